Context: an optimization exercise on an open-source flow, tuned for small area and a short achievable clock period. The choices shown serve that exercise and are no tape-out recipe. At most, simulation tests tie the RTL to the original design; equivalence was not proved. Order is by start time. A run may have started before the one above it ended, and the first run may already hold edits. Some runs may be left out. An edit can pass the tests and still lose a function that they never use. Only the layout flow was run in runs 2, 3, 8, 12, 18, 19 and 21; the RTL was not checked for function there. Power figures rest on the tool's default switching activity, not on a simulated workload.

## flow/run.sh

```bash
#!/bin/bash
# synth_recipe.tcl (not shown) runs the flow's synth.tcl, then flattens the netlist and writes it again
# the make line also repeats each setting of config.mk as NAME=value (left out here)
make -C /OpenROAD-flow-scripts/flow DESIGN_CONFIG=/design/flow/config.mk WORK_HOME=/design/flow/orfs CLKGATE_MAP_FILE= SYNTH_SCRIPT=/design/flow/synth_recipe.tcl finish
```

## flow/config.mk

```make
export PLATFORM = sky130hd
export DESIGN_NAME = datapath
export DESIGN_NICKNAME = datapath
export VERILOG_FILES = /design/flow/design.v
export SDC_FILE = /design/flow/constraint.sdc
export NUM_CORES = 4
export LEC_CHECK = 0
export CAP_MARGIN = 20
export CORE_MARGIN = 2
export CORE_UTILIZATION = 40
export SLEW_MARGIN = 20
```

## flow/constraint.sdc

```tcl
create_clock -name core_clock -period 17.0 [get_ports {clk}]
set_input_delay 3.4000 -clock core_clock [delete_from_list [all_inputs] [get_ports {clk}]]
set_output_delay 3.4000 -clock core_clock [all_outputs]
set_load 0.01 [all_outputs]
```

## flow/design.v

```verilog
`timescale 1ns / 1ps
module half_adder(A, B, Cout, Sum);
	input A, B;
	output Cout, Sum;
	assign Sum = A^B;
	assign Cout = A&B;
endmodule
`timescale 1ns / 1ps
module full_adder(A, B, Cin, Cout, Sum);
	input A, B, Cin;
	output Cout, Sum;
	wire S;
	wire [1:0] C;
	half_adder HA_1(.A(A), .B(B), .Cout(C[0]), .Sum(S));
	half_adder HA_2(.A(S), .B(Cin), .Cout(C[1]), .Sum(Sum));
	assign Cout = C[0] | C[1];
endmodule
`timescale 1ns / 1ps
module add_sub(A, B, cond, out, cout);
	parameter nBit = 16;
	input [nBit-1:0] A, B;
	input cond;
	output [nBit-1:0] out;
	output cout;
	reg [nBit-1:0] B_actual;
	wire [nBit-1:0] c;
	always@(*)
	begin
		if(cond)
			B_actual <= ~B + cond;
		else
			B_actual <= B;
	end
	genvar i;
	generate
		for(i=0; i <= nBit-1; i=i+1)
		begin: generate_add_sub
			if(i==0)
				half_adder HA(A[0], B_actual[0], c[0], out[0]);
			else
				full_adder FA(A[i], B_actual[i], c[i-1], c[i], out[i]);
		end
		assign cout = c[nBit-1];
	endgenerate
endmodule
`timescale 1ns / 1ps
module ALU_toplevel(FS, A, B, out, zero_flag);
	parameter nBit = 16;
	input [2:0] FS;
	input [nBit-1:0] A, B;
	output reg [nBit-1:0] out;
	output reg zero_flag;
	wire cout;
	wire [nBit-1:0] arith_out;
	wire op_sel;
	assign op_sel = FS[2] | FS[1];
	add_sub #(nBit) CE1(.A(A), .B(B), .cond(FS[0]), .out(arith_out), .cout(cout));
	always@(*)
	begin
		if(op_sel == 0)
			out <= arith_out;
		else
		begin
			case(FS[1:0])
				2'b10: out <= A & B;
				2'b11: out <= A | B;
				2'b00: out <= A ^ B;
				2'b01: out <= ~A;
			endcase
		end
	end
	always@(*)
	begin
		if(out != 0)
			zero_flag <= 1'b0;
		else
		begin
			if(op_sel == 0)
			begin
				if(FS[0] == 1 & cout == 1)
					zero_flag <= 1'b1;
				else if(FS[0] == 0 & cout == 0)
					zero_flag <= 1'b1;
				else
					zero_flag <= 1'b0;
			end
			else
				zero_flag <= 1'b1;
		end
	end
endmodule
`timescale 1ns / 1ps
module ShiftArray(In, sh_cond, out);
	parameter nBit = 16;
	input [nBit-1:0] In;
	input sh_cond;
	output [nBit-1:0] out;
	assign out = sh_cond ? {In[nBit-1], In[nBit-1:1]} : {In[nBit-2:0], 1'b0};
endmodule
`timescale 1ns / 1ps
module FunctionalUnit(FS, A, B, zero_flag, out);
	parameter nBit = 16;
	input [2:0] FS;
	input [nBit-1:0] A, B;
	output zero_flag;
	output reg [nBit-1:0] out;
	wire [nBit-1:0] ALU_out;
	wire [nBit-1:0] shift_out;
	ALU_toplevel #(nBit) CE2(.FS(FS), .A(A), .B(B), .out(ALU_out), .zero_flag(zero_flag));
	ShiftArray #(nBit) CE3(.In(A), .sh_cond(FS[0]), .out(shift_out));
	always@(*)
	begin
		if(FS[2] && FS[1])
			out <= shift_out;
		else
			out <= ALU_out;
	end
endmodule
`timescale 1ns / 1ps
module fileReg(
	input [15:0] D,
	input [3:0] DA, 
	input [3:0] AA,
	input [3:0] BA,  
	input RW,
	input clk,
	input clr,
	output reg [15:0] A, 
	output reg [15:0] B
    );
	 reg [15:0] register0,
	 register1, 
	 register2, 
	 register3,
	 register4,
	 register5,
	 register6,
	 register7,
	 register8,
	 register9,
	 register10,
	 register11,
	 register12,
	 register13,
	 register14,
	 register15;
	 always @(posedge clk) begin
		if(clr) begin
			register0 <= 1'b0;
			register1 <= 1'b0;
			register2 <= 1'b0;
			register3 <= 1'b0;
			register4 <= 1'b0;
			register5 <= 1'b0;
			register6 <= 1'b0;
			register7 <= 1'b0;
			register8 <= 1'b0;
			register9 <= 1'b0;
			register10 <= 1'b0;
			register11 <= 1'b0;
			register12 <= 1'b0;
			register13 <= 1'b0;
			register14 <= 1'b0;
			register15 <= 1'b0;
		end
		else if(RW) begin
			if(DA==0)
				register0 <= D;
			if(DA==1)
				register1 <= D;
			if(DA==2)
				register2 <= D;
			if(DA==3)
				register3 <= D;
			if(DA==4)
				register4 <= D;
			if(DA==5)
				register5 <= D;
			if(DA==6)
				register6 <= D;
			if(DA==7)
				register7 <= D;
			if(DA==8)
				register8 <= D;
			if(DA==9)
				register9 <= D;
			if(DA==10)
				register10 <= D;
			if(DA==11)
				register11 <= D;
			if(DA==12)
				register12 <= D;
			if(DA==13)
				register13 <= D;
			if(DA==14)
				register14 <= D;
			if(DA==15)
				register15 <= D;
		end
	end
	always @(AA, BA, register0, register1, register2, register3, register4, register5, register6, register7, register8,
				register9, register10, register11, register12, register13, register14, register15) begin
				case(AA)
					4'b0000 : A <= register0;
					4'b0001 : A <= register1;
					4'b0010 : A <= register2;
					4'b0011 : A <= register3;
					4'b0100 : A <= register4;
					4'b0101 : A <= register5;
					4'b0110 : A <= register6;
					4'b0111 : A <= register7;
					4'b1000 : A <= register8;
					4'b1001 : A <= register9;
					4'b1010 : A <= register10;
					4'b1011 : A <= register11;
					4'b1100 : A <= register12;
					4'b1101 : A <= register13;
					4'b1110 : A <= register14;
					4'b1111 : A <= register15;
				endcase
				case(BA)
					4'b0000 : B <= register0;
					4'b0001 : B <= register1;
					4'b0010 : B <= register2;
					4'b0011 : B <= register3;
					4'b0100 : B <= register4;
					4'b0101 : B <= register5;
					4'b0110 : B <= register6;
					4'b0111 : B <= register7;
					4'b1000 : B <= register8;
					4'b1001 : B <= register9;
					4'b1010 : B <= register10;
					4'b1011 : B <= register11;
					4'b1100 : B <= register12;
					4'b1101 : B <= register13;
					4'b1110 : B <= register14;
					4'b1111 : B <= register15;
				endcase
	end
endmodule
`timescale 1ns / 1ps
module datapath(
	input clk,
	input clr,
	input RW,
	input [3:0] DA,
	input [3:0] AA,
	input [3:0] BA,
	input MB,
	input [2:0] FS,
	input MD,
	input [15:0] const_in,
	input [15:0] data_in,
	output [15:0] addr_out,
	output [15:0] data_out,
	output [15:0] f_out,
	output zero_flag
	);
	wire [15:0] A_bus, B_reg, B_bus, F, D_bus;
	fileReg RF(.D(D_bus), .DA(DA), .AA(AA), .BA(BA), .RW(RW), .clk(clk), .clr(clr),
		.A(A_bus), .B(B_reg));
	assign B_bus = MB ? const_in : B_reg;
	FunctionalUnit #(16) FU(.FS(FS), .A(A_bus), .B(B_bus), .zero_flag(zero_flag), .out(F));
	assign D_bus = MD ? data_in : F;
	assign addr_out = A_bus;
	assign data_out = B_bus;
	assign f_out = F;
endmodule
```

==> impl_results.md, run 1 <==
- Initial antenna violation count: 1
- Max VDD drop: 0.0000696 V
- Die X: 212 um
- Overflow after GRT: 0
- Die Footprint: 0.0448 mm^2
- Post-route cell area: 0.0204 mm^2
- P_sw: 0.000539 W
- Hold path start: RF.register8[6]
- Cts hold-fix bufs: 0
- Syn Nets: 2,191
- CTS max path bufs: 3
- Max_cap viols: 0
- Post-route DRC: 0
- Dpl ws: -0.342 ns
- Core area: 0.0428 mm^2
- Setup CP Type: in -> out
- Most used DFF post-synth: dfxtp_1
- Internal: 0.00118 W
- Unique masters post-synth: 110
- Reg2Reg Launch Point: RF.register13[0]
- CP max-delay cell: or4_1
- Routability Congestion: 1.05
- Clock power share: 40.5%
- Hpwl dp: 62,500 um
- Share of cells above drive strength 1: 18.0%
- Seq pwr share: 36.3%
- Root Driver: clkbuf_16
- I/O Buffers: 100
- DRT iter0 DRCs: 2,450
- RSZ-0062 raised after global routing: false
- TritonCTS Buffers: 29
- Worst-path clk slew: 0.06 ns
- Highest Signal Layer: met4
- CP max stage delay: 0.52 ns
- Vias per cell: 6.68
- First-pass GRT wire length: 122,000 um
- CP Data Arrival Time: 13.18 ns
- Post-route ant nets: 0
- Tcrit/Tclk final: 97.5%
- LEAKAGE: 7.93 nW
- Post-synth EDFFs: 0
- Die Y: 212 um
- Seq/Total Area, Yosys: 29.7%
- Initial Util: 40.3%
- Row count: 76
- Switching share of total power: 31.4%
- Cell count after synthesis: 2,091
- Placed Area: 0.0192 mm^2
- Required time of the critical path: 13.60 ns
- Final setup viols: 0
- Outcome: timing/DRC/antenna clean
- Fin util: 47.6%
- GRT Overall Usage: 37.5%
- Power Total: 0.00172 W
- Met2 WL post-DR: 37,000 um
- Area of the mapped netlist: 0.0172 mm^2
- Critical path's most frequent cell: fa_1
- Io pins: 101
- CP startpoint: AA[3]
- Vias: 18,500
- Vias in the first global route: 17,300
- Mapped Avg Cell Area: 8.24 um^2
- Metal1 wirelength: 34,800 um
- #FFs+latches synth: 256
- Worst-margin pin slew: 1.19 ns
- Final count of hold timing violations: 0
- Clock tree sinks: 256
- Worst skew pair latency: 0.59 ns
- Worst Clk Skew: 0.0300 ns
- Max frequency: 0.0603 GHz
- Drt pass-1 iters: 8
- Worst Setup End Kind: primary output
- Largest net degree at the start of global routing: 93
- Worst setup margin: 0.418 ns
- Max Fanout on Critical Path: 13
- Crit path time final: 16.58 ns
- Drt wl/cell: 30.9 um
- Worst hold margin: 0.482 ns
- H-Tree Depth: 1
- Routed WL: 85,600 um
- CTS tree: built
- Synth warn: 4
- Hold WC Path Type: reg -> reg
- Share of flip-flops with an asynchronous set or reset: 0%
- Nets: 2,302
- WL met3: 8620 um
- Logic pwr share: 23.2%
- Most frequent cells in the layout: o21ai_0 (259), dfxtp_1 (256), buf_4 (190)
- Startpoint types: primary input
- Pins Over Slew Limit: 0
- P per Cell Area: 84.4 mW/mm^2
- Max_slew headroom: 20.5%
- Area delta synth->final: 18.1%
- Most common cell after layout, fill and taps aside: o21ai_0
-- stage by stage --
| step | TNS, ns | std cells |
|---|---|---|
| 2_1_floorplan | 0 | 2091 |
| 5_1_grt | 0 | 2770 |
| 3_5_place_dp | -0.342 | 2716 |
| 4_1_cts | 0 | 2769 |
| 6_report | 0 | 2772 |
| 3_3_place_gp | -0.249 | 2716 |
-- path summary, 6_finish.rpt --
path / end / slack (ns) / depth (start not counted)
worst max-delay path: zero_flag / 0.42 / 31
worst min-delay path: RF.register8[6] / 0.48 / 2
worst max register to register: RF.register12[15] / 7.67 / 27
worst min register to register: RF.register8[6] / 0.48 / 2
-- critical path, delay by kind of cell --
kind	cells	cell delay (ns)
AND/OR/NAND/NOR	5	1.61
XOR/XNOR	1	0.14
adder cells (fa/ha/maj)	15	6.00
AO/OA/AOI/OAI	6	1.31
buffers and inverters	4	0.68
-- cells by family after synthesis --
| logic type | after synthesis | share of synthesized area (%) |
|---|---|---|
| compound gates | 818 | 32.0 |
| simple gates | 583 | 18.1 |
| buf+inv | 275 | 8.51 |
| flops | 256 | 29.7 |
| mux | 94 | 6.58 |
| fa+ha+maj | 48 | 4.14 |
| xor+xnor | 17 | 0.864 |
-- per-layer routing --
| metal | up-vias | track usage, % |
|---|---|---|
| li1 | 8066 | - |
| met1 | 8998 | 49.7 |
| met2 | 1189 | 58.0 |
| met3 | 277 | 6.79 |
| met4 | 0 | 19.8 |
| met5 | - | 0 |
-- Yosys cell counts, drive strengths merged (9+ instances only) --
library cell  instances  area share, %
a311oi               10           0.51
o22a                  9           0.46
o221ai               11           0.56
o32ai                10           0.64
a21o                 21           0.91
a221oi               33            1.9
a22oi                38            1.7
o22ai                18           0.69
fa                   15            1.7
buf                 116            5.0
or3                  11           0.40
dfxtp               256             30
a32oi                12           0.65
o31ai                24            1.4
nor3                 23           0.73
mux2                 28            1.9
nand3b               25            1.1
xnor2                16           0.81
or3b                 10           0.51
ha                   33            2.4
a21oi               173            5.3
o211ai               13           0.60
clkbuf               99            2.2
a22o                 21            1.1
a211oi               13           0.57
mux2i                60            3.9
nand2b               26           0.94
nand2                95            2.1
inv                  58            1.3
nor2b                40            1.5
o21ai               276            8.0
a31oi                39            1.5
or2                  11           0.40
nand4                 9           0.41
and2                 17           0.62
nor2                113            2.5
o211a                17           0.99
and3                 29            1.1
nand3               130            3.8
-- cell type report --
class	count	area (um^2)
inverters	60	230
repair buffers	295	2460
clock buffers	39	843
diodes	2	5.00
well taps	546	683
clock inverters	14	206
flip-flops and latches	256	5120
fillers	4212	22400
multi-input cells	1560	10800
-- power groups by stage --
| stage | sequential, W | combinational [W] | clock (W) |
|---|---|---|---|
| floorplan | 0.000630 | 0.000221 | 0 |
| CTS | 0.000623 | 0.000382 | 0.000699 |
| detailed placement | 0.000636 | 0.000381 | 0 |
| global placement | 0.000636 | 0.000379 | 0 |
| finish | 0.000623 | 0.000399 | 0.000695 |
| global route | 0.000624 | 0.000416 | 0.000725 |
-- timing repair --
action,in CTS,in global routing
gates cloned,0,0
gates resized for setup,2,32
pin swaps,0,12
buffers inserted,0,1
setup endpoints to repair,1,1
==> run 2, diff against run 1 <==
==> flow/design.v (replaced) <==
`timescale 1ns / 1ps
module datapath(
	input clk,
	input clr,
	input RW,
	input [3:0] DA,
	input [3:0] AA,
	input [3:0] BA,
	input MB,
	input [2:0] FS,
	input MD,
	input [15:0] const_in,
	input [15:0] data_in,
	output [15:0] addr_out,
	output [15:0] data_out,
	output [15:0] f_out,
	output zero_flag
	);
	wire [15:0] F;
	wire [15:0] Dw = clr ? 16'd0 : (MD ? data_in : F);
	wire [15:0] dec = 16'd1 << DA;
	wire [255:0] Rf;
	genvar i;
	generate
		for (i = 0; i < 16; i = i + 1) begin: regs
			reg [15:0] q;
			wire we = clr | (RW & dec[i]);
			always @(posedge clk)
				if (we) q <= Dw;
			assign Rf[16*i +: 16] = q;
		end
	endgenerate
	wire [15:0] A = Rf[16*AA +: 16];
	wire [15:0] B = MB ? const_in : Rf[16*BA +: 16];
	wire sub = FS[0];
	wire [15:0] sum = A + (B ^ {16{sub}}) + sub;
	reg [15:0] Fr;
	always @(*)
		case (FS)
			3'b000, 3'b001: Fr = sum;
			3'b010: Fr = A & B;
			3'b011: Fr = A | B;
			3'b100: Fr = A ^ B;
			3'b101: Fr = ~A;
			3'b110: Fr = {A[14:0], 1'b0};
			default: Fr = {A[15], A[15:1]};
		endcase
	assign F = Fr;
	wire z_or = ~|(A | B);
	wire z_and = ~|(A & B);
	wire z_xor = ~|(A ^ B);
	reg z;
	always @(*)
		case (FS)
			3'b000: z = z_or;
			3'b001: z = z_xor & (|B);
			3'b010, 3'b110: z = z_and;
			3'b011, 3'b111: z = z_or;
			3'b100: z = z_xor;
			default: z = &A;
		endcase
	assign addr_out = A;
	assign data_out = B;
	assign f_out = F;
	assign zero_flag = z;
endmodule
==> run 2 against run 1 <==
Effect of this change:
- critical endpoint is now f_out[8]
- hold slack improved by 1.2 ns
- area after synthesis fell by 14%
- maximum frequency rose by 36%
- cell area fell by 15%
- utilization fell by 0.42 points
- synthesized cell count fell by 54%
- register-to-register slack improved by 4.5 ns
- clock skew rose by 0.0021 ns
- highest routed layer is now met5
- flip-flop and latch count did not move
- global-route usage fell by 12 points
- sequential power rose by 28%
- combinational power rose by 36%
- critical path type unchanged
==> impl_results.md, run 2 <==
- Core area: 0.0365 mm^2
- Most frequent cells after synthesis: edfxtp_1 (256), mux4_2 (152), a21oi_1 (51), ha_1 (46), nand2_1 (38)
- Drt pass-1 iters: 5
- Most common cell after layout, fill and taps aside: edfxtp_1
- Vias per cell: 6.50
- Crit path time final: 12.24 ns
- Max_cap viols: 0
- DRT iter0 DRCs: 1,235
- Syn Nets: 1,069
- Initial Util: 40.6%
- Max reg flops: 256
- TritonCTS Buffers: 27
- Most used DFF post-synth: edfxtp_1
- Startpoint types: primary input
- Vias in the first global route: 10,100
- Dpl ws: 4.69 ns
- Final count of hold timing violations: 0
- Area delta synth->final: 16.1%
- P_sw: 0.000574 W
- Overflow after GRT: 0
- Max_slew headroom: 28.5%
- Resize count post-CTS: 0
- Root Driver: clkbuf_16
- Fillers: 3,159
- Worst Clk Skew: 0.0321 ns
- Internal: 0.00131 W
- Grt peak-use layer: met2
- Final TNS setup: 0 ns
- Row count: 70
- Max VDD drop: 0.0000668 V
- I/O Buffers: 100
- Met2 usage: 38.3%
- Worst-margin pin slew: 1.07 ns
- Post-route DRC: 0
- Post-CTS setup buffers: 0
- Worst skew pair latency: 0.56 ns
- Required time of the critical path: 13.60 ns
- P per Cell Area: 109 mW/mm^2
- Seq pwr share: 42.4%
- Routing usage on met1: 35.9%
- Seq/Total Area, Yosys: 51.8%
- GRT Overall Usage: 25.2%
- CTS tree: built
- Routed WL: 48,200 um
- Max Fanout on Critical Path: 40
- Largest net degree at the start of global routing: 61
- Hold WC Path Type: reg -> reg
- Die Y: 197 um
- Outcome: timing/DRC/antenna clean
- Tcrit/Tclk final: 72.0%
- Most frequent cells in the layout: edfxtp_1 (256), mux4_2 (152), clkdlybuf4s50_1 (94)
- Share of flip-flops with an asynchronous set or reset: 0%
- Synth top area share: 51.8%
- CTS max path bufs: 3
- Post-synth EDFFs: 256
- CP Data Arrival Time: 8.84 ns
- Mapped Avg Cell Area: 15.3 um^2
- Cell count after synthesis: 970
- Biggest regs: regs.q: 256 flops
- Post-route ant nets: 0
- Vias: 10,100
- RSZ-0062 raised after global routing: false
- Final setup viols: 0
- Most common cell in the netlist: edfxtp_1
- Switching share of total power: 30.5%
- Pins Over Slew Limit: 0
- Nets: 1,164
- #FFs+latches synth: 256
- Worst Setup End Kind: primary output
- Area of the mapped netlist: 0.0148 mm^2
- Hpwl dp: 32,600 um
- Share of cells above drive strength 1: 24.1%
- Routability Congestion: 1.01
- Area contributors post-synth: edfxtp_1 (52%), mux4_2 (23%), ha_1 (3.9%), mux2i_1 (2.0%), a21oi_1 (1.7%)
- Setup CP Type: in -> out
- Initial antenna violation count: 3
- Worst setup margin: 4.76 ns
- First-pass GRT wire length: 69,700 um
- Die Footprint: 0.0386 mm^2
- Top reg by flops: regs.q
- Logic pwr share: 28.8%
- # diodes: 0
- Clock power share: 28.8%
- Worst-path clk slew: 0.06 ns
- Io pins: 101
- LEAKAGE: 6.05 nW
- Synth warn: 1
- Cts hold-fix bufs: 0
- H-Tree Depth: 1
- Drt wl/cell: 31.1 um
- Met3 Usage GRT: 5.72%
- Yosys top cell by area: edfxtp_1
- Die X: 197 um
- Clock tree sinks: 256
- Max frequency: 0.0817 GHz
- Unique masters post-synth: 69
[run 2: cell count changes in the layout (fill, tap and decap cells not counted), sizes merged, moves of 121 or more]
| cell | previous run | this run |
|---|---|---|
| mux4 | 6 | 152 |
| a21oi | 173 | 52 |
| edfxtp | 0 | 256 |
| buf | 204 | 38 |
| dfxtp | 256 | 0 |
| o21ai | 276 | 27 |
[run 2: worst paths after layout]
check / slack (ns) / endpoint / depth (start not counted) / startpoint
worst min register to register: 1.69 / regs[3].q[8] / 5 / regs[15].q[9]
worst max-delay path: 4.76 / f_out[8] / 17 / BA[0]
worst min-delay path: 1.69 / regs[3].q[8] / 5 / regs[15].q[9]
worst max register to register: 12.21 / regs[4].q[13] / 12 / regs[15].q[6]
[run 2: logic make-up (layout without fill, tap and decap cells)]
logic type                 after synthesis  after routing  share of synthesized area [%]
DFF                                    256            256                           51.8
muxes                                  190            190                           25.9
AOI/OAI and AO/OA                      180            180                           8.11
and+or+nand+nor                        166            166                           5.63
buffers and inverters                  112            223                           3.37
adders and majority gates               47             47                           4.02
xor gates and xnor gates                19             19                           1.12
[run 2: power by group through the flow]
stage	sequential, W	clock [W]	combinational (W)
after global placement	0.000809	0	0.000533
after floorplan	0.000802	0	0.000328
after global routing	0.000806	0.000575	0.000574
after detailed placement	0.000812	0	0.000530
final	0.000799	0.000542	0.000542
after CTS	0.000799	0.000550	0.000532
[run 2: critical path, stage by stage]
cell and delay, ns:
buf_4 0.39, buf_4 0.74, mux4_2 0.59, mux4_2 0.47, mux2i_1 0.40, xnor2_1 0.21, inv_1 0.08, fa_1 0.40
nor2b_1 0.12, o21ai_0 0.11, a21oi_1 0.33, o211ai_1 0.15, a211o_1 0.32, a31oi_1 0.21, nor2_1 0.07, a21oi_1 0.20
clkdlybuf4s50_1 0.58
[run 2: layer usage]
metal	part of all wire, %	up-vias
li1	-	4212
met1	41	5175
met2	45	565
met3	10	108
met4	3.5	4
met5	0.056	-
[run 2: cell type report]
| cell class | instances | area (um^2) | share of cell area (%) |
|---|---|---|---|
| Inverter | 46 | 173 | 1.00 |
| Multi-Input combinational cell | 602 | 6770 | 39.3 |
| Tap cell | 468 | 586 | 3.40 |
| Clock buffer | 34 | 702 | 4.08 |
| Clock inverter | 11 | 82.6 | 0.480 |
| Sequential cell | 256 | 7690 | 44.6 |
| Timing Repair Buffer | 132 | 1220 | 7.06 |
[run 2: through the flow]
stage          util [%]  instances  total power, W  instance area, um^2  hold slack (ns)
2_1_floorplan         -        970         0.00113                14800             1.44
3_3_place_gp       44.9       1504         0.00134                16400             1.68
3_5_place_dp       45.0       1504         0.00134                16400             1.67
4_1_cts            47.1       1549         0.00188                17200             1.68
5_1_grt            47.1       1549         0.00196                17200             1.77
6_report           47.1       1549         0.00188                17200             1.69
==> run 3, diff against run 2 <==
==> flow/design.v (replaced) <==
`timescale 1ns / 1ps
module FunctionalUnit(FS, A, B, zero_flag, out);
	input [2:0] FS;
	input [15:0] A, B;
	output zero_flag;
	output [15:0] out;
	wire inv = ~FS[2] & ~FS[1] & FS[0];
	wire [15:0] bx = B ^ {16{inv}};
	wire [15:0] g = A & bx;
	wire [15:0] p = A ^ bx;
	wire [15:0] c;
	prefix_carry PC(.g(g), .p(p), .cin(inv), .c(c));
	wire [15:0] sum = p ^ c;
	wire [15:0] o = g | p;
	reg [15:0] F;
	always @(*)
		case (FS)
			3'b000, 3'b001: F = sum;
			3'b010: F = g;
			3'b011: F = o;
			3'b100: F = p;
			3'b101: F = ~A;
			3'b110: F = {A[14:0], 1'b0};
			default: F = {A[15], A[15:1]};
		endcase
	reg z;
	always @(*)
		case (FS)
			3'b001: z = (&p) & (|B);
			3'b010, 3'b110: z = ~|g;
			3'b100: z = ~|p;
			3'b101: z = &A;
			default: z = ~|o;
		endcase
	assign out = F;
	assign zero_flag = z;
endmodule
module prefix_carry(input [15:0] g, input [15:0] p, input cin, output [15:0] c);
	wire [15:0] G0, P0, G1, P1, G2, P2, G3, P3;
	genvar i;
	generate
		for (i = 0; i < 16; i = i + 1) begin: lv
			if (i == 0) begin: b0
				assign G0[i] = g[0] | (p[0] & cin);
				assign P0[i] = 1'b0;
			end else begin: bn
				assign G0[i] = g[i];
				assign P0[i] = p[i];
			end
			if (i[0]) begin: l1
				assign G1[i] = G0[i] | (P0[i] & G0[i-1]);
				assign P1[i] = P0[i] & P0[i-1];
			end else begin: l1n
				assign G1[i] = G0[i];
				assign P1[i] = P0[i];
			end
			if (i[1]) begin: l2
				assign G2[i] = G1[i] | (P1[i] & G1[(i & ~1) - 1]);
				assign P2[i] = P1[i] & P1[(i & ~1) - 1];
			end else begin: l2n
				assign G2[i] = G1[i];
				assign P2[i] = P1[i];
			end
			if (i[2]) begin: l3
				assign G3[i] = G2[i] | (P2[i] & G2[(i & ~3) - 1]);
				assign P3[i] = P2[i] & P2[(i & ~3) - 1];
			end else begin: l3n
				assign G3[i] = G2[i];
				assign P3[i] = P2[i];
			end
		end
		assign c[0] = cin;
		for (i = 1; i < 16; i = i + 1) begin: co
			if (i - 1 >= 8)
				assign c[i] = G3[i-1] | (P3[i-1] & G3[7]);
			else
				assign c[i] = G3[i-1];
		end
	endgenerate
endmodule
`timescale 1ns / 1ps
module hold_mux(input we, input hold, input d, input q, output y);
	assign y = (we & d) | (hold & q);
endmodule
module aoi222(input a0, input a1, input b0, input b1, input c0, input c1, output y);
	assign y = ~((a0 & a1) | (b0 & b1) | (c0 & c1));
endmodule
module nand2g(input a, input b, output y);
	assign y = ~(a & b);
endmodule
module nand3g(input a, input b, input c, output y);
	assign y = ~(a & b & c);
endmodule
module or2g(input a, input b, output y);
	assign y = a | b;
endmodule
module rd_mux16(input [15:0] d, input [15:0] s, output y);
	wire [5:0] t;
	wire n0, n1;
	aoi222 g0(d[0], s[0], d[1], s[1], d[2], s[2], t[0]);
	aoi222 g1(d[3], s[3], d[4], s[4], d[5], s[5], t[1]);
	aoi222 g2(d[6], s[6], d[7], s[7], d[8], s[8], t[2]);
	aoi222 g3(d[9], s[9], d[10], s[10], d[11], s[11], t[3]);
	aoi222 g4(d[12], s[12], d[13], s[13], d[14], s[14], t[4]);
	nand2g g5(d[15], s[15], t[5]);
	nand3g c0(t[0], t[1], t[2], n0);
	nand3g c1(t[3], t[4], t[5], n1);
	or2g c2(n0, n1, y);
endmodule
`timescale 1ns / 1ps
module datapath(
	input clk,
	input clr,
	input RW,
	input [3:0] DA,
	input [3:0] AA,
	input [3:0] BA,
	input MB,
	input [2:0] FS,
	input MD,
	input [15:0] const_in,
	input [15:0] data_in,
	output [15:0] addr_out,
	output [15:0] data_out,
	output [15:0] f_out,
	output zero_flag
	);
	wire [15:0] F;
	wire [15:0] Dw = clr ? 16'd0 : (MD ? data_in : F);
	wire [15:0] dec = 16'd1 << DA;
	wire [15:0] selA = 16'd1 << AA;
	wire [15:0] selB = 16'd1 << BA;
	wire [15:0] A, Br;
	wire [15:0] rd [0:15];
	genvar i, j;
	generate
		for (i = 0; i < 16; i = i + 1) begin: regs
			reg [15:0] q;
			wire [15:0] nq;
			wire we = clr | (RW & dec[i]);
			wire hold = ~we;
			for (j = 0; j < 16; j = j + 1) begin: bits
				hold_mux m(.we(we), .hold(hold), .d(Dw[j]), .q(q[j]), .y(nq[j]));
				assign rd[j][i] = q[j];
			end
			always @(posedge clk)
				q <= nq;
		end
		for (j = 0; j < 16; j = j + 1) begin: rports
			rd_mux16 ma(.d(rd[j]), .s(selA), .y(A[j]));
			rd_mux16 mb(.d(rd[j]), .s(selB), .y(Br[j]));
		end
	endgenerate
	wire [15:0] B = MB ? const_in : Br;
	wire z;
	FunctionalUnit FU(.FS(FS), .A(A), .B(B), .zero_flag(z), .out(F));
	assign addr_out = A;
	assign data_out = B;
	assign f_out = F;
	assign zero_flag = z;
endmodule
--- a/flow/config.mk
+++ b/flow/config.mk
@@ -9,3 +9,4 @@
 export CORE_MARGIN = 2
 export CORE_UTILIZATION = 40
 export SLEW_MARGIN = 20
+export SYNTH_HIERARCHICAL = 1
==> run 3 against run 2 <==
Effect of this change:
- critical path depth grew 2
- cell area shrank 9.2%
- setup slack lost 0.040 ns
- via count grew 31%
- first-iteration DRC count grew 120%
- maximum frequency shrank 0.33%
- critical endpoint is now f_out[10]
- largest power group unchanged
==> impl_results.md, run 3 <==
- Most frequent cells in the layout: a22o_1 (256), dfxtp_1 (256), a222oi_1 (160)
- Post-synth EDFFs: 0
- CTS tree: built
- Outcome: timing/DRC/antenna clean
- CP max stage delay: 0.68 ns
- H-Tree Depth: 1
- Row count: 65
- Post-route DRC: 0
- Worst-path clk slew: 0.06 ns
- Power Total: 0.00185 W
- Root Driver: clkbuf_16
- Synth top area share: 39.6%
- Seq/Total Area, Yosys: 39.6%
- Tcrit/Tclk final: 72.2%
- Most frequent cells after synthesis: a22o_1 (256), dfxtp_1 (256), a222oi_1 (160), nand3_1 (68), nand2_1 (56)
- Die Y: 184 um
- Worst Setup End Kind: primary output
- DRT iter0 DRCs: 2,722
- Io pins: 101
- Final setup viols: 0
- First-pass GRT wire length: 78,300 um
- Hpwl dp: 34,900 um
- Final count of hold timing violations: 0
- Initial Util: 40.8%
- Reg2Reg Launch Point: regs[6].q[2]
- # diodes: 0
- Post-route ant nets: 0
- Drt wl/cell: 29.2 um
- Worst-margin pin slew: 1.13 ns
- Clock tree sinks: 256
- Routed WL: 53,600 um
- Max frequency: 0.0815 GHz
- CP Data Arrival Time: 8.88 ns
- Hold path start: regs[15].q[0]
- CP Cell Sequence: clkdlybuf4s50_1, nand2b_1, nor2_1, buf_4, a222oi_1, nand3_1, or2_1, mux2_2, xor2_1, inv_1, ha_1, a21oi_1, o21ai_0, nor2_1, a21oi_1, a21o_1, xnor2_1, o311ai_0, clkdlybuf4s50_1
- RSZ-0062 raised after global routing: false
- #FFs+latches synth: 256
- TritonCTS Buffers: 26
- Biggest regs: regs.q: 256 flops
- Final TNS setup: 0 ns
- P per Cell Area: 118 mW/mm^2
- Vias in the first global route: 12,200
- Share of flip-flops with an asynchronous set or reset: 0%
- Cts hold-fix bufs: 0
- Routability Congestion: 0.939
- Mapped Avg Cell Area: 10.2 um^2
- Unique masters post-synth: 59
- Max reg flops: 256
- Vias per cell: 7.17
- Hold WC Path Type: reg -> reg
- GRT Overall Usage: 30.5%
- Largest net degree at the start of global routing: 53
- Reg2reg path depth: 18
- Die X: 184 um
- Cell count after synthesis: 1,272
- Yosys top cell by area: dfxtp_1
- Top reg by flops: regs.q
- I/O Buffers: 100
- Syn Nets: 1,356
- Drt pass-1 iters: 12
- Max VDD drop: 0.0000669 V
- Core area: 0.0317 mm^2
- Synth warn: 8
- Post-CTS setup buffers: 0
- Resize count post-CTS: 0
- CP max-delay cell: o311ai_0
- Fillers: 2,974
- Crit path time final: 12.28 ns
- Max_cap viols: 0
- Pins Over Slew Limit: 0
- Max_slew headroom: 24.3%
- Vias: 13,200
- Area delta synth->final: 20.8%
- Worst Clk Skew: 0.0410 ns
- Die Footprint: 0.0338 mm^2
- Initial antenna violation count: 1
- Max Fanout on Critical Path: 16
- Most used DFF post-synth: dfxtp_1
- Overflow after GRT: 0
- Required time of the critical path: 13.60 ns
- CP startpoint: BA[0]
- Share of cells above drive strength 1: 12.0%
- Area contributors post-synth: dfxtp_1 (40%), a22o_1 (17%), a222oi_1 (12%), ha_1 (3.1%), nand3_1 (2.6%)
- Worst Hold Path Cells: 1
- CTS max path bufs: 3
- Worst skew pair latency: 0.55 ns
- Setup CP Type: in -> out
- Startpoint types: primary input
- LEAKAGE: 6.30 nW
- Area of the mapped netlist: 0.0129 mm^2
- Nets: 1,503
[run 3: cell types whose count changed after synthesis, sizes merged, moves of 29 or more]
cell	delta
a222oi	+155
mux4	-144
dfxtp	+256
edfxtp	-256
a22o	+254
or2	+29
nand3	+52
[run 3: final timing paths]
kind	to	slack, ns
setup / recovery	f_out[10]	4.72
hold / removal	regs[15].q[0]	0.50
setup reg to reg	regs[14].q[7]	12.00
hold reg to reg	regs[15].q[0]	0.50
[run 3: modules after synthesis, one instance, submodules excluded, excerpt]
module	cells	cell area [um^2]	copies in the design	flops+latches
nand2g	1	3.75	32	0
prefix_carry	44	272	1	0
nand3g	1	5.00	64	0
datapath	403	6150	1	256
or2g	1	6.26	32	0
aoi222	1	10.0	160	0
hold_mux	1	8.76	256	0
FunctionalUnit	281	2040	1	0
[run 3: critical path, delay by kind of cell]
kind,cells,cell delay [ns]
adder cells (fa/ha/maj),1,0.43
AO/OA/AOI/OAI,6,2.00
AND/OR/NAND/NOR,5,0.85
buffers and inverters,4,1.61
multiplexers,1,0.32
XOR/XNOR,2,0.27
[run 3: area by class of cell]
cell class,count,area [um^2],share of cell area [%]
sequential,256,5120,32.8
clock inverter,13,156,1.00
tap,402,503,3.22
inverter,48,180,1.15
clock buffer,33,737,4.71
multi-input combinational,935,7550,48.3
timing repair buffer,152,1380,8.84
[run 3: cells by family after synthesis]
group	after synthesis	synth area share, %
adder cells (fa/ha/maj)	32	3.09
buffers and inverters	81	3.16
AND/OR/NAND/NOR	292	11.6
AO/OA/AOI/OAI	528	35.4
XOR/XNOR	29	1.96
flip-flops	256	39.6
multiplexers	54	5.12
[run 3: per-stage QoR]
step	instances	area [um^2]	hold slack, ns	worst slack [ns]	util [%]
floorplan	1272	12900	0.461	6.26	-
global placement	1793	14700	0.476	4.87	46.4
detailed placement	1793	14700	0.477	4.85	46.4
CTS	1839	15600	0.498	4.83	49.3
global route	1839	15600	0.514	4.37	49.3
finish	1839	15600	0.497	4.72	49.3
[run 3: layer usage]
| metal | part of all wire (%) | up-vias | routed length (um) | track usage [%] |
|---|---|---|---|---|
| met3 | 11 | 157 | 5720 | 6.20 |
| li1 | - | 5654 | - | - |
| met2 | 44 | 914 | 23500 | 47.4 |
| met1 | 41 | 6455 | 21800 | 40.7 |
| met4 | 4.6 | 2 | 2480 | 13.9 |
| met5 | 0.21 | - | 113 | 2.52 |
[run 3: power by group]
| group | internal, W | switching, W |
|---|---|---|
| registers | 0.000684 | 0.0000702 |
| logic | 0.000211 | 0.000281 |
| clock network | 0.000352 | 0.000247 |
| total | 0.00125 | 0.000598 |
==> run 4, diff against run 3 <==
--- a/flow/design.v
+++ b/flow/design.v
@@ -5,35 +5,33 @@
 	output zero_flag;
 	output [15:0] out;
 	wire inv = ~FS[2] & ~FS[1] & FS[0];
-	wire [15:0] bx = B ^ {16{inv}};
-	wire [15:0] g = A & bx;
-	wire [15:0] p = A ^ bx;
-	wire [15:0] c;
+	reg ksum, kl, kr, kL, kg, kp, kna;
+	always @(*) begin
+		{ksum, kl, kr, kL, kg, kp, kna} = 7'b0;
+		case (FS)
+			3'b000: {ksum, kg, kp} = 3'b111;
+			3'b001: ksum = 1'b1;
+			3'b010: {kL, kg} = 2'b11;
+			3'b011: {kL, kg, kp} = 3'b111;
+			3'b100: {kL, kp} = 2'b11;
+			3'b101: {kL, kna} = 2'b11;
+			3'b110: {kl, kg} = 2'b11;
+			default: {kr, kg, kp} = 3'b111;
+		endcase
+	end
+	wire [15:0] g, p, L, c;
+	wire [17:0] Ae = {A[15], A, 1'b0};
+	genvar i;
+	generate
+		for (i = 0; i < 16; i = i + 1) begin: sl
+			alu_gp gp(.a(A[i]), .b(B[i]), .inv(inv), .g(g[i]), .p(p[i]));
+			alu_out fo(.ksum(ksum), .kL(kL), .kl(kl), .kr(kr), .kg(kg), .kp(kp), .kna(kna),
+				.a(A[i]), .g(g[i]), .p(p[i]), .c(c[i]),
+				.al(Ae[i]), .ar(Ae[i+2]), .L(L[i]), .f(out[i]));
+		end
+	endgenerate
 	prefix_carry PC(.g(g), .p(p), .cin(inv), .c(c));
-	wire [15:0] sum = p ^ c;
-	wire [15:0] o = g | p;
-	reg [15:0] F;
-	always @(*)
-		case (FS)
-			3'b000, 3'b001: F = sum;
-			3'b010: F = g;
-			3'b011: F = o;
-			3'b100: F = p;
-			3'b101: F = ~A;
-			3'b110: F = {A[14:0], 1'b0};
-			default: F = {A[15], A[15:1]};
-		endcase
-	reg z;
-	always @(*)
-		case (FS)
-			3'b001: z = (&p) & (|B);
-			3'b010, 3'b110: z = ~|g;
-			3'b100: z = ~|p;
-			3'b101: z = &A;
-			default: z = ~|o;
-		endcase
-	assign out = F;
-	assign zero_flag = z;
+	assign zero_flag = inv ? ((&p) & (|B)) : ~|L;
 endmodule
 module prefix_carry(input [15:0] g, input [15:0] p, input cin, output [15:0] c);
 	wire [15:0] G0, P0, G1, P1, G2, P2, G3, P3;
@@ -77,6 +75,16 @@
 				assign c[i] = G3[i-1];
 		end
 	endgenerate
+endmodule
+module alu_gp(input a, input b, input inv, output g, output p);
+	wire bx = b ^ inv;
+	assign g = a & bx;
+	assign p = a ^ bx;
+endmodule
+module alu_out(input ksum, input kL, input kl, input kr, input kg, input kp, input kna,
+	input a, input g, input p, input c, input al, input ar, output L, output f);
+	assign L = (g & kg) | (p & kp) | (~a & kna);
+	assign f = ((p ^ c) & ksum) | (L & kL) | (al & kl) | (ar & kr);
 endmodule
 `timescale 1ns / 1ps
 module hold_mux(input we, input hold, input d, input q, output y);
@@ -126,7 +134,7 @@
 	output zero_flag
 	);
 	wire [15:0] F;
-	wire [15:0] Dw = clr ? 16'd0 : (MD ? data_in : F);
+	wire [15:0] Dw = MD ? data_in : F;
 	wire [15:0] dec = 16'd1 << DA;
 	wire [15:0] selA = 16'd1 << AA;
 	wire [15:0] selB = 16'd1 << BA;
@@ -137,8 +145,8 @@
 		for (i = 0; i < 16; i = i + 1) begin: regs
 			reg [15:0] q;
 			wire [15:0] nq;
-			wire we = clr | (RW & dec[i]);
-			wire hold = ~we;
+			wire we = ~clr & RW & dec[i];
+			wire hold = ~clr & ~(RW & dec[i]);
 			for (j = 0; j < 16; j = j + 1) begin: bits
 				hold_mux m(.we(we), .hold(hold), .d(Dw[j]), .q(q[j]), .y(nq[j]));
 				assign rd[j][i] = q[j];
==> flow/flow/run.sh (new file) <==
#!/bin/bash
# Standard layout, with plain buffers (not delay cells) on the ports.
set -euo pipefail
export BUFFER_PORTS_ARGS="-buffer_cell sky130_fd_sc_hd__buf_2"
bash standard.sh > standard_flow.log 2>&1
==> flow/standard.sh (new file) <==
#!/bin/bash
# synth_recipe.tcl (not shown) runs the flow's synth.tcl, then flattens the netlist and writes it again
# the make line also repeats each setting of config.mk as NAME=value (left out here)
make -C /OpenROAD-flow-scripts/flow DESIGN_CONFIG=/design/flow/config.mk WORK_HOME=/design/flow/orfs CLKGATE_MAP_FILE= SYNTH_SCRIPT=/design/flow/synth_recipe.tcl "${@:-finish}"
removed: flow/run.sh
==> run 4 against run 3 <==
Effect of this change:
- total power fell by 24%
- still clean
- largest cell class unchanged
- non-clock buffer count up 8
- die area down 7.2%
==> impl_results.md, run 4 <==
- Max reg flops: 256
- Routed WL: 49,900 um
- Drt wl/cell: 29.3 um
- Worst Setup End Kind: primary output
- Hpwl dp: 32,700 um
- Dpl ws: 6.12 ns
- Area contributors post-synth: dfxtp_1 (43%), a22o_1 (20%), a222oi_1 (13%), mux2_2 (3.0%), nand3_1 (2.8%)
- CP Data Arrival Time: 7.55 ns
- Post-route ant nets: 0
- Placed Instances: 1,653
- Vias per cell: 7.21
- Nets: 1,361
- Startpoint types: primary input
- CTS max path bufs: 3
- Setup CP Type: in -> out
- TritonCTS Buffers: 27
- Yosys top cell by area: dfxtp_1
- Worst setup margin: 6.05 ns
- Biggest regs: regs.q: 256 flops
- Clock tree sinks: 256
- Die Y: 177 um
- Synth Area in Compound Gates: 38.3%
- Io pins: 101
- Largest family of logic cells by synthesized area: compound AO/OA/AOI/OAI gates
- Outcome: timing/DRC/antenna clean
- Synth top area share: 42.7%
- Reg2reg path depth: 15
- Overflow after GRT: 0
- Post-Synth Simple-Gate Area: 11.1%
- Hold WC Path Type: reg -> reg
- Cts hold-fix bufs: 0
- CP max stage delay: 0.50 ns
- Area of the mapped netlist: 0.0120 mm^2
- Reg2Reg Launch Point: regs[3].q[2]
- Cell count after synthesis: 1,116
- Most common cell after layout, fill and taps aside: a22o_1
- GRT Overall Usage: 30.3%
- CP max-delay cell: a222oi_1
- Largest net degree at the start of global routing: 21
- CP Cell Sequence: buf_2, nand2b_1, nor2_1, buf_6, a222oi_1, nand3_1, or2_1, mux2_2, xor2_1, ha_1, a21o_1, a21oi_1, o211a_1, o221ai_1, xor2_1, a221o_1, buf_2
- H-Tree Depth: 1
- R2R setup slack: 12.46 ns
- Area delta synth->final: 20.2%
- LEAKAGE: 5.93 nW
- Drt pass-1 iters: 14
- Share of flip-flops with an asynchronous set or reset: 0%
- Die X: 177 um
- Die Footprint: 0.0314 mm^2
- Mapped Avg Cell Area: 10.7 um^2
- Crit path to: f_out[15]
- Most common cell in the netlist: a22o_1
- Post-CTS setup buffers: 0
- Post-synth EDFFs: 0
- Pins Over Slew Limit: 0
- Worst hold margin: 0.499 ns
- Worst-path clk slew: 0.06 ns
- Final TNS setup: 0 ns
- Max Fanout on Critical Path: 9
- # diodes: 0
- Routability Congestion: 0.944
- Required time of the critical path: 13.60 ns
- Seq/Total Area, Yosys: 42.7%
- Max frequency: 0.0913 GHz
- Final instance count without filler cells: 1,701
- Vias in the first global route: 11,200
- Most frequent cells after synthesis: a22o_1 (272), dfxtp_1 (256), a222oi_1 (160), nand3_1 (67), nand2_1 (41)
- Reg-to-Reg End: regs[11].q[15]
- Row count: 63
- Max_slew headroom: 25.9%
- Tcrit/Tclk final: 64.4%
- Post-Synth XOR/XNOR Area: 2.48%
- Worst skew pair latency: 0.55 ns
- Post-route DRC: 0
- DRT iter0 DRCs: 2,462
- Root Driver: clkbuf_16
- Initial antenna violation count: 2
- CTS tree: built
- Max_cap viols: 0
- Adder-Cell Fraction of Synth Area: 1.67%
- Max VDD drop: 0.0000863 V
- Most frequent cells in the layout: a22o_1 (272), dfxtp_1 (256), a222oi_1 (160)
- Synth warn: 8
- RSZ-0062 raised after global routing: false
- Resize count post-CTS: 0
- Final count of hold timing violations: 0
- Syn Nets: 1,184
- CP startpoint: BA[3]
- First-pass GRT wire length: 72,200 um
- Unique masters post-synth: 46
- Crit path time final: 10.95 ns
- Top reg by flops: regs.q
- Core area: 0.0296 mm^2
- Worst Clk Skew: 0.0268 ns
- Hold path start: regs[15].q[6]
- Share of cells above drive strength 1: 20.4%
- Worst-margin pin slew: 1.11 ns
- Initial Util: 40.6%
- Vias: 12,300
- I/O Buffers: 100
- #FFs+latches synth: 256
- Most used DFF post-synth: dfxtp_1
- P per Cell Area: 96.7 mW/mm^2
- Final setup viols: 0
- Post-synthesis mux area share: 3.00%
## run 4: changes by cell type after synthesis, moves of 16 or more
cell     delta
a221o_1    +31
a22o_1     +16
ha_1       -16
inv_1      -44
mux2i_1    -28
nor2_1     -17
o21ai_0    -17
## run 4: cell families after synthesis
logic type | count (synthesis)
buffers and inverters | 16
XOR/XNOR | 34
adder cells (fa/ha/maj) | 16
flip-flops | 256
other | 1
AND/OR/NAND/NOR | 253
AO/OA/AOI/OAI | 508
multiplexers | 32
## run 4: worst min path at each step
stage                     to  slack (ns)  cells past startpoint
3_3_place_gp    regs[0].q[8]        0.47                      1
3_5_place_dp   regs[6].q[12]        0.48                      1
4_1_cts        regs[15].q[6]        0.50                      1
6_report       regs[15].q[6]        0.50                      1
5_1_grt        regs[10].q[8]        0.51                      1
2_1_floorplan   regs[0].q[0]        0.46                      1
## run 4: area by class of cell
class | count | area [um^2]
Multi-Input combinational cell | 844 | 6910
Clock inverter | 12 | 156
Clock buffer | 35 | 766
Inverter | 4 | 15.0
Tap cell | 390 | 488
Fill cell | 2787 | 15100
Sequential cell | 256 | 5120
Timing Repair Buffer | 160 | 955
## run 4: layer usage
metal / vias up / track usage, % / routed length (um)
met3: 158 / 6.25 / 5440
met4: 2 / 12.6 / 2290
met2: 928 / 47.2 / 21900
met5: - / 0 / 13
met1: 5923 / 40.9 / 20300
li1: 5261 / - / -
## run 4: power by group
group / internal [W] / switching (W) / total [W] / leakage, nW
logic: 0.0000503 / 0.000117 / 0.000167 / 3.40
clock network: 0.000364 / 0.000251 / 0.000615 / 0.464
registers: 0.000607 / 0.00000582 / 0.000613 / 2.06
total: 0.00102 / 0.000374 / 0.00139 / 5.93
## run 4: critical path, delay by kind of cell
family / cells / cell delay [ns]
AO/OA/AOI/OAI: 6 / 1.67
AND/OR/NAND/NOR: 4 / 1.06
buffers and inverters: 3 / 0.52
XOR/XNOR: 2 / 0.34
multiplexers: 1 / 0.32
adder cells (fa/ha/maj): 1 / 0.24
## run 4: Yosys stat by module, one instance, submodules excluded, a selection
module | cell area [um^2] | cells | copies in the design
FunctionalUnit | 189 | 28 | 1
alu_gp | 21.3 | 2 | 16
alu_out | 43.8 | 5 | 16
aoi222 | 10.0 | 1 | 160
datapath | 6010 | 388 | 1
hold_mux | 8.76 | 1 | 256
nand2g | 3.75 | 1 | 32
nand3g | 5.00 | 1 | 64
or2g | 6.26 | 1 | 32
prefix_carry | 272 | 44 | 1
## run 4: metrics by stage
stage	power, W	area [um^2]	utilization [%]
3_3_place_gp	0.000786	13400	45.5
5_1_grt	0.00143	14400	48.8
4_1_cts	0.00139	14400	48.7
2_1_floorplan	0.000715	12000	-
3_5_place_dp	0.000787	13500	45.6
6_report	0.00139	14400	48.8
==> run 5, diff against run 4 <==
==> flow/flow/run.sh (replaced) <==
#!/bin/bash
# Standard layout, with plain buffers (not delay cells) on the ports and a
# clock tree of small buffers without dummy loads.
set -euo pipefail
export BUFFER_PORTS_ARGS="-buffer_cell sky130_fd_sc_hd__buf_2"
export CTS_ARGS="-sink_clustering_enable -repair_clock_nets -dont_use_dummy_load -buf_list {sky130_fd_sc_hd__clkbuf_4 sky130_fd_sc_hd__clkbuf_8}"
bash standard.sh > standard_flow.log 2>&1
--- a/flow/config.mk
+++ b/flow/config.mk
@@ -7,6 +7,6 @@
 export LEC_CHECK = 0
 export CAP_MARGIN = 20
 export CORE_MARGIN = 2
-export CORE_UTILIZATION = 40
+export CORE_UTILIZATION = 60
 export SLEW_MARGIN = 20
 export SYNTH_HIERARCHICAL = 1
==> run 5 against run 4 <==
Effect of this change:
- setup slack improved by 0.015 ns
- cell count decreased by 7.8%
- die area decreased by 33%
- critical path type unchanged
- largest cell class unchanged
- largest power group is now sequential cells
==> impl_results.md, run 5 <==
- CTS max path bufs: 3
- Post-CTS setup buffers: 0
- Max Fanout on Critical Path: 16
- Pins Over Slew Limit: 0
- Initial antenna violation count: 1
- Vias: 12,500
- Final TNS setup: 0 ns
- Reg2Reg Launch Point: regs[6].q[6]
- Clock tree sinks: 256
- Io pins: 101
- Share of flip-flops with an asynchronous set or reset: 0%
- Most common cell after layout, fill and taps aside: a22o_1
- Cts hold-fix bufs: 0
- Initial Util: 61.4%
- Hold path start: regs[15].q[11]
- Tcrit/Tclk final: 64.3%
- Hpwl dp: 31,200 um
- Startpoint types: primary input
- Post-route ant nets: 0
- Final setup viols: 0
- P per Cell Area: 87.8 mW/mm^2
- TritonCTS Buffers: 42
- Worst Setup End Kind: primary output
- Die X: 145 um
- Drt pass-1 iters: 22
- Max_cap viols: 0
- Max frequency: 0.0915 GHz
- Hold WC Path Type: reg -> reg
- Required time of the critical path: 13.60 ns
- Sink of the worst hold path: regs[15].q[11]
- Unique masters post-synth: 46
- Area of the mapped netlist: 0.0120 mm^2
- Most common cell in the netlist: a22o_1
- CTS tree: built
- Synth top area share: 42.7%
- H-Tree Depth: 2
- Max reg flops: 256
- Worst-margin pin slew: 1.17 ns
- Area contributors post-synth: dfxtp_1 (43%), a22o_1 (20%), a222oi_1 (13%), mux2_2 (3.0%), nand3_1 (2.8%)
- Post-route DRC: 0
- Vias per cell: 7.99
- Root Driver: clkbuf_8
- CP Cell Sequence: buf_2, nand2b_1, nor3_2, buf_4, a222oi_1, nand3_1, or2_1, mux2_2, xor2_1, ha_1, nand2_1, o21ai_0, o2111ai_2, a32oi_1, xor2_1, a221o_1, buf_2
- Worst Hold Path Cells: 1
- Crit path time final: 10.93 ns
- Mapped Avg Cell Area: 10.7 um^2
- Overflow after GRT: 0
- Most frequent cells in the layout: a22o_1 (272), dfxtp_1 (256), a222oi_1 (160)
- I/O Buffers: 100
- DRT iter0 DRCs: 2,927
- Outcome: timing/DRC/antenna clean
- CP max-delay cell: a222oi_1
- #FFs+latches synth: 256
- Most frequent cells after synthesis: a22o_1 (272), dfxtp_1 (256), a222oi_1 (160), nand3_1 (67), nand2_1 (41)
- Cell count after synthesis: 1,116
- Post-synth EDFFs: 0
- Syn Nets: 1,184
- R2R setup slack: 12.44 ns
- Yosys top cell by area: dfxtp_1
- Routed WL: 47,400 um
- Most used DFF post-synth: dfxtp_1
- Core area: 0.0195 mm^2
- Final count of hold timing violations: 0
- CP max stage delay: 0.60 ns
- Vias in the first global route: 11,700
- Reg-to-Reg End: regs[13].q[14]
- LEAKAGE: 5.75 nW
- # diodes: 0
- Max VDD drop: 0.0000666 V
- First-pass GRT wire length: 70,600 um
- Die Footprint: 0.0211 mm^2
- Reg2reg path depth: 14
- Top reg by flops: regs.q
- Seq/Total Area, Yosys: 42.7%
- Worst Clk Skew: 0.0912 ns
- Largest net degree at the start of global routing: 21
- CP Data Arrival Time: 7.53 ns
- CP startpoint: BA[1]
- Synth warn: 8
- Drt wl/cell: 30.2 um
- Worst skew pair latency: 0.57 ns
- Nets: 1,374
- Worst-path clk slew: 0.06 ns
- RSZ-0062 raised after global routing: false
- Worst hold margin: 0.496 ns
- GRT Overall Usage: 42.6%
- Routability Congestion: 0.983
- Max_slew headroom: 22.2%
- Setup CP Type: in -> out
- Biggest regs: regs.q: 256 flops
- Area delta synth->final: 15.9%
- Resize count post-CTS: 0
- Share of cells above drive strength 1: 20.2%
- Row count: 51
- Die Y: 145 um
==> run 5: cell counts after synthesis <==
Identical to the previous run, type by type.
==> run 5: through the flow <==
stage	total power (W)	setup slack [ns]	instances	cell area, um^2	utilization [%]
2_1_floorplan	0.000715	6.50	1116	12000	-
3_5_place_dp	0.000783	6.22	1527	13300	68.2
6_report	0.00122	6.07	1569	13900	71.2
3_3_place_gp	0.000781	6.32	1527	13300	68.1
5_1_grt	0.00125	5.90	1569	13900	71.2
4_1_cts	0.00121	6.21	1569	13900	71.1
==> run 5: area by class of cell <==
class                           count  area (um^2)
Clock buffer                       42          578
Fill cell                        1533         5630
Inverter                            4         15.0
Multi-Input combinational cell    844         6910
Sequential cell                   256         5120
Tap cell                          265          332
Timing Repair Buffer              158          936
==> run 5: logic make-up (layout without fill, tap and decap cells) <==
group | count (synthesis) | in the layout | synth area share (%)
compound gates | 508 | 508 | 38.3
flops | 256 | 256 | 42.7
simple gates | 253 | 253 | 11.1
xor+xnor | 34 | 34 | 2.48
mux | 32 | 32 | 3.00
fa+ha+maj | 16 | 16 | 1.67
buf+inv | 16 | 204 | 0.709
other cells | 1 | 1 | 0.0313
==> run 5: per-layer routing <==
layer | global-route usage (%) | vias up | routed length, um
met4 | 24.9 | 2 | 3290
met1 | 57.4 | 5918 | 17600
met5 | 0.455 | - | 13
met2 | 60.3 | 1129 | 19500
met3 | 13.1 | 220 | 7050
li1 | - | 5269 | -
==> run 5: critical path, delay by kind of cell <==
kind | cells | cell delay (ns)
AOI/OAI and AO/OA | 5 | 1.81
and+or+nand+nor | 5 | 0.79
buffers and inverters | 3 | 0.53
adders and majority gates | 1 | 0.43
muxes | 1 | 0.32
xor gates and xnor gates | 2 | 0.26
==> run 5: Yosys stat by module, one instance, submodules excluded, excerpt <==
module | cells | cell area, um^2 | flops+latches | copies in the design
prefix_carry | 44 | 272 | 0 | 1
FunctionalUnit | 28 | 189 | 0 | 1
hold_mux | 1 | 8.76 | 0 | 256
nand2g | 1 | 3.75 | 0 | 32
nand3g | 1 | 5.00 | 0 | 64
alu_out | 5 | 43.8 | 0 | 16
aoi222 | 1 | 10.0 | 0 | 160
alu_gp | 2 | 21.3 | 0 | 16
or2g | 1 | 6.26 | 0 | 32
==> run 5: worst max-delay path by stage <==
stage	endpoint	slack, ns
final	f_out[13]	6.07
after global routing	f_out[14]	5.90
after CTS	f_out[13]	6.21
after global placement	f_out[7]	6.32
after detailed placement	f_out[13]	6.22
after floorplan	f_out[7]	6.50
==> run 5: power by group <==
group / internal, W / total, W / switching (W)
registers: 0.000607 / 0.000613 / 0.00000597
logic: 0.0000494 / 0.000164 / 0.000115
clock network: 0.000218 / 0.000442 / 0.000224
==> run 6, diff against run 5 <==
--- a/flow/flow/run.sh
+++ b/flow/flow/run.sh
@@ -4,4 +4,5 @@
 set -euo pipefail
 export BUFFER_PORTS_ARGS="-buffer_cell sky130_fd_sc_hd__buf_2"
 export CTS_ARGS="-sink_clustering_enable -repair_clock_nets -dont_use_dummy_load -buf_list {sky130_fd_sc_hd__clkbuf_4 sky130_fd_sc_hd__clkbuf_8}"
+export SETUP_SLACK_MARGIN=7.5
 bash standard.sh > standard_flow.log 2>&1
==> run 6 against run 5 <==
Effect of this change:
- first-iteration DRC count shrank 1.6%
- global-route usage up 2.0 points
- sequential share of layout area is 2.2 points lower
- clock power about the same
- hold slack worse by 0.0019 ns
- combinational power grew 16%
- flip-flop and latch count unchanged
- via count increased by 4.7%
- synthesized cell count did not move
- count of clock-buffer cells in the layout stayed put
- clock skew fell by 0.0089 ns
- sequential power about the same
==> impl_results.md, run 6 <==
- Outcome: timing/DRC/antenna clean
- Most used DFF post-synth: dfxtp_1
- Max reg flops: 256
- Clock power share: 35.4%
- Synth top area share: 42.7%
- Io pins: 101
- Die Footprint: 0.0211 mm^2
- Setup CP Type: in -> out
- Hold WC Path Type: reg -> reg
- Post-synth EDFFs: 0
- FF+latch area: 0.00512 mm^2
- Vias: 13,100
- Vias per cell: 8.08
- TritonCTS Buffers: 42
- Seq pwr share: 49.3%
- Reg2reg path depth: 16
- P_sw: 0.000354 W
- Worst skew pair latency: 0.57 ns
- Clock tree sinks: 256
- Worst Setup End Kind: primary output
- Biggest regs: regs.q: 256 flops
- Initial Util: 61.4%
- Drt pass-1 iters: 11
- Most common cell in the netlist: a22o_1
- Startpoint types: primary input
- Pins Over Slew Limit: 0
- Most frequent cells after synthesis: a22o_1 (272), dfxtp_1 (256), a222oi_1 (160), nand3_1 (67), nand2_1 (41)
- Post-route DRC: 0
- H-Tree Depth: 2
- CTS tree: built
- Max frequency: 0.0938 GHz
- Most frequent cells in the layout: a22o_1 (272), dfxtp_1 (256), a222oi_1 (160)
- First-pass GRT wire length: 73,800 um
- Max Fanout on Critical Path: 6
- Die X: 145 um
- Area delta synth->final: 23.3%
- Crit path time final: 10.66 ns
- Unique masters post-synth: 46
- Worst-path clk slew: 0.05 ns
- Most common cell after layout, fill and taps aside: a22o_1
- Worst Hold Path Cells: 1
- Worst setup margin: 6.34 ns
- Area contributors post-synth: dfxtp_1 (43%), a22o_1 (20%), a222oi_1 (13%), mux2_2 (3.0%), nand3_1 (2.8%)
- Fillers: 1,393
- Tcrit/Tclk final: 62.7%
- Syn Nets: 1,184
- CP Data Arrival Time: 7.26 ns
- CTS max path bufs: 3
- DRT iter0 DRCs: 2,879
- #FFs+latches synth: 256
- Final setup viols: 0
- Worst Clk Skew: 0.0822 ns
- Post-route ant nets: 0
- Area occupied by multi-input gates: 0.00724 mm^2
- Nets: 1,427
- Switching share of total power: 28.4%
- Sink of the worst hold path: regs[15].q[14]
- I/O Buffers: 100
- Root Driver: clkbuf_8
- Routability Congestion: 0.954
- Max_slew headroom: 20.9%
- Final count of hold timing violations: 0
- Max VDD drop: 0.0000684 V
- Initial antenna violation count: 6
- Routed WL: 49,800 um
- Hold path start: regs[15].q[14]
- Reg2Reg Launch Point: regs[0].q[1]
- RSZ-0062 raised after global routing: true
- Internal: 0.000891 W
- Hpwl dp: 30,200 um
- Final TNS setup: 0 ns
- LEAKAGE: 6.12 nW
- Dpl ws: 6.22 ns
- Cell count after synthesis: 1,116
- Share of cells above drive strength 1: 26.5%
- Overflow after GRT: 0
- Mapped Avg Cell Area: 10.7 um^2
- P per Cell Area: 84.2 mW/mm^2
- Area of the mapped netlist: 0.0120 mm^2
- Die Y: 145 um
- Max_cap viols: 0
- Share of flip-flops with an asynchronous set or reset: 0%
- Largest net degree at the start of global routing: 21
- Yosys top cell by area: dfxtp_1
- Worst-margin pin slew: 1.19 ns
- Drt wl/cell: 30.6 um
- Required time of the critical path: 13.60 ns
- Row count: 51
- GRT Overall Usage: 44.5%
- Top reg by flops: regs.q
- R2R setup slack: 12.41 ns
- Logic pwr share: 15.3%
- Reg-to-Reg End: regs[15].q[6]
- Vias in the first global route: 12,300
- Core area: 0.0195 mm^2
- Seq/Total Area, Yosys: 42.7%
- Synth warn: 8
## run 6: metrics by stage
step / instances / instance area [um^2] / hold WS [ns] / utilization, % / total power, W
after floorplan: 1116 / 12200 / 0.461 / - / 0.000717
after global placement: 1518 / 13400 / 0.475 / 68.4 / 0.000782
after detailed placement: 1518 / 13400 / 0.479 / 68.4 / 0.000783
after CTS: 1610 / 14600 / 0.496 / 74.7 / 0.00122
after global routing: 1624 / 14800 / 0.508 / 75.7 / 0.00127
final: 1624 / 14800 / 0.494 / 75.7 / 0.00124
## run 6: power groups by stage
stage / logic, W / registers (W) / clock network, W
global placement: 0.000157 / 0.000625 / 0
global route: 0.000196 / 0.000614 / 0.000463
detailed placement: 0.000158 / 0.000626 / 0
CTS: 0.000174 / 0.000613 / 0.000436
floorplan: 0.0000932 / 0.000624 / 0
finish: 0.000190 / 0.000613 / 0.000441
## run 6: worst max-delay path, cell delays in order
cell and delay (ns):
buf_12 0.10, nand2b_4 0.19, nor3_4 0.07, buf_6 0.13
a222oi_1 0.52, nand3_2 0.30, or2_1 0.32, mux2_4 0.30
xor2_1 0.15, ha_2 0.36, nand4_1 0.18, a21oi_2 0.23
o2111ai_4 0.17, a32oi_1 0.27, xor2_1 0.09, a221o_1 0.33
buf_2 0.15
## run 6: modules after synthesis (local to each module, per instance), excerpt
module	cells inside	flip-flops and latches	times used
nand2g	1	0	32
alu_out	5	0	16
aoi222	1	0	160
datapath	388	256	1
nand3g	1	0	64
alu_gp	2	0	16
prefix_carry	44	0	1
FunctionalUnit	28	0	1
or2g	1	0	32
hold_mux	1	0	256
## run 6: metal layers
layer	vias up	share of wire (%)	GRT usage, %
li1	5381	-	-
met1	6264	36	55.2
met2	1213	44	68.2
met3	263	14	15.2
met4	2	6.0	25.0
met5	-	0.016	0
## run 6: cell families (layout without fill, tap and decap cells)
logic type      Yosys count  count (layout)  synth area share [%]
compound gates          508             508                  38.3
mux                      32              32                  3.00
flops                   256             256                  42.7
simple gates            253             255                  11.1
fa+ha+maj                16              16                  1.67
other cells               1               3                0.0313
xor+xnor                 34              34                  2.48
buf+inv                  16             255                 0.709
## run 6: worst max-delay path by stage
stage / startpoint / to / slack (ns) / cells after the start
after floorplan: BA[2] / f_out[7] / 7.18 / 15
after CTS: BA[0] / f_out[13] / 6.60 / 18
after global routing: BA[3] / f_out[13] / 6.29 / 17
after global placement: BA[0] / f_out[12] / 6.29 / 18
after detailed placement: BA[0] / f_out[13] / 6.22 / 18
final: BA[3] / f_out[13] / 6.34 / 17
## run 6: cell type report
| type | instances | share of cell area (%) |
|---|---|---|
| Multi-Input combinational cell | 846 | 49.0 |
| Clock buffer | 42 | 3.91 |
| Timing Repair Buffer | 209 | 10.1 |
| Tap cell | 265 | 2.24 |
| Antenna cell | 2 | 0.0338 |
| Sequential cell | 256 | 34.7 |
| Inverter | 4 | 0.102 |
## run 6: timing repair
action,4_1_cts,5_1_grt
setup buffers,47,12
endpoints found under the hold margin,0,0
endpoints found under the setup margin,17,17
hold buffers,0,0
gates cloned,3,0
gates resized for setup,49,20
pin swaps,56,58
==> run 7, diff against run 6 <==
==> flow/flow/run.sh (replaced) <==
#!/bin/bash
# Standard layout, with plain buffers (not delay cells) on the ports and a
# smaller clock tree without dummy loads.
set -euo pipefail
export BUFFER_PORTS_ARGS="-buffer_cell sky130_fd_sc_hd__buf_2"
export CTS_ARGS="-sink_clustering_enable -repair_clock_nets -dont_use_dummy_load -buf_list {sky130_fd_sc_hd__clkbuf_8} -sink_clustering_size 18 -sink_clustering_max_diameter 80"
bash standard.sh > standard_flow.log 2>&1
--- a/flow/config.mk
+++ b/flow/config.mk
@@ -7,6 +7,6 @@
 export LEC_CHECK = 0
 export CAP_MARGIN = 20
 export CORE_MARGIN = 2
-export CORE_UTILIZATION = 60
+export CORE_UTILIZATION = 55
 export SLEW_MARGIN = 20
 export SYNTH_HIERARCHICAL = 1
==> run 7 against run 6 <==
Effect of this change:
- via count is 6.8% lower
- setup slack worse by 0.48 ns
- synthesized cell count stayed put
- count of clock-buffer cells in the layout is 24 lower
- first-iteration DRC count is 17% lower
- non-clock buffer count is 58 lower
- critical endpoint unchanged
- maximum frequency is 4.3% lower
- total power is 14% lower
- clock power is 34% lower
- area after synthesis stayed put
- sequential power hardly changed
==> impl_results.md, run 7 <==
- Largest net degree at the start of global routing: 21
- I/O Buffers: 100
- Cell count after synthesis: 1,116
- Post-Synth XOR/XNOR Area: 2.48%
- Max_cap viols: 0
- Syn Nets: 1,184
- Outcome: timing/DRC/antenna clean
- Vias in the first global route: 10,900
- Max frequency: 0.0898 GHz
- CP Cell Sequence: buf_2, nand2b_1, nor3_1, buf_4, a222oi_1, nand3_1, or2_1, mux2_2, xor2_1, ha_1, nand2_1, o21ai_0, o2111ai_2, a32oi_1, xor2_1, a221o_1, buf_2
- Seq/Total Area, Yosys: 42.7%
- Adder-Cell Fraction of Synth Area: 1.67%
- Most used DFF post-synth: dfxtp_1
- Synth warn: 8
- Share of cells above drive strength 1: 18.5%
- Cts hold-fix bufs: 0
- Vias: 12,200
- Most frequent cells in the layout: a22o_1 (272), dfxtp_1 (256), a222oi_1 (160)
- P per Cell Area: 78.9 mW/mm^2
- Worst-margin pin slew: 1.21 ns
- Core area: 0.0216 mm^2
- Resize count post-CTS: 0
- Most common cell after layout, fill and taps aside: a22o_1
- Hold WC Path Type: reg -> reg
- Mapped Avg Cell Area: 10.7 um^2
- CP max stage delay: 0.57 ns
- Yosys top cell by area: dfxtp_1
- Routed WL: 48,700 um
- Crit path time final: 11.14 ns
- Fin util: 62.7%
- Tcrit/Tclk final: 65.5%
- Die Y: 152 um
- Max reg flops: 256
- Unique masters post-synth: 46
- Row count: 54
- Initial Util: 55.5%
- Max VDD drop: 0.0000635 V
- First-pass GRT wire length: 69,800 um
- Drt wl/cell: 31.3 um
- Overflow after GRT: 0
- Routability Congestion: 0.992
- Final TNS setup: 0 ns
- CTS max path bufs: 3
- Setup CP Type: in -> out
- Max Fanout on Critical Path: 16
- Synth top area share: 42.7%
- Worst-path clk slew: 0.10 ns
- Max_slew headroom: 19.3%
- Post-CTS setup buffers: 0
- Worst Setup End Kind: primary output
- CTS tree: built
- Area of the mapped netlist: 0.0120 mm^2
- Post-synthesis mux area share: 3.00%
- GRT Overall Usage: 40.4%
- #FFs+latches synth: 256
- Area contributors post-synth: dfxtp_1 (43%), a22o_1 (20%), a222oi_1 (13%), mux2_2 (3.0%), nand3_1 (2.8%)
- Post-Synth Simple-Gate Area: 11.1%
- Pins Over Slew Limit: 0
- Initial antenna violation count: 3
- CP max-delay cell: a222oi_1
- H-Tree Depth: 1
- Most frequent cells after synthesis: a22o_1 (272), dfxtp_1 (256), a222oi_1 (160), nand3_1 (67), nand2_1 (41)
- CP Data Arrival Time: 7.74 ns
- Nets: 1,343
- Synth Area in Compound Gates: 38.3%
- Worst skew pair latency: 0.56 ns
- Most common cell in the netlist: a22o_1
- Hpwl dp: 32,200 um
- Top reg by flops: regs.q
- Required time of the critical path: 13.60 ns
- Die X: 152 um
- RSZ-0062 raised after global routing: false
- TritonCTS Buffers: 18
- DRT iter0 DRCs: 2,394
- Die Footprint: 0.0230 mm^2
- Io pins: 101
- Post-route DRC: 0
- Worst hold margin: 0.513 ns
- Share of flip-flops with an asynchronous set or reset: 0%
- LEAKAGE: 5.56 nW
- Drt pass-1 iters: 14
- Root Driver: clkbuf_8
- Post-synth EDFFs: 0
- Area delta synth->final: 13.1%
- Vias per cell: 7.86
- Post-route ant nets: 0
- Worst Clk Skew: 0.0395 ns
- Biggest regs: regs.q: 256 flops
- Final count of hold timing violations: 0
- Largest family of logic cells by synthesized area: compound AO/OA/AOI/OAI gates
- Clock tree sinks: 256
- Startpoint types: primary input
- Final setup viols: 0
==> run 7: cell counts after synthesis <==
Identical to the previous run, type by type.
==> run 7: per-stage QoR <==
step | total power (W) | cells | worst slack [ns] | instance area, um^2
after global placement | 0.000782 | 1535 | 5.97 | 13300
after CTS | 0.00106 | 1553 | 6.05 | 13500
after global routing | 0.00110 | 1553 | 5.66 | 13600
after floorplan | 0.000715 | 1116 | 6.50 | 12000
final | 0.00107 | 1556 | 5.86 | 13600
after detailed placement | 0.000784 | 1535 | 6.07 | 13300
==> run 7: layout make-up <==
class                      instances  area, um^2
inverter                           4        15.0
tap                              280         350
clock buffer                      18         248
multi-input combinational        844        6930
timing repair buffer             151         883
fill                            1863        8060
antenna                            3        7.51
sequential                       256        5120
==> run 7: where the power goes <==
| part | switching (W) | leakage (nW) | internal, W |
|---|---|---|---|
| registers | 0.00000607 | 2.06 | 0.000606 |
| clock network | 0.000196 | 0.129 | 0.0000961 |
| logic | 0.000117 | 3.36 | 0.0000487 |
==> run 7: layer usage <==
layer	track usage (%)	share of wire [%]
met4	20.0	5.8
met5	0	0.018
met2	60.4	43
met1	54.0	39
met3	10.6	13
==> run 7: cell families after synthesis <==
kind of cell,count (synthesis)
DFF,256
AOI/OAI and AO/OA,508
adders and majority gates,16
xor gates and xnor gates,34
and+or+nand+nor,253
buffers and inverters,16
muxes,32
other,1
==> run 7: critical path, delay by kind of cell <==
| family | cells | cell delay (ns) |
|---|---|---|
| AOI/OAI and AO/OA | 5 | 1.74 |
| and+or+nand+nor | 5 | 1.06 |
| adders and majority gates | 1 | 0.44 |
| muxes | 1 | 0.30 |
| buffers and inverters | 3 | 0.53 |
| xor gates and xnor gates | 2 | 0.27 |
==> run 7: path summary, 6_finish.rpt <==
kind	endpoint	cells past startpoint	slack, ns	from
worst max-delay path	f_out[13]	17	5.86	BA[3]
worst min-delay path	regs[15].q[15]	1	0.51	regs[15].q[15]
worst max register to register	regs[4].q[12]	14	12.28	regs[0].q[6]
worst min register to register	regs[15].q[15]	1	0.51	regs[15].q[15]
==> run 7: Yosys stat by module (local to each module, per instance), a selection <==
module | flip-flops and latches | cells
FunctionalUnit | 0 | 28
alu_gp | 0 | 2
alu_out | 0 | 5
aoi222 | 0 | 1
datapath | 256 | 388
hold_mux | 0 | 1
nand2g | 0 | 1
nand3g | 0 | 1
or2g | 0 | 1
prefix_carry | 0 | 44
==> run 8, diff against run 7 <==
--- a/flow/design.v
+++ b/flow/design.v
@@ -1,7 +1,8 @@
 `timescale 1ns / 1ps
-module FunctionalUnit(FS, A, B, zero_flag, out);
+module FunctionalUnit(FS, A, An, B, nbx, zero_flag, out);
 	input [2:0] FS;
-	input [15:0] A, B;
+	input [15:0] A, An, B;	 
+	input [15:0] nbx;	 
 	output zero_flag;
 	output [15:0] out;
 	wire inv = ~FS[2] & ~FS[1] & FS[0];
@@ -24,7 +25,8 @@
 	genvar i;
 	generate
 		for (i = 0; i < 16; i = i + 1) begin: sl
-			alu_gp gp(.a(A[i]), .b(B[i]), .inv(inv), .g(g[i]), .p(p[i]));
+			nor2g gg(.a(An[i]), .b(nbx[i]), .y(g[i]));
+			gen_p gp(.a(A[i]), .nb(nbx[i]), .p(p[i]));
 			alu_out fo(.ksum(ksum), .kL(kL), .kl(kl), .kr(kr), .kg(kg), .kp(kp), .kna(kna),
 				.a(A[i]), .g(g[i]), .p(p[i]), .c(c[i]),
 				.al(Ae[i]), .ar(Ae[i+2]), .L(L[i]), .f(out[i]));
@@ -76,10 +78,8 @@
 		end
 	endgenerate
 endmodule
-module alu_gp(input a, input b, input inv, output g, output p);
-	wire bx = b ^ inv;
-	assign g = a & bx;
-	assign p = a ^ bx;
+module gen_p(input a, input nb, output p);
+	assign p = ~(a ^ nb);
 endmodule
 module alu_out(input ksum, input kL, input kl, input kr, input kg, input kp, input kna,
 	input a, input g, input p, input c, input al, input ar, output L, output f);
@@ -99,10 +99,16 @@
 module nand3g(input a, input b, input c, output y);
 	assign y = ~(a & b & c);
 endmodule
+module nand4g(input a, input b, input c, input d, output y);
+	assign y = ~(a & b & c & d);
+endmodule
 module or2g(input a, input b, output y);
 	assign y = a | b;
 endmodule
-module rd_mux16(input [15:0] d, input [15:0] s, output y);
+module nor2g(input a, input b, output y);
+	assign y = ~(a | b);
+endmodule
+module rd_mux16(input [15:0] d, input [15:0] s, output y, output yn);
 	wire [5:0] t;
 	wire n0, n1;
 	aoi222 g0(d[0], s[0], d[1], s[1], d[2], s[2], t[0]);
@@ -113,6 +119,21 @@
 	nand2g g5(d[15], s[15], t[5]);
 	nand3g c0(t[0], t[1], t[2], n0);
 	nand3g c1(t[3], t[4], t[5], n1);
+	or2g c2(n0, n1, y);
+	nor2g c3(n0, n1, yn);
+endmodule
+module rd_mux17(input [16:0] d, input [16:0] s, output y);
+	wire [6:0] t;
+	wire n0, n1;
+	aoi222 g0(d[0], s[0], d[1], s[1], d[2], s[2], t[0]);
+	aoi222 g1(d[3], s[3], d[4], s[4], d[5], s[5], t[1]);
+	aoi222 g2(d[6], s[6], d[7], s[7], d[8], s[8], t[2]);
+	aoi222 g3(d[9], s[9], d[10], s[10], d[11], s[11], t[3]);
+	aoi222 g4(d[12], s[12], d[13], s[13], d[14], s[14], t[4]);
+	nand2g g5(d[15], s[15], t[5]);
+	nand2g g6(d[16], s[16], t[6]);
+	nand3g c0(t[0], t[1], t[2], n0);
+	nand4g c1(t[3], t[4], t[5], t[6], n1);
 	or2g c2(n0, n1, y);
 endmodule
 `timescale 1ns / 1ps
@@ -138,7 +159,8 @@
 	wire [15:0] dec = 16'd1 << DA;
 	wire [15:0] selA = 16'd1 << AA;
 	wire [15:0] selB = 16'd1 << BA;
-	wire [15:0] A, Br;
+	wire [15:0] A, An, B;
+	wire [16:0] selBc = {MB, selB & {16{~MB}}};
 	wire [15:0] rd [0:15];
 	genvar i, j;
 	generate
@@ -155,13 +177,19 @@
 				q <= nq;
 		end
 		for (j = 0; j < 16; j = j + 1) begin: rports
-			rd_mux16 ma(.d(rd[j]), .s(selA), .y(A[j]));
-			rd_mux16 mb(.d(rd[j]), .s(selB), .y(Br[j]));
+			rd_mux16 ma(.d(rd[j]), .s(selA), .y(A[j]), .yn(An[j]));
+			rd_mux17 mb(.d({const_in[j], rd[j]}), .s(selBc), .y(B[j]));
 		end
 	endgenerate
-	wire [15:0] B = MB ? const_in : Br;
+	wire inv = ~FS[2] & ~FS[1] & FS[0];
+	wire [15:0] nbx;
+	generate
+		for (j = 0; j < 16; j = j + 1) begin: opb
+			gen_p g(.a(B[j]), .nb(inv), .p(nbx[j]));
+		end
+	endgenerate
 	wire z;
-	FunctionalUnit FU(.FS(FS), .A(A), .B(B), .zero_flag(z), .out(F));
+	FunctionalUnit FU(.FS(FS), .A(A), .An(An), .B(B), .nbx(nbx), .zero_flag(z), .out(F));
 	assign addr_out = A;
 	assign data_out = B;
 	assign f_out = F;
==> flow/flow/run.sh (replaced) <==
#!/bin/bash
# Standard layout, with plain buffers (not delay cells) on the ports and a
# smaller clock tree without dummy loads.
set -euo pipefail
export BUFFER_PORTS_ARGS="-buffer_cell sky130_fd_sc_hd__buf_2"
export CTS_ARGS="-sink_clustering_enable -repair_clock_nets -dont_use_dummy_load -buf_list {sky130_fd_sc_hd__clkbuf_8} -sink_clustering_size 14 -sink_clustering_max_diameter 80"
bash standard.sh > standard_flow.log 2>&1
==> run 8 against run 7 <==
Effect of this change:
- setup slack improved by 0.034 ns
- register-to-register slack better by 0.26 ns
- global-route usage grew 0.90 points
- hold slack worse by 0.0038 ns
- synthesized cell count grew 2.9%
- critical endpoint unchanged
- wire length is 1.5% higher
- maximum frequency increased by 0.30%
- count of clock-buffer cells in the layout grew 4
- die area shrank 0.26%
- highest routed layer is now met4
- combinational power is essentially flat
- total power increased by 1.9%
==> impl_results.md, run 8 <==
- Outcome: timing/DRC/antenna clean
- CTS tree: built
- Max_cap viols: 0
- Startpoint types: primary input
- Most common cell after layout, fill and taps aside: a22o_1
- TritonCTS Buffers: 22
- Post-route DRC: 0
- Overflow after GRT: 0
- Biggest regs: regs.q: 256 flops
- Most used DFF post-synth: dfxtp_1
- Worst-margin pin slew: 0.761 ns
- CP Data Arrival Time: 7.70 ns
- Syn Nets: 1,200
- Core area: 0.0212 mm^2
- Worst-path clk slew: 0.09 ns
- Worst skew pair latency: 0.59 ns
- Area of the mapped netlist: 0.0120 mm^2
- Nets: 1,382
- RSZ-0062 raised after global routing: false
- Area contributors post-synth: dfxtp_1 (43%), a22o_1 (20%), a222oi_1 (13%), a221o_1 (2.7%), xnor2_1 (2.4%)
- Worst Setup End Kind: primary output
- Pins Over Slew Limit: 0
- Max Fanout on Critical Path: 20
- Final instance count without filler cells: 1,605
- Top reg by flops: regs.q
- Required time of the critical path: 13.60 ns
- Tcrit/Tclk final: 65.3%
- Final count of hold timing violations: 0
- Hpwl dp: 31,900 um
- Mapped Avg Cell Area: 10.4 um^2
- Power Total: 0.00109 W
- First-pass GRT wire length: 70,800 um
- Area occupied by multi-input gates: 0.00684 mm^2
- Root Driver: clkbuf_8
- Cell count after synthesis: 1,148
- Routed WL: 49,400 um
- CTS max path bufs: 3
- Drt pass-1 iters: 14
- Share of cells above drive strength 1: 17.3%
- Post-route ant nets: 0
- Cts hold-fix bufs: 0
- #FFs+latches synth: 256
- Final setup viols: 0
- Die X: 151 um
- Share of flip-flops with an asynchronous set or reset: 0%
- Unique masters post-synth: 47
- GRT Overall Usage: 41.3%
- Setup CP Type: in -> out
- Vias in the first global route: 11,400
- Area delta synth->final: 14.0%
- Synth top area share: 42.8%
- Post-synth EDFFs: 0
- LEAKAGE: 5.37 nW
- Yosys top cell by area: dfxtp_1
- Most frequent cells after synthesis: a22o_1 (272), dfxtp_1 (256), a222oi_1 (160), nor2_1 (72), nand2_1 (56)
- Vias: 12,700
- Most common cell in the netlist: a22o_1
- Largest net degree at the start of global routing: 21
- Io pins: 101
- Final TNS setup: 0 ns
- Clock tree sinks: 256
- P per Cell Area: 80.0 mW/mm^2
- Resize count post-CTS: 0
- Initial Util: 56.5%
- Max VDD drop: 0.0000678 V
- Worst Clk Skew: 0.106 ns
- Hold WC Path Type: reg -> reg
- I/O Buffers: 100
- Seq/Total Area, Yosys: 42.8%
- FF+latch area: 0.00512 mm^2
- Vias per cell: 7.91
- Max frequency: 0.0901 GHz
- Max reg flops: 256
- Row count: 53
- Drt wl/cell: 30.8 um
- Synth warn: 8
- Most frequent cells in the layout: a22o_1 (272), dfxtp_1 (256), a222oi_1 (160)
- Post-CTS setup buffers: 0
- DRT iter0 DRCs: 2,796
- Max_slew headroom: 49.2%
- Placed Instances: 1,581
- Die Footprint: 0.0229 mm^2
- Initial antenna violation count: 3
- Routability Congestion: 1.01
- Die Y: 151 um
- H-Tree Depth: 1
- Fillers: 1,818
- Crit path time final: 11.10 ns
-- run 8: modules after synthesis (local to each module, per instance), a selection --
| module | area [um^2] | copies in the design | flip-flops and latches | cells |
|---|---|---|---|---|
| nand3g | 5.00 | 48 | 0 | 1 |
| gen_p | 8.76 | 32 | 0 | 1 |
| or2g | 6.26 | 32 | 0 | 1 |
| hold_mux | 8.76 | 256 | 0 | 1 |
| prefix_carry | 272 | 1 | 0 | 44 |
| nand4g | 6.26 | 16 | 0 | 1 |
| nor2g | 3.75 | 32 | 0 | 1 |
| FunctionalUnit | 189 | 1 | 0 | 28 |
| alu_out | 43.8 | 16 | 0 | 5 |
-- run 8: cells by family (layout without fill, tap and decap cells) --
group | Yosys count | after routing | share of synthesized area [%]
compound gates | 508 | 508 | 38.4
simple gates | 303 | 303 | 13.0
flops | 256 | 256 | 42.8
xor+xnor | 50 | 50 | 3.66
mux | 16 | 16 | 1.51
buf+inv | 14 | 194 | 0.628
other cells | 1 | 3 | 0.0314
-- run 8: path summary, 6_finish.rpt --
check | cells past startpoint | startpoint | slack, ns | to
setup reg to reg | 13 | regs[6].q[6] | 12.54 | regs[12].q[13]
hold / removal | 1 | regs[11].q[11] | 0.51 | regs[11].q[11]
setup / recovery | 16 | MB | 5.90 | f_out[13]
hold reg to reg | 1 | regs[11].q[11] | 0.51 | regs[11].q[11]
-- run 8: critical path, cell delays in order --
cell,delay (ns)
buf_2,0.35
or3b_2,0.25
nor2_1,0.06
buf_4,0.20
a222oi_1,0.55
nand4_1,0.15
or2_1,0.31
xnor2_1,0.17
xnor2_1,0.50
a21oi_1,0.14
o21ai_0,0.41
o2111ai_2,0.29
a32oi_1,0.32
xor2_1,0.10
a221o_1,0.34
buf_2,0.15
-- run 8: report_power, final --
group / switching [W] / total, W / leakage [nW] / internal [W]
Sequential: 0.00000614 / 0.000612 / 2.06 / 0.000606
Clock: 0.000196 / 0.000312 / 0.158 / 0.000116
Combinational: 0.000117 / 0.000166 / 3.14 / 0.0000495
Total: 0.000319 / 0.00109 / 5.37 / 0.000771
-- run 8: area by class of cell --
type | instances | share of cell area, %
Antenna cell | 2 | 0.0367
Sequential cell | 256 | 37.6
Timing Repair Buffer | 168 | 7.41
Inverter | 4 | 0.110
Multi-Input combinational cell | 878 | 50.1
Clock buffer | 22 | 2.22
Tap cell | 275 | 2.52
-- run 8: through the flow --
| step | hold slack, ns | util (%) | worst slack (ns) | cell area (um^2) |
|---|---|---|---|---|
| final | 0.509 | 64.5 | 5.90 | 13600 |
| after CTS | 0.508 | 64.4 | 6.08 | 13600 |
| after detailed placement | 0.482 | 63.0 | 6.08 | 13300 |
| after global placement | 0.475 | 63.0 | 6.20 | 13300 |
| after global routing | 0.520 | 64.5 | 5.71 | 13600 |
| after floorplan | 0.461 | - | 6.45 | 12000 |
-- run 8: routing by layer --
layer	global-route usage (%)	part of all wire (%)	vias up
met5	0	0	-
met4	23.5	7.2	0
met3	11.6	14	252
met2	62.6	43	1141
met1	52.8	36	5975
li1	-	-	5328
==> run 9, diff against run 8 <==
==> flow/design.v: back to that of run 4 <==
==> run 9 against run 8 <==
Effect of this change:
- critical path depth up 1
- register-to-register slack worse by 0.32 ns
- setup slack worse by 0.11 ns
- count of clock-buffer cells in the layout unchanged
- clock skew down 0.064 ns
- total power up 0.16%
- cell count down 2.9%
- area after synthesis up 0.27%
- cell area down 0.17%
- clock power about the same
- sequential share of layout area up 0.065 points
- wire length down 1.8%
- highest routed layer is now met5
==> impl_results.md, run 9 <==
- Seq/Total Area, Yosys: 42.7%
- Reg2Reg Launch Point: regs[0].q[6]
- Most frequent cells after synthesis: a22o_1 (272), dfxtp_1 (256), a222oi_1 (160), nand3_1 (67), nand2_1 (41)
- DRT iter0 DRCs: 2,339
- First-pass GRT wire length: 69,600 um
- Max reg flops: 256
- Biggest regs: regs.q: 256 flops
- Top reg by flops: regs.q
- Power Total: 0.00109 W
- Die Footprint: 0.0230 mm^2
- Routed WL: 48,500 um
- Initial antenna violation count: 2
- Syn Nets: 1,184
- Area delta synth->final: 13.5%
- Crit path time final: 11.21 ns
- Required time of the critical path: 13.60 ns
- Share of flip-flops with an asynchronous set or reset: 0%
- Setup CP Type: in -> out
- Vias: 12,300
- GRT Overall Usage: 40.3%
- Startpoint types: primary input
- Post-CTS setup buffers: 0
- Most frequent cells in the layout: a22o_1 (272), dfxtp_1 (256), a222oi_1 (160)
- Most common cell in the netlist: a22o_1
- Overflow after GRT: 0
- Post-synth EDFFs: 0
- Post-route DRC: 0
- Synth warn: 8
- Worst Setup End Kind: primary output
- Vias per cell: 7.88
- Pins Over Slew Limit: 0
- Clock tree sinks: 256
- Drt pass-1 iters: 15
- CP Data Arrival Time: 7.81 ns
- #FFs+latches synth: 256
- Area contributors post-synth: dfxtp_1 (43%), a22o_1 (20%), a222oi_1 (13%), mux2_2 (3.0%), nand3_1 (2.8%)
- Worst Hold Path Cells: 1
- Routability Congestion: 0.992
- Final TNS setup: 0 ns
- Largest net degree at the start of global routing: 21
- Hold WC Path Type: reg -> reg
- CP max stage delay: 0.63 ns
- Worst Clk Skew: 0.0421 ns
- CTS max path bufs: 3
- CP Cell Sequence: buf_2, nand2b_1, nor3_1, buf_4, a222oi_1, nand3_1, or2_1, mux2_2, xor2_1, ha_1, nand2_1, o21ai_0, o2111ai_2, a32oi_1, xor2_1, a221o_1, buf_2
- CTS tree: built
- Cell count after synthesis: 1,116
- Vias in the first global route: 11,000
- TritonCTS Buffers: 22
- LEAKAGE: 5.59 nW
- Sink of the worst hold path: regs[12].q[5]
- Area of the mapped netlist: 0.0120 mm^2
- Hold path start: regs[12].q[5]
- Max_cap viols: 0
- Max Fanout on Critical Path: 16
- Reg2reg path depth: 14
- R2R setup slack: 12.22 ns
- Max frequency: 0.0892 GHz
- Worst hold margin: 0.508 ns
- Tcrit/Tclk final: 65.9%
- Initial Util: 55.5%
- Final count of hold timing violations: 0
- Share of cells above drive strength 1: 18.7%
- Final setup viols: 0
- Max VDD drop: 0.0000573 V
- CP max-delay cell: a222oi_1
- Yosys top cell by area: dfxtp_1
- I/O Buffers: 100
- Synth top area share: 42.7%
- Die Y: 152 um
- Outcome: timing/DRC/antenna clean
- Io pins: 101
- Worst-path clk slew: 0.09 ns
- Core area: 0.0216 mm^2
- Hpwl dp: 32,200 um
- Nets: 1,347
- Max_slew headroom: 20.0%
- Die X: 152 um
- Cts hold-fix bufs: 0
- Unique masters post-synth: 46
- Most used DFF post-synth: dfxtp_1
- H-Tree Depth: 1
- Mapped Avg Cell Area: 10.7 um^2
- P per Cell Area: 80.2 mW/mm^2
- Row count: 54
- Most common cell after layout, fill and taps aside: a22o_1
- Root Driver: clkbuf_8
- Post-route ant nets: 0
- Worst-margin pin slew: 1.20 ns
- Drt wl/cell: 31.1 um
- Worst skew pair latency: 0.56 ns
- Resize count post-CTS: 0
- RSZ-0062 raised after global routing: false
- Reg-to-Reg End: regs[10].q[13]
-- run 9: cell types whose count changed after synthesis, sizes merged, moves of 2 or more --
cell	previous run	this run
xor2	17	33
nor3	14	16
mux2	16	32
xnor2	33	1
nand4	25	9
buf	6	9
nand3	51	67
or3b	2	0
nand2b	9	11
ha	0	16
nand2	56	41
nor2	72	37
-- run 9: power by group --
part	internal [W]	switching [W]	total, W	leakage (nW)
clock network	0.000116	0.000199	0.000315	0.158
logic	0.0000487	0.000117	0.000165	3.36
registers	0.000606	0.00000605	0.000612	2.06
-- run 9: how the worst max path moves through the flow --
| stage | startpoint | end | slack, ns | depth (start not counted) |
|---|---|---|---|---|
| finish | BA[3] | f_out[13] | 5.79 | 17 |
| CTS | BA[3] | f_out[13] | 6.05 | 17 |
| floorplan | BA[2] | f_out[7] | 6.50 | 14 |
| global placement | BA[0] | f_out[13] | 5.97 | 17 |
| global route | BA[3] | f_out[13] | 5.64 | 17 |
| detailed placement | BA[3] | f_out[13] | 6.07 | 18 |
-- run 9: cells by family (layout without fill, tap and decap cells) --
logic type	count (synthesis)	after routing	share of synthesized area [%]
muxes	32	32	3.00
buffers and inverters	16	177	0.709
and+or+nand+nor	253	253	11.1
DFF	256	256	42.7
other	1	3	0.0313
xor gates and xnor gates	34	34	2.48
adders and majority gates	16	16	1.67
AOI/OAI and AO/OA	508	508	38.3
-- run 9: Yosys stat by module (local to each module, per instance), a selection --
module          cell area, um^2  flip-flops and latches  times used
prefix_carry                272                       0           1
hold_mux                   8.76                       0         256
nand3g                     5.00                       0          64
alu_out                    43.8                       0          16
aoi222                     10.0                       0         160
alu_gp                     21.3                       0          16
datapath                   6010                     256           1
FunctionalUnit              189                       0           1
-- run 9: cell type report --
| cell class | count | area [um^2] |
|---|---|---|
| Fill cell | 1856 | 8010 |
| Multi-Input combinational cell | 844 | 6930 |
| Sequential cell | 256 | 5120 |
| Timing Repair Buffer | 151 | 883 |
| Tap cell | 280 | 350 |
| Clock buffer | 22 | 303 |
| Inverter | 4 | 15.0 |
| Antenna cell | 2 | 5.00 |
-- run 9: per-stage QoR --
stage	std cells	utilization (%)	worst slack (ns)	cell area [um^2]
floorplan	1116	-	6.50	12000
global placement	1535	61.3	5.97	13300
detailed placement	1535	61.4	6.07	13300
CTS	1557	62.8	6.05	13600
global route	1557	63.0	5.64	13600
finish	1559	63.0	5.79	13600
-- run 9: critical path: cells and delay by family --
kind	cells	cell delay [ns]
xor+xnor	2	0.27
mux	1	0.30
simple gates	5	1.06
fa+ha+maj	1	0.43
compound gates	5	1.80
buf+inv	3	0.54
-- run 9: per-layer routing --
metal	track usage (%)	vias to the layer above	wire length (um)
met5	0	-	8
met4	20.0	2	2830
met3	9.94	183	6220
met2	60.7	959	20800
met1	53.9	5933	18600
li1	-	5209	-
==> run 10, diff against run 9 <==
--- a/flow/design.v
+++ b/flow/design.v
@@ -1,7 +1,8 @@
 `timescale 1ns / 1ps
-module FunctionalUnit(FS, A, B, zero_flag, out);
+module FunctionalUnit(FS, A, An, B, nbx, zero_flag, out);
 	input [2:0] FS;
-	input [15:0] A, B;
+	input [15:0] A, An, B;	 
+	input [15:0] nbx;	 
 	output zero_flag;
 	output [15:0] out;
 	wire inv = ~FS[2] & ~FS[1] & FS[0];
@@ -19,18 +20,20 @@
 			default: {kr, kg, kp} = 3'b111;
 		endcase
 	end
-	wire [15:0] g, p, L, c;
+	wire [15:0] g, p, t, L, c;
 	wire [17:0] Ae = {A[15], A, 1'b0};
 	genvar i;
 	generate
 		for (i = 0; i < 16; i = i + 1) begin: sl
-			alu_gp gp(.a(A[i]), .b(B[i]), .inv(inv), .g(g[i]), .p(p[i]));
+			nor2g gg(.a(An[i]), .b(nbx[i]), .y(g[i]));
+			gen_p gp(.a(A[i]), .nb(nbx[i]), .p(p[i]));
+			nand2g gt(.a(An[i]), .b(nbx[i]), .y(t[i]));
 			alu_out fo(.ksum(ksum), .kL(kL), .kl(kl), .kr(kr), .kg(kg), .kp(kp), .kna(kna),
 				.a(A[i]), .g(g[i]), .p(p[i]), .c(c[i]),
 				.al(Ae[i]), .ar(Ae[i+2]), .L(L[i]), .f(out[i]));
 		end
 	endgenerate
-	prefix_carry PC(.g(g), .p(p), .cin(inv), .c(c));
+	prefix_carry PC(.g(g), .p(t), .cin(inv), .c(c));
 	assign zero_flag = inv ? ((&p) & (|B)) : ~|L;
 endmodule
 module prefix_carry(input [15:0] g, input [15:0] p, input cin, output [15:0] c);
@@ -76,10 +79,8 @@
 		end
 	endgenerate
 endmodule
-module alu_gp(input a, input b, input inv, output g, output p);
-	wire bx = b ^ inv;
-	assign g = a & bx;
-	assign p = a ^ bx;
+module gen_p(input a, input nb, output p);
+	assign p = ~(a ^ nb);
 endmodule
 module alu_out(input ksum, input kL, input kl, input kr, input kg, input kp, input kna,
 	input a, input g, input p, input c, input al, input ar, output L, output f);
@@ -99,10 +100,16 @@
 module nand3g(input a, input b, input c, output y);
 	assign y = ~(a & b & c);
 endmodule
+module nand4g(input a, input b, input c, input d, output y);
+	assign y = ~(a & b & c & d);
+endmodule
 module or2g(input a, input b, output y);
 	assign y = a | b;
 endmodule
-module rd_mux16(input [15:0] d, input [15:0] s, output y);
+module nor2g(input a, input b, output y);
+	assign y = ~(a | b);
+endmodule
+module rd_mux16(input [15:0] d, input [15:0] s, output y, output yn);
 	wire [5:0] t;
 	wire n0, n1;
 	aoi222 g0(d[0], s[0], d[1], s[1], d[2], s[2], t[0]);
@@ -114,6 +121,67 @@
 	nand3g c0(t[0], t[1], t[2], n0);
 	nand3g c1(t[3], t[4], t[5], n1);
 	or2g c2(n0, n1, y);
+	nor2g c3(n0, n1, yn);
+endmodule
+module rd_mux17(input [16:0] d, input [16:0] s, output y);
+	wire [6:0] t;
+	wire n0, n1;
+	aoi222 g0(d[0], s[0], d[1], s[1], d[2], s[2], t[0]);
+	aoi222 g1(d[3], s[3], d[4], s[4], d[5], s[5], t[1]);
+	aoi222 g2(d[6], s[6], d[7], s[7], d[8], s[8], t[2]);
+	aoi222 g3(d[9], s[9], d[10], s[10], d[11], s[11], t[3]);
+	aoi222 g4(d[12], s[12], d[13], s[13], d[14], s[14], t[4]);
+	nand2g g5(d[15], s[15], t[5]);
+	nand2g g6(d[16], s[16], t[6]);
+	nand3g c0(t[0], t[1], t[2], n0);
+	nand4g c1(t[3], t[4], t[5], t[6], n1);
+	or2g c2(n0, n1, y);
+endmodule
+module nand2bg(input an, input b, output y);
+	assign y = ~(~an & b);
+endmodule
+module or3g(input a, input b, input c, output y);
+	assign y = a | b | c;
+endmodule
+module or3bg(input a, input b, input cn, output y);
+	assign y = a | b | ~cn;
+endmodule
+module nand3bg(input an, input b, input c, output y);
+	assign y = ~(~an & b & c);
+endmodule
+module predec2(input [1:0] a, output [3:0] yn);
+	or2g p0(a[1], a[0], yn[0]);
+	nand2bg p1(a[1], a[0], yn[1]);
+	nand2bg p2(a[0], a[1], yn[2]);
+	nand2g p3(a[1], a[0], yn[3]);
+endmodule
+module predec2off(input [1:0] a, input off, output [3:0] yn);
+	or3g p0(a[1], a[0], off, yn[0]);
+	or3bg p1(a[1], off, a[0], yn[1]);
+	or3bg p2(a[0], off, a[1], yn[2]);
+	nand3bg p3(off, a[1], a[0], yn[3]);
+endmodule
+module dec4(input [3:0] a, output [15:0] y);
+	wire [3:0] lo, hi;
+	predec2 pl(a[1:0], lo);
+	predec2 ph(a[3:2], hi);
+	genvar k;
+	generate
+		for (k = 0; k < 16; k = k + 1) begin: o
+			nor2g g(lo[k % 4], hi[k / 4], y[k]);
+		end
+	endgenerate
+endmodule
+module dec4off(input [3:0] a, input off, output [15:0] y);
+	wire [3:0] lo, hi;
+	predec2 pl(a[1:0], lo);
+	predec2off ph(a[3:2], off, hi);
+	genvar k;
+	generate
+		for (k = 0; k < 16; k = k + 1) begin: o
+			nor2g g(lo[k % 4], hi[k / 4], y[k]);
+		end
+	endgenerate
 endmodule
 `timescale 1ns / 1ps
 module datapath(
@@ -136,9 +204,12 @@
 	wire [15:0] F;
 	wire [15:0] Dw = MD ? data_in : F;
 	wire [15:0] dec = 16'd1 << DA;
-	wire [15:0] selA = 16'd1 << AA;
-	wire [15:0] selB = 16'd1 << BA;
-	wire [15:0] A, Br;
+	wire [15:0] selA0, selA1, selB0, selB1;
+	dec4 da0(.a(AA), .y(selA0));
+	dec4 da1(.a(AA), .y(selA1));
+	dec4off db0(.a(BA), .off(MB), .y(selB0));
+	dec4off db1(.a(BA), .off(MB), .y(selB1));
+	wire [15:0] A, An, B;
 	wire [15:0] rd [0:15];
 	genvar i, j;
 	generate
@@ -155,13 +226,19 @@
 				q <= nq;
 		end
 		for (j = 0; j < 16; j = j + 1) begin: rports
-			rd_mux16 ma(.d(rd[j]), .s(selA), .y(A[j]));
-			rd_mux16 mb(.d(rd[j]), .s(selB), .y(Br[j]));
-		end
-	endgenerate
-	wire [15:0] B = MB ? const_in : Br;
+			rd_mux16 ma(.d(rd[j]), .s(j < 8 ? selA0 : selA1), .y(A[j]), .yn(An[j]));
+			rd_mux17 mb(.d({const_in[j], rd[j]}), .s({MB, j < 8 ? selB0 : selB1}), .y(B[j]));
+		end
+	endgenerate
+	wire inv = ~FS[2] & ~FS[1] & FS[0];
+	wire [15:0] nbx;
+	generate
+		for (j = 0; j < 16; j = j + 1) begin: opb
+			gen_p g(.a(B[j]), .nb(inv), .p(nbx[j]));
+		end
+	endgenerate
 	wire z;
-	FunctionalUnit FU(.FS(FS), .A(A), .B(B), .zero_flag(z), .out(F));
+	FunctionalUnit FU(.FS(FS), .A(A), .An(An), .B(B), .nbx(nbx), .zero_flag(z), .out(F));
 	assign addr_out = A;
 	assign data_out = B;
 	assign f_out = F;
==> run 10 against run 9 <==
Effect of this change:
- synthesized cell count rose by 8.8%
- flip-flop and latch count stayed put
- wire length fell by 1.6%
- die area grew 2.0%
- area after synthesis up 2.1%
- count of clock-buffer cells in the layout unchanged
- setup slack improved by 0.37 ns
- cell area decreased by 0.10%
- sequential share of layout area barely moved
- critical path depth is 2 lower
==> impl_results.md, run 10 <==
- Largest net degree at the start of global routing: 25
- First-pass GRT wire length: 70,600 um
- Post-route cell area: 0.0136 mm^2
- Die X: 153 um
- Max Fanout on Critical Path: 24
- Clock tree sinks: 256
- Fillers: 1,919
- Hpwl dp: 33,300 um
- Post-route ant nets: 0
- Die Footprint: 0.0235 mm^2
- CP Data Arrival Time: 7.44 ns
- Share of cells above drive strength 1: 13.6%
- Worst Clk Skew: 0.0972 ns
- Vias per cell: 7.86
- Worst hold margin: 0.508 ns
- Top reg by flops: regs.q
- Drt pass-1 iters: 17
- Vias: 12,800
- Worst Hold Path Cells: 1
- CTS max path bufs: 3
- Io pins: 101
- GRT Overall Usage: 38.4%
- Max_slew headroom: 26.2%
- Tcrit/Tclk final: 63.7%
- Max frequency: 0.0923 GHz
- Biggest regs: regs.q: 256 flops
- RSZ-0062 raised after global routing: false
- Routability Congestion: 1.00
- Final instance count without filler cells: 1,635
- CP max stage delay: 0.60 ns
- Setup CP Type: in -> out
- Startpoint types: primary input
- Area of the mapped netlist: 0.0122 mm^2
- Worst Setup End Kind: primary output
- Initial antenna violation count: 1
- Final TNS setup: 0 ns
- Post-route DRC: 0
- Fin util: 62.3%
- Placed Instances: 1,613
- Most frequent cells in the layout: a22o_1 (272), dfxtp_1 (256), a222oi_1 (160)
- Crit path max-delay family: simple AND/OR/NAND/NOR gates
- Root Driver: clkbuf_8
- Worst skew pair latency: 0.58 ns
- Max VDD drop: 0.0000775 V
- Cts hold-fix bufs: 0
- Max_cap viols: 0
- Routed WL: 47,700 um
- Synth warn: 8
- Worst-path clk slew: 0.09 ns
- Initial Util: 56.1%
- H-Tree Depth: 1
- Core area: 0.0218 mm^2
- R2R setup slack: 12.77 ns
- CP max-delay cell: nor2_1
- Hold WC Path Type: reg -> reg
- Critical path's most frequent cell: buf_2
- WP depth: 15
- Cell count after synthesis: 1,214
- Nets: 1,409
- Most common cell after layout, fill and taps aside: a22o_1
- Die Y: 153 um
- Vias in the first global route: 11,700
- Row count: 54
- Reg2reg path depth: 13
- Area delta synth->final: 11.1%
- Drt wl/cell: 29.2 um
- Max reg flops: 256
- CTS tree: built
- Outcome: timing/DRC/antenna clean
- LEAKAGE: 5.32 nW
- I/O Buffers: 100
- Sum of buffers and inverters on the critical path: 2
- P per Cell Area: 79.9 mW/mm^2
- Pins Over Slew Limit: 0
- Worst-margin pin slew: 1.11 ns
- Resize count post-CTS: 0
- DRT iter0 DRCs: 2,718
- Placed Area: 0.0133 mm^2
- Post-CTS setup buffers: 0
- CP Cell Sequence: buf_2, or3b_1, nor2_1, a222oi_1, nand3_1, or2_1, xnor2_1, nand2_1, a21oi_1, o21ai_0, o2111ai_2, a32oi_1, xor2_1, a221o_1, buf_2
- Required time of the critical path: 13.60 ns
- Syn Nets: 1,266
- Overflow after GRT: 0
- Final setup viols: 0
- Final count of hold timing violations: 0
- TritonCTS Buffers: 22
- # diodes: 0
- Crit path time final: 10.84 ns
- Mapped Avg Cell Area: 10.1 um^2
## run 10: worst paths after layout
| path | start | end |
|---|---|---|
| setup reg to reg | regs[3].q[7] | regs[13].q[12] |
| setup / recovery | MB | f_out[13] |
| hold reg to reg | regs[13].q[8] | regs[13].q[8] |
| hold / removal | regs[13].q[8] | regs[13].q[8] |
## run 10: per-stage QoR
stage	power, W	worst slack, ns
2_1_floorplan	0.000719	6.69
3_3_place_gp	0.000785	6.42
3_5_place_dp	0.000785	6.40
4_1_cts	0.00108	6.39
5_1_grt	0.00112	6.03
6_report	0.00109	6.16
## run 10: power by group
group	switching (W)	internal [W]	total, W	leakage [nW]
Sequential	0.00000640	0.000606	0.000613	2.06
Clock	0.000193	0.000116	0.000309	0.158
Combinational	0.000117	0.0000486	0.000166	3.10
Total	0.000316	0.000770	0.00109	5.32
## run 10: area by class of cell
cell class / instances / area (um^2) / area share (%)
Clock buffer: 22 / 303 / 2.23
Inverter: 4 / 15.0 / 0.110
Multi-Input combinational cell: 944 / 7090 / 52.1
Tap cell: 280 / 350 / 2.58
Sequential cell: 256 / 5120 / 37.7
Timing Repair Buffer: 129 / 718 / 5.28
## run 10: routing by layer
metal | global-route usage (%) | part of all wire, % | vias to the layer above
met4 | 13.4 | 4.4 | 0
met5 | 0 | 0 | -
li1 | - | - | 5454
met1 | 52.2 | 39 | 6153
met3 | 10.7 | 14 | 168
met2 | 58.7 | 43 | 1069
==> run 11, diff against run 10 <==
--- a/flow/flow/run.sh
+++ b/flow/flow/run.sh
@@ -4,4 +4,6 @@
 set -euo pipefail
 export BUFFER_PORTS_ARGS="-buffer_cell sky130_fd_sc_hd__buf_2"
 export CTS_ARGS="-sink_clustering_enable -repair_clock_nets -dont_use_dummy_load -buf_list {sky130_fd_sc_hd__clkbuf_8} -sink_clustering_size 14 -sink_clustering_max_diameter 80"
+export SETUP_SLACK_MARGIN=7.2
+export SETUP_MOVE_SEQUENCE=sizeup,swap
 bash standard.sh > standard_flow.log 2>&1
==> run 11 against run 10 <==
Effect of this change:
- maximum frequency grew 6.6%
- via count shrank 0.20%
- hold slack gained 0.0044 ns
- global-route usage grew 0.58 points
- total power grew 1.9%
- die area is the same
- cell count shrank 0.18%
- wire length grew 0.93%
- still clean on timing, DRC and antenna
- register-to-register slack gained 0.25 ns
- flip-flop and latch count is the same
- cell area grew 3.4%
==> impl_results.md, run 11 <==
- Outcome: timing/DRC/antenna clean
- Worst hold margin: 0.513 ns
- Top reg by flops: regs.q
- Root Driver: clkbuf_8
- DRT iter0 DRCs: 2,823
- Vias: 12,800
- Share of cells above drive strength 1: 19.2%
- Reg2reg path depth: 13
- # diodes: 0
- RSZ-0062 raised after global routing: true
- Reg2Reg Launch Point: regs[0].q[7]
- I/O Buffers: 100
- Clock tree sinks: 256
- Final count of hold timing violations: 0
- Hold WC Path Type: reg -> reg
- Cell count after synthesis: 1,214
- Synth warn: 8
- Area delta synth->final: 15.0%
- CP Cell Sequence: buf_6, or3b_4, nor2_4, a222oi_1, nand4_1, or2_1, xnor2_2, nand2_1, a21oi_1, o21ai_2, o2111ai_4, o221ai_2, xor2_1, a221o_1, buf_2
- Tcrit/Tclk final: 59.8%
- Initial antenna violation count: 0
- Max_cap viols: 0
- Die Y: 153 um
- Worst-path clk slew: 0.09 ns
- P per Cell Area: 78.7 mW/mm^2
- Fin util: 64.5%
- Row count: 54
- Final setup viols: 0
- Io pins: 101
- Max frequency: 0.0984 GHz
- CTS max path bufs: 3
- Syn Nets: 1,266
- Die X: 153 um
- LEAKAGE: 5.41 nW
- Drt wl/cell: 29.5 um
- Seq pwr share: 55.3%
- Vias per cell: 7.85
- R2R setup slack: 13.02 ns
- Required time of the critical path: 13.60 ns
- CP max stage delay: 0.46 ns
- CTS tree: built
- Post-route ant nets: 0
- Biggest regs: regs.q: 256 flops
- First-pass GRT wire length: 71,800 um
- TritonCTS Buffers: 23
- Post-route DRC: 0
- Most frequent cells in the layout: a22o_1 (272), dfxtp_1 (256), a222oi_1 (160)
- Worst-margin pin slew: 1.06 ns
- Worst Clk Skew: 0.0728 ns
- Worst Setup End Kind: primary output
- Clock power share: 28.7%
- Worst Hold Path Cells: 1
- Worst skew pair latency: 0.58 ns
- Routed WL: 48,100 um
- Final TNS setup: 0 ns
- Die Footprint: 0.0235 mm^2
- Logic pwr share: 16.0%
- Initial Util: 56.1%
- Area of the mapped netlist: 0.0122 mm^2
- Startpoint types: primary input
- Drt pass-1 iters: 17
- Max VDD drop: 0.0000668 V
- GRT Overall Usage: 39.0%
- Vias in the first global route: 11,800
- Hpwl dp: 33,400 um
- Pins Over Slew Limit: 0
- H-Tree Depth: 1
- Internal: 0.000781 W
- Power Total: 0.00111 W
- Max reg flops: 256
- Largest net degree at the start of global routing: 25
- CP startpoint: BA[3]
- Max_slew headroom: 29.0%
- Setup CP Type: in -> out
- Max Fanout on Critical Path: 8
- CP max-delay cell: a222oi_1
- P_sw: 0.000326 W
- Most common cell after layout, fill and taps aside: a22o_1
- Nets: 1,406
- Reg-to-Reg End: regs[14].q[13]
- Core area: 0.0218 mm^2
- Cts hold-fix bufs: 0
- CP Data Arrival Time: 6.76 ns
- Routability Congestion: 0.985
- Crit path to: f_out[15]
- Switching share of total power: 29.5%
- Overflow after GRT: 0
- Fillers: 1,828
- Crit path time final: 10.16 ns
- Mapped Avg Cell Area: 10.1 um^2
-- run 11: changes by cell type in the layout (fill, tap and decap cells not counted), sizes merged --
cell    before  now
buf        129  125
clkbuf      22   23
-- run 11: worst max-delay path: cells and delay by family --
kind / cells / cell delay [ns]
compound gates: 6 / 1.59
xor+xnor: 2 / 0.41
buf+inv: 2 / 0.26
simple gates: 5 / 1.07
-- run 11: timing repair --
action                     4_1_cts  5_1_grt
setup endpoints to repair       17       15
resized for setup               85       31
pin swaps                       30       20
setup buffers                    0        0
-- run 11: layer usage --
metal  share of wire [%]  global-route usage [%]  wire [um]  vias to the layer above
met5                   0                       0          0                        -
met4                 4.4                    14.4       2130                        0
met3                  13                    9.61       6450                      163
met2                  43                    59.3      20600                     1002
met1                  39                    53.8      19000                     6192
li1                    -                       -          -                     5461
-- run 11: final cells by class --
| class | instances | area, um^2 | share of cell area, % |
|---|---|---|---|
| clock buffers | 23 | 317 | 2.25 |
| inverters | 4 | 15.0 | 0.107 |
| multi-input cells | 944 | 7530 | 53.5 |
| flip-flops and latches | 256 | 5120 | 36.4 |
| well taps | 280 | 350 | 2.49 |
| repair buffers | 125 | 737 | 5.24 |
-- run 11: how the worst min path moves through the flow --
stage,from,end
final,regs[9].q[4],regs[9].q[4]
after global routing,regs[4].q[10],regs[4].q[10]
after CTS,regs[10].q[11],regs[10].q[11]
after detailed placement,regs[9].q[7],regs[9].q[7]
after global placement,regs[14].q[10],regs[14].q[10]
after floorplan,regs[0].q[0],regs[0].q[0]
-- run 11: power by group through the flow --
stage | clock network [W] | registers (W) | logic (W)
final | 0.000318 | 0.000613 | 0.000177
after global routing | 0.000341 | 0.000613 | 0.000185
after CTS | 0.000320 | 0.000612 | 0.000167
after detailed placement | 0 | 0.000626 | 0.000159
after global placement | 0 | 0.000626 | 0.000158
after floorplan | 0 | 0.000624 | 0.0000946
-- run 11: metrics by stage --
stage	cell area (um^2)	instances	setup slack, ns
floorplan	12200	1214	7.35
global placement	13300	1609	6.38
detailed placement	13300	1609	6.41
CTS	13900	1632	6.90
global route	14100	1632	6.72
finish	14100	1632	6.84
==> run 12, diff against run 11 <==
--- a/flow/design.v
+++ b/flow/design.v
@@ -103,6 +103,12 @@
 module nand4g(input a, input b, input c, input d, output y);
 	assign y = ~(a & b & c & d);
 endmodule
+module a221og(input a0, input a1, input b0, input b1, input c, output y);
+	assign y = (a0 & a1) | (b0 & b1) | c;
+endmodule
+module and2g(input a, input b, output y);
+	assign y = a & b;
+endmodule
 module or2g(input a, input b, output y);
 	assign y = a | b;
 endmodule
@@ -123,8 +129,8 @@
 	or2g c2(n0, n1, y);
 	nor2g c3(n0, n1, yn);
 endmodule
-module rd_mux17(input [16:0] d, input [16:0] s, output y);
-	wire [6:0] t;
+module rd_mux16c(input [15:0] d, input [15:0] s, input nmb, input mc, output y);
+	wire [5:0] t;
 	wire n0, n1;
 	aoi222 g0(d[0], s[0], d[1], s[1], d[2], s[2], t[0]);
 	aoi222 g1(d[3], s[3], d[4], s[4], d[5], s[5], t[1]);
@@ -132,10 +138,9 @@
 	aoi222 g3(d[9], s[9], d[10], s[10], d[11], s[11], t[3]);
 	aoi222 g4(d[12], s[12], d[13], s[13], d[14], s[14], t[4]);
 	nand2g g5(d[15], s[15], t[5]);
-	nand2g g6(d[16], s[16], t[6]);
 	nand3g c0(t[0], t[1], t[2], n0);
-	nand4g c1(t[3], t[4], t[5], t[6], n1);
-	or2g c2(n0, n1, y);
+	nand3g c1(t[3], t[4], t[5], n1);
+	a221og c2(nmb, n0, nmb, n1, mc, y);
 endmodule
 module nand2bg(input an, input b, output y);
 	assign y = ~(~an & b);
@@ -207,8 +212,10 @@
 	wire [15:0] selA0, selA1, selB0, selB1;
 	dec4 da0(.a(AA), .y(selA0));
 	dec4 da1(.a(AA), .y(selA1));
-	dec4off db0(.a(BA), .off(MB), .y(selB0));
-	dec4off db1(.a(BA), .off(MB), .y(selB1));
+	dec4 db0(.a(BA), .y(selB0));
+	dec4 db1(.a(BA), .y(selB1));
+	wire nMB = ~MB;
+	wire [15:0] mc;
 	wire [15:0] A, An, B;
 	wire [15:0] rd [0:15];
 	genvar i, j;
@@ -227,7 +234,8 @@
 		end
 		for (j = 0; j < 16; j = j + 1) begin: rports
 			rd_mux16 ma(.d(rd[j]), .s(j < 8 ? selA0 : selA1), .y(A[j]), .yn(An[j]));
-			rd_mux17 mb(.d({const_in[j], rd[j]}), .s({MB, j < 8 ? selB0 : selB1}), .y(B[j]));
+			and2g gm(.a(MB), .b(const_in[j]), .y(mc[j]));
+			rd_mux16c mb(.d(rd[j]), .s(j < 8 ? selB0 : selB1), .nmb(nMB), .mc(mc[j]), .y(B[j]));
 		end
 	endgenerate
 	wire inv = ~FS[2] & ~FS[1] & FS[0];
--- a/flow/flow/run.sh
+++ b/flow/flow/run.sh
@@ -4,6 +4,6 @@
 set -euo pipefail
 export BUFFER_PORTS_ARGS="-buffer_cell sky130_fd_sc_hd__buf_2"
 export CTS_ARGS="-sink_clustering_enable -repair_clock_nets -dont_use_dummy_load -buf_list {sky130_fd_sc_hd__clkbuf_8} -sink_clustering_size 14 -sink_clustering_max_diameter 80"
-export SETUP_SLACK_MARGIN=7.2
+export SETUP_SLACK_MARGIN=6.6
 export SETUP_MOVE_SEQUENCE=sizeup,swap
 bash standard.sh > standard_flow.log 2>&1
==> run 12 against run 11 <==
Effect of this change:
- cell area decreased by 1.3%
- non-clock buffer count increased by 4
- first-iteration DRC count decreased by 12%
- combinational power decreased by 3%
- sequential share of layout area increased by 0.47 points
- wire length decreased by 2.9%
- clock skew increased by 0.053 ns
- die area increased by 0.53%
- cell count increased by 0.31%
- synthesized cell count about the same
- area after synthesis increased by 0.54%
==> impl_results.md, run 12 <==
- Clock tree sinks: 256
- Area delta synth->final: 12.9%
- Max VDD drop: 0.0000705 V
- Hold WC Path Type: reg -> reg
- CTS tree: built
- Mapped Avg Cell Area: 10.1 um^2
- I/O Buffers: 100
- Nets: 1,410
- Setup CP Type: in -> out
- P_sw: 0.000318 W
- Final count of hold timing violations: 0
- Most frequent cells in the layout: a22o_1 (272), dfxtp_1 (256), a222oi_1 (160)
- Cell count after synthesis: 1,215
- Top reg by flops: regs.q
- CP Cell Sequence: buf_6, or2_4, nor2_4, a222oi_1, nand3_1, a221o_1, xnor2_2, nand2_1, a21o_2, nand4_1, a21oi_4, o2111ai_4, o221ai_2, xor2_1, a221o_1, buf_2
- Outcome: timing/DRC/antenna clean
- Worst-margin pin slew: 1.11 ns
- LEAKAGE: 5.44 nW
- Routed WL: 46,800 um
- Max_slew headroom: 25.5%
- Crit path time final: 10.40 ns
- CP max stage delay: 0.49 ns
- Io pins: 101
- H-Tree Depth: 1
- Vias in the first global route: 11,500
- Post-CTS setup buffers: 0
- Routability Congestion: 0.964
- CP Data Arrival Time: 7.00 ns
- CP max-delay cell: a221o_1
- Critical path's most frequent cell: a221o_1
- Switching share of total power: 29.2%
- Sum of buffers and inverters on the critical path: 2
- Worst skew pair latency: 0.60 ns
- Clock power share: 28.2%
- Max reg flops: 256
- Drt pass-1 iters: 21
- Area of the mapped netlist: 0.0123 mm^2
- Worst Hold Path Cells: 1
- Largest net degree at the start of global routing: 33
- Max_cap viols: 0
- P per Cell Area: 78.6 mW/mm^2
- Logic pwr share: 15.7%
- Pins Over Slew Limit: 0
- Crit path max-delay family: compound AO/OA/AOI/OAI gates
- Biggest regs: regs.q: 256 flops
- Core area: 0.0219 mm^2
- WP depth: 16
- Worst hold margin: 0.510 ns
- Final setup viols: 0
- Worst-path clk slew: 0.08 ns
- Most common cell after layout, fill and taps aside: a22o_1
- Required time of the critical path: 13.60 ns
- Initial Util: 56.2%
- Root Driver: clkbuf_8
- Seq pwr share: 56.1%
- Initial antenna violation count: 0
- Max Fanout on Critical Path: 8
- GRT Overall Usage: 37.2%
- Die X: 154 um
- Vias: 12,600
- Worst Setup End Kind: primary output
- Startpoint types: primary input
- Hpwl dp: 33,000 um
- Vias per cell: 7.71
- Max frequency: 0.0962 GHz
- Cts hold-fix bufs: 0
- TritonCTS Buffers: 22
- Tcrit/Tclk final: 61.2%
- Internal: 0.000773 W
- Overflow after GRT: 0
- CTS max path bufs: 3
- RSZ-0062 raised after global routing: false
- Syn Nets: 1,267
- Drt wl/cell: 28.6 um
- Reg2reg path depth: 14
- Row count: 54
- Share of cells above drive strength 1: 16.1%
- Worst Clk Skew: 0.126 ns
- Die Y: 154 um
- Power Total: 0.00109 W
- Die Footprint: 0.0236 mm^2
- DRT iter0 DRCs: 2,497
- Post-route DRC: 0
- Synth warn: 8
- Final TNS setup: 0 ns
- First-pass GRT wire length: 68,700 um
- Post-route ant nets: 0
run 12: cell count changes in the layout (fill, tap and decap cells not counted), sizes merged, moves of 4 or more:
cell and change:
a221o +16, and2 +16, buf +4, nand2 -14
nand2b +4, nand3 +16, nand4 -16, or2 -14
or3b -4
run 12: layout make-up:
class                      instances  area [um^2]
timing repair buffer             129          743
sequential                       256         5120
inverter                           5         18.8
antenna                            1         2.50
multi-input combinational        944         7350
clock buffer                      22          303
tap                              280          350
fill                            1885         8000
run 12: power by group through the flow:
stage	combinational, W	sequential (W)	clock (W)
CTS	0.000162	0.000612	0.000313
global route	0.000180	0.000613	0.000330
global placement	0.000160	0.000626	0
detailed placement	0.000161	0.000626	0
floorplan	0.0000974	0.000624	0
finish	0.000172	0.000612	0.000307
run 12: layer usage:
metal | up-vias | part of all wire [%] | global-route usage [%] | routed length [um]
met3 | 172 | 12 | 6.85 | 5540
met5 | - | 0 | 0 | 0
met1 | 6044 | 40 | 52.3 | 18600
li1 | 5474 | - | - | -
met4 | 0 | 5.0 | 14.7 | 2330
met2 | 937 | 43 | 56.9 | 20300
run 12: path summary, 6_finish.rpt:
kind / start / end / slack, ns
setup / recovery: BA[1] / f_out[15] / 6.60
hold / removal: regs[6].q[3] / regs[6].q[3] / 0.51
setup reg to reg: regs[0].q[0] / regs[12].q[13] / 12.72
hold reg to reg: regs[6].q[3] / regs[6].q[3] / 0.51
run 12: metrics by stage:
step / util [%] / instance area (um^2) / setup WS (ns) / std cells
5_1_grt: 63.4 / 13900 / 6.54 / 1636
3_5_place_dp: 61.0 / 13400 / 6.45 / 1614
3_3_place_gp: 61.0 / 13400 / 6.49 / 1614
2_1_floorplan: - / 12300 / 6.69 / 1215
6_report: 63.5 / 13900 / 6.60 / 1637
4_1_cts: 62.5 / 13700 / 6.61 / 1636
run 12: worst reg2reg max path: cells and delay by family (launching register included):
| kind | cells | cell delay [ns] |
|---|---|---|
| muxes | 1 | 0.45 |
| and+or+nand+nor | 3 | 0.61 |
| AOI/OAI and AO/OA | 8 | 2.35 |
| xor gates and xnor gates | 2 | 0.30 |
| DFF | 1 | 0.34 |
run 12: what timing repair did:
item,in CTS,in global routing
gates resized for setup,4,52
pin swaps,0,29
setup endpoints to repair,7,9
==> run 13, diff against run 12 <==
--- a/flow/design.v
+++ b/flow/design.v
@@ -207,7 +207,8 @@
 	output zero_flag
 	);
 	wire [15:0] F;
-	wire [15:0] Dw = MD ? data_in : F;
+	wire [15:0] Dw;
+	wire nMD = ~MD;
 	wire [15:0] dec = 16'd1 << DA;
 	wire [15:0] selA0, selA1, selB0, selB1;
 	dec4 da0(.a(AA), .y(selA0));
@@ -232,6 +233,9 @@
 			always @(posedge clk)
 				q <= nq;
 		end
+		for (j = 0; j < 16; j = j + 1) begin: wdata
+			hold_mux m(.we(MD), .hold(nMD), .d(data_in[j]), .q(F[j]), .y(Dw[j]));
+		end
 		for (j = 0; j < 16; j = j + 1) begin: rports
 			rd_mux16 ma(.d(rd[j]), .s(j < 8 ? selA0 : selA1), .y(A[j]), .yn(An[j]));
 			and2g gm(.a(MB), .b(const_in[j]), .y(mc[j]));
==> flow/flow/run.sh (replaced) <==
#!/bin/bash
# Standard layout, with plain buffers (not delay cells) on the ports and a
# smaller clock tree without dummy loads.
set -euo pipefail
export BUFFER_PORTS_ARGS="-buffer_cell sky130_fd_sc_hd__buf_1"
export CTS_ARGS="-sink_clustering_enable -repair_clock_nets -dont_use_dummy_load -buf_list {sky130_fd_sc_hd__clkbuf_8} -sink_clustering_size 14 -sink_clustering_max_diameter 80"
export SETUP_SLACK_MARGIN=6.8
export SETUP_MOVE_SEQUENCE=sizeup,swap
bash standard.sh > standard_flow.log 2>&1
==> run 13 against run 12 <==
Effect of this change:
- still clean
- cell count up 0.24%
- clock power grew 5%
- non-clock buffer count did not move
- via count is 0.78% higher
- die area is 0.51% lower
- maximum frequency rose by 0.83%
- cell area shrank 0.41%
- critical path type unchanged
- largest power group unchanged
==> impl_results.md, run 13 <==
- Crit path time final: 10.31 ns
- Post-route DRC: 0
- Die Footprint: 0.0235 mm^2
- Biggest regs: regs.q: 256 flops
- Post-route ant nets: 0
- Hold WC Path Type: reg -> reg
- GRT Overall Usage: 38.2%
- Tcrit/Tclk final: 60.6%
- Worst setup margin: 6.69 ns
- Outcome: timing/DRC/antenna clean
- Vias per cell: 7.76
- Die Y: 153 um
- Mapped Avg Cell Area: 10.1 um^2
- Io pins: 101
- Largest net degree at the start of global routing: 33
- Max VDD drop: 0.0000608 V
- Clock tree sinks: 256
- Routability Congestion: 1.03
- Required time of the critical path: 13.60 ns
- Pins Over Slew Limit: 0
- CTS tree: built
- Drt pass-1 iters: 17
- Worst Clk Skew: 0.0513 ns
- Hpwl dp: 33,300 um
- Overflow after GRT: 0
- Dpl ws: 6.30 ns
- Cell count after synthesis: 1,212
- Fin util: 63.4%
- Share of cells above drive strength 1: 9.65%
- Initial Util: 56.1%
- Worst-path clk slew: 0.09 ns
- Drt wl/cell: 29.0 um
- Max Fanout on Critical Path: 8
- Most common cell after layout, fill and taps aside: a22o_1
- Initial antenna violation count: 3
- H-Tree Depth: 1
- Setup CP Type: in -> out
- DRT iter0 DRCs: 2,755
- Vias: 12,700
- Final count of hold timing violations: 0
- CP Data Arrival Time: 6.91 ns
- Worst Setup End Kind: primary output
- Root Driver: clkbuf_8
- Max_slew headroom: 23.6%
- Worst skew pair latency: 0.58 ns
- LEAKAGE: 5.16 nW
- Final setup viols: 0
- Most frequent cells in the layout: a22o_1 (288), dfxtp_1 (256), a222oi_1 (160)
- Vias in the first global route: 11,800
- Syn Nets: 1,264
- Core area: 0.0218 mm^2
- Startpoint types: primary input
- Max frequency: 0.0970 GHz
- Row count: 54
- Top reg by flops: regs.q
- Max_cap viols: 0
- RSZ-0062 raised after global routing: true
- Die X: 153 um
- Routed WL: 47,500 um
- Area of the mapped netlist: 0.0122 mm^2
- Worst-margin pin slew: 1.15 ns
- Nets: 1,412
- First-pass GRT wire length: 70,600 um
- TritonCTS Buffers: 23
- Cts hold-fix bufs: 0
- Worst hold margin: 0.509 ns
- CTS max path bufs: 3
- Area delta synth->final: 13.0%
- Synth warn: 8
- P per Cell Area: 79.4 mW/mm^2
- Max reg flops: 256
- Power Total: 0.00110 W
- I/O Buffers: 100
- Final TNS setup: 0 ns
==> run 13: layout make-up <==
class | instances | area, um^2
sequential | 256 | 5120
antenna | 3 | 7.51
fill | 1881 | 7990
clock buffer | 23 | 317
timing repair buffer | 129 | 662
tap | 280 | 350
multi-input combinational | 944 | 7350
inverter | 6 | 26.3
==> run 13: report_power, final <==
part	internal (W)	switching, W
Combinational	0.0000480	0.000118
Clock	0.000120	0.000200
Sequential	0.000606	0.00000568
==> run 13: worst max-delay path: stages <==
cell	delay [ns]
buf_12	0.10
nand2b_4	0.16
nor2_4	0.08
a222oi_1	0.46
nand3_1	0.31
a221o_1	0.51
xnor2_2	0.21
nand2_2	0.13
nand4_1	0.19
a21oi_2	0.29
o2111ai_4	0.19
a32oi_1	0.27
xor2_1	0.10
a221o_1	0.36
buf_2	0.15
==> run 13: repair_timing <==
| action | 4_1_cts | 5_1_grt |
|---|---|---|
| endpoints found under the setup margin | 13 | 11 |
| pin swaps | 20 | 37 |
| buffers inserted | 0 | 0 |
| gates resized for setup | 47 | 44 |
==> run 13: routing by layer <==
metal / GRT usage (%) / share of wire [%]
met1: 53.0 / 40
met2: 57.1 / 42
met3: 8.87 / 13
met4: 16.7 / 4.9
met5: 0 / 0
==> run 13: final timing paths <==
check	start	to	slack, ns	cells past startpoint
worst min register to register	regs[6].q[10]	regs[6].q[10]	0.51	1
worst min-delay path	regs[6].q[10]	regs[6].q[10]	0.51	1
worst max-delay path	BA[0]	f_out[13]	6.69	15
worst max register to register	regs[6].q[3]	regs[8].q[13]	12.71	13
==> run 13: through the flow <==
step / std cells / area, um^2
after detailed placement: 1615 / 13200
after floorplan: 1212 / 12200
final: 1641 / 13800
after CTS: 1638 / 13700
after global routing: 1641 / 13800
after global placement: 1615 / 13200
==> run 14, diff against run 13 <==
--- a/flow/design.v
+++ b/flow/design.v
@@ -103,12 +103,6 @@
 module nand4g(input a, input b, input c, input d, output y);
 	assign y = ~(a & b & c & d);
 endmodule
-module a221og(input a0, input a1, input b0, input b1, input c, output y);
-	assign y = (a0 & a1) | (b0 & b1) | c;
-endmodule
-module and2g(input a, input b, output y);
-	assign y = a & b;
-endmodule
 module or2g(input a, input b, output y);
 	assign y = a | b;
 endmodule
@@ -129,8 +123,8 @@
 	or2g c2(n0, n1, y);
 	nor2g c3(n0, n1, yn);
 endmodule
-module rd_mux16c(input [15:0] d, input [15:0] s, input nmb, input mc, output y);
-	wire [5:0] t;
+module rd_mux17(input [16:0] d, input [16:0] s, output y);
+	wire [6:0] t;
 	wire n0, n1;
 	aoi222 g0(d[0], s[0], d[1], s[1], d[2], s[2], t[0]);
 	aoi222 g1(d[3], s[3], d[4], s[4], d[5], s[5], t[1]);
@@ -138,9 +132,10 @@
 	aoi222 g3(d[9], s[9], d[10], s[10], d[11], s[11], t[3]);
 	aoi222 g4(d[12], s[12], d[13], s[13], d[14], s[14], t[4]);
 	nand2g g5(d[15], s[15], t[5]);
+	nand2g g6(d[16], s[16], t[6]);
 	nand3g c0(t[0], t[1], t[2], n0);
-	nand3g c1(t[3], t[4], t[5], n1);
-	a221og c2(nmb, n0, nmb, n1, mc, y);
+	nand4g c1(t[3], t[4], t[5], t[6], n1);
+	or2g c2(n0, n1, y);
 endmodule
 module nand2bg(input an, input b, output y);
 	assign y = ~(~an & b);
@@ -207,16 +202,13 @@
 	output zero_flag
 	);
 	wire [15:0] F;
-	wire [15:0] Dw;
-	wire nMD = ~MD;
+	wire [15:0] Dw = MD ? data_in : F;
 	wire [15:0] dec = 16'd1 << DA;
 	wire [15:0] selA0, selA1, selB0, selB1;
 	dec4 da0(.a(AA), .y(selA0));
 	dec4 da1(.a(AA), .y(selA1));
-	dec4 db0(.a(BA), .y(selB0));
-	dec4 db1(.a(BA), .y(selB1));
-	wire nMB = ~MB;
-	wire [15:0] mc;
+	dec4off db0(.a(BA), .off(MB), .y(selB0));
+	dec4off db1(.a(BA), .off(MB), .y(selB1));
 	wire [15:0] A, An, B;
 	wire [15:0] rd [0:15];
 	genvar i, j;
@@ -233,13 +225,9 @@
 			always @(posedge clk)
 				q <= nq;
 		end
-		for (j = 0; j < 16; j = j + 1) begin: wdata
-			hold_mux m(.we(MD), .hold(nMD), .d(data_in[j]), .q(F[j]), .y(Dw[j]));
-		end
 		for (j = 0; j < 16; j = j + 1) begin: rports
 			rd_mux16 ma(.d(rd[j]), .s(j < 8 ? selA0 : selA1), .y(A[j]), .yn(An[j]));
-			and2g gm(.a(MB), .b(const_in[j]), .y(mc[j]));
-			rd_mux16c mb(.d(rd[j]), .s(j < 8 ? selB0 : selB1), .nmb(nMB), .mc(mc[j]), .y(B[j]));
+			rd_mux17 mb(.d({const_in[j], rd[j]}), .s({MB, j < 8 ? selB0 : selB1}), .y(B[j]));
 		end
 	endgenerate
 	wire inv = ~FS[2] & ~FS[1] & FS[0];
==> flow/flow/run.sh (replaced) <==
#!/bin/bash
# Standard layout, with plain buffers (not delay cells) on the ports and a
# smaller clock tree without dummy loads.
set -euo pipefail
export BUFFER_PORTS_ARGS="-buffer_cell sky130_fd_sc_hd__buf_2"
export CTS_ARGS="-sink_clustering_enable -repair_clock_nets -dont_use_dummy_load -buf_list {sky130_fd_sc_hd__clkbuf_8} -sink_clustering_size 14 -sink_clustering_max_diameter 80"
export SETUP_SLACK_MARGIN=6.6
export SETUP_MOVE_SEQUENCE=sizeup,swap
bash standard.sh > standard_flow.log 2>&1
==> run 14 against run 13 <==
Effect of this change:
- cell count is 0.37% lower
- largest power group unchanged
- die area about the same
- wire length rose by 0.59%
- cell area about the same
- sequential power about the same
- critical path type unchanged
==> impl_results.md, run 14 <==
- Final TNS setup: 0 ns
- Cell count after synthesis: 1,214
- Routed WL: 47,800 um
- Core area: 0.0218 mm^2
- Max VDD drop: 0.0000778 V
- Mapped Avg Cell Area: 10.1 um^2
- Die Footprint: 0.0235 mm^2
- CTS tree: built
- H-Tree Depth: 1
- Hold WC Path Type: reg -> reg
- Vias: 12,800
- Die Y: 153 um
- Max frequency: 0.0966 GHz
- Vias in the first global route: 11,700
- Clock power share: 28.3%
- Cts hold-fix bufs: 0
- Max_cap viols: 0
- TritonCTS Buffers: 22
- Max reg flops: 256
- Startpoint types: primary input
- Io pins: 101
- Root Driver: clkbuf_8
- GRT Overall Usage: 38.4%
- Outcome: timing/DRC/antenna clean
- Most frequent cells in the layout: a22o_1 (272), dfxtp_1 (256), a222oi_1 (160)
- # diodes: 0
- RSZ-0062 raised after global routing: true
- Most common cell after layout, fill and taps aside: a22o_1
- Die X: 153 um
- Overflow after GRT: 0
- Crit path time final: 10.36 ns
- Clock tree sinks: 256
- Largest net degree at the start of global routing: 25
- CTS max path bufs: 3
- Share of cells above drive strength 1: 17.3%
- Top reg by flops: regs.q
- Hpwl dp: 33,300 um
- Drt pass-1 iters: 14
- Logic pwr share: 15.7%
- Seq pwr share: 56.1%
- First-pass GRT wire length: 70,600 um
- Post-route DRC: 0
- Worst-margin pin slew: 1.13 ns
- Routability Congestion: 1.00
- Vias per cell: 7.81
- Drt wl/cell: 29.2 um
- Worst skew pair latency: 0.58 ns
- Initial Util: 56.1%
- Setup CP Type: in -> out
- Final setup viols: 0
- Final count of hold timing violations: 0
- CP Data Arrival Time: 6.96 ns
- Post-route cell area: 0.0138 mm^2
- Tcrit/Tclk final: 60.9%
- Placed Area: 0.0133 mm^2
- Switching share of total power: 29.2%
- I/O Buffers: 100
- P per Cell Area: 78.9 mW/mm^2
- LEAKAGE: 5.36 nW
- Syn Nets: 1,266
- Max_slew headroom: 24.5%
- Area delta synth->final: 13.1%
- Row count: 54
- DRT iter0 DRCs: 2,784
- Max Fanout on Critical Path: 8
- Worst-path clk slew: 0.09 ns
- Post-route ant nets: 0
- Internal: 0.000773 W
- Initial antenna violation count: 1
- Nets: 1,409
- Required time of the critical path: 13.60 ns
- Area of the mapped netlist: 0.0122 mm^2
- Worst Clk Skew: 0.0963 ns
- Worst Setup End Kind: primary output
- P_sw: 0.000319 W
- Synth warn: 8
- Pins Over Slew Limit: 0
- Biggest regs: regs.q: 256 flops
- Power Total: 0.00109 W
==> run 14: repair_timing <==
action / 4_1_cts / 5_1_grt
endpoints found under the hold margin: 0 / 0
resized for setup: 13 / 54
cloned: 0 / 0
pin swaps: 0 / 8
setup buffers: 0 / 0
setup endpoints to repair: 8 / 10
==> run 14: power groups by stage <==
| stage | logic [W] | clock network [W] | registers [W] |
|---|---|---|---|
| 2_1_floorplan | 0.0000946 | 0 | 0.000624 |
| 3_3_place_gp | 0.000158 | 0 | 0.000626 |
| 3_5_place_dp | 0.000159 | 0 | 0.000626 |
| 4_1_cts | 0.000159 | 0.000312 | 0.000612 |
| 5_1_grt | 0.000179 | 0.000332 | 0.000613 |
| 6_report | 0.000171 | 0.000309 | 0.000613 |
==> run 14: final cells by class <==
class,count,area [um^2]
Sequential cell,256,5120
Inverter,4,15.0
Fill cell,1899,7980
Clock buffer,22,303
Tap cell,280,350
Multi-Input combinational cell,944,7330
Timing Repair Buffer,129,727
==> run 14: worst paths after layout <==
path / slack [ns] / startpoint / to / depth (start not counted)
setup reg to reg: 12.87 / regs[3].q[2] / regs[15].q[7] / 14
setup / recovery: 6.64 / BA[2] / f_out[15] / 14
hold / removal: 0.51 / regs[13].q[8] / regs[13].q[8] / 1
hold reg to reg: 0.51 / regs[13].q[8] / regs[13].q[8] / 1
==> run 14: layer usage <==
| metal | routed length (um) | share of wire [%] | GRT usage (%) | vias up |
|---|---|---|---|---|
| met5 | 0 | 0 | 0 | - |
| met4 | 2230 | 4.7 | 13.8 | 0 |
| li1 | - | - | - | 5448 |
| met2 | 20400 | 43 | 58.6 | 1025 |
| met1 | 18700 | 39 | 52.1 | 6119 |
| met3 | 6460 | 14 | 10.7 | 178 |
==> run 14: critical path: stages <==
cell and delay [ns]:
buf_2 0.25, or3_1 0.27, nor2_2 0.13, a222oi_1 0.51
nand3_1 0.30, or2_1 0.35, xnor2_1 0.27, nand2_1 0.20
a21oi_4 0.24, o211a_1 0.23, o221ai_1 0.14, xor2_1 0.18
a221o_1 0.33, buf_2 0.15
==> run 14: metrics by stage <==
| stage | util, % | instances | hold slack (ns) | worst slack [ns] |
|---|---|---|---|---|
| 3_5_place_dp | 60.9 | 1613 | 0.481 | 6.40 |
| 4_1_cts | 62.4 | 1635 | 0.507 | 6.61 |
| 5_1_grt | 63.5 | 1635 | 0.522 | 6.55 |
| 6_report | 63.5 | 1635 | 0.509 | 6.64 |
| 3_3_place_gp | 60.9 | 1613 | 0.477 | 6.42 |
| 2_1_floorplan | - | 1214 | 0.461 | 6.69 |
==> run 15, diff against run 14 <==
--- a/flow/design.v
+++ b/flow/design.v
@@ -103,6 +103,12 @@
 module nand4g(input a, input b, input c, input d, output y);
 	assign y = ~(a & b & c & d);
 endmodule
+module a221og(input a0, input a1, input b0, input b1, input c, output y);
+	assign y = (a0 & a1) | (b0 & b1) | c;
+endmodule
+module and2g(input a, input b, output y);
+	assign y = a & b;
+endmodule
 module or2g(input a, input b, output y);
 	assign y = a | b;
 endmodule
@@ -123,8 +129,8 @@
 	or2g c2(n0, n1, y);
 	nor2g c3(n0, n1, yn);
 endmodule
-module rd_mux17(input [16:0] d, input [16:0] s, output y);
-	wire [6:0] t;
+module rd_mux16c(input [15:0] d, input [15:0] s, input nmb, input mc, output y);
+	wire [5:0] t;
 	wire n0, n1;
 	aoi222 g0(d[0], s[0], d[1], s[1], d[2], s[2], t[0]);
 	aoi222 g1(d[3], s[3], d[4], s[4], d[5], s[5], t[1]);
@@ -132,10 +138,9 @@
 	aoi222 g3(d[9], s[9], d[10], s[10], d[11], s[11], t[3]);
 	aoi222 g4(d[12], s[12], d[13], s[13], d[14], s[14], t[4]);
 	nand2g g5(d[15], s[15], t[5]);
-	nand2g g6(d[16], s[16], t[6]);
 	nand3g c0(t[0], t[1], t[2], n0);
-	nand4g c1(t[3], t[4], t[5], t[6], n1);
-	or2g c2(n0, n1, y);
+	nand3g c1(t[3], t[4], t[5], n1);
+	a221og c2(nmb, n0, nmb, n1, mc, y);
 endmodule
 module nand2bg(input an, input b, output y);
 	assign y = ~(~an & b);
@@ -202,13 +207,16 @@
 	output zero_flag
 	);
 	wire [15:0] F;
-	wire [15:0] Dw = MD ? data_in : F;
+	wire [15:0] Dw;
+	wire nMD = ~MD;
 	wire [15:0] dec = 16'd1 << DA;
 	wire [15:0] selA0, selA1, selB0, selB1;
 	dec4 da0(.a(AA), .y(selA0));
 	dec4 da1(.a(AA), .y(selA1));
-	dec4off db0(.a(BA), .off(MB), .y(selB0));
-	dec4off db1(.a(BA), .off(MB), .y(selB1));
+	dec4 db0(.a(BA), .y(selB0));
+	dec4 db1(.a(BA), .y(selB1));
+	wire nMB = ~MB;
+	wire [15:0] mc;
 	wire [15:0] A, An, B;
 	wire [15:0] rd [0:15];
 	genvar i, j;
@@ -225,9 +233,13 @@
 			always @(posedge clk)
 				q <= nq;
 		end
+		for (j = 0; j < 16; j = j + 1) begin: wdata
+			hold_mux m(.we(MD), .hold(nMD), .d(data_in[j]), .q(F[j]), .y(Dw[j]));
+		end
 		for (j = 0; j < 16; j = j + 1) begin: rports
 			rd_mux16 ma(.d(rd[j]), .s(j < 8 ? selA0 : selA1), .y(A[j]), .yn(An[j]));
-			rd_mux17 mb(.d({const_in[j], rd[j]}), .s({MB, j < 8 ? selB0 : selB1}), .y(B[j]));
+			and2g gm(.a(MB), .b(const_in[j]), .y(mc[j]));
+			rd_mux16c mb(.d(rd[j]), .s(j < 8 ? selB0 : selB1), .nmb(nMB), .mc(mc[j]), .y(B[j]));
 		end
 	endgenerate
 	wire inv = ~FS[2] & ~FS[1] & FS[0];
==> flow/flow/run.sh (replaced) <==
#!/bin/bash
# Standard layout, with plain buffers (not delay cells) on the ports and a
# smaller clock tree without dummy loads.
set -euo pipefail
export BUFFER_PORTS_ARGS="-buffer_cell sky130_fd_sc_hd__buf_1"
export CTS_ARGS="-sink_clustering_enable -repair_clock_nets -dont_use_dummy_load -buf_list {sky130_fd_sc_hd__clkbuf_8} -sink_clustering_size 14 -sink_clustering_max_diameter 80"
export SETUP_SLACK_MARGIN=7.5
export SETUP_MOVE_SEQUENCE=sizeup,swap
bash standard.sh > standard_flow.log 2>&1
==> run 15 against run 14 <==
Effect of this change:
- total power rose by 1.2%
- global-route usage increased by 1.7 points
- maximum frequency up 1.1%
- cell area increased by 0.58%
- largest power group unchanged
- flip-flop and latch count unchanged
- synthesized cell count fell by 0.16%
- cell count down 0.55%
- utilization increased by 0.37 points
==> impl_results.md, run 15 <==
- Worst-path clk slew: 0.03 ns
- Most frequent cells in the layout: a22o_1 (288), dfxtp_1 (256), a222oi_1 (160)
- Drt pass-1 iters: 17
- Max_slew headroom: 18.8%
- Post-route ant nets: 0
- Post-route DRC: 0
- Worst Setup End Kind: primary output
- Vias: 13,000
- Max reg flops: 256
- Nets: 1,400
- Vias per cell: 7.97
- Max Fanout on Critical Path: 8
- Crit path time final: 10.25 ns
- Final TNS setup: 0 ns
- Worst-margin pin slew: 1.22 ns
- I/O Buffers: 100
- RSZ-0062 raised after global routing: true
- Max frequency: 0.0976 GHz
- Clock tree sinks: 256
- Top reg by flops: regs.q
- Routability Congestion: 1.10
- # diodes: 0
- Share of cells above drive strength 1: 12.1%
- CP Data Arrival Time: 6.85 ns
- Startpoint types: primary input
- Fillers: 1,891
- Initial Util: 56.1%
- Mapped Avg Cell Area: 10.1 um^2
- GRT Overall Usage: 40.1%
- Synth warn: 8
- Vias in the first global route: 12,000
- Final setup viols: 0
- Reg2reg path depth: 14
- Area delta synth->final: 13.8%
- Hold WC Path Type: reg -> reg
- Worst skew pair latency: 0.59 ns
- Biggest regs: regs.q: 256 flops
- Required time of the critical path: 13.60 ns
- Max_cap viols: 0
- Crit path to: f_out[13]
- Overflow after GRT: 0
- Row count: 54
- Outcome: timing/DRC/antenna clean
- Reg-to-Reg End: regs[12].q[6]
- Hpwl dp: 33,500 um
- Post-CTS setup buffers: 0
- Dpl ws: 6.41 ns
- CTS tree: built
- TritonCTS Buffers: 23
- H-Tree Depth: 1
- Routed WL: 49,200 um
- Final count of hold timing violations: 0
- Die X: 153 um
- Pins Over Slew Limit: 0
- Root Driver: clkbuf_8
- Reg2Reg Launch Point: regs[6].q[0]
- Drt wl/cell: 30.3 um
- P per Cell Area: 79.4 mW/mm^2
- First-pass GRT wire length: 73,500 um
- Core area: 0.0218 mm^2
- LEAKAGE: 5.13 nW
- Cell count after synthesis: 1,212
- DRT iter0 DRCs: 2,473
- Worst setup margin: 6.75 ns
- Syn Nets: 1,264
- R2R setup slack: 12.62 ns
- Max VDD drop: 0.0000746 V
- Largest net degree at the start of global routing: 33
- CTS max path bufs: 3
- Tcrit/Tclk final: 60.3%
- Initial antenna violation count: 0
- CP startpoint: BA[1]
- Area of the mapped netlist: 0.0122 mm^2
- Die Footprint: 0.0235 mm^2
- Io pins: 101
- Die Y: 153 um
- Worst Clk Skew: 0.107 ns
- Setup CP Type: in -> out
- Most common cell after layout, fill and taps aside: a22o_1
==> run 15: cell count changes in the layout (fill, tap and decap cells not counted), sizes merged, moves of 4 or more <==
cell,delta
nand4,-16
nand2,-14
or2,-14
a22o,+16
or3b,-4
a221o,+16
and2,+16
nand2b,+4
nand3,+16
buf,-12
mux2,-16
==> run 15: how the worst min path moves through the flow <==
stage,from,endpoint,cells after the start
floorplan,regs[0].q[2],regs[0].q[2],1
global placement,regs[0].q[13],regs[0].q[13],1
detailed placement,regs[15].q[15],regs[15].q[15],1
CTS,regs[12].q[9],regs[12].q[9],1
global route,regs[12].q[6],regs[12].q[6],1
finish,regs[12].q[6],regs[12].q[6],1
==> run 15: where the power goes <==
part           switching, W  total (W)  internal (W)
Combinational      0.000124   0.000173     0.0000494
Clock              0.000201   0.000321      0.000121
Sequential       0.00000560   0.000611      0.000606
Total              0.000330    0.00111      0.000776
==> run 15: metrics by stage <==
step | total power, W | area [um^2] | instances | utilization [%] | hold slack, ns
after floorplan | 0.000718 | 12300 | 1212 | - | 0.461
after global placement | 0.000780 | 13200 | 1603 | 60.6 | 0.474
after detailed placement | 0.000781 | 13200 | 1603 | 60.7 | 0.477
after CTS | 0.00110 | 13800 | 1626 | 63.3 | 0.503
after global routing | 0.00113 | 13900 | 1626 | 63.8 | 0.511
final | 0.00111 | 13900 | 1626 | 63.8 | 0.507
==> run 15: worst max-delay path: stages <==
cell and delay [ns]:
buf_12 0.11, or2_4 0.16, nor2_2 0.11, a222oi_1 0.40
nand3_1 0.31, a221o_1 0.47, xnor2_2 0.19, nor2_1 0.16
a21o_2 0.14, nand4_1 0.16, a21oi_2 0.23, o2111ai_4 0.18
a32oi_2 0.27, xor2_1 0.09, a221o_1 0.32, buf_2 0.15
==> run 15: area by class of cell <==
type | count | area (um^2) | share of cell area (%)
multi-input cells | 944 | 7530 | 54.1
flip-flops and latches | 256 | 5120 | 36.8
repair buffers | 117 | 578 | 4.15
well taps | 280 | 350 | 2.52
clock buffers | 23 | 317 | 2.27
inverters | 6 | 22.5 | 0.162
==> run 15: what timing repair did <==
action | 4_1_cts | 5_1_grt
hold buffers | 0 | 0
pin swaps | 44 | 43
endpoints found under the setup margin | 17 | 17
gates resized for setup | 69 | 30
==> run 15: per-layer routing <==
layer / track usage [%] / vias to the layer above / part of all wire, %
met3: 10.5 / 199 / 14
li1: - / 5478 / -
met1: 55.2 / 6253 / 39
met4: 18.2 / 0 / 5.3
met5: 0 / - / 0
met2: 59.1 / 1033 / 42
==> run 16, diff against run 15 <==
--- a/flow/flow/run.sh
+++ b/flow/flow/run.sh
@@ -4,6 +4,6 @@
 set -euo pipefail
 export BUFFER_PORTS_ARGS="-buffer_cell sky130_fd_sc_hd__buf_1"
 export CTS_ARGS="-sink_clustering_enable -repair_clock_nets -dont_use_dummy_load -buf_list {sky130_fd_sc_hd__clkbuf_8} -sink_clustering_size 14 -sink_clustering_max_diameter 80"
-export SETUP_SLACK_MARGIN=7.5
+export SETUP_SLACK_MARGIN=7.0
 export SETUP_MOVE_SEQUENCE=sizeup,swap
 bash standard.sh > standard_flow.log 2>&1
--- a/flow/config.mk
+++ b/flow/config.mk
@@ -5,8 +5,8 @@
 export SDC_FILE = /design/flow/constraint.sdc
 export NUM_CORES = 4
 export LEC_CHECK = 0
-export CAP_MARGIN = 20
+export CAP_MARGIN = 5
 export CORE_MARGIN = 2
 export CORE_UTILIZATION = 55
-export SLEW_MARGIN = 20
+export SLEW_MARGIN = 5
 export SYNTH_HIERARCHICAL = 1
==> run 16 against run 15 <==
Effect of this change:
- hold slack improved by 0.0011 ns
- sequential power barely moved
- clock skew fell by 0.050 ns
- highest routed layer unchanged
==> impl_results.md, run 16 <==
- Tcrit/Tclk final: 60.4%
- Syn Nets: 1,264
- Post-CTS setup buffers: 0
- Mapped Avg Cell Area: 10.1 um^2
- Io pins: 101
- Worst Clk Skew: 0.0569 ns
- Worst-path clk slew: 0.09 ns
- Vias per cell: 7.80
- Max frequency: 0.0974 GHz
- Worst skew pair latency: 0.57 ns
- Drt wl/cell: 29.0 um
- DRT iter0 DRCs: 2,716
- Required time of the critical path: 13.60 ns
- CP Data Arrival Time: 6.86 ns
- GRT Overall Usage: 38.4%
- Vias: 12,800
- Post-route DRC: 0
- Routability Congestion: 1.03
- Largest net degree at the start of global routing: 33
- P per Cell Area: 79.2 mW/mm^2
- Max_slew headroom: 24.1%
- Startpoint types: primary input
- Area delta synth->final: 13.0%
- Die Footprint: 0.0235 mm^2
- Final count of hold timing violations: 0
- Crit path time final: 10.26 ns
- Final TNS setup: 0 ns
- CP Cell Sequence: buf_12, nand2b_4, nor2_4, a222oi_1, nand3_1, a221o_1, xnor2_2, nand2_2, nand4_1, a21oi_2, o2111ai_4, a32oi_1, xor2_1, a221o_1, buf_2
- Clock tree sinks: 256
- Routed WL: 47,600 um
- RSZ-0062 raised after global routing: true
- Hold WC Path Type: reg -> reg
- Dpl ws: 6.30 ns
- Overflow after GRT: 0
- Synth warn: 8
- Hpwl dp: 33,300 um
- TritonCTS Buffers: 23
- Die X: 153 um
- Critical path's most frequent cell: a221o_1
- CTS max path bufs: 3
- Crit path max-delay family: compound AO/OA/AOI/OAI gates
- Most frequent cells in the layout: a22o_1 (288), dfxtp_1 (256), a222oi_1 (160)
- First-pass GRT wire length: 70,800 um
- Pins Over Slew Limit: 0
- H-Tree Depth: 1
- Root Driver: clkbuf_8
- Vias in the first global route: 11,800
- Share of cells above drive strength 1: 9.65%
- Worst setup margin: 6.74 ns
- Area of the mapped netlist: 0.0122 mm^2
- Core area: 0.0218 mm^2
- Final setup viols: 0
- LEAKAGE: 5.15 nW
- Max VDD drop: 0.0000608 V
- Drt pass-1 iters: 15
- Initial Util: 56.1%
- Initial antenna violation count: 3
- Worst Setup End Kind: primary output
- Max Fanout on Critical Path: 8
- Top reg by flops: regs.q
- Max reg flops: 256
- Sum of buffers and inverters on the critical path: 2
- Post-route ant nets: 0
- CP max-delay cell: a221o_1
- Setup CP Type: in -> out
- Die Y: 153 um
- Biggest regs: regs.q: 256 flops
- Cell count after synthesis: 1,212
- CP max stage delay: 0.50 ns
- CTS tree: built
- Most common cell after layout, fill and taps aside: a22o_1
- Worst-margin pin slew: 1.13 ns
- Max_cap viols: 0
- I/O Buffers: 100
- Nets: 1,412
- Outcome: timing/DRC/antenna clean
- Row count: 54
[run 16: cell types whose count changed in the layout (fill, tap and decap cells not counted), sizes merged]
cell / change
buf: +11
clkbuf: +1
diode: +3
clkinvlp: +1
inv: -1
[run 16: per-layer routing]
metal	track usage, %	vias up	wire, um	share of wire [%]
li1	-	5497	-	-
met1	53.1	6142	18800	40
met2	57.5	992	20400	43
met3	9.13	164	6090	13
met4	16.0	0	2250	4.7
met5	0	-	0	0
[run 16: cell type report]
type / count / area, um^2
Inverter: 6 / 26.3
Clock buffer: 23 / 317
Antenna cell: 3 / 7.51
Sequential cell: 256 / 5120
Multi-Input combinational cell: 944 / 7350
Fill cell: 1877 / 7990
Timing Repair Buffer: 129 / 666
Tap cell: 280 / 350
[run 16: worst reg2reg max path, cell delays in order (launching register included)]
cell,delay [ns]
dfxtp_1,0.33
a222oi_1,0.47
nand3_1,0.30
a221o_1,0.50
xnor2_2,0.20
nand2_2,0.13
nand4_1,0.18
a21oi_2,0.29
o2111ai_4,0.18
a32oi_1,0.27
xor2_1,0.19
a221o_1,0.19
a22o_1,0.70
a22o_1,0.26
[run 16: timing repair]
item	4_1_cts	5_1_grt
hold buffers	0	0
endpoints found under the hold margin	0	0
pin swaps	30	26
setup endpoints to repair	15	12
cloned	0	0
resized for setup	75	17
[run 16: final timing paths]
check	from	end	slack, ns	cells past startpoint
worst min register to register	regs[6].q[10]	regs[6].q[10]	0.51	1
worst max-delay path	BA[0]	f_out[13]	6.74	15
worst max register to register	regs[6].q[3]	regs[13].q[13]	12.74	13
worst min-delay path	regs[6].q[10]	regs[6].q[10]	0.51	1
[run 16: power by group]
group | switching [W] | internal (W) | total (W)
Clock | 0.000198 | 0.000121 | 0.000318
Sequential | 0.00000566 | 0.000606 | 0.000611
Combinational | 0.000118 | 0.0000481 | 0.000166
[run 16: metrics by stage]
stage          util [%]  area [um^2]  hold slack, ns  total power (W)  cells
2_1_floorplan         -        12200           0.461         0.000716   1212
3_3_place_gp       60.5        13200           0.477         0.000776   1615
3_5_place_dp       60.5        13200           0.480         0.000776   1615
4_1_cts            63.1        13800           0.507          0.00109   1638
5_1_grt            63.4        13800           0.524          0.00113   1641
6_report           63.4        13800           0.508          0.00110   1641
==> run 17, diff against run 16 <==
--- a/flow/flow/run.sh
+++ b/flow/flow/run.sh
@@ -4,6 +4,6 @@
 set -euo pipefail
 export BUFFER_PORTS_ARGS="-buffer_cell sky130_fd_sc_hd__buf_1"
 export CTS_ARGS="-sink_clustering_enable -repair_clock_nets -dont_use_dummy_load -buf_list {sky130_fd_sc_hd__clkbuf_8} -sink_clustering_size 14 -sink_clustering_max_diameter 80"
-export SETUP_SLACK_MARGIN=7.0
+export SETUP_SLACK_MARGIN=7.5
 export SETUP_MOVE_SEQUENCE=sizeup,swap
 bash standard.sh > standard_flow.log 2>&1
==> flow/config.mk (replaced) <==
export PLATFORM = sky130hd
export DESIGN_NAME = datapath
export DESIGN_NICKNAME = datapath
export VERILOG_FILES = /design/flow/design.v
export SDC_FILE = /design/flow/constraint.sdc
export NUM_CORES = 4
export LEC_CHECK = 0
export CAP_MARGIN = 20
export CORE_MARGIN = 2
export CORE_UTILIZATION = 65
export SLEW_MARGIN = 20
export SYNTH_HIERARCHICAL = 1
==> run 17 against run 16 <==
Effect of this change:
- still clean on timing, DRC and antenna
- cell area fell by 0.11%
- register-to-register slack better by 0.02 ns
- synthesized cell count unchanged
- hold slack got worse by 0.0026 ns
- flip-flop and latch count stayed put
- die area decreased by 15%
- critical path depth increased by 1
==> impl_results.md, run 17 <==
- Outcome: timing/DRC/antenna clean
- Final setup viols: 0
- Required time of the critical path: 13.60 ns
- Drt wl/cell: 29.1 um
- CP max stage delay: 0.48 ns
- Seq pwr share: 56.0%
- Biggest regs: regs.q: 256 flops
- Hpwl dp: 32,100 um
- Max Fanout on Critical Path: 8
- Overflow after GRT: 0
- Final count of hold timing violations: 0
- CTS tree: built
- Root Driver: clkbuf_8
- Max reg flops: 256
- Final instance count without filler cells: 1,595
- Internal: 0.000771 W
- Cts hold-fix bufs: 0
- Max_cap viols: 0
- CP Cell Sequence: buf_12, nand2b_4, nor2_4, a222oi_1, nand3_1, a221o_1, xnor2_2, nand2_2, a21o_1, a21oi_2, a21oi_2, o2111ai_4, a32oi_2, xor2_1, a221o_1, buf_2
- Tcrit/Tclk final: 60.1%
- Largest net degree at the start of global routing: 33
- Routed WL: 46,500 um
- Placed Instances: 1,570
- Most common cell after layout, fill and taps aside: a22o_1
- P_sw: 0.000320 W
- Fin util: 74.4%
- Pins Over Slew Limit: 0
- Synth warn: 8
- Post-route DRC: 0
- Die Y: 141 um
- Cell count after synthesis: 1,212
- Post-route ant nets: 0
- P per Cell Area: 78.9 mW/mm^2
- Final TNS setup: 0 ns
- Initial antenna violation count: 1
- Crit path max-delay family: compound AO/OA/AOI/OAI gates
- CP Data Arrival Time: 6.82 ns
- Worst Clk Skew: 0.0388 ns
- Nets: 1,412
- Die X: 141 um
- Worst-path clk slew: 0.09 ns
- Die Footprint: 0.0199 mm^2
- Core area: 0.0186 mm^2
- R2R setup slack: 12.76 ns
- Drt pass-1 iters: 12
- Switching share of total power: 29.3%
- Vias: 13,100
- Top reg by flops: regs.q
- Logic pwr share: 15.4%
- Clock tree sinks: 256
- LEAKAGE: 5.17 nW
- RSZ-0062 raised after global routing: true
- I/O Buffers: 100
- Routability Congestion: 1.08
- Initial Util: 65.9%
- Io pins: 101
- Post-CTS setup buffers: 0
- Worst-margin pin slew: 1.18 ns
- CTS max path bufs: 3
- Row count: 50
- Startpoint types: primary input
- Post-route cell area: 0.0138 mm^2
- CP max-delay cell: a221o_1
- Share of cells above drive strength 1: 9.79%
- H-Tree Depth: 1
- Hold WC Path Type: reg -> reg
- TritonCTS Buffers: 22
- DRT iter0 DRCs: 2,923
- Syn Nets: 1,264
- Clock power share: 28.6%
- Area delta synth->final: 12.9%
- Max frequency: 0.0979 GHz
- GRT Overall Usage: 44.5%
- First-pass GRT wire length: 69,000 um
- Worst skew pair latency: 0.58 ns
- Max VDD drop: 0.0000799 V
- Area of the mapped netlist: 0.0122 mm^2
- Placed Area: 0.0132 mm^2
- Worst Setup End Kind: primary output
- Vias in the first global route: 11,900
- Vias per cell: 8.20
- Most frequent cells in the layout: a22o_1 (288), dfxtp_1 (256), a222oi_1 (160)
- Crit path time final: 10.22 ns
- Sum of buffers and inverters on the critical path: 2
- Mapped Avg Cell Area: 10.1 um^2
- Setup CP Type: in -> out
- Max_slew headroom: 21.1%
[run 17: path summary, 6_finish.rpt]
path | start | endpoint | cells after the start
setup / recovery | BA[0] | f_out[13] | 16
hold / removal | regs[15].q[9] | regs[15].q[9] | 1
setup reg to reg | regs[3].q[2] | regs[12].q[15] | 14
hold reg to reg | regs[15].q[9] | regs[15].q[9] | 1
[run 17: worst register-to-register path: cells and delay by family, from the launching register on]
family | cells | cell delay (ns)
flip-flops | 1 | 0.34
AO/OA/AOI/OAI | 10 | 2.98
AND/OR/NAND/NOR | 2 | 0.36
XOR/XNOR | 2 | 0.45
[run 17: power by group through the flow]
stage	clock network [W]	logic [W]	registers, W
6_report	0.000312	0.000168	0.000611
5_1_grt	0.000332	0.000174	0.000612
4_1_cts	0.000309	0.000157	0.000611
3_5_place_dp	0	0.000152	0.000625
3_3_place_gp	0	0.000151	0.000625
2_1_floorplan	0	0.0000948	0.000623
[run 17: repair_timing]
action                                  CTS  global route
endpoints found under the hold margin     0             0
endpoints found under the setup margin   17            17
pin swaps                                24            40
resized for setup                        50            32
[run 17: layer usage]
metal  vias up  global-route usage [%]  part of all wire [%]
li1       5501                       -                     -
met1      6210                    58.7                    36
met2      1117                    69.0                    44
met3       249                    9.75                    14
met4         0                    22.4                   6.0
met5         -                       0                     0
[run 17: through the flow]
step	power, W	hold slack [ns]	setup WS, ns
after floorplan	0.000718	0.461	7.54
after global placement	0.000775	0.475	6.41
after detailed placement	0.000777	0.476	6.40
after CTS	0.00108	0.505	6.90
after global routing	0.00112	0.519	6.67
final	0.00109	0.506	6.78
[run 17: area by class of cell]
cell class / instances / area (um^2)
fillers: 1443 / 4760
multi-input cells: 944 / 7390
diodes: 3 / 7.51
inverters: 6 / 26.3
repair buffers: 130 / 682
flip-flops and latches: 256 / 5120
well taps: 234 / 293
clock buffers: 22 / 303
==> run 18, diff against run 17 <==
--- a/flow/design.v
+++ b/flow/design.v
@@ -26,7 +26,7 @@
 	generate
 		for (i = 0; i < 16; i = i + 1) begin: sl
 			nor2g gg(.a(An[i]), .b(nbx[i]), .y(g[i]));
-			gen_p gp(.a(A[i]), .nb(nbx[i]), .p(p[i]));
+			xor2g gp(.a(An[i]), .b(nbx[i]), .y(p[i]));
 			nand2g gt(.a(An[i]), .b(nbx[i]), .y(t[i]));
 			alu_out fo(.ksum(ksum), .kL(kL), .kl(kl), .kr(kr), .kg(kg), .kp(kp), .kna(kna),
 				.a(A[i]), .g(g[i]), .p(p[i]), .c(c[i]),
@@ -79,9 +79,6 @@
 		end
 	endgenerate
 endmodule
-module gen_p(input a, input nb, output p);
-	assign p = ~(a ^ nb);
-endmodule
 module alu_out(input ksum, input kL, input kl, input kr, input kg, input kp, input kna,
 	input a, input g, input p, input c, input al, input ar, output L, output f);
 	assign L = (g & kg) | (p & kp) | (~a & kna);
@@ -103,8 +100,14 @@
 module nand4g(input a, input b, input c, input d, output y);
 	assign y = ~(a & b & c & d);
 endmodule
-module a221og(input a0, input a1, input b0, input b1, input c, output y);
-	assign y = (a0 & a1) | (b0 & b1) | c;
+module a221oig(input a0, input a1, input b0, input b1, input c, output y);
+	assign y = ~((a0 & a1) | (b0 & b1) | c);
+endmodule
+module invg(input a, output y);
+	assign y = ~a;
+endmodule
+module xor2g(input a, input b, output y);
+	assign y = a ^ b;
 endmodule
 module and2g(input a, input b, output y);
 	assign y = a & b;
@@ -129,7 +132,7 @@
 	or2g c2(n0, n1, y);
 	nor2g c3(n0, n1, yn);
 endmodule
-module rd_mux16c(input [15:0] d, input [15:0] s, input nmb, input mc, output y);
+module rd_mux16c(input [15:0] d, input [15:0] s, input nmb, input mc, output yn);
 	wire [5:0] t;
 	wire n0, n1;
 	aoi222 g0(d[0], s[0], d[1], s[1], d[2], s[2], t[0]);
@@ -140,7 +143,7 @@
 	nand2g g5(d[15], s[15], t[5]);
 	nand3g c0(t[0], t[1], t[2], n0);
 	nand3g c1(t[3], t[4], t[5], n1);
-	a221og c2(nmb, n0, nmb, n1, mc, y);
+	a221oig c2(nmb, n0, nmb, n1, mc, yn);
 endmodule
 module nand2bg(input an, input b, output y);
 	assign y = ~(~an & b);
@@ -217,7 +220,7 @@
 	dec4 db1(.a(BA), .y(selB1));
 	wire nMB = ~MB;
 	wire [15:0] mc;
-	wire [15:0] A, An, B;
+	wire [15:0] A, An, B, Bn;
 	wire [15:0] rd [0:15];
 	genvar i, j;
 	generate
@@ -239,14 +242,15 @@
 		for (j = 0; j < 16; j = j + 1) begin: rports
 			rd_mux16 ma(.d(rd[j]), .s(j < 8 ? selA0 : selA1), .y(A[j]), .yn(An[j]));
 			and2g gm(.a(MB), .b(const_in[j]), .y(mc[j]));
-			rd_mux16c mb(.d(rd[j]), .s(j < 8 ? selB0 : selB1), .nmb(nMB), .mc(mc[j]), .y(B[j]));
+			rd_mux16c mb(.d(rd[j]), .s(j < 8 ? selB0 : selB1), .nmb(nMB), .mc(mc[j]), .yn(Bn[j]));
+			invg bi(.a(Bn[j]), .y(B[j]));
 		end
 	endgenerate
 	wire inv = ~FS[2] & ~FS[1] & FS[0];
 	wire [15:0] nbx;
 	generate
 		for (j = 0; j < 16; j = j + 1) begin: opb
-			gen_p g(.a(B[j]), .nb(inv), .p(nbx[j]));
+			xor2g g(.a(Bn[j]), .b(inv), .y(nbx[j]));
 		end
 	endgenerate
 	wire z;
==> run 18 against run 17 <==
Effect of this change:
- wire length fell by 0.15%
- highest routed layer unchanged
- non-clock buffer count is 2 lower
- clock skew up 0.0079 ns
- critical path depth decreased by 1
- setup slack got worse by 0.12 ns
- flip-flop and latch count unchanged
- cell count up 0.69%
- still clean on timing, DRC and antenna
- clock power is essentially flat
==> impl_results.md, run 18 <==
- Final count of hold timing violations: 0
- Max_slew headroom: 24.8%
- Area delta synth->final: 12.4%
- Area of the mapped netlist: 0.0124 mm^2
- Fin util: 74.4%
- Met2 WL post-DR: 19,800 um
- Initial Util: 66.2%
- CP Data Arrival Time: 6.93 ns
- H-Tree Depth: 1
- Vias per cell: 8.08
- Synth warn: 8
- Share of cells above drive strength 1: 10.7%
- Mapped Avg Cell Area: 10.1 um^2
- Final setup viols: 0
- LEAKAGE: 5.36 nW
- Io pins: 101
- Syn Nets: 1,280
- P per Cell Area: 78.2 mW/mm^2
- Die X: 142 um
- Max_cap viols: 0
- Largest net degree at the start of global routing: 33
- Tcrit/Tclk final: 60.8%
- DRT iter0 DRCs: 2,715
- Drt pass-1 iters: 14
- Routability Congestion: 1.05
- Worst skew pair latency: 0.57 ns
- Root Driver: clkbuf_8
- CP max stage delay: 0.47 ns
- WL met3: 6490 um
- Cell count after synthesis: 1,228
- Worst Setup End Kind: primary output
- Crit path time final: 10.33 ns
- Pins Over Slew Limit: 0
- Highest Signal Layer: met4
- CP max-delay cell: a221oi_2
- Max frequency: 0.0968 GHz
- Routed WL: 46,400 um
- Vias in the first global route: 11,800
- Max reg flops: 256
- Most frequent cells in the layout: a22o_1 (288), dfxtp_1 (256), a222oi_1 (160)
- Max VDD drop: 0.0000656 V
- Required time of the critical path: 13.60 ns
- Hold WC Path Type: reg -> reg
- Nets: 1,426
- Metal1 wirelength: 17,400 um
- Post-route DRC: 0
- Row count: 50
- RSZ-0062 raised after global routing: true
- Startpoint types: primary input
- Core area: 0.0187 mm^2
- Hpwl dp: 31,900 um
- Setup CP Type: in -> out
- CTS tree: built
- First-pass GRT wire length: 69,000 um
- Top reg by flops: regs.q
- Power Total: 0.00109 W
- Fillers: 1,405
- Worst-margin pin slew: 1.13 ns
- Worst-path clk slew: 0.04 ns
- Final TNS setup: 0 ns
- CTS max path bufs: 3
- Vias: 13,000
- Most common cell after layout, fill and taps aside: a22o_1
- TritonCTS Buffers: 22
- Initial antenna violation count: 0
- Drt wl/cell: 28.9 um
- Post-route ant nets: 0
- CP Cell Sequence: buf_6, nand2_1, nor2_1, a222oi_1, nand3_1, a221oi_2, xor2_2, nand2_1, a21o_1, a21oi_2, o211a_1, o21ai_1, xor2_1, a221o_1, buf_1
- Cts hold-fix bufs: 0
- I/O Buffers: 100
- Post-CTS setup buffers: 0
- Overflow after GRT: 0
- # diodes: 0
- Die Footprint: 0.0202 mm^2
- Biggest regs: regs.q: 256 flops
- Clock tree sinks: 256
- Die Y: 142 um
- Critical path's most frequent cell: nand2_1
- Worst Clk Skew: 0.0467 ns
- Max Fanout on Critical Path: 8
- GRT Overall Usage: 44.2%
- Outcome: timing/DRC/antenna clean
## run 18: area by class of cell
class	count	area, um^2	area share, %
clock buffers	22	303	2.18
well taps	234	293	2.10
inverters	22	86.3	0.620
repair buffers	128	664	4.77
flip-flops and latches	256	5120	36.8
multi-input cells	944	7440	53.5
## run 18: per-layer routing
metal,track usage [%],up-vias
li1,-,5534
met1,59.3,6113
met2,65.9,1133
met3,11.2,190
met4,22.6,0
met5,0,-
## run 18: stage by stage
step                instance area [um^2]  hold slack (ns)  setup slack [ns]  std cells
floorplan                          12400            0.461              7.51       1228
global placement                   13300            0.474              6.21       1584
detailed placement                 13300            0.478              6.05       1584
CTS                                13900            0.506              6.79       1606
global route                       13900            0.516              6.60       1606
finish                             13900            0.505              6.67       1606
## run 18: repair_timing
item / CTS / global route
setup endpoints to repair: 17 / 17
pin swaps: 57 / 20
hold endpoints to repair: 0 / 0
resized for setup: 74 / 13
cloned: 0 / 0
## run 18: final timing paths
kind	from	end	slack [ns]	cells past startpoint
worst max-delay path	BA[1]	f_out[14]	6.67	15
worst min-delay path	regs[9].q[0]	regs[9].q[0]	0.51	1
worst max register to register	regs[6].q[0]	regs[9].q[13]	12.71	14
worst min register to register	regs[9].q[0]	regs[9].q[0]	0.51	1
## run 18: power breakdown
group	internal (W)	total (W)	switching [W]
Clock	0.000116	0.000309	0.000193
Combinational	0.0000473	0.000169	0.000122
Sequential	0.000606	0.000611	0.00000551
## run 18: worst max-delay path: cells and delay by family
kind	cells	cell delay [ns]
XOR/XNOR	2	0.45
AO/OA/AOI/OAI	7	1.97
AND/OR/NAND/NOR	4	0.84
buffers and inverters	2	0.27
==> run 19, diff against run 18 <==
--- a/flow/design.v
+++ b/flow/design.v
@@ -1,8 +1,7 @@
 `timescale 1ns / 1ps
-module FunctionalUnit(FS, A, An, B, nbx, zero_flag, out);
+module FunctionalUnit(FS, A, An, Bn, zero_flag, out);
 	input [2:0] FS;
-	input [15:0] A, An, B;	 
-	input [15:0] nbx;	 
+	input [15:0] A, An, Bn;	 
 	output zero_flag;
 	output [15:0] out;
 	wire inv = ~FS[2] & ~FS[1] & FS[0];
@@ -20,29 +19,30 @@
 			default: {kr, kg, kp} = 3'b111;
 		endcase
 	end
-	wire [15:0] g, p, t, L, c;
+	wire [15:0] axn, g, p, t, L, c;
 	wire [17:0] Ae = {A[15], A, 1'b0};
 	genvar i;
 	generate
 		for (i = 0; i < 16; i = i + 1) begin: sl
-			nor2g gg(.a(An[i]), .b(nbx[i]), .y(g[i]));
-			xor2g gp(.a(An[i]), .b(nbx[i]), .y(p[i]));
-			nand2g gt(.a(An[i]), .b(nbx[i]), .y(t[i]));
+			xor2g gx(.a(An[i]), .b(inv), .y(axn[i]));	 
+			nor2g gg(.a(axn[i]), .b(Bn[i]), .y(g[i]));
+			nand2g gt(.a(axn[i]), .b(Bn[i]), .y(t[i]));
+			xor2g gp(.a(An[i]), .b(Bn[i]), .y(p[i]));
 			alu_out fo(.ksum(ksum), .kL(kL), .kl(kl), .kr(kr), .kg(kg), .kp(kp), .kna(kna),
 				.a(A[i]), .g(g[i]), .p(p[i]), .c(c[i]),
 				.al(Ae[i]), .ar(Ae[i+2]), .L(L[i]), .f(out[i]));
 		end
 	endgenerate
-	prefix_carry PC(.g(g), .p(t), .cin(inv), .c(c));
-	assign zero_flag = inv ? ((&p) & (|B)) : ~|L;
-endmodule
-module prefix_carry(input [15:0] g, input [15:0] p, input cin, output [15:0] c);
+	prefix_carry PC(.g(g), .p(t), .c(c));
+	assign zero_flag = inv ? (~|p & ~&Bn) : ~|L;
+endmodule
+module prefix_carry(input [15:0] g, input [15:0] p, output [15:0] c);
 	wire [15:0] G0, P0, G1, P1, G2, P2, G3, P3;
 	genvar i;
 	generate
 		for (i = 0; i < 16; i = i + 1) begin: lv
 			if (i == 0) begin: b0
-				assign G0[i] = g[0] | (p[0] & cin);
+				assign G0[i] = g[0];
 				assign P0[i] = 1'b0;
 			end else begin: bn
 				assign G0[i] = g[i];
@@ -70,7 +70,7 @@
 				assign P3[i] = P2[i];
 			end
 		end
-		assign c[0] = cin;
+		assign c[0] = 1'b0;
 		for (i = 1; i < 16; i = i + 1) begin: co
 			if (i - 1 >= 8)
 				assign c[i] = G3[i-1] | (P3[i-1] & G3[7]);
@@ -246,15 +246,8 @@
 			invg bi(.a(Bn[j]), .y(B[j]));
 		end
 	endgenerate
-	wire inv = ~FS[2] & ~FS[1] & FS[0];
-	wire [15:0] nbx;
-	generate
-		for (j = 0; j < 16; j = j + 1) begin: opb
-			xor2g g(.a(Bn[j]), .b(inv), .y(nbx[j]));
-		end
-	endgenerate
 	wire z;
-	FunctionalUnit FU(.FS(FS), .A(A), .An(An), .B(B), .nbx(nbx), .zero_flag(z), .out(F));
+	FunctionalUnit FU(.FS(FS), .A(A), .An(An), .Bn(Bn), .zero_flag(z), .out(F));
 	assign addr_out = A;
 	assign data_out = B;
 	assign f_out = F;
==> run 19 against run 18 <==
Effect of this change:
- flip-flop and latch count unchanged
- first-iteration DRC count rose by 8.2%
- maximum frequency is 1.7% higher
- sequential share of layout area shrank 0.65 points
- cell count is 0.37% lower
- area after synthesis shrank 0.13%
- still clean
- highest routed layer unchanged
- cell area rose by 1.8%
- utilization is 1.3 points higher
- critical path depth did not move
==> impl_results.md, run 19 <==
- Setup CP Type: in -> out
- Max VDD drop: 0.0000718 V
- FF+latch area: 0.00512 mm^2
- H-Tree Depth: 1
- Cell count after synthesis: 1,222
- Routed WL: 46,800 um
- Vias per cell: 8.12
- Max_cap viols: 0
- Die Y: 142 um
- Startpoint types: primary input
- Routability Congestion: 1.03
- Share of cells above drive strength 1: 14.3%
- Hpwl dp: 31,900 um
- Post-CTS setup buffers: 0
- Final count of hold timing violations: 0
- First-pass GRT wire length: 69,000 um
- Area delta synth->final: 14.6%
- Area occupied by multi-input gates: 0.00766 mm^2
- Biggest regs: regs.q: 256 flops
- Power Total: 0.00109 W
- Hold WC Path Type: reg -> reg
- # diodes: 0
- Area of the mapped netlist: 0.0124 mm^2
- Crit path time final: 10.16 ns
- Post-route DRC: 0
- Max frequency: 0.0984 GHz
- CP Data Arrival Time: 6.76 ns
- Max Fanout on Critical Path: 8
- Worst Setup End Kind: primary output
- Top reg by flops: regs.q
- GRT Overall Usage: 43.9%
- TritonCTS Buffers: 22
- Max_slew headroom: 25.0%
- Final setup viols: 0
- Final TNS setup: 0 ns
- CTS tree: built
- CTS max path bufs: 3
- Drt wl/cell: 29.3 um
- WL met3: 6200 um
- I/O Buffers: 100
- Most frequent cells in the layout: a22o_1 (288), dfxtp_1 (256), a222oi_1 (160)
- Largest net degree at the start of global routing: 33
- Met2 WL post-DR: 20,200 um
- Initial Util: 66.1%
- Tcrit/Tclk final: 59.8%
- Metal1 wirelength: 17,200 um
- Core area: 0.0187 mm^2
- Io pins: 101
- Syn Nets: 1,274
- Die Footprint: 0.0201 mm^2
- Synth warn: 8
- DRT iter0 DRCs: 2,938
- Worst skew pair latency: 0.56 ns
- Vias in the first global route: 11,900
- Mapped Avg Cell Area: 10.1 um^2
- Pins Over Slew Limit: 0
- Row count: 50
- Post-route ant nets: 0
- RSZ-0062 raised after global routing: true
- Vias: 13,000
- Required time of the critical path: 13.60 ns
- Drt pass-1 iters: 11
- P per Cell Area: 76.8 mW/mm^2
- Root Driver: clkbuf_8
- Nets: 1,420
- Initial antenna violation count: 0
- Worst-path clk slew: 0.09 ns
- Worst Clk Skew: 0.0257 ns
- Clock tree sinks: 256
- Die X: 142 um
- Outcome: timing/DRC/antenna clean
- Worst-margin pin slew: 1.12 ns
- LEAKAGE: 5.42 nW
- Overflow after GRT: 0
- Most common cell after layout, fill and taps aside: a22o_1
- Max reg flops: 256
- Fillers: 1,367
- Cts hold-fix bufs: 0
- Highest Signal Layer: met4
[run 19: cell types whose count changed in the layout (fill, tap and decap cells not counted), moves of 5 or more]
cell / delta
nand2b_1: -5
nand2b_2: +6
clkbuf_2: +5
nor2_2: +37
a221oi_2: -13
a21oi_2: -5
nor2_1: -42
a221oi_4: +13
[run 19: worst paths after layout]
| kind | from | end | slack, ns | cells after the start |
|---|---|---|---|---|
| max | BA[1] | f_out[11] | 6.84 | 15 |
| min | regs[15].q[0] | regs[15].q[0] | 0.51 | 1 |
| max reg2reg | regs[6].q[3] | regs[13].q[11] | 12.90 | 13 |
| min reg2reg | regs[15].q[0] | regs[15].q[0] | 0.51 | 1 |
[run 19: metal layers]
layer | GRT usage, % | vias to the layer above
met5 | 0 | -
met4 | 25.6 | 0
met3 | 11.4 | 219
met2 | 66.4 | 1145
met1 | 56.8 | 6114
li1 | - | 5507
[run 19: timing repair]
item                                    4_1_cts  5_1_grt
pin swaps                                    33       35
endpoints found under the hold margin         0        0
resized for setup                            90       68
endpoints found under the setup margin       17       16
gates cloned                                  0        0
[run 19: power breakdown]
| group | leakage [nW] | switching [W] | total (W) | internal (W) |
|---|---|---|---|---|
| Sequential | 2.06 | 0.00000582 | 0.000611 | 0.000605 |
| Combinational | 3.20 | 0.000118 | 0.000167 | 0.0000496 |
| Clock | 0.158 | 0.000193 | 0.000309 | 0.000116 |
[run 19: through the flow]
stage,setup WS [ns],std cells,hold WS (ns),utilization [%],cell area (um^2)
6_report,6.84,1600,0.511,75.7,14200
5_1_grt,6.72,1600,0.518,75.7,14200
4_1_cts,6.96,1598,0.506,74.2,13900
3_5_place_dp,6.50,1576,0.481,70.8,13200
3_3_place_gp,6.51,1576,0.474,70.7,13200
2_1_floorplan,7.49,1222,0.461,-,12400
[run 19: area by class of cell]
| cell class | instances | area share, % |
|---|---|---|
| repair buffers | 129 | 5.00 |
| clock buffers | 22 | 2.14 |
| inverters | 20 | 0.530 |
| multi-input cells | 939 | 54.1 |
| well taps | 234 | 2.07 |
| flip-flops and latches | 256 | 36.2 |
[run 19: worst max-delay path: stages]
cell	delay [ns]
buf_12	0.11
or2_4	0.17
nor2_1	0.15
a222oi_1	0.55
nand3_1	0.25
a221oi_4	0.46
nor2_2	0.12
a21oi_2	0.15
o21ai_2	0.09
a22oi_4	0.23
nand2b_1	0.14
o31a_1	0.27
xor2_1	0.16
a221o_1	0.35
clkbuf_2	0.14
==> run 20, diff against run 19 <==
==> flow/design.v: back to that of run 13 <==
--- a/flow/flow/run.sh
+++ b/flow/flow/run.sh
@@ -4,6 +4,6 @@
 set -euo pipefail
 export BUFFER_PORTS_ARGS="-buffer_cell sky130_fd_sc_hd__buf_1"
 export CTS_ARGS="-sink_clustering_enable -repair_clock_nets -dont_use_dummy_load -buf_list {sky130_fd_sc_hd__clkbuf_8} -sink_clustering_size 14 -sink_clustering_max_diameter 80"
-export SETUP_SLACK_MARGIN=7.5
+export SETUP_SLACK_MARGIN=8.2
 export SETUP_MOVE_SEQUENCE=sizeup,swap
 bash standard.sh > standard_flow.log 2>&1
==> run 20 against run 19 <==
Effect of this change:
- still clean
- sequential share of layout area is 0.93 points higher
- die area down 0.97%
- area after synthesis shrank 1.0%
- wire length rose by 0.95%
- setup slack got worse by 0.13 ns
- via count is 2.2% higher
- clock skew up 0.079 ns
- cell area down 2.5%
- largest power group unchanged
==> impl_results.md, run 20 <==
- Vias per cell: 8.35
- Startpoint types: primary input
- Cell count after synthesis: 1,212
- Initial Util: 65.9%
- DRT iter0 DRCs: 2,905
- Cts hold-fix bufs: 0
- Drt wl/cell: 29.7 um
- GRT Overall Usage: 45.6%
- Final TNS setup: 0 ns
- Die X: 141 um
- Clock tree sinks: 256
- Final setup viols: 0
- Max reg flops: 256
- Fillers: 1,389
- Nets: 1,407
- Area occupied by multi-input gates: 0.00742 mm^2
- Placed Area: 0.0132 mm^2
- Setup CP Type: in -> out
- FF+latch area: 0.00512 mm^2
- Die Footprint: 0.0199 mm^2
- LEAKAGE: 5.16 nW
- Post-route ant nets: 0
- Dpl ws: 6.45 ns
- Area of the mapped netlist: 0.0122 mm^2
- Post-CTS setup buffers: 0
- Critical path's most frequent cell: a221o_1
- Post-route cell area: 0.0138 mm^2
- Mapped Avg Cell Area: 10.1 um^2
- Core area: 0.0186 mm^2
- CP max-delay cell: nor2_1
- Top reg by flops: regs.q
- Worst-margin pin slew: 1.18 ns
- CTS max path bufs: 3
- Vias in the first global route: 12,200
- Max VDD drop: 0.0000870 V
- Worst-path clk slew: 0.09 ns
- Hpwl dp: 32,300 um
- Tcrit/Tclk final: 60.6%
- Biggest regs: regs.q: 256 flops
- Vias: 13,300
- Syn Nets: 1,264
- Worst skew pair latency: 0.61 ns
- Max Fanout on Critical Path: 8
- Row count: 50
- Die Y: 141 um
- Sum of buffers and inverters on the critical path: 2
- CP Data Arrival Time: 6.90 ns
- CP Cell Sequence: buf_12, or2_1, nor2_1, a222oi_1, nand3_1, a221o_1, xnor2_2, nand2_1, a21o_1, a21oi_2, o211a_1, o221ai_2, xor2_1, a221o_1, buf_1
- Max_cap viols: 0
- RSZ-0062 raised after global routing: true
- Final count of hold timing violations: 0
- Routability Congestion: 1.07
- Drt pass-1 iters: 15
- H-Tree Depth: 1
- Hold WC Path Type: reg -> reg
- Share of cells above drive strength 1: 10.2%
- Worst Clk Skew: 0.105 ns
- Worst setup margin: 6.70 ns
- Io pins: 101
- CP max stage delay: 0.52 ns
- Largest net degree at the start of global routing: 33
- Synth warn: 8
- Most frequent cells in the layout: a22o_1 (288), dfxtp_1 (256), a222oi_1 (160)
- I/O Buffers: 100
- Required time of the critical path: 13.60 ns
- Worst Setup End Kind: primary output
- First-pass GRT wire length: 70,500 um
- Pins Over Slew Limit: 0
- Initial antenna violation count: 2
- Routed WL: 47,300 um
- TritonCTS Buffers: 22
- Max frequency: 0.0971 GHz
- P per Cell Area: 78.8 mW/mm^2
- Most common cell after layout, fill and taps aside: a22o_1
- Crit path max-delay family: compound AO/OA/AOI/OAI gates
- Post-route DRC: 0
- Outcome: timing/DRC/antenna clean
- Overflow after GRT: 0
- Max_slew headroom: 21.5%
- Fin util: 74.3%
- Crit path time final: 10.30 ns
- CTS tree: built
- Area delta synth->final: 12.8%
- Root Driver: clkbuf_8
run 20: worst paths after layout:
| check | slack, ns | cells after the start | to | start |
|---|---|---|---|---|
| min | 0.51 | 1 | regs[15].q[12] | regs[15].q[12] |
| max | 6.70 | 15 | f_out[15] | BA[2] |
| max reg2reg | 12.67 | 13 | regs[11].q[13] | regs[6].q[3] |
| min reg2reg | 0.51 | 1 | regs[15].q[12] | regs[15].q[12] |
run 20: what timing repair did:
item,in CTS,in global routing
gates resized for setup,47,32
pin swaps,29,30
cloned,0,0
endpoints found under the setup margin,24,24
hold endpoints to repair,0,0
run 20: layer usage:
| metal | track usage, % | vias to the layer above | wire (um) |
|---|---|---|---|
| met5 | 0 | - | 0 |
| met4 | 25.7 | 0 | 3740 |
| met3 | 14.2 | 325 | 7320 |
| met2 | 66.5 | 1239 | 19200 |
| met1 | 60.1 | 6215 | 17000 |
| li1 | - | 5487 | - |
run 20: through the flow:
stage          power [W]  hold WS [ns]  std cells
2_1_floorplan   0.000719         0.461       1212
3_3_place_gp    0.000777         0.475       1565
3_5_place_dp    0.000779         0.482       1565
4_1_cts          0.00108         0.504       1587
5_1_grt          0.00111         0.520       1589
6_report         0.00109         0.512       1589
run 20: layout make-up:
cell class,instances,share of cell area (%)
multi-input combinational,944,53.7
inverter,6,0.190
clock buffer,22,2.19
timing repair buffer,125,4.66
antenna,2,0.0362
tap,234,2.12
sequential,256,37.1
run 20: report_power, final:
group	total, W	switching, W	leakage [nW]	internal (W)
sequential	0.000611	0.00000577	2.06	0.000605
clock	0.000309	0.000193	0.158	0.000116
combinational	0.000168	0.000120	2.94	0.0000484
run 20: worst register-to-register path: cells and delay by family (launching register included):
kind            cells  cell delay (ns)
compound gates      8             2.67
xor+xnor            2             0.46
flops               1             0.34
simple gates        3             0.68
==> run 21, diff against run 20 <==
--- a/flow/design.v
+++ b/flow/design.v
@@ -37,47 +37,25 @@
 	assign zero_flag = inv ? ((&p) & (|B)) : ~|L;
 endmodule
 module prefix_carry(input [15:0] g, input [15:0] p, input cin, output [15:0] c);
-	wire [15:0] G0, P0, G1, P1, G2, P2, G3, P3;
-	genvar i;
-	generate
-		for (i = 0; i < 16; i = i + 1) begin: lv
-			if (i == 0) begin: b0
-				assign G0[i] = g[0] | (p[0] & cin);
-				assign P0[i] = 1'b0;
-			end else begin: bn
-				assign G0[i] = g[i];
-				assign P0[i] = p[i];
+	wire [15:0] G [0:4];
+	wire [15:0] P [0:4];
+	assign G[0] = {g[15:1], g[0] | (p[0] & cin)};
+	assign P[0] = {p[15:1], 1'b0};
+	genvar l, i;
+	generate
+		for (l = 1; l <= 4; l = l + 1) begin: lv
+			for (i = 0; i < 16; i = i + 1) begin: b
+				if (i >= (1 << (l - 1))) begin: m
+					assign G[l][i] = G[l-1][i] | (P[l-1][i] & G[l-1][i - (1 << (l - 1))]);
+					assign P[l][i] = P[l-1][i] & P[l-1][i - (1 << (l - 1))];
+				end else begin: k
+					assign G[l][i] = G[l-1][i];
+					assign P[l][i] = P[l-1][i];
+				end
 			end
-			if (i[0]) begin: l1
-				assign G1[i] = G0[i] | (P0[i] & G0[i-1]);
-				assign P1[i] = P0[i] & P0[i-1];
-			end else begin: l1n
-				assign G1[i] = G0[i];
-				assign P1[i] = P0[i];
-			end
-			if (i[1]) begin: l2
-				assign G2[i] = G1[i] | (P1[i] & G1[(i & ~1) - 1]);
-				assign P2[i] = P1[i] & P1[(i & ~1) - 1];
-			end else begin: l2n
-				assign G2[i] = G1[i];
-				assign P2[i] = P1[i];
-			end
-			if (i[2]) begin: l3
-				assign G3[i] = G2[i] | (P2[i] & G2[(i & ~3) - 1]);
-				assign P3[i] = P2[i] & P2[(i & ~3) - 1];
-			end else begin: l3n
-				assign G3[i] = G2[i];
-				assign P3[i] = P2[i];
-			end
-		end
-		assign c[0] = cin;
-		for (i = 1; i < 16; i = i + 1) begin: co
-			if (i - 1 >= 8)
-				assign c[i] = G3[i-1] | (P3[i-1] & G3[7]);
-			else
-				assign c[i] = G3[i-1];
-		end
-	endgenerate
+		end
+	endgenerate
+	assign c = {G[4][14:0], cin};
 endmodule
 module gen_p(input a, input nb, output p);
 	assign p = ~(a ^ nb);
--- a/flow/flow/run.sh
+++ b/flow/flow/run.sh
@@ -4,6 +4,6 @@
 set -euo pipefail
 export BUFFER_PORTS_ARGS="-buffer_cell sky130_fd_sc_hd__buf_1"
 export CTS_ARGS="-sink_clustering_enable -repair_clock_nets -dont_use_dummy_load -buf_list {sky130_fd_sc_hd__clkbuf_8} -sink_clustering_size 14 -sink_clustering_max_diameter 80"
-export SETUP_SLACK_MARGIN=8.2
+export SETUP_SLACK_MARGIN=7.5
 export SETUP_MOVE_SEQUENCE=sizeup,swap
 bash standard.sh > standard_flow.log 2>&1
==> run 21 against run 20 <==
Effect of this change:
- critical endpoint is now f_out[13]
- critical path depth is 1 higher
- utilization is 0.80 points higher
- cell count is 0.50% higher
- area after synthesis is 0.68% higher
- hold slack worse by 0.0077 ns
- clock power hardly changed
==> impl_results.md, run 21 <==
- Outcome: timing/DRC/antenna clean
- Most common cell after layout, fill and taps aside: a22o_1
- Reg2Reg Launch Point: regs[3].q[1]
- Hold WC Path Type: reg -> reg
- Io pins: 101
- Max_slew headroom: 23.0%
- H-Tree Depth: 1
- Row count: 50
- DRT iter0 DRCs: 2,882
- GRT Overall Usage: 44.2%
- Final setup viols: 0
- Most frequent cells in the layout: a22o_1 (289), dfxtp_1 (256), a222oi_1 (160)
- FF+latch area: 0.00512 mm^2
- Vias in the first global route: 11,900
- Worst Clk Skew: 0.0765 ns
- Worst-path clk slew: 0.06 ns
- Pins Over Slew Limit: 0
- Final count of hold timing violations: 0
- CP max-delay cell: a221o_1
- Max frequency: 0.0942 GHz
- Routability Congestion: 1.01
- Worst skew pair latency: 0.59 ns
- CP startpoint: BA[3]
- RSZ-0062 raised after global routing: true
- Mapped Avg Cell Area: 10.1 um^2
- Worst-margin pin slew: 1.15 ns
- Hpwl dp: 32,200 um
- Core area: 0.0186 mm^2
- CTS tree: built
- Max reg flops: 256
- Cell count after synthesis: 1,220
- Reg-to-Reg End: regs[14].q[13]
- Max_cap viols: 0
- Area of the mapped netlist: 0.0123 mm^2
- # diodes: 0
- Overflow after GRT: 0
- Placed Instances: 1,575
- Initial antenna violation count: 0
- Final TNS setup: 0 ns
- Max Fanout on Critical Path: 8
- Worst hold margin: 0.504 ns
- Tcrit/Tclk final: 62.5%
- Die Y: 142 um
- Routed WL: 47,000 um
- Largest net degree at the start of global routing: 33
- Sum of buffers and inverters on the critical path: 2
- Root Driver: clkbuf_8
- Initial Util: 66.1%
- Cts hold-fix bufs: 0
- Final instance count without filler cells: 1,597
- Area occupied by multi-input gates: 0.00761 mm^2
- Post-route DRC: 0
- Vias per cell: 8.31
- First-pass GRT wire length: 68,800 um
- CP Data Arrival Time: 7.22 ns
- Vias: 13,300
- Crit path to: f_out[13]
- Reg2reg path depth: 14
- Drt pass-1 iters: 15
- TritonCTS Buffers: 22
- P per Cell Area: 78.3 mW/mm^2
- Synth warn: 9
- Syn Nets: 1,272
- Critical path's most frequent cell: a221o_1
- R2R setup slack: 12.37 ns
- Die X: 142 um
- CP max stage delay: 0.49 ns
- LEAKAGE: 5.31 nW
- Setup CP Type: in -> out
- Worst Setup End Kind: primary output
- Worst Hold Path Cells: 1
- Drt wl/cell: 29.5 um
- I/O Buffers: 100
- Post-route ant nets: 0
- Max VDD drop: 0.0000694 V
- Fillers: 1,390
- Post-route cell area: 0.0140 mm^2
- Clock tree sinks: 256
- WP depth: 16
- Startpoint types: primary input
- CTS max path bufs: 3
- Area delta synth->final: 13.6%
- Required time of the critical path: 13.60 ns
- Die Footprint: 0.0201 mm^2
- Post-CTS setup buffers: 0
- CP Cell Sequence: buf_12, or2_4, nor2_4, a222oi_1, nand3_1, a221o_1, xnor2_2, nor2_2, a21o_1, a21oi_4, nand2_2, a41o_1, o41a_1, xor2_1, a221o_1, buf_2
- Top reg by flops: regs.q
- Biggest regs: regs.q: 256 flops
- Share of cells above drive strength 1: 11.7%
- Crit path time final: 10.62 ns
- Fin util: 75.1%
- Crit path max-delay family: compound AO/OA/AOI/OAI gates
- Nets: 1,417
- Placed Area: 0.0134 mm^2
## run 21: per-layer routing
metal	wire, um	GRT usage (%)
met1	17300	59.1
met2	20000	66.4
met3	7210	13.9
met4	2520	18.2
met5	0	0
## run 21: timing repair
item,CTS,global route
setup endpoints to repair,17,17
pin swaps,21,45
gates resized for setup,32,57
## run 21: cell type report
| class | count | share of cell area [%] |
|---|---|---|
| multi-input cells | 955 | 54.3 |
| flip-flops and latches | 256 | 36.6 |
| repair buffers | 127 | 4.73 |
| clock buffers | 22 | 2.16 |
| well taps | 234 | 2.09 |
| inverters | 3 | 0.107 |
## run 21: power breakdown
part           leakage (nW)  switching, W  total [W]  internal [W]
Combinational          3.09      0.000123   0.000175     0.0000520
Clock                 0.158      0.000195   0.000310      0.000116
Sequential             2.06    0.00000567   0.000611      0.000606
Total                  5.31      0.000323    0.00110      0.000773
## run 21: worst min path at each step
stage / to / from / slack, ns
detailed placement: regs[15].q[9] / regs[15].q[9] / 0.48
global placement: regs[14].q[8] / regs[14].q[8] / 0.48
CTS: regs[7].q[12] / regs[7].q[12] / 0.51
floorplan: regs[0].q[2] / regs[0].q[2] / 0.46
global route: regs[11].q[9] / regs[11].q[9] / 0.52
finish: regs[0].q[5] / regs[0].q[5] / 0.50
## run 21: per-stage QoR
stage                     setup WS [ns]  total power [W]
after detailed placement           6.23         0.000781
after CTS                          6.63          0.00108
after global placement             6.26         0.000779
after global routing               6.38          0.00112
after floorplan                    7.34         0.000721
final                              6.38          0.00110
==> run 22, diff against run 21 <==
--- a/flow/design.v
+++ b/flow/design.v
@@ -37,25 +37,47 @@
 	assign zero_flag = inv ? ((&p) & (|B)) : ~|L;
 endmodule
 module prefix_carry(input [15:0] g, input [15:0] p, input cin, output [15:0] c);
-	wire [15:0] G [0:4];
-	wire [15:0] P [0:4];
-	assign G[0] = {g[15:1], g[0] | (p[0] & cin)};
-	assign P[0] = {p[15:1], 1'b0};
-	genvar l, i;
-	generate
-		for (l = 1; l <= 4; l = l + 1) begin: lv
-			for (i = 0; i < 16; i = i + 1) begin: b
-				if (i >= (1 << (l - 1))) begin: m
-					assign G[l][i] = G[l-1][i] | (P[l-1][i] & G[l-1][i - (1 << (l - 1))]);
-					assign P[l][i] = P[l-1][i] & P[l-1][i - (1 << (l - 1))];
-				end else begin: k
-					assign G[l][i] = G[l-1][i];
-					assign P[l][i] = P[l-1][i];
-				end
-			end
-		end
-	endgenerate
-	assign c = {G[4][14:0], cin};
+	wire [15:0] G0, P0, G1, P1, G2, P2, G3, P3;
+	genvar i;
+	generate
+		for (i = 0; i < 16; i = i + 1) begin: lv
+			if (i == 0) begin: b0
+				assign G0[i] = g[0] | (p[0] & cin);
+				assign P0[i] = 1'b0;
+			end else begin: bn
+				assign G0[i] = g[i];
+				assign P0[i] = p[i];
+			end
+			if (i[0]) begin: l1
+				assign G1[i] = G0[i] | (P0[i] & G0[i-1]);
+				assign P1[i] = P0[i] & P0[i-1];
+			end else begin: l1n
+				assign G1[i] = G0[i];
+				assign P1[i] = P0[i];
+			end
+			if (i[1]) begin: l2
+				assign G2[i] = G1[i] | (P1[i] & G1[(i & ~1) - 1]);
+				assign P2[i] = P1[i] & P1[(i & ~1) - 1];
+			end else begin: l2n
+				assign G2[i] = G1[i];
+				assign P2[i] = P1[i];
+			end
+			if (i[2]) begin: l3
+				assign G3[i] = G2[i] | (P2[i] & G2[(i & ~3) - 1]);
+				assign P3[i] = P2[i] & P2[(i & ~3) - 1];
+			end else begin: l3n
+				assign G3[i] = G2[i];
+				assign P3[i] = P2[i];
+			end
+		end
+		assign c[0] = cin;
+		for (i = 1; i < 16; i = i + 1) begin: co
+			if (i - 1 >= 8)
+				assign c[i] = G3[i-1] | (P3[i-1] & G3[7]);
+			else
+				assign c[i] = G3[i-1];
+		end
+	endgenerate
 endmodule
 module gen_p(input a, input nb, output p);
 	assign p = ~(a ^ nb);
==> flow/flow/run.sh (replaced) <==
#!/bin/bash
# Standard layout, with plain buffers (not delay cells) on the ports and a
# smaller clock tree without dummy loads.
set -euo pipefail
export BUFFER_PORTS_ARGS="-buffer_cell sky130_fd_sc_hd__buf_1"
export CTS_ARGS="-sink_clustering_enable -repair_clock_nets -dont_use_dummy_load -buf_list {sky130_fd_sc_hd__clkbuf_4 sky130_fd_sc_hd__clkbuf_8} -sink_clustering_size 9 -sink_clustering_max_diameter 60"
export SETUP_SLACK_MARGIN=7.5
export SETUP_MOVE_SEQUENCE=sizeup,swap
bash standard.sh > standard_flow.log 2>&1
==> run 22 against run 21 <==
Effect of this change:
- still clean on timing, DRC and antenna
- cell area is 0.24% higher
- clock skew is 0.012 ns lower
- critical path depth stayed put
- wire length is 0.59% lower
- utilization is 0.43 points higher
- largest power group unchanged
- first-iteration DRC count is 4.3% higher
- die area is 0.66% lower
- total power is 7.4% higher
==> impl_results.md, run 22 <==
- Outcome: timing/DRC/antenna clean
- Max Fanout on Critical Path: 8
- Worst Clk Skew: 0.0650 ns
- Post-route ant nets: 0
- Final TNS setup: 0 ns
- Die X: 141 um
- Pins Over Slew Limit: 0
- Reg2reg path depth: 14
- LEAKAGE: 5.28 nW
- P per Cell Area: 83.8 mW/mm^2
- Tcrit/Tclk final: 60.3%
- Worst skew pair latency: 0.55 ns
- Post-CTS setup buffers: 0
- Max_cap viols: 0
- Most common cell after layout, fill and taps aside: a22o_1
- Post-route cell area: 0.0140 mm^2
- Final setup viols: 0
- GRT Overall Usage: 44.8%
- Worst Setup End Kind: primary output
- Required time of the critical path: 13.60 ns
- P_sw: 0.000338 W
- Mapped Avg Cell Area: 10.1 um^2
- Setup CP Type: in -> out
- Syn Nets: 1,264
- RSZ-0062 raised after global routing: true
- First-pass GRT wire length: 69,200 um
- Fillers: 1,402
- CP startpoint: BA[3]
- CP max-delay cell: nor2_1
- Area of the mapped netlist: 0.0122 mm^2
- Final instance count without filler cells: 1,606
- R2R setup slack: 12.78 ns
- Switching share of total power: 28.7%
- Most frequent cells in the layout: a22o_1 (288), dfxtp_1 (256), a222oi_1 (160)
- Row count: 50
- Area occupied by multi-input gates: 0.00743 mm^2
- Overflow after GRT: 0
- Share of cells above drive strength 1: 11.5%
- Cell count after synthesis: 1,212
- Crit path to: f_out[13]
- Nets: 1,425
- Clock power share: 33.6%
- Initial antenna violation count: 0
- Internal: 0.000839 W
- Top reg by flops: regs.q
- Io pins: 101
- Reg-to-Reg End: regs[9].q[13]
- Worst-margin pin slew: 1.17 ns
- Hpwl dp: 32,100 um
- Placed Area: 0.0132 mm^2
- Routed WL: 46,800 um
- CP Data Arrival Time: 6.84 ns
- WP depth: 16
- Seq pwr share: 52.0%
- Placed Instances: 1,570
- Hold path start: regs[15].q[9]
- Largest net degree at the start of global routing: 33
- Core area: 0.0186 mm^2
- CP Cell Sequence: buf_12, nand2b_4, nor2_1, a222oi_1, nand3_1, a221o_1, xnor2_2, nand2_2, a21o_1, a21oi_2, a21oi_2, o2111ai_4, a32oi_2, xor2_1, a221o_1, buf_2
- CTS max path bufs: 3
- Startpoint types: primary input
- Clock tree sinks: 256
- Hold WC Path Type: reg -> reg
- Max reg flops: 256
- I/O Buffers: 100
- Max_slew headroom: 21.9%
- Crit path time final: 10.24 ns
- Post-route DRC: 0
- FF+latch area: 0.00512 mm^2
- Max frequency: 0.0976 GHz
- Vias per cell: 8.22
- Logic pwr share: 14.4%
- Crit path max-delay family: compound AO/OA/AOI/OAI gates
- Reg2Reg Launch Point: regs[3].q[0]
- CP max stage delay: 0.55 ns
- Worst-path clk slew: 0.07 ns
- Vias: 13,200
- Root Driver: clkbuf_8
- Die Footprint: 0.0199 mm^2
- Biggest regs: regs.q: 256 flops
- Die Y: 141 um
- CTS tree: built
- Final count of hold timing violations: 0
- H-Tree Depth: 2
- Routability Congestion: 1.08
- Area delta synth->final: 14.7%
- Synth warn: 8
- DRT iter0 DRCs: 3,007
- Max VDD drop: 0.0000733 V
- TritonCTS Buffers: 35
- Initial Util: 65.9%
- Drt wl/cell: 29.1 um
- Sum of buffers and inverters on the critical path: 2
- Drt pass-1 iters: 13
- Vias in the first global route: 12,000
-- run 22: metrics by stage --
step	setup slack, ns	util (%)	power [W]	hold WS (ns)
floorplan	7.54	-	0.000718	0.461
global placement	6.41	71.2	0.000775	0.475
detailed placement	6.40	71.2	0.000777	0.476
CTS	6.90	75.0	0.00117	0.498
global route	6.67	75.6	0.00120	0.511
finish	6.76	75.6	0.00118	0.498
-- run 22: worst min path at each step --
stage                     end  slack, ns  cells past startpoint
4_1_cts         regs[15].q[9]       0.50                      1
5_1_grt        regs[15].q[10]       0.51                      1
6_report        regs[15].q[9]       0.50                      1
3_5_place_dp    regs[15].q[4]       0.48                      1
3_3_place_gp     regs[6].q[6]       0.48                      1
2_1_floorplan    regs[0].q[2]       0.46                      1
-- run 22: layout make-up --
class	instances	share of cell area [%]
Antenna cell	1	0.0178
Clock buffer	35	3.43
Inverter	6	0.187
Multi-Input combinational cell	944	52.9
Sequential cell	256	36.5
Tap cell	234	2.09
Timing Repair Buffer	130	4.84
-- run 22: metal layers --
layer / track usage [%] / wire length [um] / vias to the layer above / share of wire (%)
met4: 24.1 / 2800 / 0 / 6.0
met3: 10.3 / 6470 / 252 / 14
li1: - / - / 5521 / -
met1: 58.5 / 17000 / 6250 / 36
met5: 0 / 0 / - / 0
met2: 69.0 / 20500 / 1171 / 44
-- run 22: timing repair --
item | CTS | global route
gates resized for setup | 70 | 22
pin swaps | 33 | 26
hold buffers | 0 | 0
endpoints found under the setup margin | 17 | 17
-- run 22: power groups by stage --
stage	clock network, W	registers [W]	logic, W
6_report	0.000395	0.000612	0.000170
5_1_grt	0.000417	0.000612	0.000176
4_1_cts	0.000395	0.000612	0.000160
3_5_place_dp	0	0.000625	0.000152
3_3_place_gp	0	0.000625	0.000151
2_1_floorplan	0	0.000623	0.0000948

separate check: timing with driven ports:
In the flow no input, the clock included, has a driving cell. The finished layouts below were timed again as built, in two steps. Step 1 assumes that a clkbuf_16 drives the clock port and a buf_2 every other input. Step 2, shift: input delay + t, output delay - t, t = (earliest + latest rising clock arrival at the registers) / 2. This alone moves slack from input paths to output paths. Three values: no drivers, after step 1, after step 2; two values: the first two.
run | t, ns | setup slack, ns | hold WS [ns]
run 1 | 0.626 | 0.418 / 0.376 / 0.376 | 0.482 / 0.482 / 0.482
run 2 | 0.599 | 4.764 / 4.738 / 4.738 | 1.692 / 1.692 / 1.692
run 3 | 0.583 | 4.723 / 4.697 / 4.697 | 0.497 / 0.497 / 0.497
run 4 | 0.587 | 6.050 / 6.004 / 6.004 | 0.499 / 0.499 / 0.499
run 5 | 0.568 | 6.066 / 6.045 / 6.045 | 0.496 / 0.496 / 0.496
run 6 | 0.569 | 6.342 / 6.266 / 6.266 | 0.494 / 0.494 / 0.494
run 7 | 0.593 | 5.864 / 5.841 / 5.841 | 0.513 / 0.513 / 0.513
run 8 | 0.583 | 5.898 / 5.875 / 5.875 | 0.509 / 0.509 / 0.509
run 9 | 0.590 | 5.790 / 5.767 / 5.767 | 0.508 / 0.508 / 0.508
run 10 | 0.578 | 6.164 / 6.143 / 6.143 | 0.508 / 0.508 / 0.508
run 11 | 0.594 | 6.835 / 6.789 / 6.789 | 0.513 / 0.513 / 0.513
run 12 | 0.579 | 6.604 / 6.561 / 6.561 | 0.510 / 0.510 / 0.510
run 13 | 0.597 | 6.690 / 6.629 / 6.629 | 0.509 / 0.509 / 0.509
run 14 | 0.582 | 6.643 / 6.619 / 6.619 | 0.509 / 0.509 / 0.509
run 15 | 0.580 | 6.751 / 6.683 / 6.683 | 0.507 / 0.507 / 0.507
run 16 | 0.582 | 6.737 / 6.677 / 6.677 | 0.508 / 0.508 / 0.508
run 17 | 0.599 | 6.784 / 6.710 / 6.710 | 0.506 / 0.506 / 0.506
run 18 | 0.591 | 6.668 / 6.637 / 6.637 | 0.505 / 0.505 / 0.505
run 19 | 0.592 | 6.837 / 6.757 / 6.757 | 0.511 / 0.511 / 0.511
run 20 | 0.609 | 6.704 / 6.638 / 6.638 | 0.512 / 0.512 / 0.512
run 21 | 0.598 | 6.382 / 6.314 / 6.314 | 0.504 / 0.504 / 0.504
run 22 | 0.560 | 6.756 / 6.709 / 6.709 | 0.498 / 0.498 / 0.498
After both steps every run listed still meets setup and hold. The setup slack of run 19, which loses most, moves by -0.080 ns with the drivers and by -0.080 ns with both steps.
